This design comes from an exercise in tuning for small area and a short achievable clock period on the open sky130 flow, not from production work.
Where RTL was checked, it was by simulation tests only, not by an equivalence proof against the original.
Runs are listed by start time; runs that overlapped did not see each other's results, and the first one shown may already differ from the original design.
The series may have gaps, and a smaller design here may also do less where the tests do not look.
No functional check of the RTL was part of runs 3, 7 and 8.
Power figures rest on the tool's default switching activity, not on a simulated workload.

--- design/flow/run.sh ---
#!/bin/bash
# synth_recipe.tcl (not shown) runs the flow's synth.tcl, then flattens the netlist and writes it again
# the make line also repeats each setting of config.mk as NAME=value (left out here)
make -C /OpenROAD-flow-scripts/flow DESIGN_CONFIG=/design/flow/config.mk WORK_HOME=/design/flow/orfs CLKGATE_MAP_FILE= SYNTH_SCRIPT=/design/flow/synth_recipe.tcl finish
--- design/flow/config.mk ---
export PLATFORM = sky130hd
export DESIGN_NAME = Median_Filter
export DESIGN_NICKNAME = Median_Filter
export VERILOG_FILES = /design/flow/design.v
export SDC_FILE = /design/flow/constraint.sdc
export NUM_CORES = 4
export LEC_CHECK = 0
export CAP_MARGIN = 20
export CORE_MARGIN = 2
export CORE_UTILIZATION = 40
export SLEW_MARGIN = 20
--- design/flow/constraint.sdc ---
create_clock -name core_clock -period 32.0 [get_ports {clk}]
set_input_delay 6.4000 -clock core_clock [delete_from_list [all_inputs] [get_ports {clk}]]
set_output_delay 6.4000 -clock core_clock [all_outputs]
set_load 0.01 [all_outputs]
--- design/flow/design.v ---
module Median_Filter#
  (parameter row = 554, col = 430)
  (input            clk,
  input signed[31:0]pixel,
  input       [7:0] data_in_0, data_in_1, data_in_2,
  input       [7:0] data_in_3, data_in_4, data_in_5,
  input       [7:0] data_in_6, data_in_7, data_in_8,
  output            done,
  output reg  [7:0]data_filtered);
  parameter angle0=0, angle1=1, angle2=2, angle3=3, 
            top_edge=4, bot_edge=5, left_edge=6, right_edge=7, 
            full_area=8;
  reg         [3:0]area;
  function [7:0] filter_3;
    input  [7:0]e_0;
    input  [7:0]e_1;
    input  [7:0]e_2;
    begin
      if(e_0 >= e_2 && e_0 <= e_1)
		    filter_3 = e_0;
		  else if(e_0 >= e_1 && e_0 <= e_2)
		    filter_3 = e_0;
	    else if(e_1 >= e_0 && e_1 <= e_2)
		    filter_3 = e_1;
	    else if(e_1 >= e_2 && e_1 <= e_0)
		    filter_3 = e_1;
	    else if(e_2 >= e_0 && e_2 <= e_1)
		    filter_3 = e_2;
	    else if(e_2 >= e_1 && e_2 <= e_0)
		    filter_3 = e_2;
	    else
		    filter_3 = e_2;  
    end
  endfunction
  function  [7:0] filter_9;
    input	  [7:0] e0_0;
    input	  [7:0] e0_1;
    input	  [7:0] e0_2;
    input	  [7:0] e1_0;
    input	  [7:0] e1_1;
    input	  [7:0] e1_2;
    input	  [7:0] e2_0;
    input	  [7:0] e2_1;
    input	  [7:0] e2_2;
    reg   	 [7:0] median_1;
    reg     [7:0] median_2;
    reg     [7:0] median_3;
    begin
      median_1 = filter_3(e0_0, e0_1, e0_2);
      median_2 = filter_3(e1_0, e1_1, e1_2);
      median_3 = filter_3(e2_0, e2_1, e2_2);
      filter_9 = filter_3(median_1, median_2, median_3);
    end
  endfunction 
  always@(posedge clk)
  begin
    if( pixel==0 ) 
      begin
        area = angle0;
      end
    else begin
      if( pixel==(row-1) )
        begin
          area = angle1;
        end
      else begin
        if( pixel==(row*(col-1)) )
          begin
            area = angle2;
          end
        else begin
          if( pixel==(row*col-1) )
            begin
              area = angle3;
            end
          else begin
            if( (pixel%row)==0 && pixel>0 && pixel<(row*(col-1)) )
              begin
                area = top_edge;
              end
            else begin
              if( ((pixel+1)%row)==0 && pixel>(row-1) && pixel<(row*col-1) )
                begin
                  area = bot_edge;
                end
              else begin
                if( pixel>=1 && pixel<=(row-2) )
                  begin
                   	area = left_edge;
                 	end
                else begin
                  if( pixel>=(row*(col-1)+1) && pixel<=(row*col-2) )
                    begin
                      area = right_edge;
                    end
                  else begin
                      area = full_area;
                    end
                end
              end
            end
          end
        end
      end
    end
    case (area)
      angle0:
      begin
        data_filtered = filter_9(data_in_4, data_in_4, data_in_5,
                                 data_in_4, data_in_4, data_in_5,
                                 data_in_7, data_in_7, data_in_8);
      end
      angle1:
      begin
        data_filtered = filter_9(data_in_1, data_in_1, data_in_2,
                                 data_in_4, data_in_4, data_in_5,
                                 data_in_4, data_in_4, data_in_5);
      end
      angle2:
      begin
        data_filtered = filter_9(data_in_3, data_in_4, data_in_4,
                                 data_in_3, data_in_4, data_in_4,
                                 data_in_6, data_in_7, data_in_7);
      end
      angle3:
      begin
        data_filtered = filter_9(data_in_0, data_in_1, data_in_1,
                                 data_in_3, data_in_4, data_in_4,
                                 data_in_3, data_in_4, data_in_4);
      end
      top_edge:
      begin
        data_filtered = filter_9(data_in_3, data_in_4, data_in_5,
                                 data_in_3, data_in_4, data_in_5,
                                 data_in_6, data_in_7, data_in_8);
      end
      bot_edge:
      begin
        data_filtered = filter_9(data_in_0, data_in_1, data_in_2,
                                 data_in_3, data_in_4, data_in_5,
                                 data_in_3, data_in_4, data_in_5);
      end
      left_edge:
      begin
        data_filtered = filter_9(data_in_1, data_in_1, data_in_2,
                                 data_in_4, data_in_4, data_in_5,
                                 data_in_7, data_in_7, data_in_8);
      end
      right_edge:
      begin
        data_filtered = filter_9(data_in_0, data_in_1, data_in_1,
                                 data_in_3, data_in_4, data_in_4,
                                 data_in_6, data_in_7, data_in_7);
      end
      full_area:
      begin
        data_filtered = filter_9(data_in_0, data_in_1, data_in_2,
                                 data_in_3, data_in_4, data_in_5,
                                 data_in_6, data_in_7, data_in_8);
      end
    endcase 
  end
    assign done = (pixel>=row*col) ? 1 : 0;           
endmodule
==> results.toml, run 1 <==
[drt]
dr_wl_met3_um = 6250
topRoutingLayerUsed = "met4"
first_pass_iters = 6
wirelength_um = 110700
route.met2.wl_um = 50190
postRouteAntennaNets = 0
drt-initial-drc-count = 3092
drc_errors = 0
via_per_inst = 6.381
vias = 37320
post_drt_wl_per_cell_um = 18.93
met1_length_um = 51420

[clock_network]
numCtsBuffers = 3
cts-root-buf = "clkbuf_16"
cts_tree = "done"
htree_levels = 1
cts_sinks = 8
path_clk_slew_ns = 0.04
clk_path_buf_depth = 2
hold_buffers = 0

[status]
status = "complete, no violations"

[logic_synthesis]
yosys.area.top_type = "xnor2_1"
synth_cell_type_count = 150
yosysTopAreaCellShare_pct = 7.266
async_flop_share_pct = 0
ys.flop_type = "edfxtp_1"
synth.avg_cell_area_um2 = 6.664
syn_area_mm2 = 0.03122
synthCells = 4685
synth_top_cells_by_area = "xnor2_1, ha_1, nor2_1, a21oi_1, nand2_1"
yosysSeqAreaShare_pct = 0.7695
yosysWarnings = 1
synth_edf_count = 8
synth_common_cells = "nor2_1, nand2_1, a21oi_1"
post-synth-top-count-cell = "nor2_1"
ys_ff_latch = 8

[grt]
grt_max_degree = 53
grt_pass1_wl_um = 176500
grtUsageTotal_pct = 25.46
grt_pass1_vias = 33420
grt_antenna_before_repair = 5
grt_overflow = 0

[final_layout]
largest_reg_flops = 8
fillCellCount = 8033
final_nets = 5062
final_util_pct = 45.97
drive_above_1_share_pct = 13.91
area_delta_synth_final_pct = 13.88

[worst_setup_path]
path_max_fanout = 16
critPathMaxStageDelay_ns = 0.62
required_ns = 31.96
worstPathArrival_ns = 30.72
crit_path_frequent_cell = "buf_4"
crit_type = "in -> reg"
slowest_stage = "clkdlybuf4s50_1"
endpoint_kind = "flop"
crit_path_start_kind = "primary input"

[min_path]
hp-class = "in -> reg"
hp-start = "data_in_4[6]"
whs_endpoint = "data_filtered[6]"
hold_depth = 3

[timing]
finalSetupViolCount = 0
maxSlewHeadroom_pct = 21.81
fmax_mhz = 32.51
min_period_over_period_pct = 96.12
period_needed_ns = 30.76
hold_viol = 0
maxSlewViolCount = 0
worst_pin_slew_ns = 1.158

[die]
dieWidth_um = 283.4
core-area_mm2 = 0.07734
fp.dieH_um = 283.4
initial_core_util_pct = 40.37
io_pins = 114
rows = 102
die_area_mm2 = 0.08030

[placement]
io_buffers = 113
place.gp.congestion = 0.9834
hpwl_um = 88420

[flow_run]
drv_cap = 0
layout by cell type, fill, tap and decap left out, types with 76 or more instances in the layout:
| master | netlist | layout |
|---|---|---|
| a211oi_1 | 80 | 76 |
| o21ai_0 | 253 | 247 |
| a21oi_1 | 320 | 311 |
| nor3_1 | 193 | 185 |
| nor2_1 | 455 | 444 |
| clkdlybuf4s50_1 | 0 | 105 |
| ha_1 | 154 | 154 |
| xor2_1 | 86 | 82 |
| nand4_1 | 91 | 91 |
| buf_4 | 13 | 229 |
| a31oi_1 | 82 | 78 |
| mux2i_1 | 139 | 125 |
| inv_1 | 152 | 152 |
| nand3_1 | 174 | 173 |
| nand2_1 | 403 | 402 |
| xnor2_1 | 259 | 245 |
| o211ai_1 | 83 | 83 |
what timing repair did:
| item | 4_1_cts | 5_1_grt |
|---|---|---|
| endpoints found under the setup margin | 8 | 8 |
| gates cloned | 0 | 2 |
| gates resized for setup | 1 | 210 |
| pin swaps | 0 | 31 |
| buffers inserted | 0 | 42 |
metal layers:
metal | track usage (%) | vias to the layer above
met4 | 6.680 | 0
li1 | - | 18310
met3 | 1.182 | 170
met2 | 41.95 | 1257
met1 | 36.06 | 17580
met5 | 0 | -
metrics by stage:
step	area, µm²	TNS [ns]	hold WS, ns	std cells	setup slack, ns
after floorplan	31250	0	6.670	4692	3.411
after global placement	34010	0	7.300	5792	0.01367
after detailed placement	34010	-1.745	7.300	5792	-0.2315
after CTS	34090	0	7.247	5795	0.03231
after global routing	35540	-0.3299	7.307	5843	-0.08410
final	35550	0	7.256	5848	1.242
worst max path at each step:
| stage | start | end | slack (ns) | depth (start not counted) |
|---|---|---|---|---|
| after floorplan | pixel[20] | data_filtered[5] | 3.41 | 89 |
| after global placement | pixel[3] | data_filtered[3] | 0.01 | 85 |
| after detailed placement | pixel[0] | data_filtered[7] | -0.23 | 86 |
| after CTS | pixel[0] | data_filtered[4] | 0.03 | 87 |
| after global routing | pixel[4] | data_filtered[2] | -0.08 | 89 |
| final | pixel[1] | data_filtered[1] | 1.24 | 88 |
logic make-up after synthesis:
group / count (synthesis) / synth area share [%]
DFF: 8 / 0.7695
muxes: 190 / 6.545
other: 1 / 0.01201
buffers and inverters: 393 / 5.294
adders and majority gates: 178 / 6.946
AOI/OAI and AO/OA: 1671 / 39.11
xor gates and xnor gates: 362 / 10.60
and+or+nand+nor: 1882 / 30.72
area by class of cell:
type,count,area (µm²),area share [%]
multi-input cells,4293,30470,85.71
well taps,1040,1301,3.660
diodes,7,17.52,0.04927
flip-flops and latches,8,240.2,0.6757
inverters,154,578.1,1.626
repair buffers,343,2868,8.067
clock buffers,3,75.07,0.2112
worst max-delay path: cells and delay by family:
kind                     cells  cell delay [ns]
AND/OR/NAND/NOR             27             8.22
multiplexers                 4             1.40
AO/OA/AOI/OAI               45            11.87
XOR/XNOR                     1             0.17
buffers and inverters        9             1.99
adder cells (fa/ha/maj)      2             0.58
Power of run 1 is not shown: default switching activity piles up to over one toggle a cycle in this logic, so the estimate is an artifact.
==> run 2: changes to the inputs <==
==> design/flow/design.v (replaced) <==
module Median_Filter#
  (parameter row = 554, col = 430)
  (input            clk,
  input signed[31:0]pixel,
  input       [7:0] data_in_0, data_in_1, data_in_2,
  input       [7:0] data_in_3, data_in_4, data_in_5,
  input       [7:0] data_in_6, data_in_7, data_in_8,
  output            done,
  output reg  [7:0]data_filtered);
  function gt8;
    input [7:0] a, b;
    integer i;
    begin
      gt8 = 1'b0;
      for (i = 0; i < 8; i = i + 1)
        gt8 = (a[i] & ~b[i]) | ((a[i] | ~b[i]) & gt8);
    end
  endfunction
  function [7:0] med3;
    input [7:0] a, b, c;
    input       force_b;
    reg gab, gbc, gac;
    begin
      gab = gt8(a, b);
      gbc = gt8(b, c);
      gac = gt8(a, c);
      if ((gab == gbc) || force_b)
        med3 = b;
      else if (gab ^ gac)
        med3 = a;
      else
        med3 = c;
    end
  endfunction
  wire [17:0] p  = pixel[17:0];
  wire [16:0] q  = pixel[17:1];
  wire        p0 = pixel[0];
  wire p_lt_n;
  assign p_lt_n = (~p[17] | (~p[16] | (~p[15] | (~p[14] & (~p[13] | (~p[12] & (~p[11] & (~p[10] & (~p[9] | (~p[8] & (~p[7] | (~p[6] & (~p[5] & (~p[4] & (~p[3] | ~p[2])))))))))))))));
  wire p_lt_r;
  assign p_lt_r = (~p[17] & (~p[16] & (~p[15] & (~p[14] & (~p[13] & (~p[12] & (~p[11] & (~p[10] & (~p[9] | (~p[8] & (~p[7] & (~p[6] & (~p[5] | (~p[4] & (~p[3] | (~p[2] & ~p[1]))))))))))))))));
  wire p_lt_last;
  assign p_lt_last = (~p[17] | (~p[16] | (~p[15] | (~p[14] & (~p[13] | (~p[12] & (~p[11] & (~p[10] & (~p[9] & (~p[8] & (~p[7] & (~p[6] | (~p[5] | (~p[4] & (~p[3] & (~p[2] & ~p[1]))))))))))))))));
  wire hi_zero = ~|pixel[31:18];
  wire in_img  = hi_zero & p_lt_n;
  assign done  = ~pixel[31] & ~in_img;
  wire col_edge = in_img & (p_lt_r | ~p_lt_last);
  wire rw1 = q[0] & p0;
  wire rw2 = q[1] & rw1;
  wire rw3 = q[2] ^ ~q[0] ^ ~p0;
  wire rw4 = (q[2] & ~q[0]) | (q[2] & ~p0) | (~q[0] & ~p0);
  wire rw5 = rw2 & rw3;
  wire rw6 = q[3] ^ ~q[1] ^ rw4;
  wire rw7 = (q[3] & ~q[1]) | (q[3] & rw4) | (~q[1] & rw4);
  wire rw8 = rw5 & rw6;
  wire rw9 = q[4] ^ ~q[2] ^ rw7;
  wire rw10 = (q[4] & ~q[2]) | (q[4] & rw7) | (~q[2] & rw7);
  wire rw11 = rw8 & rw9;
  wire rw12 = q[5] ^ ~q[3] ^ rw10;
  wire rw13 = (q[5] & ~q[3]) | (q[5] & rw10) | (~q[3] & rw10);
  wire rw14 = rw11 & rw12;
  wire rw15 = q[6] ^ ~q[4] ^ q[0];
  wire rw16 = (q[6] & ~q[4]) | (q[6] & q[0]) | (~q[4] & q[0]);
  wire rw17 = p0 ^ rw13 ^ rw14;
  wire rw18 = (p0 & rw13) | (p0 & rw14) | (rw13 & rw14);
  wire rw19 = rw15 ^ rw17;
  wire rw20 = rw15 & rw17;
  wire rw21 = q[7] ^ ~q[5] ^ q[1];
  wire rw22 = (q[7] & ~q[5]) | (q[7] & q[1]) | (~q[5] & q[1]);
  wire rw23 = rw16 ^ rw18 ^ rw20;
  wire rw24 = (rw16 & rw18) | (rw16 & rw20) | (rw18 & rw20);
  wire rw25 = rw21 ^ rw23;
  wire rw26 = rw21 & rw23;
  wire rw27 = q[8] ^ ~q[6] ^ q[2];
  wire rw28 = (q[8] & ~q[6]) | (q[8] & q[2]) | (~q[6] & q[2]);
  wire rw29 = rw22 ^ rw24 ^ rw26;
  wire rw30 = (rw22 & rw24) | (rw22 & rw26) | (rw24 & rw26);
  wire rw31 = rw27 ^ rw29;
  wire rw32 = rw27 & rw29;
  wire rw33 = q[9] ^ ~q[7] ^ q[3];
  wire rw34 = (q[9] & ~q[7]) | (q[9] & q[3]) | (~q[7] & q[3]);
  wire rw35 = ~q[0] ^ ~p0 ^ rw28;
  wire rw36 = (~q[0] & ~p0) | (~q[0] & rw28) | (~p0 & rw28);
  wire rw37 = rw30 ^ rw32 ^ rw33;
  wire rw38 = (rw30 & rw32) | (rw30 & rw33) | (rw32 & rw33);
  wire rw39 = rw35 ^ rw37;
  wire rw40 = rw35 & rw37;
  wire rw41 = q[10] ^ ~q[8] ^ q[4];
  wire rw42 = (q[10] & ~q[8]) | (q[10] & q[4]) | (~q[8] & q[4]);
  wire rw43 = ~q[1] ^ rw34 ^ rw36;
  wire rw44 = (~q[1] & rw34) | (~q[1] & rw36) | (rw34 & rw36);
  wire rw45 = rw38 ^ rw40 ^ rw41;
  wire rw46 = (rw38 & rw40) | (rw38 & rw41) | (rw40 & rw41);
  wire rw47 = rw43 ^ rw45;
  wire rw48 = rw43 & rw45;
  wire rw49 = q[11] ^ ~q[9] ^ q[5];
  wire rw50 = (q[11] & ~q[9]) | (q[11] & q[5]) | (~q[9] & q[5]);
  wire rw51 = ~q[2] ^ q[0] ^ p0;
  wire rw52 = (~q[2] & q[0]) | (~q[2] & p0) | (q[0] & p0);
  wire rw53 = rw42 ^ rw44 ^ rw46;
  wire rw54 = (rw42 & rw44) | (rw42 & rw46) | (rw44 & rw46);
  wire rw55 = rw48 ^ rw49 ^ rw51;
  wire rw56 = (rw48 & rw49) | (rw48 & rw51) | (rw49 & rw51);
  wire rw57 = rw53 ^ rw55;
  wire rw58 = rw53 & rw55;
  wire rw59 = q[12] ^ ~q[10] ^ q[6];
  wire rw60 = (q[12] & ~q[10]) | (q[12] & q[6]) | (~q[10] & q[6]);
  wire rw61 = ~q[3] ^ q[1] ^ rw50;
  wire rw62 = (~q[3] & q[1]) | (~q[3] & rw50) | (q[1] & rw50);
  wire rw63 = rw52 ^ rw54 ^ rw56;
  wire rw64 = (rw52 & rw54) | (rw52 & rw56) | (rw54 & rw56);
  wire rw65 = rw58 ^ rw59 ^ rw61;
  wire rw66 = (rw58 & rw59) | (rw58 & rw61) | (rw59 & rw61);
  wire rw67 = rw63 ^ rw65;
  wire rw68 = rw63 & rw65;
  wire rw69 = q[13] ^ ~q[11] ^ q[7];
  wire rw70 = (q[13] & ~q[11]) | (q[13] & q[7]) | (~q[11] & q[7]);
  wire rw71 = ~q[4] ^ q[2] ^ rw60;
  wire rw72 = (~q[4] & q[2]) | (~q[4] & rw60) | (q[2] & rw60);
  wire rw73 = rw62 ^ rw64 ^ rw66;
  wire rw74 = (rw62 & rw64) | (rw62 & rw66) | (rw64 & rw66);
  wire rw75 = rw68 ^ rw69 ^ rw71;
  wire rw76 = (rw68 & rw69) | (rw68 & rw71) | (rw69 & rw71);
  wire rw77 = rw73 ^ rw75;
  wire rw78 = rw73 & rw75;
  wire rw79 = q[14] ^ ~q[12] ^ q[8];
  wire rw80 = (q[14] & ~q[12]) | (q[14] & q[8]) | (~q[12] & q[8]);
  wire rw81 = ~q[5] ^ q[3] ^ q[0];
  wire rw82 = (~q[5] & q[3]) | (~q[5] & q[0]) | (q[3] & q[0]);
  wire rw83 = p0 ^ rw70 ^ rw72;
  wire rw84 = (p0 & rw70) | (p0 & rw72) | (rw70 & rw72);
  wire rw85 = rw74 ^ rw76 ^ rw78;
  wire rw86 = (rw74 & rw76) | (rw74 & rw78) | (rw76 & rw78);
  wire rw87 = rw79 ^ rw81 ^ rw83;
  wire rw88 = (rw79 & rw81) | (rw79 & rw83) | (rw81 & rw83);
  wire rw89 = rw85 ^ rw87;
  wire rw90 = rw85 & rw87;
  wire rw91 = q[15] ^ ~q[13] ^ q[9];
  wire rw92 = (q[15] & ~q[13]) | (q[15] & q[9]) | (~q[13] & q[9]);
  wire rw93 = ~q[6] ^ q[4] ^ q[1];
  wire rw94 = (~q[6] & q[4]) | (~q[6] & q[1]) | (q[4] & q[1]);
  wire rw95 = rw80 ^ rw82 ^ rw84;
  wire rw96 = (rw80 & rw82) | (rw80 & rw84) | (rw82 & rw84);
  wire rw97 = rw86 ^ rw88 ^ rw90;
  wire rw98 = (rw86 & rw88) | (rw86 & rw90) | (rw88 & rw90);
  wire rw99 = rw91 ^ rw93 ^ rw95;
  wire rw100 = (rw91 & rw93) | (rw91 & rw95) | (rw93 & rw95);
  wire rw101 = rw97 ^ rw99;
  wire rw102 = rw97 & rw99;
  wire rw103 = q[16] ^ ~q[14] ^ q[10];
  wire rw104 = ~q[7] ^ q[5] ^ q[2];
  wire rw105 = rw92 ^ rw94 ^ rw96;
  wire rw106 = rw98 ^ rw100 ^ rw102;
  wire rw107 = rw103 ^ rw104 ^ rw105;
  wire rw108 = rw106 ^ rw107;
  wire rx6 = rw19;
  wire rx7 = rw25;
  wire rx8 = rw31;
  wire rx9 = rw39;
  wire rx10 = rw47;
  wire rx11 = rw57;
  wire rx12 = rw67;
  wire rx13 = rw77;
  wire rx14 = rw89;
  wire rx15 = rw101;
  wire rx16 = rw108;
  wire row_mult_ok = ~(rx9 | rx10 | rx11 | rx12 | rx13 | rx14 | rx15 | rx16) & ~(rx8 & rx7 & rx6);
  wire row_edge = in_img & row_mult_ok;
  wire [7:0] m0 = med3(data_in_0, data_in_1, data_in_2, col_edge);
  wire [7:0] m1 = med3(data_in_3, data_in_4, data_in_5, col_edge);
  wire [7:0] m2 = med3(data_in_6, data_in_7, data_in_8, col_edge);
  always @(posedge clk)
    data_filtered <= med3(m0, m1, m2, row_edge);
endmodule
--- a/design/flow/config.mk
+++ b/design/flow/config.mk
@@ -5,6 +5,7 @@
 export SDC_FILE = /design/flow/constraint.sdc
 export NUM_CORES = 4
 export LEC_CHECK = 0
+export ABC_AREA = 1
 export CAP_MARGIN = 20
 export CORE_MARGIN = 2
 export CORE_UTILIZATION = 40
==> run 2 against run 1 <==
Net effect:
- still clean
- synthesized cell count down 84%
- final cell count fell by 83%
- via count is 87% lower
- global-route usage is 4.3 points lower
- sequential share of layout area up 2.2 points
==> results.toml, run 2 <==
[grt]
grt_antenna_before_repair = 0
grtUsageTotal_pct = 21.15
grt_pass1_wl_um = 20470
grt_max_degree = 12
grt_pass1_vias = 4741
grt_overflow = 0

[drt]
first_pass_iters = 4
drc_errors = 0
post_drt_wl_per_cell_um = 11.73
via_per_inst = 4.784
vias = 4861
wirelength_um = 11920
drt-initial-drc-count = 176
postRouteAntennaNets = 0

[timing]
fmax_mhz = 59.33
rsz0062_at_grt = "no"
hold_viol = 0
period_needed_ns = 16.86
finalSetupViolCount = 0
setup_slack_ns = 15.14
maxSlewViolCount = 0
worst_pin_slew_ns = 0.4877
min_period_over_period_pct = 52.67
finalSetupTns_ns = 0
maxSlewHeadroom_pct = 67.14

[placement]
pre_cts_ws_ns = 14.87
place.gp.congestion = 0.9085
placed_area_mm2 = 0.005535
io_buffers = 113
hpwl_um = 10550

[final_layout]
final_util_pct = 54.02
fillCellCount = 1067
multi_input_area_mm2 = 0.003377
regArea_um2 = 160.2
final_nets = 1036
final_cell_area_mm2 = 0.005577
area_delta_synth_final_pct = 30.78
layout_common_cells = "nand2_1, inv_1, clkdlybuf4s50_1"
diodes = 0
drive_above_1_share_pct = 7.386
final_common_cell = "nand2_1"
largest_reg_flops = 8

[worst_setup_path]
crit_path_start_kind = "primary input"
crit_type = "in -> reg"
critPathMaxStageDelay_ns = 0.68
worstPathArrival_ns = 17.03
slowest_stage = "clkdlybuf4s50_1"
endpoint_kind = "flop"
crit_path_frequent_cell = "fa_1"
required_ns = 32.17
path_max_fanout = 9

[pwr]
switching_power_mw = 0.1272
ir_drop_uv = 44.22
swShare_pct = 53.08
power_mw = 0.2395
p_per_area_mw_per_mm2 = 42.96
clkPwrFrac_pct = 5.1
leakage_nw = 3.112
comb_power_share_pct = 87.5
p_int_mw = 0.1124
pwr-share-seq_pct = 7.4

[clock_network]
path_clk_slew_ns = 0.04
cts_sinks = 8
cts_tree = "done"
postCtsSetupBuffers = 0
htree_levels = 1
hold_buffers = 0
numCtsBuffers = 3
cts-root-buf = "clkbuf_8"
cts-resized-gates = 0
clk_path_buf_depth = 2

[logic_synthesis]
yosysWarnings = 1
synth_common_cells = "nand2_1, inv_1, nand3_1"
yosysSeqAreaShare_pct = 3.756
ys.flop_type = "dfxtp_1"
post-synth-top-count-cell = "nand2_1"
async_flop_share_pct = 0
yosysTopAreaCellShare_pct = 26.32
yosys.area.top_type = "nand2_1"
synth.avg_cell_area_um2 = 5.559
synth_edf_count = 0
ys_ff_latch = 8
syn_area_mm2 = 0.004264
synthCells = 767
synth_top_cells_by_area = "nand2_1, fa_1, inv_1, nand3_1, dfxtp_1"
synth_cell_type_count = 43

[flow_run]
drv_cap = 0

[min_path]
hp-class = "in -> reg"

[die]
die_area_mm2 = 0.01150
rows = 37
io_pins = 114
dieWidth_um = 107.3
initial_core_util_pct = 41.30
fp.dieH_um = 107.3
core-area_mm2 = 0.01032

[status]
status = "complete, no violations"
run 2: cell types whose count changed in the layout (fill, tap and decap cells not counted), moves of 182 or more:
cell	previous run	this run
nor3_1	185	3
a21oi_1	311	5
nor2_1	444	15
xnor2_1	245	3
buf_4	229	0
o21ai_0	247	14
run 2: kinds of logic after synthesis:
family,share of synthesized area (%)
compound gates,10.56
simple gates,45.89
fa+ha+maj,20.89
flops,3.756
xor+xnor,1.849
buf+inv,17.05
run 2: routing by layer:
layer / part of all wire (%) / routed length, µm / GRT usage, % / up-vias
met1: 46 / 5442 / 27.23 / 2178
met4: 0.88 / 105 / 2.041 / 0
met5: 0 / 0 / 0 / -
met2: 49 / 5828 / 39.47 / 102
li1: - / - / - / 2571
met3: 4.6 / 544 / 1.937 / 10
run 2: cell type report:
type                            count  area share [%]
Inverter                          185           12.50
Timing Repair Buffer              113           20.28
Sequential cell                     8           2.872
Clock buffer                        3          0.7404
Multi-Input combinational cell    571           60.56
Tap cell                          136           3.051
run 2: critical path, delay by kind of cell:
kind,cells,cell delay [ns]
xor gates and xnor gates,3,0.52
adders and majority gates,24,7.99
buffers and inverters,13,1.37
and+or+nand+nor,7,0.74
run 2: power groups by stage:
stage	Clock [mW]	Sequential (mW)	Combinational (mW)
finish	0.0121	0.0178	0.210
global route	0.0129	0.0183	0.243
CTS	0.0124	0.0178	0.212
detailed placement	0	0.0176	0.210
global placement	0	0.0180	0.206
floorplan	0	0.0202	0.144
run 2: path summary, 6_finish.rpt:
check,start,end,slack [ns],depth (start not counted)
min,data_in_4[0],data_filtered[0],6.91,5
max,pixel[0],data_filtered[7],15.14,47
run 2: stage by stage:
step | hold slack, ns | std cells
2_1_floorplan | 6.625 | 767
3_3_place_gp | 7.120 | 1013
3_5_place_dp | 7.144 | 1013
4_1_cts | 6.899 | 1016
5_1_grt | 6.961 | 1016
6_report | 6.911 | 1016
==> run 3: changes to the inputs <==
==> design/flow/design.v (replaced) <==
module Median_Filter#
  (parameter row = 554, col = 430)
  (input            clk,
  input signed[31:0]pixel,
  input       [7:0] data_in_0, data_in_1, data_in_2,
  input       [7:0] data_in_3, data_in_4, data_in_5,
  input       [7:0] data_in_6, data_in_7, data_in_8,
  output            done,
  output reg  [7:0]data_filtered);
  function gt8;
    input [7:0] a, b;
    integer i;
    begin
      gt8 = 1'b0;
      for (i = 0; i < 8; i = i + 1)
        gt8 = (a[i] & ~b[i]) | ((a[i] | ~b[i]) & gt8);
    end
  endfunction
  function [7:0] med3;
    input [7:0] a, b, c;
    input       force_b;
    reg gab, gbc, gac;
    begin
      gab = gt8(a, b);
      gbc = gt8(b, c);
      gac = gt8(a, c);
      if ((gab == gbc) || force_b)
        med3 = b;
      else if (gab ^ gac)
        med3 = a;
      else
        med3 = c;
    end
  endfunction
  wire [17:0] p  = pixel[17:0];
  wire [16:0] q  = pixel[17:1];
  wire        p0 = pixel[0];
  wire p_lt_n;
  assign p_lt_n = (~p[17] | (~p[16] | (~p[15] | (~p[14] & (~p[13] | (~p[12] & (~p[11] & (~p[10] & (~p[9] | (~p[8] & (~p[7] | (~p[6] & (~p[5] & (~p[4] & (~p[3] | ~p[2])))))))))))))));
  wire p_lt_r;
  assign p_lt_r = (~p[17] & (~p[16] & (~p[15] & (~p[14] & (~p[13] & (~p[12] & (~p[11] & (~p[10] & (~p[9] | (~p[8] & (~p[7] & (~p[6] & (~p[5] | (~p[4] & (~p[3] | (~p[2] & ~p[1]))))))))))))))));
  wire p_lt_last;
  assign p_lt_last = (~p[17] | (~p[16] | (~p[15] | (~p[14] & (~p[13] | (~p[12] & (~p[11] & (~p[10] & (~p[9] & (~p[8] & (~p[7] & (~p[6] | (~p[5] | (~p[4] & (~p[3] & (~p[2] & ~p[1]))))))))))))))));
  wire hi_zero = ~|pixel[31:18];
  wire in_img  = hi_zero & p_lt_n;
  assign done  = ~pixel[31] & ~in_img;
  wire col_edge = in_img & (p_lt_r | ~p_lt_last);
  wire rw1 = q[14] ^ q[8];
  wire rw2 = q[14] & q[8];
  wire rw3 = q[15] ^ q[9];
  wire rw4 = q[15] & q[9];
  wire rw5 = q[16] ^ q[10];
  wire rw6 = q[9] ^ q[3];
  wire rw7 = q[9] & q[3];
  wire rw8 = q[10] ^ q[4];
  wire rw9 = q[10] & q[4];
  wire rw10 = q[11] ^ q[5] ^ q[0];
  wire rw11 = (q[11] & q[5]) | (q[11] & q[0]) | (q[5] & q[0]);
  wire rw12 = q[9] ^ q[2];
  wire rw13 = q[9] | q[2];
  wire rw14 = q[12] ^ q[6] ^ q[1];
  wire rw15 = (q[12] & q[6]) | (q[12] & q[1]) | (q[6] & q[1]);
  wire rw16 = q[10] ^ q[3];
  wire rw17 = q[10] | q[3];
  wire rw18 = q[13] ^ q[7] ^ q[2];
  wire rw19 = (q[13] & q[7]) | (q[13] & q[2]) | (q[7] & q[2]);
  wire rw20 = q[11] ^ q[4];
  wire rw21 = q[11] | q[4];
  wire rw22 = rw1 ^ q[3] ^ q[0];
  wire rw23 = (rw1 & q[3]) | (rw1 & q[0]) | (q[3] & q[0]);
  wire rw25 = ~p0;
  wire rw26 = q[12] ^ q[5] ^ rw25;
  wire rw27 = (q[12] & q[5]) | (q[12] & rw25) | (q[5] & rw25);
  wire rw28 = rw2 ^ rw3 ^ q[4];
  wire rw29 = (rw2 & rw3) | (rw2 & q[4]) | (rw3 & q[4]);
  wire rw31 = ~q[1];
  wire rw32 = q[13] ^ q[6] ^ rw31;
  wire rw33 = (q[13] & q[6]) | (q[13] & rw31) | (q[6] & rw31);
  wire rw34 = rw4 ^ rw5 ^ q[5];
  wire rw36 = ~q[2];
  wire rw37 = q[14] ^ q[7] ^ rw36;
  wire rw38 = q[6] ^ q[0];
  wire rw39 = q[6] & q[0];
  wire rw40 = q[7] ^ q[1];
  wire rw41 = q[7] & q[1];
  wire rw42 = q[8] ^ q[2];
  wire rw43 = q[8] & q[2];
  wire rw44 = q[7] ^ q[0] ^ p0;
  wire rw45 = (q[7] & q[0]) | (q[7] & p0) | (q[0] & p0);
  wire rw47 = ~q[8];
  wire rw48 = rw7 ^ rw8 ^ rw47;
  wire rw49 = (rw7 & rw8) | (rw7 & rw47) | (rw8 & rw47);
  wire rw50 = rw9 ^ rw10 ^ rw12;
  wire rw51 = (rw9 & rw10) | (rw9 & rw12) | (rw10 & rw12);
  wire rw52 = rw11 ^ rw14 ^ rw16;
  wire rw53 = (rw11 & rw14) | (rw11 & rw16) | (rw14 & rw16);
  wire rw54 = rw15 ^ rw18 ^ rw20;
  wire rw55 = (rw15 & rw18) | (rw15 & rw20) | (rw18 & rw20);
  wire rw57 = ~rw21;
  wire rw58 = rw19 ^ rw22 ^ rw57;
  wire rw59 = (rw19 & rw22) | (rw19 & rw57) | (rw22 & rw57);
  wire rw61 = ~rw27;
  wire rw62 = rw23 ^ rw28 ^ rw61;
  wire rw63 = (rw23 & rw28) | (rw23 & rw61) | (rw28 & rw61);
  wire rw65 = ~rw33;
  wire rw66 = rw29 ^ rw34 ^ rw65;
  wire rw67 = q[0] ^ p0;
  wire rw68 = q[0] | p0;
  wire rw69 = q[3] ^ q[1];
  wire rw70 = q[3] & ~q[1];
  wire rw71 = q[4] ^ q[2];
  wire rw72 = q[4] & ~q[2];
  wire rw73 = q[5] ^ q[3];
  wire rw74 = q[5] & ~q[3];
  wire rw76 = ~q[4];
  wire rw77 = rw38 ^ p0 ^ rw76;
  wire rw78 = (rw38 & p0) | (rw38 & rw76) | (p0 & rw76);
  wire rw80 = ~q[5];
  wire rw81 = rw39 ^ rw40 ^ rw80;
  wire rw82 = (rw39 & rw40) | (rw39 & rw80) | (rw40 & rw80);
  wire rw84 = ~q[6];
  wire rw85 = rw41 ^ rw42 ^ rw84;
  wire rw86 = (rw41 & rw42) | (rw41 & rw84) | (rw42 & rw84);
  wire rw88 = ~rw44;
  wire rw89 = rw43 ^ rw6 ^ rw88;
  wire rw90 = (rw43 & rw6) | (rw43 & rw88) | (rw6 & rw88);
  wire rw92 = ~rw48;
  wire rw93 = rw45 ^ q[1] ^ rw92;
  wire rw94 = (rw45 & q[1]) | (rw45 & rw92) | (q[1] & rw92);
  wire rw95 = rw49 ^ rw50 ^ p0;
  wire rw96 = (rw49 & rw50) | (rw49 & p0) | (rw50 & p0);
  wire rw98 = ~rw13;
  wire rw99 = rw51 ^ rw52 ^ rw98;
  wire rw100 = (rw51 & rw52) | (rw51 & rw98) | (rw52 & rw98);
  wire rw102 = ~rw17;
  wire rw103 = rw53 ^ rw54 ^ rw102;
  wire rw104 = (rw53 & rw54) | (rw53 & rw102) | (rw54 & rw102);
  wire rw106 = ~rw26;
  wire rw107 = rw55 ^ rw58 ^ rw106;
  wire rw108 = (rw55 & rw58) | (rw55 & rw106) | (rw58 & rw106);
  wire rw110 = ~rw32;
  wire rw111 = rw59 ^ rw62 ^ rw110;
  wire rw112 = (rw59 & rw62) | (rw59 & rw110) | (rw62 & rw110);
  wire rw114 = ~rw37;
  wire rw115 = rw63 ^ rw66 ^ rw114;
  wire rw116 = q[0] & p0;
  wire rw117 = q[1] & rw116;
  wire rw118 = (rw67 & q[2]) | (rw67 & rw117) | (q[2] & rw117);
  wire rw119 = (~rw68 & ~rw69) | (~rw68 & rw118) | (~rw69 & rw118);
  wire rw120 = (rw70 & ~rw71) | (rw70 & rw119) | (~rw71 & rw119);
  wire rw121 = (rw72 & ~rw73) | (rw72 & rw120) | (~rw73 & rw120);
  wire rw122 = rw74 ^ rw77 ^ rw121;
  wire rw123 = (rw74 & rw77) | (rw74 & rw121) | (rw77 & rw121);
  wire rw124 = rw78 ^ rw81 ^ rw123;
  wire rw125 = (rw78 & rw81) | (rw78 & rw123) | (rw81 & rw123);
  wire rw126 = rw82 ^ rw85 ^ rw125;
  wire rw127 = (rw82 & rw85) | (rw82 & rw125) | (rw85 & rw125);
  wire rw128 = ((rw86 ^ rw89) ~^ rw127) & ((rw90 ^ ~rw93) ~^ (rw86 | rw89)) & ((~rw94 ^ rw95) ~^ (rw90 | ~rw93)) & ((rw96 ^ rw99) ~^ (~rw94 | rw95)) & ((rw100 ^ rw103) ~^ (rw96 | rw99)) & ((rw104 ^ rw107) ~^ (rw100 | rw103)) & ((rw108 ^ rw111) ~^ (rw104 | rw107)) & ((rw112 ^ rw115) ~^ (rw108 | rw111));
  wire rw129 = rw128 & ~(rw122 & rw124 & rw126);
  wire row_mult_ok = rw129;
  wire row_edge = in_img & row_mult_ok;
  wire [7:0] m0 = med3(data_in_0, data_in_1, data_in_2, col_edge);
  wire [7:0] m1 = med3(data_in_3, data_in_4, data_in_5, col_edge);
  wire [7:0] m2 = med3(data_in_6, data_in_7, data_in_8, col_edge);
  always @(posedge clk)
    data_filtered <= med3(m0, m1, m2, row_edge);
endmodule
==> design/flow/flow/run.sh (new file) <==
#!/bin/bash
set -euo pipefail
W=$(pwd)
export MY_ABC_SCRIPT="$W/flow/area.abc"
export BUFFER_PORTS_ARGS="-buffer_cell sky130_fd_sc_hd__buf_1"
make -C "$FLOW_HOME" DESIGN_CONFIG="$W/config.mk" WORK_HOME="$W/orfs" CLKGATE_MAP_FILE= \
  SYNTH_SCRIPT="$W/flow/synth.tcl" synth > "$W/synth.log" 2>&1
bash "$W/standard.sh" > "$W/layout.log" 2>&1
test -f "$W/out/final.def"
==> design/flow/flow/area.abc (new file) <==
strash
dc2
dch -f
map -a
strash
dch -f
map -a
topo
==> design/flow/flow/synth.tcl (new file) <==
proc synth {args} { yosys synth -nofsm -noshare {*}$args }
# As synth_recipe.tcl, except that cell mapping uses the ABC script in $MY_ABC_SCRIPT.
proc abc {args} {
  set i [lsearch -exact $args -script]
  if { $i >= 0 } { set args [lreplace $args [expr {$i + 1}] [expr {$i + 1}] $::env(MY_ABC_SCRIPT)] }
  yosys abc {*}$args
}
source $::env(SCRIPTS_DIR)/synth.tcl
# left out here: clear keep_hierarchy, flatten, clean up, hide names made inside functions, write 1_2_yosys.v
==> design/flow/standard.sh (new file) <==
#!/bin/bash
# synth_recipe.tcl (not shown) runs the flow's synth.tcl, then flattens the netlist and writes it again
# the make line also repeats each setting of config.mk as NAME=value (left out here)
make -C /OpenROAD-flow-scripts/flow DESIGN_CONFIG=/design/flow/config.mk WORK_HOME=/design/flow/orfs CLKGATE_MAP_FILE= SYNTH_SCRIPT=/design/flow/synth_recipe.tcl "${@:-finish}"
--- a/design/flow/config.mk
+++ b/design/flow/config.mk
@@ -5,7 +5,6 @@
 export SDC_FILE = /design/flow/constraint.sdc
 export NUM_CORES = 4
 export LEC_CHECK = 0
-export ABC_AREA = 1
 export CAP_MARGIN = 20
 export CORE_MARGIN = 2
 export CORE_UTILIZATION = 40
removed: design/flow/run.sh
==> run 3 against run 2 <==
Net effect:
- critical path depth is 40 lower
- synthesized cell count is 34% lower
- sequential power hardly changed
- critical path type is now in -> out
==> results.toml, run 3 <==
[placement]
hpwl_um = 8474
pre_cts_ws_ns = 17.87
io_buffers = 113
numPlacedInstances = 725
place.gp.congestion = 0.9038

[die]
die_area_mm2 = 0.008991
dieWidth_um = 94.82
rows = 33
fp.dieH_um = 94.82
core-area_mm2 = 0.008093
initial_core_util_pct = 40.77
io_pins = 114

[final_layout]
layout_common_cells = "clkinv_1, buf_1, nand2_1"
final_common_cell = "clkinv_1"
diodes = 0
area_delta_synth_final_pct = 18.09
largest_reg_flops = 8
final_cells = 728
final_nets = 779
fillCellCount = 893
drive_above_1_share_pct = 2.568

[clock_network]
htree_levels = 1
cts-resized-gates = 0
hold_buffers = 0
numCtsBuffers = 3
postCtsSetupBuffers = 0
cts-root-buf = "clkbuf_8"
path_clk_slew_ns = 0.04
clk_path_buf_depth = 2
cts_sinks = 8
cts_tree = "done"

[pwr]
p_int_mw = 0.07700
p_per_area_mw_per_mm2 = 42.14
swShare_pct = 53.10
pwr-share-seq_pct = 10.7
ir_drop_uv = 19.22
clkPwrFrac_pct = 7.3
leakage_nw = 1.353
comb_power_share_pct = 81.9
switching_power_mw = 0.08718

[drt]
drc_errors = 0
wirelength_um = 9748
via_per_inst = 5.507
post_drt_wl_per_cell_um = 13.39
postRouteAntennaNets = 0
first_pass_iters = 5
drt-initial-drc-count = 124
vias = 4009

[worst_setup_path]
required_ns = 25.60
critPathMaxStageDelay_ns = 0.28
endpoint_kind = "primary output"
cp_num_buf_inv = 3
slowest_stage = "clkinv_1"
cp_cell_sequence = "buf_1, clkinv_1, nand4_1, a21oi_1, o211ai_1, and2b_2, buf_1"
crit_path_start_kind = "primary input"
worstPathArrival_ns = 7.71
crit_path_frequent_cell = "buf_1"
crit_type = "in -> out"
crit_family = "buffers and inverters"
cp-startpoint = "pixel[6]"
path_max_fanout = 5

[logic_synthesis]
syn_area_mm2 = 0.003299
yosysSeqAreaShare_pct = 4.854
ys.flop_type = "dfxtp_1"
synth_edf_count = 0
synth_cell_type_count = 30
synth_common_cells = "clkinv_1, nand2_1, o21ai_0"
post-synth-top-count-cell = "clkinv_1"
synthCells = 507
ys_ff_latch = 8
synth_top_cells_by_area = "fa_1, clkinv_1, o21ai_0, ha_1, a21oi_1"
yosys.area.top_type = "fa_1"
yosysWarnings = 1
yosysTopAreaCellShare_pct = 16.38
synth.avg_cell_area_um2 = 6.508
async_flop_share_pct = 0

[min_path]
hp-start = "data_in_4[1]"
hp-class = "in -> reg"

[status]
status = "complete, no violations"

[grt]
grt_pass1_vias = 3597
grtUsageTotal_pct = 22.09
grt_max_degree = 16
grt_overflow = 0
grt_antenna_before_repair = 0
grt_pass1_wl_um = 16290

[timing]
rsz0062_at_grt = "no"
min_period_over_period_pct = 44.08
maxSlewHeadroom_pct = 54.81
finalSetupViolCount = 0
worst_pin_slew_ns = 0.6707
maxSlewViolCount = 0
hold_viol = 0
fmax_mhz = 70.89
period_needed_ns = 14.11
setup_slack_ns = 17.89
finalSetupTns_ns = 0

[flow_run]
drv_cap = 0
[run 3: cell types whose count changed after synthesis, sizes merged, moves of 5 or more]
cell,previous run,this run
a21oi,8,50
o221ai,0,11
nand2,319,63
o21ai,30,62
ha,12,22
nor2,22,17
a22oi,1,24
xnor2,3,10
clkinv,1,125
o211ai,1,6
a221oi,0,15
fa,37,27
nand3,83,5
inv,184,0
[run 3: cells by family (layout without fill, tap and decap cells)]
family	after synthesis	after routing	synth area share [%]
simple gates	105	105	13.65
fa+ha+maj	50	50	25.03
buf+inv	125	241	14.22
compound gates	206	206	38.79
flops	8	8	4.854
xor+xnor	13	13	3.451
[run 3: cell type report]
| cell class | count | area, µm² | area share [%] |
|---|---|---|---|
| clock buffer | 3 | 41.29 | 1.060 |
| inverter | 125 | 469.2 | 12.04 |
| multi-input combinational | 374 | 2670 | 68.53 |
| sequential | 8 | 160.2 | 4.110 |
| tap | 105 | 131.4 | 3.372 |
| timing repair buffer | 113 | 424.2 | 10.89 |
[run 3: worst min-delay path: cells and delay by family]
family | cells | cell delay, ns
buffers and inverters | 1 | 0.14
AOI/OAI and AO/OA | 2 | 0.31
[run 3: per-stage QoR]
stage	cell area [µm²]	util, %	hold slack (ns)	power, mW
global route	3896	48.14	6.714	0.1870
detailed placement	3855	47.63	6.788	0.1519
finish	3896	48.14	6.682	0.1642
CTS	3896	48.14	6.685	0.1647
global placement	3855	47.63	6.787	0.1502
floorplan	3299	-	6.630	0.1152
[run 3: layer usage]
metal  up-vias  wire [µm]  GRT usage [%]
met1      1824       4430          30.86
met4         0         97          4.227
met3        10        568         0.9577
met5         -          0              0
met2       147       4652          38.12
li1       2028          -              -
[run 3: path summary, 6_finish.rpt]
check / end / slack (ns) / cells after the start
max: done / 17.89 / 7
min: data_filtered[1] / 6.68 / 3
[run 3: power by group through the flow]
stage / combinational [mW] / sequential, mW / clock, mW
4_1_cts: 0.135 / 0.0177 / 0.0121
3_3_place_gp: 0.132 / 0.0177 / 0
2_1_floorplan: 0.0949 / 0.0203 / 0
3_5_place_dp: 0.134 / 0.0179 / 0
5_1_grt: 0.156 / 0.0181 / 0.0128
6_report: 0.135 / 0.0176 / 0.0120
==> run 4: changes to the inputs <==
==> design/flow/design.v (replaced) <==
module Median_Filter#
  (parameter row = 554, col = 430)
  (input            clk,
  input signed[31:0]pixel,
  input       [7:0] data_in_0, data_in_1, data_in_2,
  input       [7:0] data_in_3, data_in_4, data_in_5,
  input       [7:0] data_in_6, data_in_7, data_in_8,
  output            done,
  output reg  [7:0]data_filtered);
  function gt8;
    input [7:0] a, b;
    integer i;
    begin
      gt8 = 1'b0;
      for (i = 0; i < 8; i = i + 1)
        gt8 = (a[i] & ~b[i]) | ((a[i] | ~b[i]) & gt8);
    end
  endfunction
  wire [17:0] p  = pixel[17:0];
  wire [16:0] q  = pixel[17:1];
  wire        p0 = pixel[0];
  wire p_lt_n;
  assign p_lt_n = (~p[17] | (~p[16] | (~p[15] | (~p[14] & (~p[13] | (~p[12] & (~p[11] & (~p[10] & (~p[9] | (~p[8] & (~p[7] | (~p[6] & (~p[5] & (~p[4] & (~p[3] | ~p[2])))))))))))))));
  wire p_lt_r;
  assign p_lt_r = (~p[17] & (~p[16] & (~p[15] & (~p[14] & (~p[13] & (~p[12] & (~p[11] & (~p[10] & (~p[9] | (~p[8] & (~p[7] & (~p[6] & (~p[5] | (~p[4] & (~p[3] | (~p[2] & ~p[1]))))))))))))))));
  wire p_lt_last;
  assign p_lt_last = (~p[17] | (~p[16] | (~p[15] | (~p[14] & (~p[13] | (~p[12] & (~p[11] & (~p[10] & (~p[9] & (~p[8] & (~p[7] & (~p[6] | (~p[5] | (~p[4] & (~p[3] & (~p[2] & ~p[1]))))))))))))))));
  wire hi_zero = ~|pixel[31:18];
  wire in_img  = hi_zero & p_lt_n;
  assign done  = ~pixel[31] & ~in_img;
  wire col_edge = in_img & (p_lt_r | ~p_lt_last);
  wire [14:0] nq = ~q[14:0];
  wire rw1 = ~p0;
  wire rw2 = q[14] ^ nq[12];
  wire rw3 = q[14] & nq[12];
  wire rw4 = q[15] ^ nq[13];
  wire rw5 = q[15] & nq[13];
  wire rw6 = q[16] ^ nq[14];
  wire rw7 = q[9] ^ nq[7];
  wire rw8 = q[9] & nq[7];
  wire rw9 = q[10] ^ nq[8];
  wire rw10 = q[10] & nq[8];
  wire rw11 = q[11] ^ nq[9] ^ q[5];
  wire rw12 = (q[11] & nq[9]) | (q[11] & q[5]) | (nq[9] & q[5]);
  wire rw13 = nq[2] ^ q[0];
  wire rw14 = nq[2] & q[0];
  wire rw15 = q[12] ^ nq[10] ^ q[6];
  wire rw16 = (q[12] & nq[10]) | (q[12] & q[6]) | (nq[10] & q[6]);
  wire rw17 = nq[3] ^ q[1];
  wire rw18 = nq[3] & q[1];
  wire rw19 = q[13] ^ nq[11] ^ q[7];
  wire rw20 = (q[13] & nq[11]) | (q[13] & q[7]) | (nq[11] & q[7]);
  wire rw21 = nq[4] ^ q[2];
  wire rw22 = nq[4] & q[2];
  wire rw23 = rw2 ^ q[8] ^ nq[5];
  wire rw24 = (rw2 & q[8]) | (rw2 & nq[5]) | (q[8] & nq[5]);
  wire rw25 = q[3] ^ q[0] ^ p0;
  wire rw26 = (q[3] & q[0]) | (q[3] & p0) | (q[0] & p0);
  wire rw27 = rw3 ^ rw4 ^ q[9];
  wire rw28 = (rw3 & rw4) | (rw3 & q[9]) | (rw4 & q[9]);
  wire rw29 = nq[6] ^ q[4] ^ q[1];
  wire rw30 = (nq[6] & q[4]) | (nq[6] & q[1]) | (q[4] & q[1]);
  wire rw31 = rw5 ^ rw6 ^ q[10];
  wire rw32 = nq[7] ^ q[5] ^ q[2];
  wire rw33 = q[6] ^ nq[4];
  wire rw34 = q[6] & nq[4];
  wire rw35 = q[7] ^ nq[5];
  wire rw36 = q[7] & nq[5];
  wire rw37 = q[8] ^ nq[6];
  wire rw38 = q[8] & nq[6];
  wire rw39 = rw7 ^ q[3] ^ nq[0];
  wire rw40 = (rw7 & q[3]) | (rw7 & nq[0]) | (q[3] & nq[0]);
  wire rw41 = rw8 ^ rw9 ^ q[4];
  wire rw42 = (rw8 & rw9) | (rw8 & q[4]) | (rw9 & q[4]);
  wire rw43 = rw10 ^ rw11 ^ rw13;
  wire rw44 = (rw10 & rw11) | (rw10 & rw13) | (rw11 & rw13);
  wire rw45 = rw12 ^ rw14 ^ rw15;
  wire rw46 = (rw12 & rw14) | (rw12 & rw15) | (rw14 & rw15);
  wire rw47 = rw16 ^ rw18 ^ rw19;
  wire rw48 = (rw16 & rw18) | (rw16 & rw19) | (rw18 & rw19);
  wire rw49 = rw20 ^ rw22 ^ rw23;
  wire rw50 = (rw20 & rw22) | (rw20 & rw23) | (rw22 & rw23);
  wire rw51 = rw24 ^ rw26 ^ rw27;
  wire rw52 = (rw24 & rw26) | (rw24 & rw27) | (rw26 & rw27);
  wire rw53 = rw28 ^ rw30 ^ rw31;
  wire rw54 = q[2] ^ nq[0];
  wire rw55 = q[2] & nq[0];
  wire rw56 = q[3] ^ nq[1];
  wire rw57 = q[3] & nq[1];
  wire rw58 = q[4] ^ nq[2];
  wire rw59 = q[4] & nq[2];
  wire rw60 = q[5] ^ nq[3];
  wire rw61 = q[5] & nq[3];
  wire rw62 = rw33 ^ q[0] ^ p0;
  wire rw63 = (rw33 & q[0]) | (rw33 & p0) | (q[0] & p0);
  wire rw64 = rw34 ^ rw35 ^ q[1];
  wire rw65 = (rw34 & rw35) | (rw34 & q[1]) | (rw35 & q[1]);
  wire rw66 = rw36 ^ rw37 ^ q[2];
  wire rw67 = (rw36 & rw37) | (rw36 & q[2]) | (rw37 & q[2]);
  wire rw68 = rw38 ^ rw39 ^ rw1;
  wire rw69 = (rw38 & rw39) | (rw38 & rw1) | (rw39 & rw1);
  wire rw70 = rw40 ^ rw41 ^ nq[1];
  wire rw71 = (rw40 & rw41) | (rw40 & nq[1]) | (rw41 & nq[1]);
  wire rw72 = rw42 ^ rw43 ^ p0;
  wire rw73 = (rw42 & rw43) | (rw42 & p0) | (rw43 & p0);
  wire rw74 = rw44 ^ rw45 ^ rw17;
  wire rw75 = (rw44 & rw45) | (rw44 & rw17) | (rw45 & rw17);
  wire rw76 = rw46 ^ rw47 ^ rw21;
  wire rw77 = (rw46 & rw47) | (rw46 & rw21) | (rw47 & rw21);
  wire rw78 = rw48 ^ rw49 ^ rw25;
  wire rw79 = (rw48 & rw49) | (rw48 & rw25) | (rw49 & rw25);
  wire rw80 = rw50 ^ rw51 ^ rw29;
  wire rw81 = (rw50 & rw51) | (rw50 & rw29) | (rw51 & rw29);
  wire rw82 = rw52 ^ rw53 ^ rw32;
  wire rw83 = q[0] & p0;
  wire rw84 = q[1] & rw83;
  wire rw85 = (rw54 & rw1) | (rw54 & rw84) | (rw1 & rw84);
  wire rw86 = (rw55 & rw56) | (rw55 & rw85) | (rw56 & rw85);
  wire rw87 = (rw57 & rw58) | (rw57 & rw86) | (rw58 & rw86);
  wire rw88 = (rw59 & rw60) | (rw59 & rw87) | (rw60 & rw87);
  wire rw89 = rw61 ^ rw62 ^ rw88;
  wire rw90 = (rw61 & rw62) | (rw61 & rw88) | (rw62 & rw88);
  wire rw91 = rw63 ^ rw64 ^ rw90;
  wire rw92 = (rw63 & rw64) | (rw63 & rw90) | (rw64 & rw90);
  wire rw93 = rw65 ^ rw66 ^ rw92;
  wire rw94 = (rw65 & rw66) | (rw65 & rw92) | (rw66 & rw92);
  wire rw95 = rw67 ^ rw68 ^ rw94;
  wire rw96 = (rw67 & rw68) | (rw67 & rw94) | (rw68 & rw94);
  wire rw97 = rw69 ^ rw70 ^ rw96;
  wire rw98 = (rw69 & rw70) | (rw69 & rw96) | (rw70 & rw96);
  wire rw99 = rw71 ^ rw72 ^ rw98;
  wire rw100 = (rw71 & rw72) | (rw71 & rw98) | (rw72 & rw98);
  wire rw101 = rw73 ^ rw74 ^ rw100;
  wire rw102 = (rw73 & rw74) | (rw73 & rw100) | (rw74 & rw100);
  wire rw103 = rw75 ^ rw76 ^ rw102;
  wire rw104 = (rw75 & rw76) | (rw75 & rw102) | (rw76 & rw102);
  wire rw105 = rw77 ^ rw78 ^ rw104;
  wire rw106 = (rw77 & rw78) | (rw77 & rw104) | (rw78 & rw104);
  wire rw107 = rw79 ^ rw80 ^ rw106;
  wire rw108 = (rw79 & rw80) | (rw79 & rw106) | (rw80 & rw106);
  wire rw109 = rw81 ^ rw82 ^ rw108;
  wire rw110 = ~(rw95 | rw97 | rw99 | rw101 | rw103 | rw105 | rw107 | rw109);
  wire rw111 = rw110 & ~(rw89 & rw91 & rw93);
  wire row_mult_ok = rw111;
  wire row_edge = in_img & row_mult_ok;
  wire [7:0] m0n, m1n, m2n, res;
  mf_med3n u_m0 (.a(data_in_0), .b(data_in_1), .c(data_in_2), .force_b(col_edge), .yn(m0n));
  mf_med3n u_m1 (.a(data_in_3), .b(data_in_4), .c(data_in_5), .force_b(col_edge), .yn(m1n));
  mf_med3n u_m2 (.a(data_in_6), .b(data_in_7), .c(data_in_8), .force_b(col_edge), .yn(m2n));
  mf_med3n u_mf (.a(m0n), .b(m1n), .c(m2n), .force_b(row_edge), .yn(res));
  always @(posedge clk)
    data_filtered <= res;
endmodule
module mf_med3n
  (input  [7:0] a, b, c,
   input        force_b,
   output [7:0] yn);
  function gt8;
    input [7:0] a, b;
    integer i;
    begin
      gt8 = 1'b0;
      for (i = 0; i < 8; i = i + 1)
        gt8 = (a[i] & ~b[i]) | ((a[i] | ~b[i]) & gt8);
    end
  endfunction
  wire gab = gt8(a, b);
  wire gbc = gt8(b, c);
  wire gac = gt8(a, c);
  wire sb = ~(gab ^ gbc) | force_b;
  wire sa = ~sb & (gab ^ gac);
  wire sc = ~sb & ~(gab ^ gac);
  genvar i;
  generate
    for (i = 0; i < 8; i = i + 1) begin : g_sel
      mf_aoi222 u_sel (.a1(sa), .a2(a[i]), .b1(sb), .b2(b[i]), .c1(sc), .c2(c[i]), .y(yn[i]));
    end
  endgenerate
endmodule
module mf_aoi222
  (input a1, a2, b1, b2, c1, c2,
   output y);
  assign y = ~((a1 & a2) | (b1 & b2) | (c1 & c2));
endmodule
==> design/flow/flow/run.sh (replaced) <==
#!/bin/bash
# Own layout flow: the standard ORFS flow with these changes:
#  2. ports are buffered with sky130_fd_sc_hd__buf_1.
# Each tool's output goes to a log file in the work folder.
set -euo pipefail
W=$(pwd)
export MF_FLOW="$W/flow"
export BUFFER_PORTS_ARGS="-buffer_cell sky130_fd_sc_hd__buf_1"
make -C "$FLOW_HOME" DESIGN_CONFIG="$W/config.mk" WORK_HOME="$W/orfs" CLKGATE_MAP_FILE= \
  SYNTH_SCRIPT="$W/flow/synth.tcl" synth > "$W/synth.log" 2>&1
bash "$W/standard.sh" > "$W/layout.log" 2>&1
test -f "$W/out/final.def"
==> design/flow/flow/cells_map.v (new file) <==
// Hand mapping of the design's leaf modules onto library cells.
module mf_aoi222 (input a1, a2, b1, b2, c1, c2, output y);
  sky130_fd_sc_hd__a222oi_1 _TECHMAP_REPLACE_ (.A1(a1), .A2(a2), .B1(b1), .B2(b2), .C1(c1), .C2(c2), .Y(y));
endmodule
==> design/flow/flow/synth.tcl (replaced) <==
proc synth {args} { yosys synth -nofsm -noshare {*}$args }
# As synth_recipe.tcl, except:
#  - after the first hierarchy pass, the design's leaf modules listed in
#    flow/cells_map.v are mapped onto the library cells given there;
#  - the logic cone of the output `done` is mapped with ORFS's speed script,
#    the rest with the area-oriented script flow/area.abc.
set ::mf_mapped 0
proc hierarchy {args} {
  yosys hierarchy {*}$args
  if { !$::mf_mapped } {
    set ::mf_mapped 1
    yosys techmap -map $::env(MF_FLOW)/cells_map.v
    yosys hierarchy {*}$args
  }
}
proc abc {args} {
  set i [lsearch -exact $args -script]
  set speed [lreplace $args [expr {$i + 1}] [expr {$i + 1}] $::env(SCRIPTS_DIR)/abc_speed.script]
  set area [lreplace $args [expr {$i + 1}] [expr {$i + 1}] $::env(MF_FLOW)/area.abc]
  yosys select -set mf_done_cone w:done %ci*
  yosys abc {*}$speed @mf_done_cone
  yosys abc {*}$area
}
source $::env(SCRIPTS_DIR)/synth.tcl
# left out here: clear keep_hierarchy, flatten, clean up, hide names made inside functions, write 1_2_yosys.v
==> run 4 against run 3 <==
Net effect:
- still clean
- clock power about the same
- area after synthesis fell by 7.1%
- power is 1.6% higher
- global-route usage fell by 1.4 points
- setup slack improved by 0.24 ns
- flip-flop and latch count unchanged
- final area decreased by 6.2%
- sequential power rose by 2%
- combinational power about the same
- critical path depth decreased by 1
- via count down 10%
- non-clock buffer count unchanged
- critical endpoint unchanged
==> results.toml, run 4 <==
[worst_setup_path]
crit_type = "in -> out"
required_ns = 25.60
endpoint_kind = "primary output"
crit_path_start_kind = "primary input"
worstPathArrival_ns = 7.47
path_max_fanout = 6

[timing]
period_needed_ns = 13.87
rsz0062_at_grt = "no"
worst_pin_slew_ns = 0.9057
fmax_mhz = 72.12
fin_hold_ws_ns = 6.706
finalSetupViolCount = 0
finalSetupTns_ns = 0
hold_viol = 0
maxSlewViolCount = 0
maxSlewHeadroom_pct = 39.62
min_period_over_period_pct = 43.33

[clock_network]
htree_levels = 1
cts-resized-gates = 0
path_clk_slew_ns = 0.04
cts-root-buf = "clkbuf_8"
cts_tree = "done"
hold_buffers = 0
clk_path_buf_depth = 2
cts_sinks = 8
postCtsSetupBuffers = 0
numCtsBuffers = 3

[final_layout]
diodes = 0
final_cells = 626
multi_input_area_mm2 = 0.002494
drive_above_1_share_pct = 2.277
final_common_cell = "buf_1"
largest_reg_flops = 8
area_delta_synth_final_pct = 19.22
layout_common_cells = "buf_1, clkinv_1, fa_1"
fillCellCount = 751
regArea_um2 = 160.2
final_nets = 682

[logic_synthesis]
synth_common_cells = "clkinv_1, fa_1, a222oi_1"
yosys.area.top_type = "fa_1"
syn_area_mm2 = 0.003067
synth_top_cells_by_area = "fa_1, clkinv_1, a222oi_1, ha_1, dfxtp_1"
ys_ff_latch = 8
post-synth-top-count-cell = "clkinv_1"
synth_edf_count = 0
synth_cell_type_count = 39
yosysSeqAreaShare_pct = 5.222
ys.flop_type = "dfxtp_1"
yosysTopAreaCellShare_pct = 22.20
yosysWarnings = 2
async_flop_share_pct = 0
synth.avg_cell_area_um2 = 7.462
synthCells = 411

[status]
status = "complete, no violations"

[min_path]
hp-class = "in -> reg"

[grt]
grt_antenna_before_repair = 0
grt_max_degree = 11
grt_overflow = 0
grt_pass1_wl_um = 14750
grt_pass1_vias = 3262
grtUsageTotal_pct = 20.68

[drt]
wirelength_um = 8883
drc_errors = 0
first_pass_iters = 8
via_per_inst = 5.736
postRouteAntennaNets = 0
vias = 3591
drt-initial-drc-count = 346
post_drt_wl_per_cell_um = 14.19

[die]
core-area_mm2 = 0.007331
die_area_mm2 = 0.008383
fp.dieH_um = 91.56
dieWidth_um = 91.56
rows = 31
io_pins = 114
initial_core_util_pct = 41.83

[placement]
numPlacedInstances = 623
hpwl_um = 7753
io_buffers = 113
place.gp.congestion = 0.9479

[pwr]
p_per_area_mw_per_mm2 = 45.64
leakage_nw = 1.242
ir_drop_uv = 24.53

[flow_run]
drv_cap = 0
## run 4: cell count changes after synthesis, moves of 5 or more
| cell | before | now |
|---|---|---|
| a22oi_1 | 24 | 19 |
| inv_1 | 0 | 6 |
| nand2_1 | 63 | 26 |
| o21ai_0 | 62 | 23 |
| a222oi_1 | 0 | 32 |
| fa_1 | 27 | 34 |
| or2_2 | 6 | 1 |
| a21oi_1 | 50 | 24 |
| clkinv_1 | 125 | 104 |
| nor2_1 | 17 | 23 |
| ha_1 | 22 | 14 |
## run 4: worst paths after layout
check / endpoint / slack, ns / from / cells after the start
max: done / 18.13 / pixel[8] / 6
min: data_filtered[1] / 6.71 / data_in_8[1] / 3
## run 4: layer usage
layer  track usage (%)  routed length, µm  part of all wire, %  vias to the layer above
li1                  -                  -                    -                     1780
met1             30.03               4100                   46                     1640
met2             33.21               4019                   45                      159
met3             1.494                636                  7.2                       12
met4             5.177                127                  1.4                        0
met5                 0                  0                    0                        -
## run 4: metrics by stage
| step | area, µm² | power [mW] | utilization, % | setup WS, ns |
|---|---|---|---|---|
| 2_1_floorplan | 3067 | 0.1177 | - | 18.49 |
| 3_3_place_gp | 3615 | 0.1525 | 49.31 | 18.15 |
| 3_5_place_dp | 3615 | 0.1547 | 49.31 | 18.13 |
| 4_1_cts | 3656 | 0.1673 | 49.87 | 18.13 |
| 5_1_grt | 3656 | 0.1871 | 49.87 | 18.01 |
| 6_report | 3656 | 0.1669 | 49.87 | 18.13 |
## run 4: final cells by class
cell class              instances  area share (%)
inverters                     110           11.29
repair buffers                113           11.60
clock buffers                   3           1.129
multi-input cells             293           68.21
flip-flops and latches          8           4.381
well taps                      99           3.388
## run 4: cell families after synthesis
| kind of cell | count (synthesis) | share of synthesized area (%) |
|---|---|---|
| fa+ha+maj | 49 | 28.23 |
| buf+inv | 110 | 13.46 |
| compound gates | 163 | 39.37 |
| simple gates | 66 | 9.425 |
| flops | 8 | 5.222 |
| xor+xnor | 15 | 4.284 |
## run 4: critical path: stages
cell     delay [ns]
buf_1          0.16
nor4_1         0.29
a21oi_1        0.13
o41ai_2        0.25
a21oi_1        0.10
buf_1          0.14
## run 4: report_power, final
| part | switching [mW] | internal, mW | total, mW |
|---|---|---|---|
| Combinational | 0.0813 | 0.0557 | 0.137 |
| Sequential | 0.00151 | 0.0165 | 0.0180 |
| Clock | 0.00374 | 0.00813 | 0.0119 |
| Total | 0.0866 | 0.0803 | 0.167 |
==> run 5: changes to the inputs <==
==> design/flow/design.v (replaced) <==
module Median_Filter#
  (parameter row = 554, col = 430)
  (input            clk,
  input signed[31:0]pixel,
  input       [7:0] data_in_0, data_in_1, data_in_2,
  input       [7:0] data_in_3, data_in_4, data_in_5,
  input       [7:0] data_in_6, data_in_7, data_in_8,
  output            done,
  output reg  [7:0]data_filtered);
  function gt8;
    input [7:0] a, b;
    integer i;
    begin
      gt8 = 1'b0;
      for (i = 0; i < 8; i = i + 1)
        gt8 = (a[i] & ~b[i]) | ((a[i] | ~b[i]) & gt8);
    end
  endfunction
  wire [17:0] p  = pixel[17:0];
  wire [16:0] q  = pixel[17:1];
  wire        p0 = pixel[0];
  wire p_lt_n;
  assign p_lt_n = (~p[17] | (~p[16] | (~p[15] | (~p[14] & (~p[13] | (~p[12] & (~p[11] & (~p[10] & (~p[9] | (~p[8] & (~p[7] | (~p[6] & (~p[5] & (~p[4] & (~p[3] | ~p[2])))))))))))))));
  wire p_lt_r;
  assign p_lt_r = (~p[17] & (~p[16] & (~p[15] & (~p[14] & (~p[13] & (~p[12] & (~p[11] & (~p[10] & (~p[9] | (~p[8] & (~p[7] & (~p[6] & (~p[5] | (~p[4] & (~p[3] | (~p[2] & ~p[1]))))))))))))))));
  wire p_lt_last;
  assign p_lt_last = (~p[17] | (~p[16] | (~p[15] | (~p[14] & (~p[13] | (~p[12] & (~p[11] & (~p[10] & (~p[9] & (~p[8] & (~p[7] & (~p[6] | (~p[5] | (~p[4] & (~p[3] & (~p[2] & ~p[1]))))))))))))))));
  wire hi_zero = ~|pixel[31:18];
  wire in_img  = hi_zero & p_lt_n;
  assign done  = ~pixel[31] & ~in_img;
  wire col_edge = in_img & (p_lt_r | ~p_lt_last);
  wire [14:0] nq = ~q[14:0];
  wire rw1 = ~p0;
  wire rs2, rc2;
  mf_ha u_ha2 (.a(q[14]), .b(nq[12]), .s(rs2), .co(rc2));
  wire rs3, rc3;
  mf_ha u_ha3 (.a(q[15]), .b(nq[13]), .s(rs3), .co(rc3));
  wire rw4 = q[16] ^ nq[14];
  wire rs5, rc5;
  mf_ha u_ha5 (.a(q[9]), .b(nq[7]), .s(rs5), .co(rc5));
  wire rs6, rc6;
  mf_ha u_ha6 (.a(q[10]), .b(nq[8]), .s(rs6), .co(rc6));
  wire rs7, rc7;
  mf_fa u_fa7 (.a(q[11]), .b(nq[9]), .c(q[5]), .s(rs7), .co(rc7));
  wire rs8, rc8;
  mf_ha u_ha8 (.a(nq[2]), .b(q[0]), .s(rs8), .co(rc8));
  wire rs9, rc9;
  mf_fa u_fa9 (.a(q[12]), .b(nq[10]), .c(q[6]), .s(rs9), .co(rc9));
  wire rs10, rc10;
  mf_ha u_ha10 (.a(nq[3]), .b(q[1]), .s(rs10), .co(rc10));
  wire rs11, rc11;
  mf_fa u_fa11 (.a(q[13]), .b(nq[11]), .c(q[7]), .s(rs11), .co(rc11));
  wire rs12, rc12;
  mf_ha u_ha12 (.a(nq[4]), .b(q[2]), .s(rs12), .co(rc12));
  wire rs13, rc13;
  mf_fa u_fa13 (.a(rs2), .b(q[8]), .c(nq[5]), .s(rs13), .co(rc13));
  wire rs14, rc14;
  mf_fa u_fa14 (.a(q[3]), .b(q[0]), .c(p0), .s(rs14), .co(rc14));
  wire rs15, rc15;
  mf_fa u_fa15 (.a(rc2), .b(rs3), .c(q[9]), .s(rs15), .co(rc15));
  wire rs16, rc16;
  mf_fa u_fa16 (.a(nq[6]), .b(q[4]), .c(q[1]), .s(rs16), .co(rc16));
  wire rw17 = rc3 ^ rw4 ^ q[10];
  wire rw18 = nq[7] ^ q[5] ^ q[2];
  wire rs19, rc19;
  mf_ha u_ha19 (.a(q[6]), .b(nq[4]), .s(rs19), .co(rc19));
  wire rs20, rc20;
  mf_ha u_ha20 (.a(q[7]), .b(nq[5]), .s(rs20), .co(rc20));
  wire rs21, rc21;
  mf_ha u_ha21 (.a(q[8]), .b(nq[6]), .s(rs21), .co(rc21));
  wire rs22, rc22;
  mf_fa u_fa22 (.a(rs5), .b(q[3]), .c(nq[0]), .s(rs22), .co(rc22));
  wire rs23, rc23;
  mf_fa u_fa23 (.a(rc5), .b(rs6), .c(q[4]), .s(rs23), .co(rc23));
  wire rs24, rc24;
  mf_fa u_fa24 (.a(rc6), .b(rs7), .c(rs8), .s(rs24), .co(rc24));
  wire rs25, rc25;
  mf_fa u_fa25 (.a(rc7), .b(rc8), .c(rs9), .s(rs25), .co(rc25));
  wire rs26, rc26;
  mf_fa u_fa26 (.a(rc9), .b(rc10), .c(rs11), .s(rs26), .co(rc26));
  wire rs27, rc27;
  mf_fa u_fa27 (.a(rc11), .b(rc12), .c(rs13), .s(rs27), .co(rc27));
  wire rs28, rc28;
  mf_fa u_fa28 (.a(rc13), .b(rc14), .c(rs15), .s(rs28), .co(rc28));
  wire rw29 = rc15 ^ rc16 ^ rw17;
  wire rs30, rc30;
  mf_ha u_ha30 (.a(q[2]), .b(nq[0]), .s(rs30), .co(rc30));
  wire rs31, rc31;
  mf_ha u_ha31 (.a(q[3]), .b(nq[1]), .s(rs31), .co(rc31));
  wire rs32, rc32;
  mf_ha u_ha32 (.a(q[4]), .b(nq[2]), .s(rs32), .co(rc32));
  wire rs33, rc33;
  mf_ha u_ha33 (.a(q[5]), .b(nq[3]), .s(rs33), .co(rc33));
  wire rs34, rc34;
  mf_fa u_fa34 (.a(rs19), .b(q[0]), .c(p0), .s(rs34), .co(rc34));
  wire rs35, rc35;
  mf_fa u_fa35 (.a(rc19), .b(rs20), .c(q[1]), .s(rs35), .co(rc35));
  wire rs36, rc36;
  mf_fa u_fa36 (.a(rc20), .b(rs21), .c(q[2]), .s(rs36), .co(rc36));
  wire rs37, rc37;
  mf_fa u_fa37 (.a(rc21), .b(rs22), .c(rw1), .s(rs37), .co(rc37));
  wire rs38, rc38;
  mf_fa u_fa38 (.a(rc22), .b(rs23), .c(nq[1]), .s(rs38), .co(rc38));
  wire rs39, rc39;
  mf_fa u_fa39 (.a(rc23), .b(rs24), .c(p0), .s(rs39), .co(rc39));
  wire rs40, rc40;
  mf_fa u_fa40 (.a(rc24), .b(rs25), .c(rs10), .s(rs40), .co(rc40));
  wire rs41, rc41;
  mf_fa u_fa41 (.a(rc25), .b(rs26), .c(rs12), .s(rs41), .co(rc41));
  wire rs42, rc42;
  mf_fa u_fa42 (.a(rc26), .b(rs27), .c(rs14), .s(rs42), .co(rc42));
  wire rs43, rc43;
  mf_fa u_fa43 (.a(rc27), .b(rs28), .c(rs16), .s(rs43), .co(rc43));
  wire rw44 = rc28 ^ rw29 ^ rw18;
  wire rw45 = q[0] & p0;
  wire rw46 = q[1] & rw45;
  wire rm47;
  mf_maj u_mj47 (.a(rs30), .b(rw1), .c(rw46), .y(rm47));
  wire rm48;
  mf_maj u_mj48 (.a(rc30), .b(rs31), .c(rm47), .y(rm48));
  wire rm49;
  mf_maj u_mj49 (.a(rc31), .b(rs32), .c(rm48), .y(rm49));
  wire rm50;
  mf_maj u_mj50 (.a(rc32), .b(rs33), .c(rm49), .y(rm50));
  wire rs51, rc51;
  mf_fa u_fa51 (.a(rc33), .b(rs34), .c(rm50), .s(rs51), .co(rc51));
  wire rs52, rc52;
  mf_fa u_fa52 (.a(rc34), .b(rs35), .c(rc51), .s(rs52), .co(rc52));
  wire rs53, rc53;
  mf_fa u_fa53 (.a(rc35), .b(rs36), .c(rc52), .s(rs53), .co(rc53));
  wire rs54, rc54;
  mf_fa u_fa54 (.a(rc36), .b(rs37), .c(rc53), .s(rs54), .co(rc54));
  wire rs55, rc55;
  mf_fa u_fa55 (.a(rc37), .b(rs38), .c(rc54), .s(rs55), .co(rc55));
  wire rs56, rc56;
  mf_fa u_fa56 (.a(rc38), .b(rs39), .c(rc55), .s(rs56), .co(rc56));
  wire rs57, rc57;
  mf_fa u_fa57 (.a(rc39), .b(rs40), .c(rc56), .s(rs57), .co(rc57));
  wire rs58, rc58;
  mf_fa u_fa58 (.a(rc40), .b(rs41), .c(rc57), .s(rs58), .co(rc58));
  wire rs59, rc59;
  mf_fa u_fa59 (.a(rc41), .b(rs42), .c(rc58), .s(rs59), .co(rc59));
  wire rs60, rc60;
  mf_fa u_fa60 (.a(rc42), .b(rs43), .c(rc59), .s(rs60), .co(rc60));
  wire rw61 = rc43 ^ rw44 ^ rc60;
  wire rw62 = ~(rs54 | rs55 | rs56 | rs57 | rs58 | rs59 | rs60 | rw61);
  wire rw63 = rw62 & ~(rs51 & rs52 & rs53);
  wire row_mult_ok = rw63;
  wire row_edge = in_img & row_mult_ok;
  wire [7:0] m0n, m1n, m2n, res;
  mf_med3n u_m0 (.a(data_in_0), .b(data_in_1), .c(data_in_2), .force_b(col_edge), .yn(m0n));
  mf_med3n u_m1 (.a(data_in_3), .b(data_in_4), .c(data_in_5), .force_b(col_edge), .yn(m1n));
  mf_med3n u_m2 (.a(data_in_6), .b(data_in_7), .c(data_in_8), .force_b(col_edge), .yn(m2n));
  mf_med3n u_mf (.a(m0n), .b(m1n), .c(m2n), .force_b(row_edge), .yn(res));
  always @(posedge clk)
    data_filtered <= res;
endmodule
module mf_med3n
  (input  [7:0] a, b, c,
   input        force_b,
   output [7:0] yn);
  function gt8;
    input [7:0] a, b;
    integer i;
    begin
      gt8 = 1'b0;
      for (i = 0; i < 8; i = i + 1)
        gt8 = (a[i] & ~b[i]) | ((a[i] | ~b[i]) & gt8);
    end
  endfunction
  wire gab = gt8(a, b);
  wire gbc = gt8(b, c);
  wire gac = gt8(a, c);
  wire sb = ~(gab ^ gbc) | force_b;
  wire sa = ~sb & (gab ^ gac);
  wire sc = ~sb & ~(gab ^ gac);
  genvar i;
  generate
    for (i = 0; i < 8; i = i + 1) begin : g_sel
      mf_aoi222 u_sel (.a1(sa), .a2(a[i]), .b1(sb), .b2(b[i]), .c1(sc), .c2(c[i]), .y(yn[i]));
    end
  endgenerate
endmodule
module mf_fa (input a, b, c, output s, co);
  assign s  = a ^ b ^ c;
  assign co = (a & b) | (a & c) | (b & c);
endmodule
module mf_ha (input a, b, output s, co);
  assign s  = a ^ b;
  assign co = a & b;
endmodule
module mf_maj (input a, b, c, output y);
  assign y = (a & b) | (a & c) | (b & c);
endmodule
module mf_aoi222
  (input a1, a2, b1, b2, c1, c2,
   output y);
  assign y = ~((a1 & a2) | (b1 & b2) | (c1 & c2));
endmodule
==> design/flow/flow/cells_map.v (replaced) <==
// Hand mapping of the design's leaf modules onto library cells.
module mf_aoi222 (input a1, a2, b1, b2, c1, c2, output y);
  sky130_fd_sc_hd__a222oi_1 _TECHMAP_REPLACE_ (.A1(a1), .A2(a2), .B1(b1), .B2(b2), .C1(c1), .C2(c2), .Y(y));
endmodule
module mf_fa (input a, b, c, output s, co);
  sky130_fd_sc_hd__fa_1 _TECHMAP_REPLACE_ (.A(a), .B(b), .CIN(c), .SUM(s), .COUT(co));
endmodule
module mf_ha (input a, b, output s, co);
  sky130_fd_sc_hd__ha_1 _TECHMAP_REPLACE_ (.A(a), .B(b), .SUM(s), .COUT(co));
endmodule
module mf_maj (input a, b, c, output y);
  sky130_fd_sc_hd__maj3_1 _TECHMAP_REPLACE_ (.A(a), .B(b), .C(c), .X(y));
endmodule
--- a/design/flow/config.mk
+++ b/design/flow/config.mk
@@ -8,4 +8,5 @@
 export CAP_MARGIN = 20
 export CORE_MARGIN = 2
 export CORE_UTILIZATION = 40
+export CTS_BUF_LIST = sky130_fd_sc_hd__clkbuf_2
 export SLEW_MARGIN = 20
==> run 5 against run 4 <==
Net effect:
- sequential power up 3%
- hold slack better by 0.081 ns
- combinational power about the same
- die area fell by 1.9%
- global-route usage is 0.99 points higher
- critical path type is now in -> reg
- final area shrank 2.4%
- largest cell class unchanged
- setup slack got worse by 0.43 ns
- power shrank 5.0%
- clock power down 53%
- synthesized cell count decreased by 2.9%
- final cell count shrank 1.9%
- critical path depth up 19
==> results.toml, run 5 <==
[clock_network]
postCtsSetupBuffers = 0
cts-root-buf = "clkbuf_2"
htree_levels = 1
clk_path_buf_depth = 2
cts-resized-gates = 0
cts_sinks = 8
path_clk_slew_ns = 0.07
cts_tree = "done"
hold_buffers = 0
numCtsBuffers = 3

[worst_setup_path]
crit_path_start_kind = "primary input"
crit_type = "in -> reg"
worstPathArrival_ns = 14.41
required_ns = 32.12
endpoint_kind = "flop"
path_max_fanout = 10

[pwr]
p_int_mw = 0.07343
clkPwrFrac_pct = 3.5
leakage_nw = 1.251
pwr-share-seq_pct = 11.8
p_per_area_mw_per_mm2 = 44.42
switching_power_mw = 0.08512
power_mw = 0.1586
comb_power_share_pct = 84.7
ir_drop_uv = 21.69
swShare_pct = 53.68

[drt]
postRouteAntennaNets = 0
vias = 3549
first_pass_iters = 8
drt-initial-drc-count = 268
post_drt_wl_per_cell_um = 15.07
drc_errors = 0
wirelength_um = 9252
via_per_inst = 5.780

[grt]
grt_antenna_before_repair = 0
grt_pass1_vias = 3279
grtUsageTotal_pct = 21.67
grt_pass1_wl_um = 15120
grt_overflow = 0
grt_max_degree = 11

[final_layout]
layout_common_cells = "buf_1, clkinv_1, fa_1"
area_delta_synth_final_pct = 18.73
final_common_cell = "buf_1"
diodes = 0
final_nets = 670
largest_reg_flops = 8
drive_above_1_share_pct = 1.359

[logic_synthesis]
syn_area_mm2 = 0.003007
async_flop_share_pct = 0
synth_common_cells = "clkinv_1, fa_1, a222oi_1"
muxShareOfSynthArea_pct = 0
yosysTopAreaCellShare_pct = 22.64
synthXorXnorAreaFrac_pct = 4.370
synthCells = 399
synth_cell_type_count = 33
post-synth-top-count-cell = "clkinv_1"
synthSimpleGateAreaFrac_pct = 10.03
ys_ff_latch = 8
yosys.area.top_type = "fa_1"
synth_edf_count = 0
yosysWarnings = 2
yosysSeqAreaShare_pct = 5.327
synth_compound_area_share_pct = 38.87
synth_top_cells_by_area = "fa_1, a222oi_1, clkinv_1, o22ai_1, ha_1"
synth_adder_area_share_pct = 29.80
synth.avg_cell_area_um2 = 7.535
synth_top_family_by_area = "compound AO/OA/AOI/OAI gates"
ys.flop_type = "dfxtp_1"

[die]
io_pins = 114
core-area_mm2 = 0.007253
rows = 31
die_area_mm2 = 0.008226
initial_core_util_pct = 41.45
dieWidth_um = 90.70
fp.dieH_um = 90.70

[placement]
io_buffers = 113
place.gp.congestion = 0.8758
pre_cts_ws_ns = 17.51
hpwl_um = 8142

[timing]
finalSetupTns_ns = 0
hold_viol = 0
maxSlewViolCount = 0
min_period_over_period_pct = 44.67
fin_hold_ws_ns = 6.787
rsz0062_at_grt = "no"
finalSetupViolCount = 0
period_needed_ns = 14.29
setup_slack_ns = 17.71
fmax_mhz = 69.96
maxSlewHeadroom_pct = 33.27
worst_pin_slew_ns = 0.9904

[status]
status = "complete, no violations"

[flow_run]
drv_cap = 0

[min_path]
hp-class = "in -> reg"
hp-start = "data_in_8[5]"
hold_depth = 3
whs_endpoint = "data_filtered[5]"
## run 5: cell type report
type                    instances  area, µm²
fillers                       776       3684
multi-input cells             298       2497
repair buffers                113      424.2
inverters                      93      349.1
flip-flops and latches          8      160.2
well taps                      99      123.9
clock buffers                   3      15.01
## run 5: worst max-delay path by stage
| stage | startpoint | cells after the start | endpoint |
|---|---|---|---|
| 6_report | pixel[1] | 25 | data_filtered[0] |
| 4_1_cts | pixel[1] | 25 | data_filtered[0] |
| 3_5_place_dp | pixel[1] | 25 | data_filtered[0] |
| 5_1_grt | pixel[1] | 25 | data_filtered[0] |
| 2_1_floorplan | pixel[8] | 4 | done |
| 3_3_place_gp | pixel[1] | 25 | data_filtered[0] |
## run 5: kinds of logic after synthesis
logic type	count (synthesis)
DFF	8
buffers and inverters	93
xor gates and xnor gates	15
and+or+nand+nor	69
adders and majority gates	52
AOI/OAI and AO/OA	162
## run 5: worst max-delay path, cell delays in order
cell and delay, ns:
buf_1 0.27, inv_1 0.14, ha_1 0.29, maj3_1 0.36, maj3_1 0.37, maj3_1 0.36
maj3_1 0.37, fa_1 0.39, fa_1 0.39, fa_1 0.40, fa_1 0.40, fa_1 0.39
fa_1 0.40, fa_1 0.41, fa_1 0.39, fa_1 0.39, fa_1 0.43, nor4_1 0.21
nand3_1 0.10, a31oi_1 0.15, nand2_1 0.07, o21a_1 0.16, o21ai_0 0.36, nor2_1 0.34
a222oi_1 0.44
## run 5: power by group through the flow
stage / Clock [mW] / Sequential (mW) / Combinational (mW)
after floorplan: 0 / 0.0207 / 0.0931
after global placement: 0 / 0.0187 / 0.130
after detailed placement: 0 / 0.0189 / 0.134
after CTS: 0.00577 / 0.0187 / 0.135
after global routing: 0.00600 / 0.0187 / 0.151
final: 0.00562 / 0.0186 / 0.134
## run 5: metal layers
metal	vias to the layer above	track usage [%]	wire, µm
li1	1758	-	-
met1	1659	32.05	4471
met2	128	35.14	4167
met3	4	1.336	561
met4	0	3.846	52
met5	-	0	0
## run 5: per-stage QoR
stage	instance area [µm²]	utilization (%)	std cells
3_5_place_dp	3555	49.01	611
4_1_cts	3570	49.22	614
6_report	3570	49.22	614
3_3_place_gp	3555	49.01	611
5_1_grt	3570	49.22	614
2_1_floorplan	3007	-	399
==> run 6: changes to the inputs <==
--- a/design/flow/design.v
+++ b/design/flow/design.v
@@ -129,23 +129,30 @@
   wire rs53, rc53;
   mf_fa u_fa53 (.a(rc35), .b(rs36), .c(rc52), .s(rs53), .co(rc53));
   wire rs54, rc54;
-  mf_fa u_fa54 (.a(rc36), .b(rs37), .c(rc53), .s(rs54), .co(rc54));
-  wire rs55, rc55;
-  mf_fa u_fa55 (.a(rc37), .b(rs38), .c(rc54), .s(rs55), .co(rc55));
+  mf_ha u_ha54 (.a(rc36), .b(rs37), .s(rs54), .co(rc54));
+  wire rw55 = rs54 | rc54;
   wire rs56, rc56;
-  mf_fa u_fa56 (.a(rc38), .b(rs39), .c(rc55), .s(rs56), .co(rc56));
-  wire rs57, rc57;
-  mf_fa u_fa57 (.a(rc39), .b(rs40), .c(rc56), .s(rs57), .co(rc57));
+  mf_ha u_ha56 (.a(rc37), .b(rs38), .s(rs56), .co(rc56));
+  wire rw57 = rs56 | rc56;
   wire rs58, rc58;
-  mf_fa u_fa58 (.a(rc40), .b(rs41), .c(rc57), .s(rs58), .co(rc58));
-  wire rs59, rc59;
-  mf_fa u_fa59 (.a(rc41), .b(rs42), .c(rc58), .s(rs59), .co(rc59));
+  mf_ha u_ha58 (.a(rc38), .b(rs39), .s(rs58), .co(rc58));
+  wire rw59 = rs58 | rc58;
   wire rs60, rc60;
-  mf_fa u_fa60 (.a(rc42), .b(rs43), .c(rc59), .s(rs60), .co(rc60));
-  wire rw61 = rc43 ^ rw44 ^ rc60;
-  wire rw62 = ~(rs54 | rs55 | rs56 | rs57 | rs58 | rs59 | rs60 | rw61);
-  wire rw63 = rw62 & ~(rs51 & rs52 & rs53);
-  wire row_mult_ok = rw63;
+  mf_ha u_ha60 (.a(rc39), .b(rs40), .s(rs60), .co(rc60));
+  wire rw61 = rs60 | rc60;
+  wire rs62, rc62;
+  mf_ha u_ha62 (.a(rc40), .b(rs41), .s(rs62), .co(rc62));
+  wire rw63 = rs62 | rc62;
+  wire rs64, rc64;
+  mf_ha u_ha64 (.a(rc41), .b(rs42), .s(rs64), .co(rc64));
+  wire rw65 = rs64 | rc64;
+  wire rs66, rc66;
+  mf_ha u_ha66 (.a(rc42), .b(rs43), .s(rs66), .co(rc66));
+  wire rw67 = rs66 | rc66;
+  wire rw68 = rc43 ^ rw44;
+  wire rw69 = (rs54 ~^ rc53) & (rs56 ~^ rw55) & (rs58 ~^ rw57) & (rs60 ~^ rw59) & (rs62 ~^ rw61) & (rs64 ~^ rw63) & (rs66 ~^ rw65) & (rw68 ~^ rw67);
+  wire rw70 = rw69 & ~(rs51 & rs52 & rs53);
+  wire row_mult_ok = rw70;
   wire row_edge = in_img & row_mult_ok;
   wire [7:0] m0n, m1n, m2n, res;
   mf_med3n u_m0 (.a(data_in_0), .b(data_in_1), .c(data_in_2), .force_b(col_edge), .yn(m0n));
==> run 6 against run 5 <==
Net effect:
- die area grew 0.63%
- setup slack better by 0.29 ns
- via count increased by 1.2%
- count of clock-buffer cells in the layout did not move
- fmax grew 2.1%
- utilization barely moved
- final area grew 0.56%
- area after synthesis rose by 0.67%
- still clean
- final cell count up 1.3%
==> results.toml, run 6 <==
[final_layout]
final_nets = 678
layout_common_cells = "buf_1, clkinv_1, o22ai_1"
final_common_cell = "buf_1"
area_delta_synth_final_pct = 18.60
largest_reg_flops = 8
diodes = 0
final_cell_area_mm2 = 0.003590
drive_above_1_share_pct = 1.530

[drt]
first_pass_iters = 8
postRouteAntennaNets = 0
drt-initial-drc-count = 261
wirelength_um = 9115
drc_errors = 0
via_per_inst = 5.777
vias = 3593
post_drt_wl_per_cell_um = 14.65

[pwr]
ir_drop_uv = 16.67
p_per_area_mw_per_mm2 = 45.26
leakage_nw = 1.282
power_mw = 0.1625

[worst_setup_path]
cp_cell_sequence = "buf_1, inv_1, a221oi_1, o41ai_2, a21oi_1, buf_1"
endpoint_kind = "primary output"
crit_type = "in -> out"
required_ns = 25.60
critPathMaxStageDelay_ns = 0.41
crit_path_frequent_cell = "buf_1"
worstPathArrival_ns = 7.60
crit_path_start_kind = "primary input"
slowest_stage = "a221oi_1"
path_max_fanout = 6

[clock_network]
path_clk_slew_ns = 0.06
cts_tree = "done"
cts_sinks = 8
numCtsBuffers = 3
clk_path_buf_depth = 2
htree_levels = 1
cts-resized-gates = 0
hold_buffers = 0
cts-root-buf = "clkbuf_2"
postCtsSetupBuffers = 0

[min_path]
hp-class = "in -> reg"
whs_endpoint = "data_filtered[7]"
hold_depth = 3
hp-start = "data_in_8[7]"

[timing]
finalSetupViolCount = 0
rsz0062_at_grt = "no"
fmax_mhz = 71.42
hold_viol = 0
maxSlewHeadroom_pct = 34.55
worst_pin_slew_ns = 0.9715
period_needed_ns = 14.00
min_period_over_period_pct = 43.75
finalSetupTns_ns = 0
maxSlewViolCount = 0

[placement]
place.gp.congestion = 0.8860
placed_area_mm2 = 0.003575
io_buffers = 113
hpwl_um = 7833

[logic_synthesis]
synth_common_cells = "clkinv_1, o22ai_1, a222oi_1"
syn_area_mm2 = 0.003027
yosysTopAreaCellShare_pct = 17.86
yosysSeqAreaShare_pct = 5.291
ys.flop_type = "dfxtp_1"
async_flop_share_pct = 0
synthCells = 407
ys_ff_latch = 8
yosysWarnings = 2
post-synth-top-count-cell = "clkinv_1"
synth_cell_type_count = 36
synth_top_cells_by_area = "fa_1, a222oi_1, clkinv_1, ha_1, o22ai_1"
yosys.area.top_type = "fa_1"
synth.avg_cell_area_um2 = 7.436
synth_edf_count = 0

[flow_run]
drv_cap = 0

[grt]
grtUsageTotal_pct = 20.88
grt_max_degree = 11
grt_overflow = 0
grt_antenna_before_repair = 0
grt_pass1_vias = 3230
grt_pass1_wl_um = 14710

[status]
status = "complete, no violations"

[die]
initial_core_util_pct = 41.51
dieWidth_um = 90.99
rows = 31
fp.dieH_um = 90.99
die_area_mm2 = 0.008278
io_pins = 114
core-area_mm2 = 0.007292
[run 6: worst max-delay path by stage]
stage,from,to,cells past startpoint
CTS,pixel[4],done,6
finish,pixel[8],done,6
detailed placement,pixel[4],done,6
global placement,pixel[8],done,6
floorplan,pixel[8],done,4
global route,pixel[4],done,6
[run 6: cell type report]
class	count	area [µm²]
clock buffers	3	15.01
inverters	89	334.1
well taps	99	123.9
repair buffers	113	424.2
flip-flops and latches	8	160.2
fillers	792	3702
multi-input cells	310	2532
[run 6: through the flow]
step	hold WS, ns	setup slack (ns)	util, %	std cells
final	6.800	18.00	49.23	622
after floorplan	6.704	18.49	-	407
after global routing	6.849	17.88	49.23	622
after global placement	6.788	18.04	49.02	619
after detailed placement	6.787	17.99	49.02	619
after CTS	6.772	17.99	49.23	622
[run 6: routing by layer]
metal | track usage, % | vias to the layer above | share of wire [%]
li1 | - | 1802 | -
met1 | 30.04 | 1646 | 47
met2 | 35.43 | 141 | 46
met3 | 1.992 | 4 | 5.9
met4 | 1.515 | 0 | 0.26
met5 | 0 | - | 0
[run 6: cell families (layout without fill, tap and decap cells)]
family / Yosys count / in the layout / synth area share, %
xor gates and xnor gates: 19 / 19 / 5.498
AOI/OAI and AO/OA: 165 / 165 / 39.23
DFF: 8 / 8 / 5.291
buffers and inverters: 89 / 205 / 11.04
and+or+nand+nor: 72 / 72 / 10.42
adders and majority gates: 54 / 54 / 28.52
[run 6: power breakdown]
| group | total [mW] | leakage, nW | switching (mW) | internal [mW] |
|---|---|---|---|---|
| clock network | 0.00530 | 0.0125 | 0.00276 | 0.00255 |
| logic | 0.140 | 1.20 | 0.0831 | 0.0564 |
| registers | 0.0176 | 0.0675 | 0.00123 | 0.0164 |
[run 6: critical path: cells and delay by family]
kind,cells,cell delay [ns]
AO/OA/AOI/OAI,3,0.66
buffers and inverters,3,0.55
==> run 7: changes to the inputs <==
--- a/design/flow/design.v
+++ b/design/flow/design.v
@@ -27,7 +27,10 @@
   assign p_lt_last = (~p[17] | (~p[16] | (~p[15] | (~p[14] & (~p[13] | (~p[12] & (~p[11] & (~p[10] & (~p[9] & (~p[8] & (~p[7] & (~p[6] | (~p[5] | (~p[4] & (~p[3] & (~p[2] & ~p[1]))))))))))))))));
   wire hi_zero = ~|pixel[31:18];
   wire in_img  = hi_zero & p_lt_n;
-  assign done  = ~pixel[31] & ~in_img;
+  wire p_ge_n = p[17] & p[16] & p[15] &
+                (p[14] | p[13] & (p[12] | p[11] | p[10] |
+                                  p[9] & (p[8] | p[7] & (p[6] | p[5] | p[4] | p[3] & p[2]))));
+  assign done  = ~pixel[31] & ((|pixel[30:18]) | p_ge_n);
   wire col_edge = in_img & (p_lt_r | ~p_lt_last);
   wire [14:0] nq = ~q[14:0];
   wire rw1 = ~p0;
==> run 7 against run 6 <==
Net effect:
- clock power rose by about 10%
- critical path depth did not move
- synthesized cell count rose by 0.49%
- final cell count rose by 0.48%
- power rose by 7.1%
- via count rose by 0.97%
- area after synthesis rose by 1.1%
- hold slack got worse by 0.11 ns
- wire length rose by 0.48%
- die area rose by 1.1%
- non-clock buffer count rose by 1
- flip-flop and latch count did not move
==> results.toml, run 7 <==
[status]
status = "complete, no violations"

[logic_synthesis]
yosysWarnings = 2
synth_top_cells_by_area = "fa_1, a222oi_1, clkinv_1, ha_1, o22ai_1"
ys.flop_type = "dfxtp_1"
yosysSeqAreaShare_pct = 5.233
yosysTopAreaCellShare_pct = 17.66
post-synth-top-count-cell = "clkinv_1"
async_flop_share_pct = 0
synthCells = 409
synth.avg_cell_area_um2 = 7.483
syn_area_mm2 = 0.003060
synth_edf_count = 0
synth_cell_type_count = 37
yosys.area.top_type = "fa_1"
ys_ff_latch = 8
synth_common_cells = "clkinv_1, a222oi_1, o22ai_1"

[timing]
fmax_mhz = 71.15
rsz0062_at_grt = "no"
finalSetupViolCount = 0
maxSlewViolCount = 0
min_period_over_period_pct = 43.92
worst_pin_slew_ns = 0.8622
period_needed_ns = 14.06
maxSlewHeadroom_pct = 42.52
finalSetupTns_ns = 0
hold_viol = 0

[placement]
hpwl_um = 7919
place.gp.congestion = 0.9171
io_buffers = 113
placed_area_mm2 = 0.003616

[worst_setup_path]
slowest_stage = "nor4_1"
required_ns = 25.60
crit_path_start_kind = "primary input"
worstPathArrival_ns = 7.66
cp-startpoint = "pixel[5]"
endpoint_kind = "primary output"
cp_cell_sequence = "buf_1, nor4_1, a221oi_1, o41ai_1, o221ai_1, buf_1"
critPathMaxStageDelay_ns = 0.32
crit_type = "in -> out"
crit_path_frequent_cell = "buf_1"
path_max_fanout = 7
endpoint = "done"

[final_layout]
largest_reg_flops = 8
layout_common_cells = "buf_1, clkinv_1, a222oi_1"
final_common_cell = "buf_1"
final_cell_area_mm2 = 0.003631
drive_above_1_share_pct = 1.901
area_delta_synth_final_pct = 18.64
diodes = 0
final_nets = 681
fillCellCount = 769
final_util_pct = 49.53

[clock_network]
clk_path_buf_depth = 2
path_clk_slew_ns = 0.07
postCtsSetupBuffers = 0
cts_tree = "done"
cts-root-buf = "clkbuf_2"
htree_levels = 1
cts-resized-gates = 0
cts_sinks = 8
numCtsBuffers = 3
hold_buffers = 0

[grt]
grt_max_degree = 11
grtUsageTotal_pct = 21.47
grt_pass1_wl_um = 15200
grt_pass1_vias = 3350
grt_overflow = 0
grt_antenna_before_repair = 0

[drt]
postRouteAntennaNets = 0
post_drt_wl_per_cell_um = 14.65
drt-initial-drc-count = 253
wirelength_um = 9159
via_per_inst = 5.805
first_pass_iters = 9
drc_errors = 0
vias = 3628

[pwr]
ir_drop_uv = 47.61
p_per_area_mw_per_mm2 = 47.94
leakage_nw = 1.286
power_mw = 0.1741

[die]
dieWidth_um = 91.47
die_area_mm2 = 0.008367
core-area_mm2 = 0.007331
rows = 31
fp.dieH_um = 91.47
initial_core_util_pct = 41.75
io_pins = 114

[flow_run]
drv_cap = 0

[min_path]
hp-class = "in -> reg"
-- run 7: critical path, delay by kind of cell --
kind	cells	cell delay [ns]
and+or+nand+nor	1	0.32
AOI/OAI and AO/OA	3	0.60
buffers and inverters	2	0.33
-- run 7: cell families after synthesis --
logic type	synth area share (%)
buf+inv	11.04
simple gates	11.73
flops	5.233
compound gates	38.10
xor+xnor	6.010
fa+ha+maj	27.88
-- run 7: worst min path at each step --
stage                                 from          endpoint  slack, ns  depth (start not counted)
final                         data_in_8[0]  data_filtered[0]       6.69                          3
after global routing          data_in_8[0]  data_filtered[0]       6.73                          3
after detailed placement  data_filtered[2]  data_filtered[2]       6.79                          1
after floorplan           data_filtered[0]  data_filtered[0]       6.70                          0
after CTS                     data_in_8[0]  data_filtered[0]       6.70                          3
after global placement    data_filtered[5]  data_filtered[5]       6.79                          1
-- run 7: cell type report --
class / instances / area, µm² / share of cell area, %
Multi-Input combinational cell: 311 / 2562 / 70.57
Tap cell: 99 / 123.9 / 3.411
Clock buffer: 3 / 15.01 / 0.4135
Sequential cell: 8 / 160.2 / 4.411
Timing Repair Buffer: 114 / 431.7 / 11.89
Inverter: 90 / 337.8 / 9.304
-- run 7: metal layers --
layer / GRT usage, % / routed length (µm)
met5: 0 / 0
met3: 3.154 / 671
met1: 30.66 / 4193
met4: 2.904 / 68
met2: 35.05 / 4225
-- run 7: per-stage QoR --
| step | worst slack, ns | hold slack (ns) | cells |
|---|---|---|---|
| 2_1_floorplan | 18.24 | 6.704 | 409 |
| 3_3_place_gp | 17.98 | 6.795 | 622 |
| 3_5_place_dp | 17.93 | 6.789 | 622 |
| 4_1_cts | 17.93 | 6.697 | 625 |
| 5_1_grt | 17.82 | 6.726 | 625 |
| 6_report | 17.94 | 6.694 | 625 |
-- run 7: where the power goes --
| group | internal [mW] | switching (mW) | total, mW |
|---|---|---|---|
| clock network | 0.00256 | 0.00329 | 0.00585 |
| registers | 0.0166 | 0.00197 | 0.0186 |
| logic | 0.0627 | 0.0869 | 0.150 |
| total | 0.0819 | 0.0922 | 0.174 |
==> run 8: changes to the inputs <==
==> design/flow/flow/run.sh (replaced) <==
#!/bin/bash
# Own layout flow: the standard ORFS flow with these changes:
#  2. ports are buffered with sky130_fd_sc_hd__buf_1;
#  3. timing repair aims at a setup slack of 18.7 ns (a 13.3 ns period) instead
#     of 0, so that it speeds up the short combinational path to `done`.
# Each tool's output goes to a log file in the work folder.
set -euo pipefail
W=$(pwd)
export MF_FLOW="$W/flow"
export BUFFER_PORTS_ARGS="-buffer_cell sky130_fd_sc_hd__buf_1"
export SETUP_SLACK_MARGIN=18.7
make -C "$FLOW_HOME" DESIGN_CONFIG="$W/config.mk" WORK_HOME="$W/orfs" CLKGATE_MAP_FILE= \
  SYNTH_SCRIPT="$W/flow/synth.tcl" synth > "$W/synth.log" 2>&1
bash "$W/standard.sh" > "$W/layout.log" 2>&1
test -f "$W/out/final.def"
==> run 8 against run 7 <==
Net effect:
- largest cell class unchanged
- sequential share of layout area decreased by 0.064 points
- clock power is 6.7% higher
- combinational power hardly changed
- die area is the same
- non-clock buffer count did not move
- hold slack lost 0.0074 ns
- sequential power is essentially flat
- still clean on timing, DRC and antenna
- power grew 0.59%
- wire length is 1.8% higher
- setup slack better by 0.11 ns
- first-iteration DRC count is 14% lower
- critical path depth down 1
==> results.toml, run 8 <==
[die]
die_area_mm2 = 0.008367
initial_core_util_pct = 41.75
io_pins = 114
core-area_mm2 = 0.007331
fp.dieH_um = 91.47
rows = 31
dieWidth_um = 91.47

[worst_setup_path]
worstPathArrival_ns = 7.54
required_ns = 25.60
path_max_fanout = 2
crit_path_start_kind = "primary input"
crit_type = "in -> out"
endpoint_kind = "primary output"

[logic_synthesis]
async_flop_share_pct = 0
yosysTopAreaCellShare_pct = 17.66
synth_top_cells_by_area = "fa_1, a222oi_1, clkinv_1, ha_1, o22ai_1"
synth_cell_type_count = 37
synthCells = 409
syn_area_mm2 = 0.003060
yosys.area.top_type = "fa_1"
post-synth-top-count-cell = "clkinv_1"
yosysWarnings = 2
synth_edf_count = 0
ys_ff_latch = 8
synth.avg_cell_area_um2 = 7.483
yosysSeqAreaShare_pct = 5.233
synth_common_cells = "clkinv_1, a222oi_1, o22ai_1"
ys.flop_type = "dfxtp_1"

[clock_network]
htree_levels = 1
numCtsBuffers = 3
postCtsSetupBuffers = 0
cts_sinks = 8
cts-root-buf = "clkbuf_2"
clk_path_buf_depth = 2
path_clk_slew_ns = 0.08
cts_tree = "done"

[final_layout]
layout_common_cells = "buf_1, clkinv_1, a222oi_1"
largest_reg_flops = 8
final_common_cell = "buf_1"
diodes = 0
final_nets = 681
area_delta_synth_final_pct = 20.40
drive_above_1_share_pct = 3.802
fillCellCount = 758

[timing]
maxSlewHeadroom_pct = 43.00
finalSetupTns_ns = 0
maxSlewViolCount = 0
min_period_over_period_pct = 43.58
fmax_mhz = 71.71
period_needed_ns = 13.94
finalSetupViolCount = 0
worst_pin_slew_ns = 0.8550
hold_viol = 0
rsz0062_at_grt = "yes"
setup_slack_ns = 18.06

[min_path]
hold_depth = 3
whs_endpoint = "data_filtered[5]"
hp-class = "in -> reg"
hp-start = "data_in_8[5]"

[placement]
io_buffers = 113
place.gp.congestion = 0.9411
pre_cts_ws_ns = 17.91
hpwl_um = 7993

[drt]
drt-initial-drc-count = 217
wirelength_um = 9324
drc_errors = 0
first_pass_iters = 9
postRouteAntennaNets = 0
via_per_inst = 5.899
vias = 3687
post_drt_wl_per_cell_um = 14.92

[grt]
grt_overflow = 0
grt_max_degree = 11
grt_pass1_vias = 3403
grtUsageTotal_pct = 21.71
grt_antenna_before_repair = 0
grt_pass1_wl_um = 15350

[pwr]
leakage_nw = 1.315
ir_drop_uv = 46.22
p_per_area_mw_per_mm2 = 47.52

[flow_run]
drv_cap = 0

[status]
status = "complete, no violations"
## run 8: worst max-delay path: stages
cell,delay (ns)
buf_1,0.07
or4_4,0.54
nor4_4,0.28
o221ai_2,0.11
buf_1,0.14
## run 8: metrics by stage
stage,util (%),cells,cell area [µm²],total power [mW],hold slack (ns)
after global placement,49.58,622,3635,0.1656,6.791
final,50.26,625,3685,0.1751,6.687
after global routing,50.26,625,3685,0.1952,6.690
after floorplan,-,409,3079,0.1254,6.704
after detailed placement,49.58,622,3635,0.1654,6.787
after CTS,50.26,625,3685,0.1739,6.690
## run 8: worst max path at each step
stage | startpoint | end | slack [ns] | depth (start not counted)
6_report | pixel[23] | done | 18.06 | 5
5_1_grt | pixel[23] | done | 17.98 | 5
3_5_place_dp | pixel[5] | done | 17.91 | 6
4_1_cts | pixel[4] | done | 18.04 | 6
3_3_place_gp | pixel[5] | done | 17.95 | 6
2_1_floorplan | pixel[23] | done | 18.26 | 3
## run 8: timing repair
item | 4_1_cts | 5_1_grt
cloned | 0 | 0
hold buffers | 0 | 0
pin swaps | 2 | 1
endpoints found under the setup margin | 1 | 1
gates resized for setup | 9 | 0
## run 8: area by class of cell
| class | count | area [µm²] | share of cell area, % |
|---|---|---|---|
| Timing Repair Buffer | 114 | 437.9 | 11.88 |
| Tap cell | 99 | 123.9 | 3.362 |
| Inverter | 90 | 337.8 | 9.168 |
| Clock buffer | 3 | 15.01 | 0.4075 |
| Sequential cell | 8 | 160.2 | 4.346 |
| Multi-Input combinational cell | 311 | 2610 | 70.83 |
## run 8: per-layer routing
layer | vias to the layer above | global-route usage (%) | wire, µm
met4 | 0 | 3.662 | 101
met3 | 10 | 2.490 | 622
met5 | - | 0 | 0
met2 | 154 | 35.66 | 4283
li1 | 1815 | - | -
met1 | 1708 | 30.95 | 4316
## run 8: cells by family (layout without fill, tap and decap cells)
group | after synthesis | in the layout | synth area share (%)
compound gates | 159 | 159 | 38.10
xor+xnor | 21 | 21 | 6.010
fa+ha+maj | 53 | 53 | 27.88
buf+inv | 90 | 207 | 11.04
flops | 8 | 8 | 5.233
simple gates | 78 | 78 | 11.73
## run 8: power breakdown
group | total, mW | switching (mW) | leakage (nW) | internal, mW
sequential | 0.0186 | 0.00203 | 0.0675 | 0.0166
combinational | 0.150 | 0.0874 | 1.23 | 0.0629
clock | 0.00624 | 0.00369 | 0.0125 | 0.00255
==> run 9: changes to the inputs <==
--- a/design/flow/design.v
+++ b/design/flow/design.v
@@ -19,18 +19,12 @@
   wire [17:0] p  = pixel[17:0];
   wire [16:0] q  = pixel[17:1];
   wire        p0 = pixel[0];
-  wire p_lt_n;
-  assign p_lt_n = (~p[17] | (~p[16] | (~p[15] | (~p[14] & (~p[13] | (~p[12] & (~p[11] & (~p[10] & (~p[9] | (~p[8] & (~p[7] | (~p[6] & (~p[5] & (~p[4] & (~p[3] | ~p[2])))))))))))))));
   wire p_lt_r;
   assign p_lt_r = (~p[17] & (~p[16] & (~p[15] & (~p[14] & (~p[13] & (~p[12] & (~p[11] & (~p[10] & (~p[9] | (~p[8] & (~p[7] & (~p[6] & (~p[5] | (~p[4] & (~p[3] | (~p[2] & ~p[1]))))))))))))))));
   wire p_lt_last;
   assign p_lt_last = (~p[17] | (~p[16] | (~p[15] | (~p[14] & (~p[13] | (~p[12] & (~p[11] & (~p[10] & (~p[9] & (~p[8] & (~p[7] & (~p[6] | (~p[5] | (~p[4] & (~p[3] & (~p[2] & ~p[1]))))))))))))))));
-  wire hi_zero = ~|pixel[31:18];
-  wire in_img  = hi_zero & p_lt_n;
-  wire p_ge_n = p[17] & p[16] & p[15] &
-                (p[14] | p[13] & (p[12] | p[11] | p[10] |
-                                  p[9] & (p[8] | p[7] & (p[6] | p[5] | p[4] | p[3] & p[2]))));
-  assign done  = ~pixel[31] & ((|pixel[30:18]) | p_ge_n);
+  wire in_img;
+  mf_bound u_bound (.p(pixel), .done(done), .in_img(in_img));
   wire col_edge = in_img & (p_lt_r | ~p_lt_last);
   wire [14:0] nq = ~q[14:0];
   wire rw1 = ~p0;
@@ -191,6 +185,11 @@
     end
   endgenerate
 endmodule
+module mf_bound (input [31:0] p, output done, in_img);
+  wire past = (|p[30:18]) | (p[17:0] >= 18'd238220);
+  assign done   = ~p[31] & past;
+  assign in_img = ~p[31] & ~past;
+endmodule
 module mf_fa (input a, b, c, output s, co);
   assign s  = a ^ b ^ c;
   assign co = (a & b) | (a & c) | (b & c);
==> design/flow/flow/run.sh (replaced) <==
#!/bin/bash
# Own layout flow: the standard ORFS flow with these changes:
#  2. ports are buffered with sky130_fd_sc_hd__buf_1.
# Each tool's output goes to a log file in the work folder.
set -euo pipefail
W=$(pwd)
export MF_FLOW="$W/flow"
export BUFFER_PORTS_ARGS="-buffer_cell sky130_fd_sc_hd__buf_1"
make -C "$FLOW_HOME" DESIGN_CONFIG="$W/config.mk" WORK_HOME="$W/orfs" CLKGATE_MAP_FILE= \
  SYNTH_SCRIPT="$W/flow/synth.tcl" synth > "$W/synth.log" 2>&1
bash "$W/standard.sh" > "$W/layout.log" 2>&1
test -f "$W/out/final.def"
--- a/design/flow/flow/cells_map.v
+++ b/design/flow/flow/cells_map.v
@@ -11,3 +11,38 @@
 module mf_maj (input a, b, c, output y);
   sky130_fd_sc_hd__maj3_1 _TECHMAP_REPLACE_ (.A(a), .B(b), .C(c), .X(y));
 endmodule
+// done = ~p[31] & past, in_img = ~p[31] & ~past, with
+// past = (p[30:18] != 0 | p[17:0] >= 238220), as a shallow gate network:
+// past = o1 | o2 | t1 | t2 | f & h with
+//   o1 | o2 = p[30:18] != 0,  e0 = p17 p16 p15,  t1 = e0 p14,
+//   t2 = e0 p13 (p12 | p11 | p10),  f = e0 p13 p9,
+//   h = p8 | p7 (p6 | p5 | p4 | p3 p2)
+module mf_bound (input [31:0] p, output done, in_img);
+  wire e0n, fn, r3, r2, c32, n1, n2, n3, n4, n5, p8n;
+  wire o1, o2, t1, t2, w, f, k, a1, a2, h, a, g;
+  sky130_fd_sc_hd__nand3_1 g_e0n (.A(p[17]), .B(p[16]), .C(p[15]), .Y(e0n));
+  sky130_fd_sc_hd__nand2_1 g_fn  (.A(p[13]), .B(p[9]), .Y(fn));
+  sky130_fd_sc_hd__nor3_1  g_r3  (.A(p[12]), .B(p[11]), .C(p[10]), .Y(r3));
+  sky130_fd_sc_hd__nor3_1  g_r2  (.A(p[6]), .B(p[5]), .C(p[4]), .Y(r2));
+  sky130_fd_sc_hd__nand2_1 g_c32 (.A(p[3]), .B(p[2]), .Y(c32));
+  sky130_fd_sc_hd__nor3_1  g_n1  (.A(p[18]), .B(p[19]), .C(p[20]), .Y(n1));
+  sky130_fd_sc_hd__nor3_1  g_n2  (.A(p[21]), .B(p[22]), .C(p[23]), .Y(n2));
+  sky130_fd_sc_hd__nor3_1  g_n3  (.A(p[24]), .B(p[25]), .C(p[26]), .Y(n3));
+  sky130_fd_sc_hd__nor2_1  g_n4  (.A(p[27]), .B(p[28]), .Y(n4));
+  sky130_fd_sc_hd__nor2_1  g_n5  (.A(p[29]), .B(p[30]), .Y(n5));
+  sky130_fd_sc_hd__inv_1   g_p8n (.A(p[8]), .Y(p8n));
+  sky130_fd_sc_hd__nand3_1 g_o1  (.A(n1), .B(n2), .C(n3), .Y(o1));
+  sky130_fd_sc_hd__nand2_1 g_o2  (.A(n4), .B(n5), .Y(o2));
+  sky130_fd_sc_hd__nor2b_1 g_t1  (.A(e0n), .B_N(p[14]), .Y(t1));
+  sky130_fd_sc_hd__nor3b_1 g_t2  (.A(e0n), .B(r3), .C_N(p[13]), .Y(t2));
+  sky130_fd_sc_hd__nand2_1 g_w   (.A(r2), .B(c32), .Y(w));
+  sky130_fd_sc_hd__nor2_1  g_f   (.A(e0n), .B(fn), .Y(f));
+  sky130_fd_sc_hd__nand2_1 g_k   (.A(p[7]), .B(w), .Y(k));
+  sky130_fd_sc_hd__nor2_1  g_a1  (.A(o1), .B(o2), .Y(a1));
+  sky130_fd_sc_hd__nor2_1  g_a2  (.A(t1), .B(t2), .Y(a2));
+  sky130_fd_sc_hd__nand2_1 g_h   (.A(p8n), .B(k), .Y(h));
+  sky130_fd_sc_hd__nand2_1 g_a   (.A(a1), .B(a2), .Y(a));
+  sky130_fd_sc_hd__a21oi_1 g_g   (.A1(f), .A2(h), .B1(a), .Y(g));
+  sky130_fd_sc_hd__nor2_1  g_done (.A(p[31]), .B(g), .Y(done));
+  sky130_fd_sc_hd__nor2b_1 g_in  (.A(p[31]), .B_N(g), .Y(in_img));
+endmodule
==> design/flow/flow/synth.tcl (replaced) <==
proc synth {args} { yosys synth -nofsm -noshare {*}$args }
# As synth_recipe.tcl, except:
#  - after the first hierarchy pass, the design's leaf modules listed in
#    flow/cells_map.v are mapped onto the library cells given there;
#  - cells are mapped with the area-oriented ABC script flow/area.abc.
set ::mf_mapped 0
proc hierarchy {args} {
  yosys hierarchy {*}$args
  if { !$::mf_mapped } {
    set ::mf_mapped 1
    yosys techmap -map $::env(MF_FLOW)/cells_map.v
    yosys hierarchy {*}$args
  }
}
proc abc {args} {
  set i [lsearch -exact $args -script]
  set area [lreplace $args [expr {$i + 1}] [expr {$i + 1}] $::env(MF_FLOW)/area.abc]
  yosys abc {*}$area
}
source $::env(SCRIPTS_DIR)/synth.tcl
# left out here: clear keep_hierarchy, flatten, clean up, hide names made inside functions, write 1_2_yosys.v
==> run 9 against run 8 <==
Net effect:
- still clean on timing, DRC and antenna
- final area shrank 2.6%
- flip-flop and latch count is the same
- hold slack gained 0.066 ns
- setup slack gained 0.19 ns
- die area shrank 1.1%
- global-route usage grew 0.69 points
- sequential power shrank 2%
- fmax grew 1.4%
- sequential share of layout area grew 0.12 points
- non-clock buffer count shrank 1
- critical path type unchanged
- largest cell class unchanged
- largest power group unchanged
==> results.toml, run 9 <==
[status]
status = "complete, no violations"

[logic_synthesis]
ys_ff_latch = 8
synth_top_cells_by_area = "fa_1, clkinv_1, a222oi_1, ha_1, o22ai_1"
syn_area_mm2 = 0.003027
synth_common_cells = "clkinv_1, nand2_1, a222oi_1, nor2_1, o22ai_1"
post-synth-top-count-cell = "clkinv_1"
yosysTopAreaCellShare_pct = 17.86
yosysSeqAreaShare_pct = 5.291
yosysWarnings = 2
yosys.area.top_type = "fa_1"
ys.flop_type = "dfxtp_1"
synth.avg_cell_area_um2 = 7.258
synth_cell_type_count = 28
async_flop_share_pct = 0
synthCells = 417
synth_edf_count = 0

[die]
initial_core_util_pct = 41.51
fp.dieH_um = 90.99
io_pins = 114
core-area_mm2 = 0.007292
die_area_mm2 = 0.008278
rows = 31
dieWidth_um = 90.99

[final_layout]
largest_reg_flops = 8
layout_common_cells = "buf_1, clkinv_1, nand2_1"
area_delta_synth_final_pct = 18.60
final_nets = 688
diodes = 0
drive_above_1_share_pct = 0.9381
final_common_cell = "buf_1"

[placement]
io_buffers = 113
pre_cts_ws_ns = 18.23
hpwl_um = 8102
place.gp.congestion = 0.9605

[min_path]
hp-class = "in -> reg"

[flow_run]
drv_cap = 0

[drt]
via_per_inst = 5.729
drt-initial-drc-count = 323
first_pass_iters = 9
post_drt_wl_per_cell_um = 14.66
wirelength_um = 9263
vias = 3621
postRouteAntennaNets = 0
drc_errors = 0

[clock_network]
cts_sinks = 8
cts_tree = "done"
path_clk_slew_ns = 0.07
hold_buffers = 0
cts-root-buf = "clkbuf_2"
postCtsSetupBuffers = 0
numCtsBuffers = 3
cts-resized-gates = 0
htree_levels = 1
clk_path_buf_depth = 2

[grt]
grt_pass1_wl_um = 15710
grt_pass1_vias = 3467
grtUsageTotal_pct = 22.39
grt_overflow = 0
grt_antenna_before_repair = 0
grt_max_degree = 11

[timing]
fmax_mhz = 72.69
period_needed_ns = 13.76
rsz0062_at_grt = "no"
maxSlewViolCount = 0
setup_slack_ns = 18.24
worst_pin_slew_ns = 0.8250
min_period_over_period_pct = 42.99
finalSetupTns_ns = 0
maxSlewHeadroom_pct = 45.00
hold_viol = 0
finalSetupViolCount = 0

[worst_setup_path]
path_max_fanout = 5
endpoint_kind = "primary output"
crit_family = "simple AND/OR/NAND/NOR gates"
crit_path_start_kind = "primary input"
cp_cell_sequence = "buf_1, nand3_1, nor3b_1, nor2_1, nand2_1, a21oi_1, nor2_1, buf_1"
cp_num_buf_inv = 2
required_ns = 25.60
crit_type = "in -> out"
slowest_stage = "nor3b_1"
critPathMaxStageDelay_ns = 0.21
worstPathArrival_ns = 7.36

[pwr]
leakage_nw = 1.232
ir_drop_uv = 33.11
p_per_area_mw_per_mm2 = 47.94
-- run 9: logic make-up (layout without fill, tap and decap cells) --
logic type | after synthesis | after routing | share of synthesized area [%]
compound gates | 150 | 150 | 36.38
xor+xnor | 20 | 20 | 5.788
buf+inv | 89 | 205 | 11.04
simple gates | 98 | 98 | 13.64
fa+ha+maj | 52 | 52 | 27.86
flops | 8 | 8 | 5.291
-- run 9: final timing paths --
path | startpoint | to | slack (ns) | cells past startpoint
setup / recovery | pixel[15] | done | 18.24 | 8
hold / removal | data_in_8[3] | data_filtered[3] | 6.75 | 3
-- run 9: through the flow --
step / hold slack, ns / power [mW] / area (µm²) / std cells / utilization, %
6_report: 6.753 / 0.1721 / 3590 / 632 / 49.23
5_1_grt: 6.753 / 0.1925 / 3590 / 632 / 49.23
4_1_cts: 6.753 / 0.1730 / 3590 / 632 / 49.23
3_5_place_dp: 6.795 / 0.1656 / 3575 / 629 / 49.02
3_3_place_gp: 6.792 / 0.1653 / 3575 / 629 / 49.02
2_1_floorplan: 6.704 / 0.1269 / 3027 / 417 / -
-- run 9: where the power goes --
group	switching [mW]	internal (mW)
clock network	0.00300	0.00255
logic	0.0875	0.0609
registers	0.00171	0.0165
-- run 9: per-layer routing --
metal | up-vias | track usage [%] | wire [µm]
met2 | 133 | 37.96 | 4369
met3 | 8 | 1.992 | 521
met1 | 1666 | 31.55 | 4294
li1 | 1814 | - | -
met5 | - | 0 | 0
met4 | 0 | 3.535 | 78
-- run 9: final cells by class --
class | count | area [µm²]
fillers | 801 | 3702
flip-flops and latches | 8 | 160.2
inverters | 89 | 334.1
repair buffers | 113 | 424.2
multi-input cells | 320 | 2532
clock buffers | 3 | 15.01
well taps | 99 | 123.9
-- run 9: worst min-delay path, cell delays in order --
cell and delay, ns:
buf_1 0.11, a222oi_1 0.10, a222oi_1 0.29
==> run 10: changes to the inputs <==
==> design/flow/design.v (replaced) <==
module Median_Filter#
  (parameter row = 554, col = 430)
  (input            clk,
  input signed[31:0]pixel,
  input       [7:0] data_in_0, data_in_1, data_in_2,
  input       [7:0] data_in_3, data_in_4, data_in_5,
  input       [7:0] data_in_6, data_in_7, data_in_8,
  output            done,
  output reg  [7:0]data_filtered);
  function gt8;
    input [7:0] a, b;
    integer i;
    begin
      gt8 = 1'b0;
      for (i = 0; i < 8; i = i + 1)
        gt8 = (a[i] & ~b[i]) | ((a[i] | ~b[i]) & gt8);
    end
  endfunction
  wire [17:0] p  = pixel[17:0];
  wire [16:0] q  = pixel[17:1];
  wire        p0 = pixel[0];
  wire p_lt_r;
  assign p_lt_r = (~p[17] & (~p[16] & (~p[15] & (~p[14] & (~p[13] & (~p[12] & (~p[11] & (~p[10] & (~p[9] | (~p[8] & (~p[7] & (~p[6] & (~p[5] | (~p[4] & (~p[3] | (~p[2] & ~p[1]))))))))))))))));
  wire p_lt_last;
  assign p_lt_last = (~p[17] | (~p[16] | (~p[15] | (~p[14] & (~p[13] | (~p[12] & (~p[11] & (~p[10] & (~p[9] & (~p[8] & (~p[7] & (~p[6] | (~p[5] | (~p[4] & (~p[3] & (~p[2] & ~p[1]))))))))))))))));
  wire in_img;
  mf_bound u_bound (.p(pixel), .done(done), .in_img(in_img));
  wire col_edge = in_img & (p_lt_r | ~p_lt_last);
  wire [12:0] nq = ~q[12:0];
  wire rw1 = ~p0;
  wire rw2 = q[14] ^ nq[12];
  wire rs3, rc3;
  mf_ha u_ha3 (.a(q[9]), .b(nq[7]), .s(rs3), .co(rc3));
  wire rs4, rc4;
  mf_ha u_ha4 (.a(q[10]), .b(nq[8]), .s(rs4), .co(rc4));
  wire rs5, rc5;
  mf_fa u_fa5 (.a(q[11]), .b(nq[9]), .c(q[5]), .s(rs5), .co(rc5));
  wire rs6, rc6;
  mf_ha u_ha6 (.a(nq[2]), .b(q[0]), .s(rs6), .co(rc6));
  wire rs7, rc7;
  mf_fa u_fa7 (.a(q[12]), .b(nq[10]), .c(q[6]), .s(rs7), .co(rc7));
  wire rs8, rc8;
  mf_ha u_ha8 (.a(nq[3]), .b(q[1]), .s(rs8), .co(rc8));
  wire rs9, rc9;
  mf_fa u_fa9 (.a(q[13]), .b(nq[11]), .c(q[7]), .s(rs9), .co(rc9));
  wire rs10, rc10;
  mf_ha u_ha10 (.a(nq[4]), .b(q[2]), .s(rs10), .co(rc10));
  wire rw11 = rw2 ^ q[8] ^ nq[5];
  wire rw12 = q[3] ^ q[0] ^ p0;
  wire rs13, rc13;
  mf_ha u_ha13 (.a(q[6]), .b(nq[4]), .s(rs13), .co(rc13));
  wire rs14, rc14;
  mf_ha u_ha14 (.a(q[7]), .b(nq[5]), .s(rs14), .co(rc14));
  wire rs15, rc15;
  mf_ha u_ha15 (.a(q[8]), .b(nq[6]), .s(rs15), .co(rc15));
  wire rs16, rc16;
  mf_fa u_fa16 (.a(rs3), .b(q[3]), .c(nq[0]), .s(rs16), .co(rc16));
  wire rs17, rc17;
  mf_fa u_fa17 (.a(rc3), .b(rs4), .c(q[4]), .s(rs17), .co(rc17));
  wire rs18, rc18;
  mf_fa u_fa18 (.a(rc4), .b(rs5), .c(rs6), .s(rs18), .co(rc18));
  wire rs19, rc19;
  mf_fa u_fa19 (.a(rc5), .b(rc6), .c(rs7), .s(rs19), .co(rc19));
  wire rs20, rc20;
  mf_fa u_fa20 (.a(rc7), .b(rc8), .c(rs9), .s(rs20), .co(rc20));
  wire rw21 = rc9 ^ rc10 ^ rw11;
  wire rs22, rc22;
  mf_ha u_ha22 (.a(q[2]), .b(nq[0]), .s(rs22), .co(rc22));
  wire rs23, rc23;
  mf_ha u_ha23 (.a(q[3]), .b(nq[1]), .s(rs23), .co(rc23));
  wire rs24, rc24;
  mf_ha u_ha24 (.a(q[4]), .b(nq[2]), .s(rs24), .co(rc24));
  wire rs25, rc25;
  mf_ha u_ha25 (.a(q[5]), .b(nq[3]), .s(rs25), .co(rc25));
  wire rs26, rc26;
  mf_fa u_fa26 (.a(rs13), .b(q[0]), .c(p0), .s(rs26), .co(rc26));
  wire rs27, rc27;
  mf_fa u_fa27 (.a(rc13), .b(rs14), .c(q[1]), .s(rs27), .co(rc27));
  wire rs28, rc28;
  mf_fa u_fa28 (.a(rc14), .b(rs15), .c(q[2]), .s(rs28), .co(rc28));
  wire rs29, rc29;
  mf_fa u_fa29 (.a(rc15), .b(rs16), .c(rw1), .s(rs29), .co(rc29));
  wire rs30, rc30;
  mf_fa u_fa30 (.a(rc16), .b(rs17), .c(nq[1]), .s(rs30), .co(rc30));
  wire rs31, rc31;
  mf_fa u_fa31 (.a(rc17), .b(rs18), .c(p0), .s(rs31), .co(rc31));
  wire rs32, rc32;
  mf_fa u_fa32 (.a(rc18), .b(rs19), .c(rs8), .s(rs32), .co(rc32));
  wire rs33, rc33;
  mf_fa u_fa33 (.a(rc19), .b(rs20), .c(rs10), .s(rs33), .co(rc33));
  wire rw34 = rc20 ^ rw21 ^ rw12;
  wire rs35, rc35;
  mf_ha u_ha35 (.a(q[0]), .b(p0), .s(rs35), .co(rc35));
  wire rs36, rc36;
  mf_ha u_ha36 (.a(q[1]), .b(rc35), .s(rs36), .co(rc36));
  wire rs37, rc37;
  mf_fa u_fa37 (.a(rs22), .b(rw1), .c(rc36), .s(rs37), .co(rc37));
  wire rs38, rc38;
  mf_fa u_fa38 (.a(rc22), .b(rs23), .c(rc37), .s(rs38), .co(rc38));
  wire rs39, rc39;
  mf_fa u_fa39 (.a(rc23), .b(rs24), .c(rc38), .s(rs39), .co(rc39));
  wire rs40, rc40;
  mf_fa u_fa40 (.a(rc24), .b(rs25), .c(rc39), .s(rs40), .co(rc40));
  wire rs41, rc41;
  mf_fa u_fa41 (.a(rc25), .b(rs26), .c(rc40), .s(rs41), .co(rc41));
  wire rs42, rc42;
  mf_fa u_fa42 (.a(rc26), .b(rs27), .c(rc41), .s(rs42), .co(rc42));
  wire rs43, rc43;
  mf_fa u_fa43 (.a(rc27), .b(rs28), .c(rc42), .s(rs43), .co(rc43));
  wire rs44, rc44;
  mf_ha u_ha44 (.a(rc28), .b(rs29), .s(rs44), .co(rc44));
  wire rw45 = rs44 | rc44;
  wire rs46, rc46;
  mf_ha u_ha46 (.a(rc29), .b(rs30), .s(rs46), .co(rc46));
  wire rw47 = rs46 | rc46;
  wire rs48, rc48;
  mf_ha u_ha48 (.a(rc30), .b(rs31), .s(rs48), .co(rc48));
  wire rw49 = rs48 | rc48;
  wire rs50, rc50;
  mf_ha u_ha50 (.a(rc31), .b(rs32), .s(rs50), .co(rc50));
  wire rw51 = rs50 | rc50;
  wire rs52, rc52;
  mf_ha u_ha52 (.a(rc32), .b(rs33), .s(rs52), .co(rc52));
  wire rw53 = rs52 | rc52;
  wire rw54 = rc33 ^ rw34;
  wire rw55 = (rs44 ~^ rc43) & (rs46 ~^ rw45) & (rs48 ~^ rw47) & (rs50 ~^ rw49) & (rs52 ~^ rw51) & (rw54 ~^ rw53);
  wire rw56 = rw55 & ~(rs41 & rs42 & rs43);
  wire rw57 = p0 & (&q[14:0]);
  wire rw58 = q[15] ^ rw57;
  wire rw59 = q[15] & rw57;
  wire rw60 = q[16] ^ rw59;
  wire rw61 = ~((~rs43 & (~rs42 & (~rs41 | (~rs40 | (~rs39 | (~rs38 & (~rs37 | (~rs36 | ~rs35)))))))));
  wire rw62 = ~((~rw60 & ~rw58));
  wire rw63 = ~((~rs43 & (~rs42 | (~rs41 | (~rs40 | (~rs39 & (~rs38 | (~rs37 | (~rs36 & ~rs35)))))))));
  wire rw64 = ~(~rw60);
  wire rw65 = ~((~rs43 | (~rs42 & (~rs41 | (~rs40 | (~rs39 & (~rs38 & (~rs37 & (~rs36 | ~rs35)))))))));
  wire rw66 = ~((~rw60 | ~rw58));
  wire rw67 = rw56 & (rw61 ~^ rw62) & (rw63 ~^ rw64) & (rw65 ~^ rw66);
  wire row_mult_ok = rw67;
  wire row_edge = in_img & row_mult_ok;
  wire [7:0] m0n, m1n, m2n, res;
  mf_med3n u_m0 (.a(data_in_0), .b(data_in_1), .c(data_in_2), .force_b(col_edge), .yn(m0n));
  mf_med3n u_m1 (.a(data_in_3), .b(data_in_4), .c(data_in_5), .force_b(col_edge), .yn(m1n));
  mf_med3n u_m2 (.a(data_in_6), .b(data_in_7), .c(data_in_8), .force_b(col_edge), .yn(m2n));
  mf_med3n u_mf (.a(m0n), .b(m1n), .c(m2n), .force_b(row_edge), .yn(res));
  always @(posedge clk)
    data_filtered <= res;
endmodule
module mf_med3n
  (input  [7:0] a, b, c,
   input        force_b,
   output [7:0] yn);
  function gt8;
    input [7:0] a, b;
    integer i;
    begin
      gt8 = 1'b0;
      for (i = 0; i < 8; i = i + 1)
        gt8 = (a[i] & ~b[i]) | ((a[i] | ~b[i]) & gt8);
    end
  endfunction
  wire gab = gt8(a, b);
  wire gbc = gt8(b, c);
  wire gac = gt8(a, c);
  wire sb = ~(gab ^ gbc) | force_b;
  wire sa = ~sb & (gab ^ gac);
  wire sc = ~sb & ~(gab ^ gac);
  genvar i;
  generate
    for (i = 0; i < 8; i = i + 1) begin : g_sel
      mf_aoi222 u_sel (.a1(sa), .a2(a[i]), .b1(sb), .b2(b[i]), .c1(sc), .c2(c[i]), .y(yn[i]));
    end
  endgenerate
endmodule
module mf_bound (input [31:0] p, output done, in_img);
  wire past = (|p[30:18]) | (p[17:0] >= 18'd238220);
  assign done   = ~p[31] & past;
  assign in_img = ~p[31] & ~past;
endmodule
module mf_fa (input a, b, c, output s, co);
  assign s  = a ^ b ^ c;
  assign co = (a & b) | (a & c) | (b & c);
endmodule
module mf_ha (input a, b, output s, co);
  assign s  = a ^ b;
  assign co = a & b;
endmodule
module mf_maj (input a, b, c, output y);
  assign y = (a & b) | (a & c) | (b & c);
endmodule
module mf_aoi222
  (input a1, a2, b1, b2, c1, c2,
   output y);
  assign y = ~((a1 & a2) | (b1 & b2) | (c1 & c2));
endmodule
==> run 10 against run 9 <==
Net effect:
- largest cell class unchanged
- global-route usage up 0.18 points
- critical endpoint unchanged
- critical path depth is the same
- final area fell by 0.73%
- still clean on timing, DRC and antenna
==> results.toml, run 10 <==
[status]
status = "complete, no violations"

[timing]
rsz0062_at_grt = "no"
finalSetupTns_ns = 0
setup_slack_ns = 18.24
period_needed_ns = 13.76
finalSetupViolCount = 0
maxSlewHeadroom_pct = 46.59
maxSlewViolCount = 0
hold_viol = 0
fin_hold_ws_ns = 6.734
worst_pin_slew_ns = 0.8012
fmax_mhz = 72.66
min_period_over_period_pct = 43.01

[worst_setup_path]
crit_path_frequent_cell = "nand2_1"
cp_cell_sequence = "buf_1, nor3_1, nand2_1, nand2_1, nand2_1, a21oi_1, nor2_1, buf_1"
worstPathArrival_ns = 7.36
endpoint_kind = "primary output"
crit_path_start_kind = "primary input"
crit_type = "in -> out"
critPathMaxStageDelay_ns = 0.22
required_ns = 25.60
slowest_stage = "nor3_1"
path_max_fanout = 7

[clock_network]
clk_path_buf_depth = 2
hold_buffers = 0
numCtsBuffers = 3
cts_tree = "done"
cts-root-buf = "clkbuf_2"
postCtsSetupBuffers = 0
cts_sinks = 8
cts-resized-gates = 0
htree_levels = 1
path_clk_slew_ns = 0.07

[logic_synthesis]
ys_ff_latch = 8
synth_edf_count = 0
synth_cell_type_count = 34
yosysWarnings = 2
ys.flop_type = "dfxtp_1"
synth_common_cells = "clkinv_1, nand2_1, a222oi_1, nor2_1, a21oi_1"
synth.avg_cell_area_um2 = 7.076
yosysTopAreaCellShare_pct = 15.35
synth_top_cells_by_area = "fa_1, clkinv_1, a222oi_1, ha_1, a22oi_1"
syn_area_mm2 = 0.003000
yosys.area.top_type = "fa_1"
async_flop_share_pct = 0
synthCells = 424
post-synth-top-count-cell = "clkinv_1"
yosysSeqAreaShare_pct = 5.338

[final_layout]
layout_common_cells = "buf_1, clkinv_1, nand2_1"
diodes = 0
final_nets = 690
regArea_um2 = 160.2
final_cells = 639
fillCellCount = 789
area_delta_synth_final_pct = 18.77
final_common_cell = "buf_1"
largest_reg_flops = 8
drive_above_1_share_pct = 1.481
multi_input_area_mm2 = 0.002510

[die]
dieWidth_um = 90.61
fp.dieH_um = 90.61
die_area_mm2 = 0.008209
core-area_mm2 = 0.007253
io_pins = 114
rows = 31
initial_core_util_pct = 41.37

[grt]
grt_antenna_before_repair = 0
grt_max_degree = 11
grt_pass1_wl_um = 15840
grt_pass1_vias = 3472
grtUsageTotal_pct = 22.57
grt_overflow = 0

[pwr]
p_per_area_mw_per_mm2 = 46.63
ir_drop_uv = 42.21
leakage_nw = 1.224

[drt]
via_per_inst = 5.682
postRouteAntennaNets = 0
wirelength_um = 9345
drt-initial-drc-count = 232
first_pass_iters = 6
vias = 3631
post_drt_wl_per_cell_um = 14.62
drc_errors = 0

[min_path]
hp-class = "in -> reg"

[placement]
place.gp.congestion = 0.8810
numPlacedInstances = 636
io_buffers = 113
pre_cts_ws_ns = 18.25
hpwl_um = 8052

[flow_run]
drv_cap = 0
[run 10: cell types whose count changed after synthesis, moves of 3 or more]
| cell | previous run | this run |
|---|---|---|
| maj3_1 | 4 | 0 |
| o22ai_1 | 28 | 25 |
| xnor2_1 | 14 | 9 |
| o21ai_0 | 19 | 22 |
| fa_1 | 27 | 23 |
| o211ai_1 | 4 | 7 |
| a22oi_1 | 16 | 22 |
| a211oi_1 | 3 | 6 |
| a31oi_1 | 1 | 4 |
| a21oi_1 | 21 | 26 |
| a221oi_1 | 9 | 4 |
[run 10: worst paths after layout]
check             cells past startpoint          endpoint  slack (ns)    startpoint
setup / recovery                      8              done       18.24      pixel[6]
hold / removal                        3  data_filtered[0]        6.73  data_in_8[0]
[run 10: per-stage QoR]
stage          utilization, %  cell area, µm²  power, mW
6_report                49.13            3563     0.1662
5_1_grt                 49.13            3563     0.1868
4_1_cts                 49.13            3563     0.1658
3_5_place_dp            48.92            3548     0.1580
3_3_place_gp            48.92            3548     0.1579
2_1_floorplan               -            3000     0.1195
[run 10: where the power goes]
group | leakage, nW | switching (mW) | internal, mW
registers | 0.0675 | 0.00194 | 0.0166
clock network | 0.0125 | 0.00369 | 0.00256
logic | 1.14 | 0.0857 | 0.0556
total | 1.22 | 0.0914 | 0.0748
[run 10: layer usage]
| metal | track usage (%) | wire [µm] |
|---|---|---|
| met1 | 30.50 | 4262 |
| met2 | 40.24 | 4626 |
| met3 | 2.504 | 456 |
| met4 | 1.795 | 0 |
| met5 | 0 | 0 |
[run 10: layout make-up]
cell class              count  share of cell area [%]
clock buffers               3                  0.4213
multi-input cells         328                   70.44
repair buffers            113                   11.90
inverters                  88                   9.270
flip-flops and latches      8                   4.494
well taps                  99                   3.476
[run 10: worst max-delay path: cells and delay by family]
family	cells	cell delay (ns)
buffers and inverters	2	0.32
AO/OA/AOI/OAI	1	0.16
AND/OR/NAND/NOR	5	0.48
[run 10: kinds of logic (layout without fill, tap and decap cells)]
family | after synthesis | in the layout | synth area share [%]
AO/OA/AOI/OAI | 171 | 171 | 41.28
AND/OR/NAND/NOR | 97 | 97 | 13.72
XOR/XNOR | 17 | 17 | 4.963
flip-flops | 8 | 8 | 5.338
buffers and inverters | 88 | 204 | 11.01
adder cells (fa/ha/maj) | 43 | 43 | 23.69
==> run 11: changes to the inputs <==
==> design/flow/design.v (replaced) <==
module Median_Filter#
  (parameter row = 554, col = 430)
  (input            clk,
  input signed[31:0]pixel,
  input       [7:0] data_in_0, data_in_1, data_in_2,
  input       [7:0] data_in_3, data_in_4, data_in_5,
  input       [7:0] data_in_6, data_in_7, data_in_8,
  output            done,
  output reg  [7:0]data_filtered);
  function gt8;
    input [7:0] a, b;
    integer i;
    begin
      gt8 = 1'b0;
      for (i = 0; i < 8; i = i + 1)
        gt8 = (a[i] & ~b[i]) | ((a[i] | ~b[i]) & gt8);
    end
  endfunction
  wire [17:0] p  = pixel[17:0];
  wire [16:0] q  = pixel[17:1];
  wire        p0 = pixel[0];
  wire p_lt_r;
  assign p_lt_r = (~p[17] & (~p[16] & (~p[15] & (~p[14] & (~p[13] & (~p[12] & (~p[11] & (~p[10] & (~p[9] | (~p[8] & (~p[7] & (~p[6] & (~p[5] | (~p[4] & (~p[3] | (~p[2] & ~p[1]))))))))))))))));
  wire p_lt_last;
  assign p_lt_last = (~p[17] | (~p[16] | (~p[15] | (~p[14] & (~p[13] | (~p[12] & (~p[11] & (~p[10] & (~p[9] & (~p[8] & (~p[7] & (~p[6] | (~p[5] | (~p[4] & (~p[3] & (~p[2] & ~p[1]))))))))))))))));
  wire in_img;
  mf_bound u_bound (.p(pixel), .done(done), .in_img(in_img));
  wire col_edge = in_img & (p_lt_r | ~p_lt_last);
  wire [14:0] nq = ~q[14:0];
  wire np0 = ~p0;
  wire ry1;
  mf_and2 u_and21 (.a(q[0]), .b(np0), .y(ry1));
  wire ry2;
  mf_maj u_maj2 (.a(q[1]), .b(np0), .c(ry1), .y(ry2));
  wire ry3;
  mf_maj u_maj3 (.a(q[2]), .b(nq[0]), .c(ry2), .y(ry3));
  wire ry4;
  mf_xnor2 u_xnor24 (.a(q[3]), .b(nq[1]), .y(ry4));
  wire ry5;
  mf_or2 u_or25 (.a(q[3]), .b(nq[1]), .y(ry5));
  wire ry6;
  mf_and2 u_and26 (.a(ry4), .b(ry3), .y(ry6));
  wire rs7, rco7;
  mf_fa u_fa7 (.a(q[4]), .b(nq[2]), .c(ry5), .s(rs7), .co(rco7));
  wire ry8;
  mf_and2 u_and28 (.a(rs7), .b(ry6), .y(ry8));
  wire ry9;
  mf_xnor2 u_xnor29 (.a(q[5]), .b(nq[3]), .y(ry9));
  wire ry10;
  mf_or2 u_or210 (.a(q[5]), .b(nq[3]), .y(ry10));
  wire ry11;
  mf_maj u_maj11 (.a(ry9), .b(rco7), .c(ry8), .y(ry11));
  wire rs12, rco12;
  mf_fa u_fa12 (.a(q[6]), .b(q[0]), .c(p0), .s(rs12), .co(rco12));
  wire rs13, rco13;
  mf_fa u_fa13 (.a(nq[4]), .b(ry10), .c(rs12), .s(rs13), .co(rco13));
  wire ry14;
  mf_and2 u_and214 (.a(rs13), .b(ry11), .y(ry14));
  wire rs15, rco15;
  mf_fa u_fa15 (.a(q[7]), .b(q[1]), .c(nq[5]), .s(rs15), .co(rco15));
  wire rs16, rco16;
  mf_fa u_fa16 (.a(rco12), .b(rs15), .c(rco13), .s(rs16), .co(rco16));
  wire ry17;
  mf_and2 u_and217 (.a(rs16), .b(ry14), .y(ry17));
  wire rs18, rco18;
  mf_fa u_fa18 (.a(q[8]), .b(q[2]), .c(nq[6]), .s(rs18), .co(rco18));
  wire rs19, rco19;
  mf_fa u_fa19 (.a(rco15), .b(rs18), .c(rco16), .s(rs19), .co(rco19));
  wire ry20;
  mf_and2 u_and220 (.a(rs19), .b(ry17), .y(ry20));
  wire rs21, rco21;
  mf_fa u_fa21 (.a(q[9]), .b(q[3]), .c(nq[7]), .s(rs21), .co(rco21));
  wire rs22, rco22;
  mf_fa u_fa22 (.a(nq[0]), .b(np0), .c(rco18), .s(rs22), .co(rco22));
  wire rs23, rco23;
  mf_fa u_fa23 (.a(rs21), .b(rs22), .c(rco19), .s(rs23), .co(rco23));
  wire rs24, rco24;
  mf_fa u_fa24 (.a(q[10]), .b(q[4]), .c(nq[8]), .s(rs24), .co(rco24));
  wire rs25, rco25;
  mf_fa u_fa25 (.a(nq[1]), .b(rco21), .c(rs24), .s(rs25), .co(rco25));
  wire rs26, rco26;
  mf_fa u_fa26 (.a(rco22), .b(rs25), .c(rco23), .s(rs26), .co(rco26));
  wire rs27, rco27;
  mf_fa u_fa27 (.a(q[11]), .b(q[5]), .c(q[0]), .s(rs27), .co(rco27));
  wire rs28, rco28;
  mf_fa u_fa28 (.a(p0), .b(nq[9]), .c(nq[2]), .s(rs28), .co(rco28));
  wire rs29, rco29;
  mf_fa u_fa29 (.a(rs27), .b(rco24), .c(rs28), .s(rs29), .co(rco29));
  wire rs30, rco30;
  mf_fa u_fa30 (.a(rco25), .b(rs29), .c(rco26), .s(rs30), .co(rco30));
  wire rs31, rco31;
  mf_fa u_fa31 (.a(q[12]), .b(q[6]), .c(q[1]), .s(rs31), .co(rco31));
  wire rs32, rco32;
  mf_fa u_fa32 (.a(nq[10]), .b(nq[3]), .c(rco27), .s(rs32), .co(rco32));
  wire rs33, rco33;
  mf_fa u_fa33 (.a(rs31), .b(rco28), .c(rs32), .s(rs33), .co(rco33));
  wire rs34, rco34;
  mf_fa u_fa34 (.a(rco29), .b(rs33), .c(rco30), .s(rs34), .co(rco34));
  wire rs35, rco35;
  mf_fa u_fa35 (.a(q[13]), .b(q[7]), .c(q[2]), .s(rs35), .co(rco35));
  wire rs36, rco36;
  mf_fa u_fa36 (.a(nq[11]), .b(nq[4]), .c(rco31), .s(rs36), .co(rco36));
  wire rs37, rco37;
  mf_fa u_fa37 (.a(rs35), .b(rco32), .c(rs36), .s(rs37), .co(rco37));
  wire rs38, rco38;
  mf_fa u_fa38 (.a(rco33), .b(rs37), .c(rco34), .s(rs38), .co(rco38));
  wire rs39, rco39;
  mf_fa u_fa39 (.a(q[14]), .b(q[8]), .c(q[3]), .s(rs39), .co(rco39));
  wire rs40, rco40;
  mf_fa u_fa40 (.a(q[0]), .b(p0), .c(nq[12]), .s(rs40), .co(rco40));
  wire rs41, rco41;
  mf_fa u_fa41 (.a(nq[5]), .b(rco35), .c(rs39), .s(rs41), .co(rco41));
  wire rs42, rco42;
  mf_fa u_fa42 (.a(rs40), .b(rco36), .c(rs41), .s(rs42), .co(rco42));
  wire rs43, rco43;
  mf_fa u_fa43 (.a(rco37), .b(rs42), .c(rco38), .s(rs43), .co(rco43));
  wire rs44, rco44;
  mf_fa u_fa44 (.a(q[15]), .b(q[9]), .c(q[4]), .s(rs44), .co(rco44));
  wire rs45, rco45;
  mf_fa u_fa45 (.a(q[1]), .b(nq[13]), .c(nq[6]), .s(rs45), .co(rco45));
  wire rs46, rco46;
  mf_fa u_fa46 (.a(rco39), .b(rs44), .c(rco40), .s(rs46), .co(rco46));
  wire rs47, rco47;
  mf_fa u_fa47 (.a(rs45), .b(rco41), .c(rs46), .s(rs47), .co(rco47));
  wire rs48, rco48;
  mf_fa u_fa48 (.a(rco42), .b(rs47), .c(rco43), .s(rs48), .co(rco48));
  wire rt48 = q[16] ^ q[10] ^ q[5];
  wire rt49 = q[2] ^ nq[14] ^ nq[7];
  wire rt50 = rco44 ^ rt48 ^ rco45;
  wire rt51 = rt49 ^ rco46 ^ rt50;
  wire rt52 = rco47 ^ rt51 ^ rco48;
  wire row_mult_ok = (rs23 ~^ ry20) & (rs26 ~^ rs23) & (rs30 ~^ rs26) & (rs34 ~^ rs30) & (rs38 ~^ rs34) & (rs43 ~^ rs38) & (rs48 ~^ rs43) & (rt52 ~^ rs48);
  wire row_edge = in_img & row_mult_ok;
  wire [7:0] m0n, m1n, m2n, res;
  mf_med3n u_m0 (.a(data_in_0), .b(data_in_1), .c(data_in_2), .force_b(col_edge), .yn(m0n));
  mf_med3n u_m1 (.a(data_in_3), .b(data_in_4), .c(data_in_5), .force_b(col_edge), .yn(m1n));
  mf_med3n u_m2 (.a(data_in_6), .b(data_in_7), .c(data_in_8), .force_b(col_edge), .yn(m2n));
  mf_med3n u_mf (.a(m0n), .b(m1n), .c(m2n), .force_b(row_edge), .yn(res));
  always @(posedge clk)
    data_filtered <= res;
endmodule
module mf_med3n
  (input  [7:0] a, b, c,
   input        force_b,
   output [7:0] yn);
  function gt8;
    input [7:0] a, b;
    integer i;
    begin
      gt8 = 1'b0;
      for (i = 0; i < 8; i = i + 1)
        gt8 = (a[i] & ~b[i]) | ((a[i] | ~b[i]) & gt8);
    end
  endfunction
  wire gab = gt8(a, b);
  wire gbc = gt8(b, c);
  wire gac = gt8(a, c);
  wire sb = ~(gab ^ gbc) | force_b;
  wire sa = ~sb & (gab ^ gac);
  wire sc = ~sb & ~(gab ^ gac);
  genvar i;
  generate
    for (i = 0; i < 8; i = i + 1) begin : g_sel
      mf_aoi222 u_sel (.a1(sa), .a2(a[i]), .b1(sb), .b2(b[i]), .c1(sc), .c2(c[i]), .y(yn[i]));
    end
  endgenerate
endmodule
module mf_bound (input [31:0] p, output done, in_img);
  wire past = (|p[30:18]) | (p[17:0] >= 18'd238220);
  assign done   = ~p[31] & past;
  assign in_img = ~p[31] & ~past;
endmodule
module mf_fa (input a, b, c, output s, co);
  assign s  = a ^ b ^ c;
  assign co = (a & b) | (a & c) | (b & c);
endmodule
module mf_ha (input a, b, output s, co);
  assign s  = a ^ b;
  assign co = a & b;
endmodule
module mf_and2 (input a, b, output y);
  assign y = a & b;
endmodule
module mf_or2 (input a, b, output y);
  assign y = a | b;
endmodule
module mf_xnor2 (input a, b, output y);
  assign y = ~(a ^ b);
endmodule
module mf_xor2 (input a, b, output y);
  assign y = a ^ b;
endmodule
module mf_maj (input a, b, c, output y);
  assign y = (a & b) | (a & c) | (b & c);
endmodule
module mf_aoi222
  (input a1, a2, b1, b2, c1, c2,
   output y);
  assign y = ~((a1 & a2) | (b1 & b2) | (c1 & c2));
endmodule
--- a/design/flow/flow/cells_map.v
+++ b/design/flow/flow/cells_map.v
@@ -46,3 +46,15 @@
   sky130_fd_sc_hd__nor2_1  g_done (.A(p[31]), .B(g), .Y(done));
   sky130_fd_sc_hd__nor2b_1 g_in  (.A(p[31]), .B_N(g), .Y(in_img));
 endmodule
+module mf_and2 (input a, b, output y);
+  sky130_fd_sc_hd__and2_0 _TECHMAP_REPLACE_ (.A(a), .B(b), .X(y));
+endmodule
+module mf_or2 (input a, b, output y);
+  sky130_fd_sc_hd__or2_0 _TECHMAP_REPLACE_ (.A(a), .B(b), .X(y));
+endmodule
+module mf_xor2 (input a, b, output y);
+  sky130_fd_sc_hd__xor2_1 _TECHMAP_REPLACE_ (.A(a), .B(b), .X(y));
+endmodule
+module mf_xnor2 (input a, b, output y);
+  sky130_fd_sc_hd__xnor2_1 _TECHMAP_REPLACE_ (.A(a), .B(b), .Y(y));
+endmodule
==> run 11 against run 10 <==
Net effect:
- still clean on timing, DRC and antenna
- flip-flop and latch count is the same
- non-clock buffer count grew 1
- via count shrank 2.6%
- first-iteration DRC count shrank 0.86%
- fmax shrank 0.31%
- wire length shrank 6.5%
- critical path type unchanged
- largest cell class unchanged
==> results.toml, run 11 <==
[timing]
finalSetupViolCount = 0
rsz0062_at_grt = "no"
period_needed_ns = 13.81
hold_viol = 0
fin_hold_ws_ns = 6.727
maxSlewViolCount = 0
min_period_over_period_pct = 43.14
worst_pin_slew_ns = 1.103
finalSetupTns_ns = 0
fmax_mhz = 72.43
maxSlewHeadroom_pct = 25.69

[pwr]
p_int_mw = 0.07138
switching_power_mw = 0.08418
ir_drop_uv = 17.17
leakage_nw = 1.100
clkPwrFrac_pct = 3.7
pwr-share-seq_pct = 11.3
swShare_pct = 54.11
p_per_area_mw_per_mm2 = 44.88
comb_power_share_pct = 85.0

[grt]
grt_max_degree = 11
grt_antenna_before_repair = 0
grt_overflow = 0
grt_pass1_wl_um = 13810
grt_pass1_vias = 3099
grtUsageTotal_pct = 21.38

[worst_setup_path]
crit_type = "in -> out"
crit_path_start_kind = "primary input"
endpoint_kind = "primary output"
cp-startpoint = "pixel[3]"
endpoint = "done"
required_ns = 25.60
worstPathArrival_ns = 7.41
path_max_fanout = 8

[drt]
post_drt_wl_per_cell_um = 14.24
wirelength_um = 8742
via_per_inst = 5.757
vias = 3535
postRouteAntennaNets = 0
drt-initial-drc-count = 230
drc_errors = 0
first_pass_iters = 9

[logic_synthesis]
synthCells = 398
synth_top_cells_by_area = "fa_1, clkinv_1, a222oi_1, o22ai_1, dfxtp_1"
yosysSeqAreaShare_pct = 5.532
synthXorXnorAreaFrac_pct = 5.143
synth_top_family_by_area = "compound AO/OA/AOI/OAI gates"
synth_edf_count = 0
synth_cell_type_count = 32
synth_common_cells = "clkinv_1, fa_1, nand2_1"
muxShareOfSynthArea_pct = 0
synthSimpleGateAreaFrac_pct = 13.70
synth.avg_cell_area_um2 = 7.275
ys.flop_type = "dfxtp_1"
synth_adder_area_share_pct = 25.24
async_flop_share_pct = 0
ys_ff_latch = 8
synth_compound_area_share_pct = 39.11
yosysTopAreaCellShare_pct = 24.20
yosys.area.top_type = "fa_1"
post-synth-top-count-cell = "clkinv_1"
yosysWarnings = 2
syn_area_mm2 = 0.002895

[clock_network]
postCtsSetupBuffers = 0
path_clk_slew_ns = 0.07
numCtsBuffers = 3
cts_sinks = 8
hold_buffers = 0
cts-resized-gates = 0
clk_path_buf_depth = 2
cts-root-buf = "clkbuf_2"
htree_levels = 1
cts_tree = "done"

[die]
rows = 31
initial_core_util_pct = 40.57
die_area_mm2 = 0.007934
io_pins = 114
fp.dieH_um = 89.08
dieWidth_um = 89.08
core-area_mm2 = 0.007137

[final_layout]
area_delta_synth_final_pct = 19.71
layout_common_cells = "buf_1, clkinv_1, fa_1"
drive_above_1_share_pct = 0.9709
final_nets = 657
diodes = 0
final_common_cell = "buf_1"
largest_reg_flops = 8

[min_path]
hold_depth = 3
hp-start = "data_in_8[7]"
hp-class = "in -> reg"

[status]
status = "complete, no violations"

[placement]
io_buffers = 113
hpwl_um = 7585
place.gp.congestion = 0.9726

[flow_run]
drv_cap = 0
[run 11: changes by cell type in the layout (fill, tap and decap cells not counted), sizes merged, moves of 6 or more]
| cell | before | now |
|---|---|---|
| o221ai | 14 | 8 |
| fa | 23 | 35 |
| a21oi | 26 | 20 |
| and2 | 0 | 6 |
| ha | 20 | 0 |
[run 11: cells by family (layout without fill, tap and decap cells)]
kind of cell / count (synthesis) / count (layout)
flops: 8 / 8
compound gates: 158 / 158
fa+ha+maj: 38 / 38
buf+inv: 87 / 204
simple gates: 90 / 90
xor+xnor: 17 / 17
[run 11: how the worst min path moves through the flow]
stage	to	slack, ns
after detailed placement	data_filtered[3]	6.79
after floorplan	data_filtered[0]	6.70
after global placement	data_filtered[3]	6.79
after CTS	data_filtered[7]	6.73
after global routing	data_filtered[7]	6.76
final	data_filtered[7]	6.73
[run 11: worst max-delay path, stage by stage]
cell	delay [ns]
buf_1	0.36
nand2_1	0.11
nand2_1	0.09
nand2_1	0.06
nand2_1	0.08
a21oi_1	0.07
nor2_1	0.08
buf_1	0.15
[run 11: power by group through the flow]
stage | logic, mW | clock network, mW | registers [mW]
2_1_floorplan | 0.0926 | 0 | 0.0206
3_3_place_gp | 0.129 | 0 | 0.0179
3_5_place_dp | 0.131 | 0 | 0.0178
4_1_cts | 0.132 | 0.00592 | 0.0176
5_1_grt | 0.150 | 0.00617 | 0.0180
6_report | 0.132 | 0.00572 | 0.0176
[run 11: final cells by class]
class / instances / area (µm²)
Multi-Input combinational cell: 303 / 2409
Sequential cell: 8 / 160.2
Fill cell: 755 / 3671
Tap cell: 99 / 123.9
Timing Repair Buffer: 114 / 431.7
Clock buffer: 3 / 15.01
Inverter: 87 / 326.6
[run 11: through the flow]
step / utilization, % / instance area (µm²) / setup slack, ns / total power [mW] / instances
floorplan: - / 2895 / 18.60 / 0.1132 / 398
global placement: 48.35 / 3451 / 18.22 / 0.1464 / 611
detailed placement: 48.35 / 3451 / 18.19 / 0.1490 / 611
CTS: 48.56 / 3466 / 18.19 / 0.1552 / 614
global route: 48.56 / 3466 / 18.02 / 0.1740 / 614
finish: 48.56 / 3466 / 18.19 / 0.1556 / 614
[run 11: routing by layer]
| layer | share of wire, % | vias to the layer above | track usage (%) |
|---|---|---|---|
| met5 | 0 | - | 0 |
| met4 | 0.80 | 0 | 4.071 |
| met3 | 6.0 | 8 | 0.8310 |
| met2 | 47 | 150 | 37.45 |
| met1 | 46 | 1636 | 29.73 |
| li1 | - | 1741 | - |
==> run 12: changes to the inputs <==
==> design/flow/flow/run.sh (replaced) <==
#!/bin/bash
# Own layout flow: the standard ORFS flow with these changes:
#  2. ports are buffered with sky130_fd_sc_hd__buf_1;
#  3. timing repair aims at a setup slack of 18.35 ns instead of 0, so that it
#     speeds up the short combinational path to `done` (e.g. by sizing the
#     port buffers that drive it).
# Each tool's output goes to a log file in the work folder.
set -euo pipefail
W=$(pwd)
export MF_FLOW="$W/flow"
export BUFFER_PORTS_ARGS="-buffer_cell sky130_fd_sc_hd__buf_1"
export SETUP_SLACK_MARGIN=18.35
make -C "$FLOW_HOME" DESIGN_CONFIG="$W/config.mk" WORK_HOME="$W/orfs" CLKGATE_MAP_FILE= \
  SYNTH_SCRIPT="$W/flow/synth.tcl" synth > "$W/synth.log" 2>&1
bash "$W/standard.sh" > "$W/layout.log" 2>&1
test -f "$W/out/final.def"
==> run 12 against run 11 <==
Net effect:
- count of clock-buffer cells in the layout did not move
- wire length rose by 1.2%
- die area did not move
- fmax rose by 1.1%
- sequential share of layout area fell by 0.098 points
- power rose by 0.72%
- combinational power barely moved
- sequential power barely moved
- synthesized cell count did not move
- critical endpoint unchanged
- largest power group unchanged
==> results.toml, run 12 <==
[clock_network]
clk_path_buf_depth = 2
cts_sinks = 8
htree_levels = 1
cts_tree = "done"
path_clk_slew_ns = 0.07
postCtsSetupBuffers = 0
numCtsBuffers = 3
cts-root-buf = "clkbuf_2"

[logic_synthesis]
synth.avg_cell_area_um2 = 7.275
post-synth-top-count-cell = "clkinv_1"
async_flop_share_pct = 0
ys.flop_type = "dfxtp_1"
yosysSeqAreaShare_pct = 5.532
yosysWarnings = 2
synth_common_cells = "clkinv_1, fa_1, nand2_1"
yosys.area.top_type = "fa_1"
synth_cell_type_count = 32
ys_ff_latch = 8
synthCells = 398
syn_area_mm2 = 0.002895
synth_edf_count = 0
yosysTopAreaCellShare_pct = 24.20
synth_top_cells_by_area = "fa_1, clkinv_1, a222oi_1, o22ai_1, dfxtp_1"

[die]
initial_core_util_pct = 40.57
rows = 31
dieWidth_um = 89.08
fp.dieH_um = 89.08
io_pins = 114
die_area_mm2 = 0.007934
core-area_mm2 = 0.007137

[final_layout]
largest_reg_flops = 8
multi_input_area_mm2 = 0.002462
regArea_um2 = 160.2
final_cell_area_mm2 = 0.003541
final_cells = 614
drive_above_1_share_pct = 4.854
fillCellCount = 747
final_common_cell = "buf_1"
layout_common_cells = "buf_1, clkinv_1, fa_1"
diodes = 0
final_nets = 657
area_delta_synth_final_pct = 22.30

[drt]
drc_errors = 0
via_per_inst = 5.769
wirelength_um = 8846
postRouteAntennaNets = 0
vias = 3542
first_pass_iters = 6
drt-initial-drc-count = 260
post_drt_wl_per_cell_um = 14.41

[timing]
rsz0062_at_grt = "yes"
worst_pin_slew_ns = 1.076
maxSlewViolCount = 0
min_period_over_period_pct = 42.68
maxSlewHeadroom_pct = 27.53
fmax_mhz = 73.23
period_needed_ns = 13.66
finalSetupTns_ns = 0
finalSetupViolCount = 0
hold_viol = 0

[grt]
grt_pass1_vias = 3136
grt_pass1_wl_um = 13990
grtUsageTotal_pct = 21.63
grt_overflow = 0
grt_max_degree = 11
grt_antenna_before_repair = 0

[worst_setup_path]
crit_path_start_kind = "primary input"
cp-startpoint = "pixel[11]"
crit_type = "in -> out"
endpoint = "done"
path_max_fanout = 5
endpoint_kind = "primary output"
required_ns = 25.60
worstPathArrival_ns = 7.26

[placement]
io_buffers = 113
hpwl_um = 7585
place.gp.congestion = 0.9726
placed_area_mm2 = 0.003451
numPlacedInstances = 611

[pwr]
leakage_nw = 1.144
power_mw = 0.1567
ir_drop_uv = 17.23
p_per_area_mw_per_mm2 = 44.25

[status]
status = "complete, no violations"

[flow_run]
drv_cap = 0

[min_path]
hp-class = "in -> reg"
run 12: changes by cell type in the layout (fill, tap and decap cells not counted), moves of 2 or more:
cell    change
buf_2       +8
buf_1      -11
nor3_2      +3
nor3_4      +2
buf_4       +3
nor3_1      -5
run 12: what timing repair did:
item / CTS / global route
resized for setup: 20 / 5
pin swaps: 2 / 2
hold buffers: 0 / 0
endpoints found under the setup margin: 1 / 1
run 12: layout make-up:
class / count / area share (%)
clock buffer: 3 / 0.4240
tap: 99 / 3.498
inverter: 87 / 9.223
timing repair buffer: 114 / 12.79
sequential: 8 / 4.523
multi-input combinational: 303 / 69.54
run 12: routing by layer:
layer | track usage (%) | vias up | share of wire, %
met1 | 30.09 | 1631 | 45
li1 | - | 1746 | -
met3 | 0.8310 | 4 | 6.5
met5 | 0 | - | 0
met4 | 4.342 | 0 | 0.50
met2 | 37.79 | 161 | 48
run 12: how the worst min path moves through the flow:
stage	from	to	slack, ns	cells past startpoint
after floorplan	data_filtered[0]	data_filtered[0]	6.70	0
final	data_in_8[7]	data_filtered[7]	6.77	3
after global routing	data_in_8[7]	data_filtered[7]	6.76	3
after CTS	data_in_8[7]	data_filtered[7]	6.73	3
after detailed placement	data_filtered[3]	data_filtered[3]	6.79	1
after global placement	data_filtered[3]	data_filtered[3]	6.79	1
run 12: metrics by stage:
stage                     utilization (%)  hold WS, ns  setup WS, ns
after floorplan                         -        6.704         18.60
after global placement              48.35        6.789         18.22
after detailed placement            48.35        6.786         18.19
after CTS                           49.28        6.734         18.35
after global routing                49.61        6.759         18.26
final                               49.61        6.771         18.34
run 12: cell families (layout without fill, tap and decap cells):
logic type | after synthesis | after routing | synth area share, %
simple gates | 90 | 90 | 13.70
xor+xnor | 17 | 17 | 5.143
flops | 8 | 8 | 5.531
compound gates | 158 | 158 | 39.11
fa+ha+maj | 38 | 38 | 25.24
buf+inv | 87 | 204 | 11.28
run 12: report_power, final:
part	switching, mW	internal [mW]	total, mW
Clock	0.00319	0.00255	0.00575
Combinational	0.0802	0.0531	0.133
Sequential	0.00137	0.0162	0.0176
Total	0.0848	0.0719	0.157
run 12: worst max-delay path, cell delays in order:
cell and delay, ns:
buf_2 0.15, nor3_4 0.19, nor3b_2 0.06, nor2_1 0.09, nand2_1 0.08, a21oi_2 0.12, nor2_1 0.05, buf_2 0.13
==> run 13: changes to the inputs <==
==> design/flow/flow/run.sh (replaced) <==
#!/bin/bash
# Own layout flow: the standard ORFS flow with these changes:
#  2. ports are buffered with sky130_fd_sc_hd__buf_1;
#  3. timing repair aims at a setup slack of 18.55 ns instead of 0, so that it
#     speeds up the short combinational path to `done` (e.g. by sizing the
#     port buffers that drive it).
# Each tool's output goes to a log file in the work folder.
set -euo pipefail
W=$(pwd)
export MF_FLOW="$W/flow"
export BUFFER_PORTS_ARGS="-buffer_cell sky130_fd_sc_hd__buf_1"
export SETUP_SLACK_MARGIN=18.55
make -C "$FLOW_HOME" DESIGN_CONFIG="$W/config.mk" WORK_HOME="$W/orfs" CLKGATE_MAP_FILE= \
  SYNTH_SCRIPT="$W/flow/synth.tcl" synth > "$W/synth.log" 2>&1
bash "$W/standard.sh" > "$W/layout.log" 2>&1
test -f "$W/out/final.def"
==> run 13 against run 12 <==
Net effect:
- final area grew 0.67%
- via count decreased by 0.11%
- wire length about the same
- final cell count unchanged
- combinational power about the same
- global-route usage unchanged
- die area stayed put
- clock power up 1%
- utilization rose by 0.33 points
- critical path depth is the same
- critical endpoint unchanged
- largest cell class unchanged
- largest power group unchanged
==> results.toml, run 13 <==
[timing]
fmax_mhz = 73.33
maxSlewViolCount = 0
worst_pin_slew_ns = 0.9612
hold_viol = 0
finalSetupViolCount = 0
finalSetupTns_ns = 0
maxSlewHeadroom_pct = 35.24
rsz0062_at_grt = "yes"
min_period_over_period_pct = 42.62
period_needed_ns = 13.64

[final_layout]
fillCellCount = 737
final_common_cell = "buf_1"
area_delta_synth_final_pct = 23.12
multi_input_area_mm2 = 0.002461
diodes = 0
drive_above_1_share_pct = 5.243
final_cell_area_mm2 = 0.003565
layout_common_cells = "buf_1, clkinv_1, fa_1"
final_nets = 657
largest_reg_flops = 8
regArea_um2 = 160.2

[worst_setup_path]
crit_type = "in -> out"
path_max_fanout = 2
required_ns = 25.60
crit_path_start_kind = "primary input"
cp_cell_sequence = "buf_1, nor3_1, nand3_1, nor2_2, nand2_1, a21oi_2, nor2_1, buf_2"
endpoint_kind = "primary output"
critPathMaxStageDelay_ns = 0.18
worstPathArrival_ns = 7.24
slowest_stage = "nor3_1"

[logic_synthesis]
synth_cell_type_count = 32
synth_common_cells = "clkinv_1, fa_1, nand2_1"
synth_edf_count = 0
synth_top_cells_by_area = "fa_1, clkinv_1, a222oi_1, o22ai_1, dfxtp_1"
ys.flop_type = "dfxtp_1"
syn_area_mm2 = 0.002895
synthCells = 398
yosysSeqAreaShare_pct = 5.532
async_flop_share_pct = 0
post-synth-top-count-cell = "clkinv_1"
synth.avg_cell_area_um2 = 7.275
yosysWarnings = 2
yosys.area.top_type = "fa_1"
ys_ff_latch = 8
yosysTopAreaCellShare_pct = 24.20

[grt]
met1_usage_pct = 30.09
grtUsageTotal_pct = 21.63
grt_pass1_wl_um = 13990
grt-busiest-layer = "met2"
grt_overflow = 0
use_met2_pct = 37.79
grt_pass1_vias = 3132
grtUsageMet3_pct = 0.8310
grt_antenna_before_repair = 0
grt_max_degree = 11

[drt]
drc_errors = 0
vias = 3538
drt-initial-drc-count = 250
postRouteAntennaNets = 0
post_drt_wl_per_cell_um = 14.40
wirelength_um = 8839
first_pass_iters = 9
via_per_inst = 5.762

[die]
dieWidth_um = 89.08
initial_core_util_pct = 40.57
core-area_mm2 = 0.007137
rows = 31
io_pins = 114
fp.dieH_um = 89.08
die_area_mm2 = 0.007934

[clock_network]
htree_levels = 1
cts_sinks = 8
numCtsBuffers = 3
cts-root-buf = "clkbuf_2"
cts_tree = "done"
path_clk_slew_ns = 0.07
postCtsSetupBuffers = 0
clk_path_buf_depth = 2

[min_path]
whs_endpoint = "data_filtered[7]"
hp-class = "in -> reg"
hold_depth = 3
hp-start = "data_in_8[7]"

[pwr]
ir_drop_uv = 17.43
p_per_area_mw_per_mm2 = 44.08
leakage_nw = 1.158

[status]
status = "complete, no violations"

[placement]
placed_area_mm2 = 0.003451
place.gp.congestion = 0.9726
hpwl_um = 7585
io_buffers = 113

[flow_run]
drv_cap = 0
## run 13: cell count changes in the layout (fill, tap and decap cells not counted), sizes merged
cell | before | now
buf | 114 | 111
clkbuf | 3 | 6
## run 13: where the power goes
group	internal (mW)	switching (mW)
clock	0.00255	0.00328
combinational	0.0538	0.0799
sequential	0.0162	0.00137
## run 13: how the worst max path moves through the flow
stage / from / to / cells past startpoint
after detailed placement: pixel[15] / done / 8
after floorplan: pixel[15] / done / 6
after CTS: pixel[11] / done / 8
final: pixel[18] / done / 8
after global placement: pixel[15] / done / 8
after global routing: pixel[18] / done / 8
## run 13: per-layer routing
layer  routed length (µm)  up-vias
li1                     -     1739
met1                 3979     1637
met2                 4254      158
met3                  560        4
met4                   44        0
met5                    0        -
## run 13: area by class of cell
| type | count | area share (%) |
|---|---|---|
| multi-input combinational | 303 | 69.04 |
| timing repair buffer | 114 | 13.41 |
| inverter | 87 | 9.161 |
| sequential | 8 | 4.493 |
| tap | 99 | 3.475 |
| clock buffer | 3 | 0.4212 |
## run 13: per-stage QoR
step | worst slack [ns] | power [mW] | cells | utilization, % | hold WS (ns)
2_1_floorplan | 18.60 | 0.1132 | 398 | - | 6.704
3_3_place_gp | 18.22 | 0.1464 | 611 | 48.35 | 6.789
3_5_place_dp | 18.19 | 0.1490 | 611 | 48.35 | 6.786
4_1_cts | 18.36 | 0.1560 | 614 | 49.44 | 6.734
5_1_grt | 18.28 | 0.1758 | 614 | 49.95 | 6.759
6_report | 18.36 | 0.1571 | 614 | 49.95 | 6.716
## run 13: cells by family after synthesis
group	count (synthesis)	share of synthesized area [%]
xor+xnor	17	5.143
buf+inv	87	11.28
flops	8	5.531
compound gates	158	39.11
fa+ha+maj	38	25.24
simple gates	90	13.70
## run 13: timing repair
| item | in CTS | in global routing |
|---|---|---|
| pin swaps | 6 | 8 |
| endpoints found under the setup margin | 1 | 9 |
| hold buffers | 0 | 0 |
| cloned | 0 | 0 |
| resized for setup | 23 | 13 |
## run 13: worst max-delay path: cells and delay by family
kind                   cells  cell delay [ns]
and+or+nand+nor            5             0.52
buffers and inverters      2             0.20
AOI/OAI and AO/OA          1             0.12
==> run 14: changes to the inputs <==
==> design/flow/flow/run.sh (replaced) <==
#!/bin/bash
# Own layout flow: the standard ORFS flow with these changes:
#  2. ports are buffered with sky130_fd_sc_hd__buf_1.
# Each tool's output goes to a log file in the work folder.
set -euo pipefail
W=$(pwd)
export MF_FLOW="$W/flow"
export BUFFER_PORTS_ARGS="-buffer_cell sky130_fd_sc_hd__buf_1"
make -C "$FLOW_HOME" DESIGN_CONFIG="$W/config.mk" WORK_HOME="$W/orfs" CLKGATE_MAP_FILE= \
  SYNTH_SCRIPT="$W/flow/synth.tcl" synth > "$W/synth.log" 2>&1
bash "$W/standard.sh" > "$W/layout.log" 2>&1
test -f "$W/out/final.def"
--- a/design/flow/config.mk
+++ b/design/flow/config.mk
@@ -9,4 +9,7 @@
 export CORE_MARGIN = 2
 export CORE_UTILIZATION = 40
 export CTS_BUF_LIST = sky130_fd_sc_hd__clkbuf_2
+export CTS_CLUSTER_DIAMETER = 200
+export CTS_CLUSTER_SIZE = 10
+export GPL_TIMING_DRIVEN = 0
 export SLEW_MARGIN = 20
==> run 14 against run 13 <==
Net effect:
- still clean on timing, DRC and antenna
- power fell by 1.0%
- count of clock-buffer cells in the layout unchanged
- combinational power about the same
- highest routed layer unchanged
==> results.toml, run 14 <==
[status]
status = "complete, no violations"

[timing]
setup_slack_ns = 18.16
rsz0062_at_grt = "no"
finalSetupTns_ns = 0
maxSlewHeadroom_pct = 29.56
hold_viol = 0
fmax_mhz = 72.24
period_needed_ns = 13.84
min_period_over_period_pct = 43.26
finalSetupViolCount = 0
maxSlewViolCount = 0
worst_pin_slew_ns = 1.046

[drt]
vias = 3567
post_drt_wl_per_cell_um = 14.50
drc_errors = 0
wirelength_um = 8889
drt-initial-drc-count = 281
first_pass_iters = 6
postRouteAntennaNets = 0
via_per_inst = 5.819

[clock_network]
path_clk_slew_ns = 0.07
cts_tree = "done"
postCtsSetupBuffers = 0
hold_buffers = 0
cts_sinks = 8
htree_levels = 1
clk_path_buf_depth = 2
numCtsBuffers = 3
cts-root-buf = "clkbuf_2"
cts-resized-gates = 0

[final_layout]
layout_common_cells = "buf_1, clkinv_1, fa_1"
final_common_cell = "buf_1"
final_cells = 613
final_nets = 656
drive_above_1_share_pct = 0.7782
fillCellCount = 765
area_delta_synth_final_pct = 19.45
diodes = 0
largest_reg_flops = 8

[grt]
grt_overflow = 0
grtUsageTotal_pct = 21.83
grt_antenna_before_repair = 0
grt_max_degree = 11
grt_pass1_wl_um = 14120
grt_pass1_vias = 3147

[pwr]
switching_power_mw = 0.08451
leakage_nw = 1.095
pwr-share-seq_pct = 11.3
p_int_mw = 0.07106
p_per_area_mw_per_mm2 = 44.98
ir_drop_uv = 23.80
swShare_pct = 54.32
comb_power_share_pct = 85.1
clkPwrFrac_pct = 3.6

[logic_synthesis]
yosysWarnings = 2
synthCells = 398
synth.avg_cell_area_um2 = 7.275
post-synth-top-count-cell = "clkinv_1"
yosys.area.top_type = "fa_1"
synthXorXnorAreaFrac_pct = 5.143
synth_adder_area_share_pct = 25.24
ys_ff_latch = 8
synthSimpleGateAreaFrac_pct = 13.70
yosysTopAreaCellShare_pct = 24.20
ys.flop_type = "dfxtp_1"
synth_common_cells = "clkinv_1, fa_1, nand2_1"
muxShareOfSynthArea_pct = 0
async_flop_share_pct = 0
yosysSeqAreaShare_pct = 5.532
synth_top_cells_by_area = "fa_1, clkinv_1, a222oi_1, o22ai_1, dfxtp_1"
synth_top_family_by_area = "compound AO/OA/AOI/OAI gates"
synth_compound_area_share_pct = 39.11
synth_edf_count = 0
synth_cell_type_count = 32
syn_area_mm2 = 0.002895

[flow_run]
drv_cap = 0

[die]
dieWidth_um = 89.08
rows = 31
die_area_mm2 = 0.007934
io_pins = 114
fp.dieH_um = 89.08
initial_core_util_pct = 40.57
core-area_mm2 = 0.007137

[worst_setup_path]
worstPathArrival_ns = 7.44
required_ns = 25.60
endpoint_kind = "primary output"
crit_path_start_kind = "primary input"
crit_type = "in -> out"
path_max_fanout = 8

[placement]
pre_cts_ws_ns = 18.16
hpwl_um = 7610
numPlacedInstances = 610
io_buffers = 113
place.gp.congestion = 0.9978

[min_path]
hp-class = "in -> reg"
-- run 14: power groups by stage --
stage | combinational (mW) | clock [mW] | sequential, mW
after detailed placement | 0.131 | 0 | 0.0179
after global placement | 0.128 | 0 | 0.0180
after global routing | 0.150 | 0.00639 | 0.0180
after floorplan | 0.0926 | 0 | 0.0206
final | 0.132 | 0.00561 | 0.0176
after CTS | 0.132 | 0.00589 | 0.0177
-- run 14: final cells by class --
type	instances	area, µm²	area share [%]
multi-input cells	303	2409	69.65
repair buffers	113	424.2	12.26
inverters	87	326.6	9.443
flip-flops and latches	8	160.2	4.631
well taps	99	123.9	3.582
clock buffers	3	15.01	0.4342
-- run 14: layer usage --
metal	routed length, µm	GRT usage (%)	vias to the layer above	part of all wire (%)
met3	533	0.8310	4	6.0
met5	0	0	-	0
met1	4028	30.10	1677	45
li1	-	-	1743	-
met4	46	3.256	0	0.52
met2	4280	39.01	143	48
-- run 14: cells by family (layout without fill, tap and decap cells) --
kind of cell	Yosys count	count (layout)
buf+inv	87	203
fa+ha+maj	38	38
compound gates	158	158
xor+xnor	17	17
flops	8	8
simple gates	90	90
-- run 14: metrics by stage --
stage / hold WS (ns) / power [mW] / utilization (%) / area (µm²)
after global routing: 6.783 / 0.1748 / 48.46 / 3458
after CTS: 6.726 / 0.1554 / 48.46 / 3458
after global placement: 6.788 / 0.1459 / 48.25 / 3443
after floorplan: 6.704 / 0.1132 / - / 2895
after detailed placement: 6.786 / 0.1493 / 48.25 / 3443
final: 6.724 / 0.1556 / 48.46 / 3458
-- run 14: path summary, 6_finish.rpt --
path / start / endpoint / slack [ns] / cells after the start
min: data_in_8[7] / data_filtered[7] / 6.72 / 3
max: pixel[3] / done / 18.16 / 8
-- run 14: critical path, cell delays in order --
cell	delay, ns
buf_1	0.38
nand2_1	0.09
nand2_1	0.08
nand2_1	0.05
nand2_1	0.12
a21oi_1	0.08
nor2_1	0.08
buf_1	0.15
==> run 15: changes to the inputs <==
--- a/design/flow/design.v
+++ b/design/flow/design.v
@@ -129,7 +129,7 @@
   wire rt50 = rco44 ^ rt48 ^ rco45;
   wire rt51 = rt49 ^ rco46 ^ rt50;
   wire rt52 = rco47 ^ rt51 ^ rco48;
-  wire row_mult_ok = (rs23 ~^ ry20) & (rs26 ~^ rs23) & (rs30 ~^ rs26) & (rs34 ~^ rs30) & (rs38 ~^ rs34) & (rs43 ~^ rs38) & (rs48 ~^ rs43) & (rt52 ~^ rs48);
+  wire row_mult_ok = (ry20 & rs23 & rs26 & rs30 & rs34 & rs38 & rs43 & rs48 & rt52) | ~(ry20 | rs23 | rs26 | rs30 | rs34 | rs38 | rs43 | rs48 | rt52);
   wire row_edge = in_img & row_mult_ok;
   wire [7:0] m0n, m1n, m2n, res;
   mf_med3n u_m0 (.a(data_in_0), .b(data_in_1), .c(data_in_2), .force_b(col_edge), .yn(m0n));
--- a/design/flow/config.mk
+++ b/design/flow/config.mk
@@ -9,7 +9,4 @@
 export CORE_MARGIN = 2
 export CORE_UTILIZATION = 40
 export CTS_BUF_LIST = sky130_fd_sc_hd__clkbuf_2
-export CTS_CLUSTER_DIAMETER = 200
-export CTS_CLUSTER_SIZE = 10
-export GPL_TIMING_DRIVEN = 0
 export SLEW_MARGIN = 20
==> run 15 against run 14 <==
Net effect:
- still clean on timing, DRC and antenna
- first-iteration DRC count rose by 5.7%
- area after synthesis down 0.35%
- via count fell by 1.0%
- setup slack gained 0.034 ns
- synthesized cell count is 3.5% lower
- power fell by 1.0%
- largest cell class unchanged
- largest power group unchanged
- highest routed layer unchanged
==> results.toml, run 15 <==
[placement]
place.gp.congestion = 0.9173
hpwl_um = 7574
io_buffers = 113

[timing]
maxSlewViolCount = 0
finalSetupTns_ns = 0
hold_viol = 0
fmax_mhz = 72.42
maxSlewHeadroom_pct = 34.04
period_needed_ns = 13.81
rsz0062_at_grt = "no"
worst_pin_slew_ns = 0.9791
min_period_over_period_pct = 43.15
finalSetupViolCount = 0

[worst_setup_path]
crit_type = "in -> out"
endpoint_kind = "primary output"
required_ns = 25.60
crit_path_start_kind = "primary input"
path_max_fanout = 5
worstPathArrival_ns = 7.41

[logic_synthesis]
async_flop_share_pct = 0
yosysWarnings = 2
synth.avg_cell_area_um2 = 7.514
yosysTopAreaCellShare_pct = 24.28
synth_edf_count = 0
syn_area_mm2 = 0.002885
yosys.area.top_type = "fa_1"
ys_ff_latch = 8
synth_cell_type_count = 37
yosysSeqAreaShare_pct = 5.551
synth_top_cells_by_area = "fa_1, a222oi_1, clkinv_1, o22ai_1, dfxtp_1"
synthCells = 384
synth_common_cells = "clkinv_1, fa_1, a222oi_1"
post-synth-top-count-cell = "clkinv_1"
ys.flop_type = "dfxtp_1"

[die]
initial_core_util_pct = 42.00
dieWidth_um = 88.93
rows = 30
io_pins = 114
fp.dieH_um = 88.93
die_area_mm2 = 0.007909
core-area_mm2 = 0.006869

[clock_network]
cts-resized-gates = 0
postCtsSetupBuffers = 0
path_clk_slew_ns = 0.07
numCtsBuffers = 3
cts-root-buf = "clkbuf_2"
cts_tree = "done"
cts_sinks = 8
clk_path_buf_depth = 2
hold_buffers = 0
htree_levels = 1

[grt]
grt_antenna_before_repair = 0
use_met2_pct = 37.79
grt_pass1_vias = 3168
grtUsageMet3_pct = 1.662
grt-busiest-layer = "met2"
grtUsageTotal_pct = 21.93
grt_max_degree = 11
grt_pass1_wl_um = 14290
grt_overflow = 0
met1_usage_pct = 31.40

[pwr]
clkPwrFrac_pct = 3.7
p_per_area_mw_per_mm2 = 44.65
comb_power_share_pct = 84.8
switching_power_mw = 0.08286
p_int_mw = 0.07115
swShare_pct = 53.80
leakage_nw = 1.074
pwr-share-seq_pct = 11.5
ir_drop_uv = 20.65

[final_layout]
layout_common_cells = "buf_1, clkinv_1, fa_1"
diodes = 0
fillCellCount = 715
final_util_pct = 50.22
area_delta_synth_final_pct = 19.56
largest_reg_flops = 8
final_common_cell = "buf_1"
final_nets = 643
drive_above_1_share_pct = 1.996

[status]
status = "complete, no violations"

[drt]
via_per_inst = 5.913
post_drt_wl_per_cell_um = 15.07
first_pass_iters = 8
drc_errors = 0
vias = 3530
drt-initial-drc-count = 297
wirelength_um = 8998
postRouteAntennaNets = 0

[min_path]
hp-start = "data_in_8[0]"
hold_depth = 3
hp-class = "in -> reg"
whs_endpoint = "data_filtered[0]"

[flow_run]
drv_cap = 0
-- run 15: power groups by stage --
| stage | Combinational (mW) | Clock, mW | Sequential, mW |
|---|---|---|---|
| after detailed placement | 0.128 | 0 | 0.0181 |
| after CTS | 0.130 | 0.00590 | 0.0179 |
| after floorplan | 0.0894 | 0 | 0.0208 |
| after global routing | 0.148 | 0.00633 | 0.0184 |
| final | 0.131 | 0.00564 | 0.0178 |
| after global placement | 0.126 | 0 | 0.0181 |
-- run 15: stage by stage --
step / instances / area, µm² / setup WS (ns) / hold slack, ns / total power [mW]
final: 597 / 3450 / 18.19 / 6.758 / 0.1540
after global routing: 597 / 3450 / 18.04 / 6.823 / 0.1732
after CTS: 596 / 3445 / 18.19 / 6.739 / 0.1535
after detailed placement: 593 / 3430 / 18.19 / 6.789 / 0.1466
after global placement: 593 / 3430 / 18.23 / 6.786 / 0.1442
after floorplan: 384 / 2885 / 18.60 / 6.704 / 0.1102
-- run 15: worst max-delay path by stage --
| stage | startpoint | to | cells past startpoint |
|---|---|---|---|
| finish | pixel[15] | done | 8 |
| global route | pixel[15] | done | 8 |
| CTS | pixel[15] | done | 8 |
| detailed placement | pixel[15] | done | 8 |
| global placement | pixel[15] | done | 8 |
| floorplan | pixel[15] | done | 6 |
-- run 15: cells by family (layout without fill, tap and decap cells) --
group / Yosys count / after routing / synth area share, %
XOR/XNOR: 17 / 17 / 5.160
adder cells (fa/ha/maj): 39 / 39 / 25.67
AO/OA/AOI/OAI: 156 / 156 / 39.72
flip-flops: 8 / 8 / 5.551
buffers and inverters: 84 / 201 / 10.93
AND/OR/NAND/NOR: 80 / 80 / 12.97
-- run 15: cell type report --
cell class | instances | area, µm² | share of cell area, %
sequential | 8 | 160.2 | 4.643
timing repair buffer | 114 | 429.2 | 12.44
multi-input combinational | 292 | 2410 | 69.86
inverter | 84 | 315.3 | 9.140
tap | 96 | 120.1 | 3.482
clock buffer | 3 | 15.01 | 0.4353
-- run 15: critical path, cell delays in order --
cell     delay [ns]
buf_1          0.23
nand3_1        0.17
nor3b_1        0.22
nor2_1         0.06
nand2_1        0.06
a21oi_1        0.04
nor2_1         0.09
buf_1          0.15
-- run 15: metal layers --
layer	vias up	share of wire (%)	wire, µm
met5	-	0	0
met4	0	0.61	55
met3	4	7.2	646
met2	156	48	4317
met1	1656	44	3979
li1	1714	-	-
==> run 16: changes to the inputs <==
--- a/design/flow/design.v
+++ b/design/flow/design.v
@@ -7,15 +7,6 @@
   input       [7:0] data_in_6, data_in_7, data_in_8,
   output            done,
   output reg  [7:0]data_filtered);
-  function gt8;
-    input [7:0] a, b;
-    integer i;
-    begin
-      gt8 = 1'b0;
-      for (i = 0; i < 8; i = i + 1)
-        gt8 = (a[i] & ~b[i]) | ((a[i] | ~b[i]) & gt8);
-    end
-  endfunction
   wire [17:0] p  = pixel[17:0];
   wire [16:0] q  = pixel[17:1];
   wire        p0 = pixel[0];
@@ -149,7 +140,7 @@
     begin
       gt8 = 1'b0;
       for (i = 0; i < 8; i = i + 1)
-        gt8 = (a[i] & ~b[i]) | ((a[i] | ~b[i]) & gt8);
+        gt8 = (a[i] ^ b[i]) ? a[i] : gt8;
     end
   endfunction
   wire gab = gt8(a, b);
==> design/flow/flow/area.abc (replaced) <==
strash
dc2
dch -f
map -a
strash
dc2
dch -f
map -a
strash
dch -f
map -a
topo
==> run 16 against run 15 <==
Net effect:
- critical path depth unchanged
- hold slack gained 0.0021 ns
- via count down 3.0%
- power rose by 5.2%
- critical path type unchanged
- count of clock-buffer cells in the layout is the same
- wire length fell by 4.7%
- sequential share of layout area barely moved
==> results.toml, run 16 <==
[status]
status = "complete, no violations"

[logic_synthesis]
ys.flop_type = "dfxtp_1"
synth_edf_count = 0
post-synth-top-count-cell = "clkinv_1"
synth_cell_type_count = 28
yosysTopAreaCellShare_pct = 24.45
yosys.area.top_type = "fa_1"
yosysSeqAreaShare_pct = 5.590
synth_common_cells = "clkinv_1, o22ai_1, fa_1"
yosysWarnings = 2
async_flop_share_pct = 0
synth_top_cells_by_area = "fa_1, clkinv_1, a222oi_1, o22ai_1, dfxtp_1"
synthCells = 385
synth.avg_cell_area_um2 = 7.442
ys_ff_latch = 8
syn_area_mm2 = 0.002865

[drt]
first_pass_iters = 9
via_per_inst = 5.737
drt-initial-drc-count = 324
wirelength_um = 8578
post_drt_wl_per_cell_um = 14.37
vias = 3425
drc_errors = 0
postRouteAntennaNets = 0

[grt]
grtUsageTotal_pct = 21.20
grt_overflow = 0
grt_pass1_wl_um = 13590
grt_pass1_vias = 3008
grt_antenna_before_repair = 0
grt_max_degree = 11

[die]
io_pins = 114
fp.dieH_um = 88.64
core-area_mm2 = 0.006869
dieWidth_um = 88.64
rows = 30
initial_core_util_pct = 41.71
die_area_mm2 = 0.007856

[pwr]
power_mw = 0.1621
leakage_nw = 1.077
p_per_area_mw_per_mm2 = 47.32
ir_drop_uv = 32.61

[timing]
fin_hold_ws_ns = 6.760
finalSetupTns_ns = 0
fmax_mhz = 72.47
rsz0062_at_grt = "no"
min_period_over_period_pct = 43.12
period_needed_ns = 13.80
maxSlewViolCount = 0
maxSlewHeadroom_pct = 33.21
worst_pin_slew_ns = 0.9914
finalSetupViolCount = 0
setup_slack_ns = 18.20
hold_viol = 0

[worst_setup_path]
required_ns = 25.60
endpoint_kind = "primary output"
path_max_fanout = 4
worstPathArrival_ns = 7.40
crit_path_start_kind = "primary input"
crit_type = "in -> out"

[clock_network]
numCtsBuffers = 3
cts_tree = "done"
hold_buffers = 0
cts_sinks = 8
clk_path_buf_depth = 2
htree_levels = 1
cts-root-buf = "clkbuf_2"
cts-resized-gates = 0
path_clk_slew_ns = 0.08
postCtsSetupBuffers = 0

[final_layout]
final_util_pct = 49.85
final_cells = 597
final_nets = 643
layout_common_cells = "buf_1, clkinv_1, o22ai_1"
area_delta_synth_final_pct = 19.52
largest_reg_flops = 8
drive_above_1_share_pct = 0.7984
final_cell_area_mm2 = 0.003425
final_common_cell = "buf_1"
diodes = 0

[placement]
hpwl_um = 7506
numPlacedInstances = 594
io_buffers = 113
place.gp.congestion = 0.9226
pre_cts_ws_ns = 18.21
placed_area_mm2 = 0.003410

[flow_run]
drv_cap = 0

[min_path]
hp-class = "in -> reg"
==> run 16: final cells by class <==
type                       count  area [µm²]
multi-input combinational    287        2367
inverter                      90       337.8
tap                           96       120.1
sequential                     8       160.2
fill                         759        3445
timing repair buffer         113       424.2
clock buffer                   3       15.01
==> run 16: path summary, 6_finish.rpt <==
| kind | startpoint | to | cells after the start |
|---|---|---|---|
| setup / recovery | pixel[15] | done | 8 |
| hold / removal | data_in_4[2] | data_filtered[2] | 3 |
==> run 16: logic make-up (layout without fill, tap and decap cells) <==
logic type                 after synthesis  count (layout)  share of synthesized area [%]
AOI/OAI and AO/OA                      154             154                          39.61
xor gates and xnor gates                18              18                          5.502
adders and majority gates               38              38                          25.50
buffers and inverters                   90             206                          11.79
DFF                                      8               8                          5.589
and+or+nand+nor                         77              77                          12.01
==> run 16: per-layer routing <==
| metal | global-route usage [%] | share of wire (%) | vias up |
|---|---|---|---|
| met3 | 1.866 | 7.2 | 4 |
| met5 | 0 | 0 | - |
| met2 | 36.57 | 49 | 145 |
| met4 | 3.168 | 0.65 | 0 |
| met1 | 29.52 | 43 | 1564 |
| li1 | - | - | 1712 |
==> run 16: critical path, cell delays in order <==
cell     delay, ns
buf_1         0.20
nand3_1       0.17
nor3b_1       0.22
nor2_1        0.06
nand2_1       0.06
a21oi_1       0.05
nor2_1        0.08
buf_1         0.15
==> run 16: power breakdown <==
| part | switching (mW) | internal [mW] | leakage [nW] |
|---|---|---|---|
| registers | 0.00132 | 0.0165 | 0.0675 |
| logic | 0.0825 | 0.0558 | 0.997 |
| clock network | 0.00335 | 0.00255 | 0.0125 |
==> run 17: changes to the inputs <==
==> design/flow/flow/cells_map.v (replaced) <==
// Hand mapping of the design's leaf modules onto library cells.
module mf_aoi222 (input a1, a2, b1, b2, c1, c2, output y);
  sky130_fd_sc_hd__a222oi_1 _TECHMAP_REPLACE_ (.A1(a1), .A2(a2), .B1(b1), .B2(b2), .C1(c1), .C2(c2), .Y(y));
endmodule
module mf_fa (input a, b, c, output s, co);
  sky130_fd_sc_hd__fa_1 _TECHMAP_REPLACE_ (.A(a), .B(b), .CIN(c), .SUM(s), .COUT(co));
endmodule
module mf_ha (input a, b, output s, co);
  sky130_fd_sc_hd__ha_1 _TECHMAP_REPLACE_ (.A(a), .B(b), .SUM(s), .COUT(co));
endmodule
module mf_maj (input a, b, c, output y);
  sky130_fd_sc_hd__maj3_1 _TECHMAP_REPLACE_ (.A(a), .B(b), .C(c), .X(y));
endmodule
// done = ~p[31] & past, in_img = ~p[31] & ~past, with
// past = (p[30:18] != 0 | p[17:0] >= 238220), as a four-level gate network:
// past = o1 | o2 | t1 | t34 | t5 with
//   o1 | o2 = p[30:18] != 0,  e0 = p17 p16 p15,  t1 = e0 p14,
//   t34 = e0 p13 (p12 | p11 | p10 | p9 p8),
//   t5 = e0 p13 p9 p7 (p6 | p5 | p4 | p3 p2)
module mf_bound (input [31:0] p, output done, in_img);
  wire c32, r2, r3, x13, t1n, g98n, g97n, n1, n2, n3, n4, n5;
  wire w, y, f7, o1, o2, t5n, v1, v2;
  sky130_fd_sc_hd__nand2_1 g_c32 (.A(p[3]), .B(p[2]), .Y(c32));
  sky130_fd_sc_hd__nor3_1  g_r2  (.A(p[6]), .B(p[5]), .C(p[4]), .Y(r2));
  sky130_fd_sc_hd__nor3_1  g_r3  (.A(p[12]), .B(p[11]), .C(p[10]), .Y(r3));
  sky130_fd_sc_hd__nand4_1 g_x13 (.A(p[17]), .B(p[16]), .C(p[15]), .D(p[13]), .Y(x13));
  sky130_fd_sc_hd__nand4_1 g_t1n (.A(p[17]), .B(p[16]), .C(p[15]), .D(p[14]), .Y(t1n));
  sky130_fd_sc_hd__nand2_1 g_g98 (.A(p[9]), .B(p[8]), .Y(g98n));
  sky130_fd_sc_hd__nand2_1 g_g97 (.A(p[9]), .B(p[7]), .Y(g97n));
  sky130_fd_sc_hd__nor3_1  g_n1  (.A(p[18]), .B(p[19]), .C(p[20]), .Y(n1));
  sky130_fd_sc_hd__nor3_1  g_n2  (.A(p[21]), .B(p[22]), .C(p[23]), .Y(n2));
  sky130_fd_sc_hd__nor3_1  g_n3  (.A(p[24]), .B(p[25]), .C(p[26]), .Y(n3));
  sky130_fd_sc_hd__nor2_1  g_n4  (.A(p[27]), .B(p[28]), .Y(n4));
  sky130_fd_sc_hd__nor2_1  g_n5  (.A(p[29]), .B(p[30]), .Y(n5));
  sky130_fd_sc_hd__nand2_1 g_w   (.A(r2), .B(c32), .Y(w));
  sky130_fd_sc_hd__nand2_1 g_y   (.A(r3), .B(g98n), .Y(y));
  sky130_fd_sc_hd__nor2_1  g_f7  (.A(x13), .B(g97n), .Y(f7));
  sky130_fd_sc_hd__nand3_1 g_o1  (.A(n1), .B(n2), .C(n3), .Y(o1));
  sky130_fd_sc_hd__nand2_1 g_o2  (.A(n4), .B(n5), .Y(o2));
  sky130_fd_sc_hd__nand2_1 g_t5n (.A(f7), .B(w), .Y(t5n));
  sky130_fd_sc_hd__nor3b_1 g_v1  (.A(o1), .B(o2), .C_N(t1n), .Y(v1));
  sky130_fd_sc_hd__nand2b_1 g_v2 (.A_N(x13), .B(y), .Y(v2));
  sky130_fd_sc_hd__a31oi_1 g_done (.A1(v1), .A2(v2), .A3(t5n), .B1(p[31]), .Y(done));
  sky130_fd_sc_hd__and4b_1 g_in  (.A_N(p[31]), .B(v1), .C(v2), .D(t5n), .X(in_img));
endmodule
module mf_and2 (input a, b, output y);
  sky130_fd_sc_hd__and2_0 _TECHMAP_REPLACE_ (.A(a), .B(b), .X(y));
endmodule
module mf_or2 (input a, b, output y);
  sky130_fd_sc_hd__or2_0 _TECHMAP_REPLACE_ (.A(a), .B(b), .X(y));
endmodule
module mf_xor2 (input a, b, output y);
  sky130_fd_sc_hd__xor2_1 _TECHMAP_REPLACE_ (.A(a), .B(b), .X(y));
endmodule
module mf_xnor2 (input a, b, output y);
  sky130_fd_sc_hd__xnor2_1 _TECHMAP_REPLACE_ (.A(a), .B(b), .Y(y));
endmodule
==> run 17 against run 16 <==
Net effect:
- wire length increased by 0.24%
- combinational power about the same
- first-iteration DRC count increased by 17%
- critical path depth decreased by 2
- largest cell class unchanged
==> results.toml, run 17 <==
[worst_setup_path]
worstPathArrival_ns = 7.34
endpoint_kind = "primary output"
path_max_fanout = 7
crit_type = "in -> out"
cp_cell_sequence = "buf_1, nand2_1, nand2_1, nand2_1, a31oi_1, buf_1"
critPathMaxStageDelay_ns = 0.33
crit_path_start_kind = "primary input"
required_ns = 25.60
crit_family = "buffers and inverters"
cp_num_buf_inv = 2
cp-startpoint = "pixel[2]"
crit_path_frequent_cell = "nand2_1"
cp.depth = 6
slowest_stage = "buf_1"
endpoint = "done"

[drt]
via_per_inst = 5.778
post_drt_wl_per_cell_um = 14.48
vias = 3432
drc_errors = 0
wirelength_um = 8599
drt-initial-drc-count = 379
first_pass_iters = 9
postRouteAntennaNets = 0

[logic_synthesis]
synth_top_cells_by_area = "fa_1, clkinv_1, a222oi_1, o22ai_1, dfxtp_1"
synthCells = 382
synth_edf_count = 0
yosys.area.top_type = "fa_1"
synthSimpleGateAreaFrac_pct = 12.02
ys.flop_type = "dfxtp_1"
synth_compound_area_share_pct = 39.69
synth_common_cells = "clkinv_1, o22ai_1, fa_1"
synth.avg_cell_area_um2 = 7.494
synth_adder_area_share_pct = 25.52
yosysSeqAreaShare_pct = 5.594
async_flop_share_pct = 0
syn_area_mm2 = 0.002863
synth_cell_type_count = 28
post-synth-top-count-cell = "clkinv_1"
ys_ff_latch = 8
muxShareOfSynthArea_pct = 0
synthXorXnorAreaFrac_pct = 5.507
yosysTopAreaCellShare_pct = 24.48
yosysWarnings = 2
synth_top_family_by_area = "compound AO/OA/AOI/OAI gates"

[final_layout]
final_common_cell = "buf_1"
fillCellCount = 744
area_delta_synth_final_pct = 19.54
final_nets = 640
largest_reg_flops = 8
layout_common_cells = "buf_1, clkinv_1, o22ai_1"
diodes = 0
drive_above_1_share_pct = 0.8032

[flow_run]
drv_cap = 0

[grt]
grtUsageMet3_pct = 1.866
use_met2_pct = 39.23
grt_max_degree = 11
grt_pass1_vias = 3095
met1_usage_pct = 29.08
grt_pass1_wl_um = 13790
grt_antenna_before_repair = 0
grtUsageTotal_pct = 21.57
grt-busiest-layer = "met2"
grt_overflow = 0

[clock_network]
hold_buffers = 0
postCtsSetupBuffers = 0
cts-root-buf = "clkbuf_2"
htree_levels = 1
path_clk_slew_ns = 0.07
clk_path_buf_depth = 2
cts-resized-gates = 0
cts_tree = "done"
cts_sinks = 8
numCtsBuffers = 3

[timing]
maxSlewViolCount = 0
finalSetupTns_ns = 0
rsz0062_at_grt = "no"
hold_viol = 0
min_period_over_period_pct = 42.93
worst_pin_slew_ns = 1.008
period_needed_ns = 13.74
fmax_mhz = 72.79
finalSetupViolCount = 0
maxSlewHeadroom_pct = 32.12
fin_hold_ws_ns = 6.776

[pwr]
leakage_nw = 1.068
ir_drop_uv = 18.94
p_per_area_mw_per_mm2 = 47.22

[status]
status = "complete, no violations"

[placement]
io_buffers = 113
place.gp.congestion = 0.8917
hpwl_um = 7556

[die]
initial_core_util_pct = 41.68
dieWidth_um = 88.60
die_area_mm2 = 0.007850
fp.dieH_um = 88.60
rows = 30
io_pins = 114
core-area_mm2 = 0.006869

[min_path]
hp-class = "in -> reg"
-- run 17: cell count changes after synthesis, sizes merged --
| cell | change |
|---|---|
| a21oi | -1 |
| and4b | +1 |
| nor2b | -2 |
| nand4 | +2 |
| nor2 | -3 |
| inv | -1 |
| a31oi | +1 |
| nand3 | -1 |
| nand2b | +1 |
-- run 17: worst min path at each step --
| stage | start | to | cells after the start | slack, ns |
|---|---|---|---|---|
| 2_1_floorplan | data_filtered[0] | data_filtered[0] | 0 | 6.70 |
| 3_3_place_gp | data_filtered[4] | data_filtered[4] | 1 | 6.79 |
| 3_5_place_dp | data_filtered[4] | data_filtered[4] | 1 | 6.79 |
| 4_1_cts | data_in_4[2] | data_filtered[2] | 3 | 6.77 |
| 5_1_grt | data_in_4[2] | data_filtered[2] | 3 | 6.80 |
| 6_report | data_in_4[2] | data_filtered[2] | 3 | 6.78 |
-- run 17: report_power, final --
group	leakage [nW]	switching [mW]	internal [mW]
Combinational	0.988	0.0825	0.0557
Sequential	0.0675	0.00132	0.0165
Clock	0.0125	0.00302	0.00255
-- run 17: logic make-up after synthesis --
family,count (synthesis)
compound gates,154
xor+xnor,18
fa+ha+maj,38
simple gates,75
flops,8
buf+inv,89
-- run 17: routing by layer --
| metal | wire length (µm) | vias to the layer above |
|---|---|---|
| met2 | 4227 | 134 |
| met5 | 0 | - |
| li1 | - | 1706 |
| met3 | 552 | 2 |
| met1 | 3814 | 1590 |
| met4 | 4 | 0 |
-- run 17: through the flow --
stage | total power [mW] | util (%) | setup slack [ns] | area [µm²] | std cells
after detailed placement | 0.1561 | 49.60 | 18.25 | 3407 | 591
after CTS | 0.1620 | 49.82 | 18.25 | 3422 | 594
after global placement | 0.1544 | 49.60 | 18.29 | 3407 | 591
after global routing | 0.1825 | 49.82 | 18.16 | 3422 | 594
after floorplan | 0.1170 | - | 18.58 | 2863 | 382
final | 0.1616 | 49.82 | 18.26 | 3422 | 594
-- run 17: cell type report --
cell class                 count  area (µm²)  area share (%)
tap                           96       120.1           3.510
clock buffer                   3       15.01          0.4388
inverter                      89       334.1           9.762
multi-input combinational    285        2369           69.21
sequential                     8       160.2           4.680
timing repair buffer         113       424.2           12.39
==> run 18: changes to the inputs <==
--- a/design/flow/config.mk
+++ b/design/flow/config.mk
@@ -7,6 +7,6 @@
 export LEC_CHECK = 0
 export CAP_MARGIN = 20
 export CORE_MARGIN = 2
-export CORE_UTILIZATION = 40
+export CORE_UTILIZATION = 30
 export CTS_BUF_LIST = sky130_fd_sc_hd__clkbuf_2
 export SLEW_MARGIN = 20
==> run 18 against run 17 <==
Net effect:
- sequential share of layout area shrank 0.056 points
- first-iteration DRC count shrank 42%
- hold slack gained 0.0056 ns
- largest cell class unchanged
- synthesized cell count is the same
- critical path depth is the same
- count of clock-buffer cells in the layout is the same
- combinational power is essentially flat
- utilization shrank 12 points
- fmax is essentially flat
- critical path type unchanged
- flip-flop and latch count is the same
- highest routed layer unchanged
==> results.toml, run 18 <==
[grt]
grtUsageMet3_pct = 1.656
use_met2_pct = 28.64
grt-busiest-layer = "met2"
grt_pass1_vias = 3229
met1_usage_pct = 22.76
grt_overflow = 0
grt_max_degree = 11
grt_antenna_before_repair = 0
grtUsageTotal_pct = 16.76
grt_pass1_wl_um = 14230

[final_layout]
diodes = 0
final_common_cell = "buf_1"
final_cells = 627
layout_common_cells = "buf_1, clkinv_1, o22ai_1"
final_nets = 640
drive_above_1_share_pct = 0.8032
area_delta_synth_final_pct = 20.98
largest_reg_flops = 8

[placement]
numPlacedInstances = 624
place.gp.congestion = 0.8826
hpwl_um = 8003
io_buffers = 113
pre_cts_ws_ns = 18.27

[logic_synthesis]
yosys.area.top_type = "fa_1"
yosysTopAreaCellShare_pct = 24.48
synth_top_cells_by_area = "fa_1, clkinv_1, a222oi_1, o22ai_1, dfxtp_1"
yosysSeqAreaShare_pct = 5.594
ys_ff_latch = 8
ys.flop_type = "dfxtp_1"
async_flop_share_pct = 0
synth_cell_type_count = 28
syn_area_mm2 = 0.002863
post-synth-top-count-cell = "clkinv_1"
synth_edf_count = 0
yosysWarnings = 2
synth_common_cells = "clkinv_1, o22ai_1, fa_1"
synth.avg_cell_area_um2 = 7.494
synthCells = 382

[worst_setup_path]
crit_path_start_kind = "primary input"
crit_family = "buffers and inverters"
cp_num_buf_inv = 2
slowest_stage = "buf_1"
cp_cell_sequence = "buf_1, nand4_1, nor2_1, nand2_1, a31oi_1, buf_1"
crit_path_frequent_cell = "buf_1"
path_max_fanout = 5
crit_type = "in -> out"
endpoint_kind = "primary output"
cp.depth = 6
required_ns = 25.60
worstPathArrival_ns = 7.34
critPathMaxStageDelay_ns = 0.24

[clock_network]
postCtsSetupBuffers = 0
cts-resized-gates = 0
hold_buffers = 0
cts_sinks = 8
numCtsBuffers = 3
path_clk_slew_ns = 0.09
htree_levels = 1
cts-root-buf = "clkbuf_2"
clk_path_buf_depth = 2
cts_tree = "done"

[drt]
first_pass_iters = 9
vias = 3561
post_drt_wl_per_cell_um = 14.54
wirelength_um = 9119
drt-initial-drc-count = 220
drc_errors = 0
via_per_inst = 5.679
postRouteAntennaNets = 0

[flow_run]
drv_cap = 0

[die]
fp.dieH_um = 101.7
die_area_mm2 = 0.01034
io_pins = 114
rows = 35
initial_core_util_pct = 30.98
core-area_mm2 = 0.009240
dieWidth_um = 101.7

[timing]
maxSlewViolCount = 0
hold_viol = 0
fin_hold_ws_ns = 6.782
finalSetupTns_ns = 0
setup_slack_ns = 18.26
finalSetupViolCount = 0
fmax_mhz = 72.79
min_period_over_period_pct = 42.93
worst_pin_slew_ns = 0.9989
maxSlewHeadroom_pct = 32.70
period_needed_ns = 13.74
rsz0062_at_grt = "no"

[pwr]
leakage_nw = 1.068
ir_drop_uv = 19.73
p_per_area_mw_per_mm2 = 46.99
power_mw = 0.1628

[status]
status = "complete, no violations"

[min_path]
hp-class = "in -> reg"
hold_depth = 3
[run 18: layout make-up]
| cell class | count | area [µm²] |
|---|---|---|
| Multi-Input combinational cell | 285 | 2369 |
| Tap cell | 129 | 161.4 |
| Sequential cell | 8 | 160.2 |
| Clock buffer | 3 | 15.01 |
| Inverter | 89 | 334.1 |
| Timing Repair Buffer | 113 | 424.2 |
| Fill cell | 1001 | 5777 |
[run 18: cells by family after synthesis]
| logic type | count (synthesis) | synth area share, % |
|---|---|---|
| AND/OR/NAND/NOR | 75 | 12.02 |
| adder cells (fa/ha/maj) | 38 | 25.52 |
| buffers and inverters | 89 | 11.67 |
| AO/OA/AOI/OAI | 154 | 39.69 |
| flip-flops | 8 | 5.594 |
| XOR/XNOR | 18 | 5.507 |
[run 18: path summary, 6_finish.rpt]
path	startpoint	end
setup / recovery	pixel[15]	done
hold / removal	data_in_6[4]	data_filtered[4]
[run 18: metal layers]
metal / wire length, µm / vias up
li1: - / 1727
met4: 94 / 0
met2: 4297 / 160
met3: 683 / 10
met5: 0 / -
met1: 4044 / 1664
[run 18: report_power, final]
part / internal, mW / switching (mW) / leakage, nW
registers: 0.0165 / 0.00163 / 0.0675
clock network: 0.00255 / 0.00371 / 0.0125
logic: 0.0557 / 0.0827 / 0.988
[run 18: tightest hold or removal path: cells and delay by family]
| family | cells | cell delay [ns] |
|---|---|---|
| AO/OA/AOI/OAI | 2 | 0.44 |
| buffers and inverters | 1 | 0.12 |
[run 18: through the flow]
| stage | cell area, µm² | util, % |
|---|---|---|
| after global routing | 3463 | 37.48 |
| after floorplan | 2863 | - |
| final | 3463 | 37.48 |
| after detailed placement | 3448 | 37.32 |
| after global placement | 3448 | 37.32 |
| after CTS | 3463 | 37.48 |
==> run 19: changes to the inputs <==
--- a/design/flow/config.mk
+++ b/design/flow/config.mk
@@ -7,6 +7,6 @@
 export LEC_CHECK = 0
 export CAP_MARGIN = 20
 export CORE_MARGIN = 2
-export CORE_UTILIZATION = 30
+export CORE_UTILIZATION = 60
 export CTS_BUF_LIST = sky130_fd_sc_hd__clkbuf_2
 export SLEW_MARGIN = 20
==> run 19 against run 18 <==
Net effect:
- sequential power barely moved
- setup slack better by 0.020 ns
- combinational power hardly changed
- still clean
- final area fell by 2.7%
- non-clock buffer count stayed put
==> results.toml, run 19 <==
[pwr]
ir_drop_uv = 33.16
p_int_mw = 0.07520
clkPwrFrac_pct = 3.6
comb_power_share_pct = 85.2
swShare_pct = 52.97
leakage_nw = 1.068
p_per_area_mw_per_mm2 = 47.46
power_mw = 0.1599
pwr-share-seq_pct = 11.2
switching_power_mw = 0.08471

[timing]
maxSlewHeadroom_pct = 33.94
fmax_mhz = 72.89
finalSetupTns_ns = 0
finalSetupViolCount = 0
rsz0062_at_grt = "no"
hold_viol = 0
min_period_over_period_pct = 42.87
worst_pin_slew_ns = 0.9806
maxSlewViolCount = 0
setup_slack_ns = 18.28
period_needed_ns = 13.72

[worst_setup_path]
cp_num_buf_inv = 2
endpoint_kind = "primary output"
cp-startpoint = "pixel[15]"
path_max_fanout = 5
critPathMaxStageDelay_ns = 0.24
crit_type = "in -> out"
crit_path_frequent_cell = "buf_1"
worstPathArrival_ns = 7.32
cp_cell_sequence = "buf_1, nand4_1, nor2_1, nand2_1, a31oi_1, buf_1"
slowest_stage = "buf_1"
required_ns = 25.60
crit_family = "buffers and inverters"
crit_path_start_kind = "primary input"

[logic_synthesis]
synth_cell_type_count = 28
yosysWarnings = 2
synth_common_cells = "clkinv_1, o22ai_1, fa_1"
synth_top_cells_by_area = "fa_1, clkinv_1, a222oi_1, o22ai_1, dfxtp_1"
syn_area_mm2 = 0.002863
post-synth-top-count-cell = "clkinv_1"
ys_ff_latch = 8
yosys.area.top_type = "fa_1"
synth.avg_cell_area_um2 = 7.494
yosysSeqAreaShare_pct = 5.594
synthCells = 382
async_flop_share_pct = 0
synth_edf_count = 0
ys.flop_type = "dfxtp_1"
yosysTopAreaCellShare_pct = 24.48

[grt]
grtUsageTotal_pct = 29.27
grt_antenna_before_repair = 0
grt_max_degree = 11
grt_pass1_vias = 2966
grt_overflow = 0
grt_pass1_wl_um = 12740

[final_layout]
final_common_cell = "buf_1"
diodes = 0
layout_common_cells = "buf_1, clkinv_1, o22ai_1"
final_cell_area_mm2 = 0.003369
area_delta_synth_final_pct = 17.70
drive_above_1_share_pct = 0.8032
final_nets = 640
largest_reg_flops = 8
final_util_pct = 72.30

[die]
die_area_mm2 = 0.005340
initial_core_util_pct = 61.42
fp.dieH_um = 73.08
core-area_mm2 = 0.004661
dieWidth_um = 73.08
rows = 25
io_pins = 114

[placement]
place.gp.congestion = 0.9294
hpwl_um = 6878
placed_area_mm2 = 0.003354
io_buffers = 113
pre_cts_ws_ns = 18.28

[drt]
first_pass_iters = 11
postRouteAntennaNets = 0
drc_errors = 0
via_per_inst = 6.223
wirelength_um = 7816
post_drt_wl_per_cell_um = 14.16
vias = 3435
drt-initial-drc-count = 298

[clock_network]
htree_levels = 1
cts-root-buf = "clkbuf_2"
postCtsSetupBuffers = 0
cts_tree = "done"
cts_sinks = 8
cts-resized-gates = 0
clk_path_buf_depth = 2
numCtsBuffers = 3
path_clk_slew_ns = 0.07
hold_buffers = 0

[min_path]
hp-class = "in -> reg"
hp-start = "data_in_4[2]"

[status]
status = "complete, no violations"

[flow_run]
drv_cap = 0
## run 19: cell counts after synthesis
Identical to the previous run, type by type.
## run 19: layout make-up
type                    count  area [µm²]
well taps                  54       67.56
clock buffers               3       15.01
fillers                   391        1291
inverters                  89       334.1
flip-flops and latches      8       160.2
repair buffers            113       424.2
multi-input cells         285        2369
## run 19: cells by family (layout without fill, tap and decap cells)
family / count (synthesis) / count (layout) / synth area share [%]
xor+xnor: 18 / 18 / 5.507
buf+inv: 89 / 205 / 11.67
fa+ha+maj: 38 / 38 / 25.52
simple gates: 75 / 75 / 12.02
flops: 8 / 8 / 5.594
compound gates: 154 / 154 / 39.69
## run 19: layer usage
metal / vias to the layer above / GRT usage, % / share of wire (%)
met1: 1560 / 39.51 / 41
met2: 150 / 50.85 / 50
met3: 8 / 5.110 / 8.3
met4: 0 / 2.881 / 0.75
li1: 1717 / - / -
met5: - / 0 / 0
## run 19: worst paths after layout
path,end,depth (start not counted)
worst max-delay path,done,6
worst min-delay path,data_filtered[2],3
## run 19: through the flow
| stage | hold WS, ns | std cells |
|---|---|---|
| 2_1_floorplan | 6.704 | 382 |
| 3_3_place_gp | 6.787 | 549 |
| 3_5_place_dp | 6.784 | 549 |
| 4_1_cts | 6.765 | 552 |
| 5_1_grt | 6.801 | 552 |
| 6_report | 6.781 | 552 |
## run 19: power by group through the flow
stage	Sequential [mW]	Combinational [mW]	Clock, mW
6_report	0.0179	0.136	0.00574
4_1_cts	0.0179	0.135	0.00581
3_5_place_dp	0.0181	0.134	0
3_3_place_gp	0.0183	0.130	0
2_1_floorplan	0.0209	0.0960	0
5_1_grt	0.0183	0.152	0.00619
==> run 20: changes to the inputs <==
--- a/design/flow/flow/cells_map.v
+++ b/design/flow/flow/cells_map.v
@@ -43,15 +43,3 @@
   sky130_fd_sc_hd__a31oi_1 g_done (.A1(v1), .A2(v2), .A3(t5n), .B1(p[31]), .Y(done));
   sky130_fd_sc_hd__and4b_1 g_in  (.A_N(p[31]), .B(v1), .C(v2), .D(t5n), .X(in_img));
 endmodule
-module mf_and2 (input a, b, output y);
-  sky130_fd_sc_hd__and2_0 _TECHMAP_REPLACE_ (.A(a), .B(b), .X(y));
-endmodule
-module mf_or2 (input a, b, output y);
-  sky130_fd_sc_hd__or2_0 _TECHMAP_REPLACE_ (.A(a), .B(b), .X(y));
-endmodule
-module mf_xor2 (input a, b, output y);
-  sky130_fd_sc_hd__xor2_1 _TECHMAP_REPLACE_ (.A(a), .B(b), .X(y));
-endmodule
-module mf_xnor2 (input a, b, output y);
-  sky130_fd_sc_hd__xnor2_1 _TECHMAP_REPLACE_ (.A(a), .B(b), .Y(y));
-endmodule
--- a/design/flow/config.mk
+++ b/design/flow/config.mk
@@ -7,6 +7,6 @@
 export LEC_CHECK = 0
 export CAP_MARGIN = 20
 export CORE_MARGIN = 2
-export CORE_UTILIZATION = 60
+export CORE_UTILIZATION = 40
 export CTS_BUF_LIST = sky130_fd_sc_hd__clkbuf_2
 export SLEW_MARGIN = 20
==> run 20 against run 19 <==
Net effect:
- sequential share of layout area barely moved
- critical path depth unchanged
- clock power is essentially flat
- non-clock buffer count unchanged
- utilization is 22 points lower
- fmax down 0.35%
- wire length is 9.6% higher
- global-route usage is 7.3 points lower
- sequential power barely moved
- synthesized cell count shrank 2.1%
- largest power group unchanged
- highest routed layer unchanged
==> results.toml, run 20 <==
[logic_synthesis]
synthCells = 374
yosysTopAreaCellShare_pct = 24.64
yosysWarnings = 2
yosysSeqAreaShare_pct = 5.631
ys_ff_latch = 8
async_flop_share_pct = 0
synth_edf_count = 0
synth_top_cells_by_area = "fa_1, clkinv_1, a222oi_1, o22ai_1, o221ai_1"
synth_cell_type_count = 31
ys.flop_type = "dfxtp_1"
synth_common_cells = "clkinv_1, fa_1, o22ai_1"
yosys.area.top_type = "fa_1"
syn_area_mm2 = 0.002844
synth.avg_cell_area_um2 = 7.604
post-synth-top-count-cell = "clkinv_1"

[drt]
first_pass_iters = 10
postRouteAntennaNets = 0
drt-initial-drc-count = 298
post_drt_wl_per_cell_um = 14.61
via_per_inst = 5.826
vias = 3414
wirelength_um = 8563
drc_errors = 0

[final_layout]
drive_above_1_share_pct = 1.020
final_util_pct = 49.82
final_nets = 634
final_cell_area_mm2 = 0.003403
largest_reg_flops = 8
final_common_cell = "buf_1"
layout_common_cells = "buf_1, clkinv_1, fa_1"
fillCellCount = 741
area_delta_synth_final_pct = 19.67
diodes = 0

[clock_network]
cts_tree = "done"
cts-resized-gates = 0
hold_buffers = 0
numCtsBuffers = 3
path_clk_slew_ns = 0.07
htree_levels = 1
cts_sinks = 8
cts-root-buf = "clkbuf_2"
clk_path_buf_depth = 2
postCtsSetupBuffers = 0

[pwr]
power_mw = 0.1652
p_per_area_mw_per_mm2 = 48.53
leakage_nw = 1.062
ir_drop_uv = 23.88

[grt]
grt_pass1_vias = 3100
grtUsageTotal_pct = 21.97
grt_pass1_wl_um = 14020
grt_antenna_before_repair = 0
grt_max_degree = 11
grt_overflow = 0

[status]
status = "complete, no violations"

[flow_run]
drv_cap = 0

[worst_setup_path]
critPathMaxStageDelay_ns = 0.37
path_max_fanout = 8
slowest_stage = "buf_1"
cp_cell_sequence = "buf_1, nand2_1, nand2_1, nand2_1, a31oi_1, buf_1"
cp_num_buf_inv = 2
crit_path_frequent_cell = "nand2_1"
worstPathArrival_ns = 7.37
crit_family = "buffers and inverters"
required_ns = 25.60
crit_type = "in -> out"
endpoint_kind = "primary output"
crit_path_start_kind = "primary input"

[timing]
min_period_over_period_pct = 43.02
finalSetupTns_ns = 0
fmax_mhz = 72.64
finalSetupViolCount = 0
fin_hold_ws_ns = 6.780
rsz0062_at_grt = "no"
period_needed_ns = 13.77
maxSlewViolCount = 0
hold_viol = 0
maxSlewHeadroom_pct = 48.52
worst_pin_slew_ns = 0.7722

[placement]
io_buffers = 113
hpwl_um = 7455
placed_area_mm2 = 0.003388
place.gp.congestion = 0.8454

[die]
core-area_mm2 = 0.006832
dieWidth_um = 88.32
io_pins = 114
rows = 30
initial_core_util_pct = 41.63
fp.dieH_um = 88.32
die_area_mm2 = 0.007800

[min_path]
hp-class = "in -> reg"
==> run 20: cells by family after synthesis <==
kind of cell | count (synthesis) | synth area share [%]
AO/OA/AOI/OAI | 153 | 40.43
adder cells (fa/ha/maj) | 40 | 26.57
flip-flops | 8 | 5.631
XOR/XNOR | 17 | 5.235
AND/OR/NAND/NOR | 67 | 10.38
buffers and inverters | 89 | 11.75
==> run 20: layout make-up <==
| class | instances | area (µm²) | area share (%) |
|---|---|---|---|
| clock buffers | 3 | 15.01 | 0.4412 |
| flip-flops and latches | 8 | 160.2 | 4.706 |
| repair buffers | 113 | 424.2 | 12.46 |
| well taps | 96 | 120.1 | 3.529 |
| inverters | 89 | 334.1 | 9.816 |
| multi-input cells | 277 | 2350 | 69.04 |
==> run 20: where the power goes <==
group / leakage [nW] / total, mW / internal, mW / switching, mW
logic: 0.982 / 0.142 / 0.0563 / 0.0853
registers: 0.0675 / 0.0179 / 0.0166 / 0.00127
clock network: 0.0125 / 0.00573 / 0.00256 / 0.00317
==> run 20: metal layers <==
layer | global-route usage (%) | part of all wire [%]
met1 | 30.78 | 45
met2 | 38.28 | 48
met3 | 1.866 | 6.8
met4 | 2.342 | 0.47
met5 | 0 | 0
==> run 20: path summary, 6_finish.rpt <==
| check | start | to | depth (start not counted) |
|---|---|---|---|
| setup / recovery | pixel[3] | done | 6 |
| hold / removal | data_in_8[0] | data_filtered[0] | 3 |
==> run 20: metrics by stage <==
| step | worst slack [ns] | cells |
|---|---|---|
| finish | 18.23 | 586 |
| global route | 18.08 | 586 |
| CTS | 18.23 | 586 |
| detailed placement | 18.24 | 583 |
| global placement | 18.25 | 583 |
| floorplan | 18.58 | 374 |
==> run 20: tightest hold or removal path: stages <==
cell and delay, ns:
buf_1 0.12, a222oi_1 0.16, a222oi_1 0.26

[static timing again, ports no longer ideal]
The results above use ideal ports. As a check the final layouts listed here were re-extracted and re-timed, cells and wires unchanged. Step 1 assumes that a clkbuf_16 drives the clock port and a buf_2 every other input. Step 2 moves the port delays by t, midway between the first and last clock arrival at a register: inputs arrive t later, outputs are due t later. That takes back most of the time a late clock gives input paths. a / b / c = ideal / step 1 / step 2; a / b = the first two.
run | shift t [ns] | slack for setup (ns) | worst hold slack (ns) | worst slew at a driven data input, ns | pins driven straight from the clock port
run 1 | 0.275 | 1.242 / 1.191 / 0.916 | 7.256 / 7.240 / 7.305 | 0.11 | 1
run 2 | 0.252 | 15.145 / 15.147 / 14.895 | 6.911 / 6.908 / 7.160 | 0.04 | 1
run 3 | 0.247 | 17.893 / 17.870 / 17.870 | 6.682 / 6.685 / 6.796 | 0.04 | 1
run 4 | 0.249 | 18.134 / 18.115 / 18.115 | 6.706 / 6.705 / 6.799 | 0.05 | 1
run 5 | 0.245 | 17.706 / 17.702 / 17.456 | 6.787 / 6.794 / 6.817 | 0.05 | 1
run 6 | 0.231 | 17.999 / 17.977 / 17.977 | 6.800 / 6.816 / 6.811 | 0.04 | 1
run 7 | 0.247 | 17.945 / 17.923 / 17.923 | 6.694 / 6.697 / 6.820 | 0.05 | 1
run 8 | 0.266 | 18.055 / 18.034 / 18.034 | 6.687 / 6.692 / 6.814 | 0.05 | 1
run 9 | 0.238 | 18.243 / 18.216 / 18.216 | 6.753 / 6.762 / 6.819 | 0.04 | 1
run 10 | 0.259 | 18.237 / 18.216 / 18.216 | 6.734 / 6.736 / 6.815 | 0.04 | 1
run 11 | 0.249 | 18.194 / 18.171 / 18.171 | 6.727 / 6.730 / 6.811 | 0.04 | 1
run 12 | 0.249 | 18.344 / 18.323 / 18.323 | 6.770 / 6.774 / 6.811 | 0.04 | 1
run 13 | 0.251 | 18.363 / 18.334 / 18.334 | 6.716 / 6.719 / 6.809 | 0.04 | 1
run 14 | 0.243 | 18.157 / 18.136 / 18.136 | 6.724 / 6.728 / 6.810 | 0.05 | 1
run 15 | 0.240 | 18.191 / 18.168 / 18.168 | 6.758 / 6.771 / 6.813 | 0.04 | 1
run 16 | 0.249 | 18.202 / 18.179 / 18.179 | 6.760 / 6.771 / 6.809 | 0.04 | 1
run 17 | 0.242 | 18.262 / 18.241 / 18.241 | 6.776 / 6.796 / 6.806 | 0.04 | 1
run 18 | 0.265 | 18.261 / 18.241 / 18.241 | 6.782 / 6.790 / 6.805 | 0.04 | 1
run 19 | 0.247 | 18.281 / 18.260 / 18.260 | 6.781 / 6.788 / 6.812 | 0.04 | 1
run 20 | 0.239 | 18.233 / 18.203 / 18.203 | 6.780 / 6.786 / 6.807 | 0.05 | 1
After both steps setup and hold are still met in every run listed. For run 1, which loses most, drivers alone change the setup slack by -0.051 ns; drivers and shift together by -0.326 ns.
